What follows belongs to an exercise in optimizing a design on an open flow for small area and a short achievable clock period; a production flow would make more cautious choices.
Function was checked by simulation only, so behaviour that the tests miss may differ from the original.
Runs are listed by start time; runs that overlapped did not see each other's results, and the first one shown may already differ from the original design.
Some runs may be left out. An edit can pass the tests and still lose a function that they never use.
Power and IR drop assume default switching activity. The flow treats the clock pin as an ideal source, which a real chip does not have.

==> flow/config.mk <==
export PLATFORM = sky130hd
export DESIGN_NAME = Nto1_sync_fifo
export DESIGN_NICKNAME = Nto1_sync_fifo
export VERILOG_FILES = /design/flow/design.v
export SDC_FILE = /design/flow/constraint.sdc
export NUM_CORES = 4
export LEC_CHECK = 0
export CAP_MARGIN = 20
export CORE_MARGIN = 2
export CORE_UTILIZATION = 40
export SLEW_MARGIN = 20
==> flow/constraint.sdc <==
create_clock -name core_clock -period 6.0 [get_ports {clk_i}]
set_input_delay 1.2000 -clock core_clock [delete_from_list [all_inputs] [get_ports {clk_i}]]
set_output_delay 1.2000 -clock core_clock [all_outputs]
set_load 0.01 [all_outputs]
==> flow/design.v <==
module sync_fifo #(parameter DATA_WIDTH  = 8,
                   parameter FIFO_DEPTH  = 32,
                   parameter FIFO_AF_CNT = 16,
                   parameter INIT_FIFO   = 0)(
input   logic                  clk, 
input   logic                  rst_n,
input   logic [DATA_WIDTH-1:0] data_in,
input   logic                  rd_en,
input   logic                  wr_en,
output  logic [DATA_WIDTH-1:0] data_out,
output  logic                  empty,
output  logic                  afull,
output  logic                  full
);    
localparam ADDR_WIDTH = $clog2(FIFO_DEPTH);
typedef logic [DATA_WIDTH-1:0] DATA_VEC;
logic [DATA_WIDTH-1:0] fifo_data [0:FIFO_DEPTH-1];
logic [ADDR_WIDTH-1:0] wr_ptr;
logic [ADDR_WIDTH-1:0] rd_ptr;
logic [ADDR_WIDTH :0]  fill_cnt;
logic [DATA_WIDTH-1:0] data_ram ;
assign full    = (fill_cnt == FIFO_DEPTH);
assign empty   = (fill_cnt == 0);
assign afull   = (fill_cnt == FIFO_AF_CNT);
assign data_out = fifo_data[rd_ptr];
always_ff @ (posedge clk, negedge rst_n)
begin : wr_ptr_update
  if (!rst_n) begin
    wr_ptr <= 0;
  end else if (wr_en) begin
    if (!full)
      wr_ptr <= wr_ptr + 1;
  end
end
always_ff @ (posedge clk, negedge rst_n)
begin : rd_ptr_update
  if (!rst_n) begin
    rd_ptr <= 0;
  end else if (rd_en && !empty) begin
    rd_ptr <= rd_ptr + 1;
  end
end
always_ff @ (posedge clk, negedge rst_n)
begin : write_fifo
  if (!rst_n) begin
    for(int i=0;i<FIFO_DEPTH;i++) begin
      if (INIT_FIFO) begin
        fifo_data[i] <= i;
      end
      else begin
        fifo_data[i] <= '0;
      end
    end
  end 
  else begin
    if (wr_en && !full) fifo_data[wr_ptr] <= data_in;
  end
end
always_ff @ (posedge clk, negedge rst_n)
begin : fill_cnt_update
  if (!rst_n) begin
    if (INIT_FIFO)
      fill_cnt <= FIFO_DEPTH;
    else
      fill_cnt <= 0;
  end else if ((rd_en) && !(wr_en) && (fill_cnt != 0) || (rd_en && (fill_cnt == FIFO_DEPTH))) begin
    fill_cnt <= fill_cnt - 1;
  end else if ((wr_en) && !(rd_en) && (fill_cnt != FIFO_DEPTH) || (wr_en && (fill_cnt == 0))) begin
    fill_cnt <= fill_cnt + 1;
  end
end 
endmodule
 module Nto1_sync_fifo #(N = 4, DATA_WIDTH = 32, DEPTH = 16)
         (input logic clk_i,
          input logic rst_n_i,
          input logic [N*DATA_WIDTH-1:0] data_i,  
          input logic [N-1:0] wr_en_i,            
          input logic rd_en_i,
          output logic                   fifo_full_o,
          output logic                   fifo_empty_o,
          output logic [DATA_WIDTH-1:0]  data_o
         );
logic            fifo_rd_en;
logic [N-1:0] [DATA_WIDTH-1:0] infifo_data;
logic     outfifo_wr_en;
logic     outfifo_full;
logic [N-1:0] validfifo_data;
logic         validfifo_empty;
logic [$clog2(N+1)-1:0] fifo_sel;
logic [$clog2(N+1)-1:0] fifo_sel_reg;
generate
  for (genvar i=0; i<N; i++) begin
    sync_fifo #(
      .DATA_WIDTH  (DATA_WIDTH),
      .FIFO_DEPTH  (DEPTH), 
      .FIFO_AF_CNT (DEPTH-1), 
      .INIT_FIFO   (0))
    input_fifo (
      .clk       (clk_i), 
      .rst_n     (rst_n_i),
      .data_in   (data_i[i*DATA_WIDTH +: DATA_WIDTH]),
      .rd_en     (fifo_rd_en),
      .wr_en     (|wr_en_i),  
      .data_out  (infifo_data[i]),
      .empty     (),
      .afull     (),
      .full      ()
    );
  end
endgenerate
    sync_fifo #(
      .DATA_WIDTH  (N),
      .FIFO_DEPTH  (DEPTH), 
      .FIFO_AF_CNT (DEPTH-1), 
      .INIT_FIFO   (0))
    valid_fifo (
      .clk       (clk_i), 
      .rst_n     (rst_n_i),
      .data_in   (wr_en_i),
      .rd_en     (fifo_rd_en),
      .wr_en     (|wr_en_i),  
      .data_out  (validfifo_data),
      .empty     (validfifo_empty),
      .afull     (),
      .full      (fifo_full_o)
    );
logic valid_found;  
always_comb
begin
  fifo_rd_en       = 0;
  outfifo_wr_en    = 0;
  valid_found      = 0;  
  fifo_sel         = fifo_sel_reg;
  if (!validfifo_empty && !outfifo_full) begin
    fifo_rd_en       = 1;
    fifo_sel         = 0;
    fifo_rd_en       = 1;
    for (int i=N-1; i>=0; i--) begin
      if (i>=fifo_sel_reg) begin
        if (validfifo_data[i]) begin
          outfifo_wr_en    = 1;
          if (valid_found) begin
            fifo_rd_en    = 0;
            fifo_sel      = i;
          end
          else begin
            valid_found = 1;
            fifo_sel    = i;
          end
        end
      end
    end
  end
end
always_ff @(posedge clk_i) begin
  if (!rst_n_i) begin
    fifo_sel_reg <= 0;
  end
  else begin
    if (outfifo_wr_en) begin
      if (fifo_rd_en) begin
        fifo_sel_reg <= 0;
      end
      else begin
        fifo_sel_reg <= fifo_sel+1;
      end
    end
  end
end
    sync_fifo #(
      .DATA_WIDTH (DATA_WIDTH),
      .FIFO_DEPTH (DEPTH/2),  
      .INIT_FIFO  (0))
    output_fifo (
      .clk       (clk_i), 
      .rst_n     (rst_n_i),
      .data_in   (infifo_data[fifo_sel]),
      .rd_en     (rd_en_i),
      .wr_en     (outfifo_wr_en),
      .data_out  (data_o),
      .empty     (fifo_empty_o),
      .full      (outfifo_full)
    );
endmodule
==> flow/run.sh <==
#!/bin/bash
# synth_recipe.tcl (not shown) runs the flow's synth.tcl, then flattens the netlist and writes it again
# the make line also repeats each setting of config.mk as NAME=value (left out here)
make -C /OpenROAD-flow-scripts/flow DESIGN_CONFIG=/design/flow/config.mk WORK_HOME=/design/flow/orfs CLKGATE_MAP_FILE= SYNTH_SCRIPT=/design/flow/synth_recipe.tcl finish
==> results of run 1 <==
## worst paths after layout
| path | start | end | cells past startpoint |
|---|---|---|---|
| setup / recovery | output_fifo.rd_ptr[1] | data_o[1] | 7 |
| hold / removal | rst_n_i | genblk1[2].input_fifo.fifo_data[10][29] | 1 |
| setup reg to reg | valid_fifo.rd_ptr[3] | genblk1[2].input_fifo.fill_cnt[4] | 15 |
| hold reg to reg | output_fifo.fifo_data[6][9] | output_fifo.fifo_data[6][9] | 2 |
| max in group asynchronous | rst_n_i | genblk1[3].input_fifo.fifo_data[5][4] | 2 |
| min in group core_clock | output_fifo.fifo_data[6][9] | output_fifo.fifo_data[6][9] | 2 |
## kinds of logic (layout without fill, tap and decap cells)
logic type,Yosys count,count (layout),share of synthesized area [%]
XOR/XNOR,53,53,0.433
flip-flops,2446,2446,57.0
AO/OA/AOI/OAI,1457,1457,10.6
adder cells (fa/ha/maj),76,76,0.928
AND/OR/NAND/NOR,697,697,3.29
multiplexers,2401,2401,25.2
buffers and inverters,690,958,2.53
other,0,16,0
## cell usage after synthesis (37+ instances only)
cell and count:
inv_1 37, o21ai_0 90, xnor2_1 43, a221oi_1 209
a22oi_1 418, a21oi_1 163, ha_1 70, dfrtp_1 2443
nand3_1 100, buf_1 172, a22o_1 241, nand2_1 210
nand4_1 113, nor2_1 122, clkbuf_1 429, a222oi_1 107
mux2_2 2365
## layout by cell type, fill, tap and decap left out, types with 107 or more instances in the layout
cell type	Yosys	routed
a21oi_1	163	163
a221oi_1	209	209
a222oi_1	107	107
a22o_1	241	241
a22oi_1	418	418
buf_4	15	248
clkbuf_16	0	282
clkdlybuf4s50_1	0	167
dfrtp_1	2443	2443
mux2_2	2365	2365
nand2_1	210	162
nand4_1	113	113
## area by class of cell
cell class | instances | area share (%)
clock inverters | 77 | 0.710
flip-flops and latches | 2446 | 49.9
multi-input cells | 4684 | 35.7
repair buffers | 443 | 3.34
diodes | 16 | 0.0326
inverters | 39 | 0.120
clock buffers | 399 | 6.59
well taps | 3552 | 3.62
## layer usage
layer	vias up	share of wire (%)
li1	29600	-
met1	38300	43
met2	2463	46
met3	675	6.6
met4	36	4.4
met5	-	0.067
## power breakdown
part | switching, W | internal (W) | leakage, nW | total, W
combinational | 0.0208 | 0.0151 | 18.2 | 0.0359
clock | 0.00710 | 0.00974 | 4.41 | 0.0168
sequential | 0.00467 | 0.0251 | 29.4 | 0.0297
## metrics by stage
stage	cells	power (W)	hold WS, ns
5_1_grt	11700	0.0864	0.363
3_3_place_gp	11200	0.0643	0.459
3_5_place_dp	11200	0.0656	0.472
2_1_floorplan	7820	0.0507	0.444
6_report	11700	0.0825	0.343
4_1_cts	11600	0.0826	0.335
## critical path, cell delays in order (launching register included)
cell	delay (ns)
dfrtp_1	0.43
inv_1	0.11
ha_1	0.60
nor2b_2	0.65
buf_4	0.35
a22oi_1	0.10
a41oi_1	0.74
clkdlybuf4s50_1	0.69
==> run summary, run 1 <==
* Mapped Cells at 7820
* Fin. Hold Viols at 0
* Critical path class: flop to primary output
* Post-DR vias/cell at 6.10
* Peak Freq at 0.174 GHz
* Tcrit/Tclk final at 95.8%
* Flop2flop setup slack at 0.90 ns
* TritonRoute pass-1 iters at 8
* H-tree Lvls at 5
* Synthesized flop and latch total at 2446
* P_leak at 52.0 nW
* Yosys top cell by area: dfrtp_1
* Postcts setup bufs at 0
* Share of layout cells above drive strength 1 at 40.0%
* Met1 layer usage reported by global route at 34.5%
* Critical path data required time at 4.80 ns
* # resized after CTS at 0
* Worst-Margin Slew at 1.26 ns
* Die Y-Extent at 522 µm
* Average wire per standard cell at 29.8 µm
* Min Clock Period, post-route at 5.75 ns
* Total CTS buffers at 276
* Synth top area share at 57.0%
* Multi-input combinational cell area at 43800 µm²
* Asr flop ratio synth at 99.9%
* Vias after detailed routing at 71200
* # setup viols final at 0
* Top flop regs: genblk1.input_fifo.fifo_data (2048), output_fifo.fifo_data (256), valid_fifo.fifo_data (64)
* Area growth, synth to finish at 14.3%
* Residual DRC count at 0
* Insertion delay to the later sink of the worst-skew pair at 0.92 ns
* Routability cong. at 0.819
* Met3 usage at 4.23%
* Sink Count at 2446
* Cts hold-fix bufs at 0
* Crit. End Element: primary output
* FP Rows at 190
* Clock tree buffer depth at 4
* Worst Skew at 0.0701 ns
* Syn Std Cell Area at 107000 µm²
* Core Util, Final at 45.9%
* Clk slew on worst S/H paths at 0.06 ns
* Antenna violations before repair at 42
* Fin. max-slew vios at 0
* Warnings, synthesis at 7
* Vias in the first global route at 73500
* Biggest register: genblk1.input_fifo.fifo_data
* Top Ports at 169
* Syn_nets at 8031
* Setup TNS at 0 ns
* Worst setup margin at 0.251 ns
* EDFF count, synth at 0
* Mapped Avg Cell Area at 13.7 µm²
* Synth cell types at 83
* Die area at 272000 µm²
* DPL Wire Length at 209000 µm
* Slew headroom at 16.3%
* Top cells by area, synth: dfrtp_1, mux2_2, a22oi_1, a22o_1, a221oi_1
* ANT nets after route at 0
* Grt met2 use at 39.4%
* Max-Cap Viols at 0
* Area after DPL at 114000 µm²
* CTS tree: built
* Largest register FFs at 2048
* Core Area at 267000 µm²
* CP arrival at 4.55 ns
* Status: finished clean
* First-pass GRT wire length at 512000 µm
* Largest net degree at the start of global routing at 166
* Fillers at 23600
* Overflow after GRT at 0
* Crit path launch type: flop
* Worst Hold Class: input port to asynchronous set/reset pin
* Die X-Extent at 522 µm
* Initial Util at 40.1%
* WL final at 347000 µm
* Max Fanout on Critical Path at 15
* Clock root buffer: clkbuf_16
* Final nets at 8101
* GRT busiest layer: met2
* Gr usage total at 25.1%
* Seq/Total Area, Yosys at 57.0%
* Pre-CTS WS at 1.00 ns
* Drt initial violations at 6351
* RSZ-0062 raised after global routing: false
* Reg area at 61200 µm²
* IO buf count at 168
* Main flop type after synthesis: dfrtp_1
* Final instance area at 123000 µm²
* PD cells at 673 nW/µm²
* Max VDD drop at 0.662 mV
==> inputs of run 2 (changes only) <==
==> flow/design.v (replaced) <==
module Nto1_sync_fifo #(N = 4, DATA_WIDTH = 32, DEPTH = 16)
         (input logic clk_i,
          input logic rst_n_i,
          input logic [N*DATA_WIDTH-1:0] data_i,  
          input logic [N-1:0] wr_en_i,            
          input logic rd_en_i,
          output logic                   fifo_full_o,
          output logic                   fifo_empty_o,
          output logic [DATA_WIDTH-1:0]  data_o
         );
localparam AW  = $clog2(DEPTH);
localparam OD  = DEPTH/2;         
localparam BD  = OD-1;            
localparam BW  = $clog2(BD);
localparam OCW = $clog2(OD+1);
localparam ECW = $clog2(DEPTH+1);
logic [DATA_WIDTH-1:0] e_data [0:DEPTH-1][0:N-1];
logic [N-1:0]          e_mask [0:DEPTH-1];
logic [AW-1:0]    e_wp;
logic [DEPTH-1:0] e_rp;           
logic [ECW-1:0]   e_cnt;
logic             e_full, e_empty, e_one;
wire any_wr = |wr_en_i;
wire e_wr   = any_wr & ~e_full;
always_ff @(posedge clk_i) begin
  for (int k = 0; k < DEPTH; k++) begin
    for (int j = 0; j < N; j++)
      if (wr_en_i[j] && !e_full && e_wp == AW'(k))
        e_data[k][j] <= data_i[j*DATA_WIDTH +: DATA_WIDTH];
    if (any_wr && !e_full && e_wp == AW'(k))
      e_mask[k] <= wr_en_i;
  end
end
logic o_full, o_empty, o_one;
logic [N-1:0] h_rem;              
wire xfer = ~e_empty & ~o_full;
wire [N-1:0] lane = h_rem & ~(h_rem - 1'b1);    
wire         last = ((h_rem & ~lane) == '0);
wire         pop  = xfer & last;
logic [DATA_WIDTH-1:0] h_word [0:N-1];
logic [N-1:0]          n_mask;
always_comb begin
  for (int j = 0; j < N; j++) begin
    h_word[j] = '0;
    for (int k = 0; k < DEPTH; k++)
      if (e_rp[k]) h_word[j] = h_word[j] | e_data[k][j];
  end
  n_mask = '0;
  for (int k = 0; k < DEPTH; k++)
    if (e_rp[(k+DEPTH-1)%DEPTH]) n_mask = n_mask | e_mask[k];
end
logic [DATA_WIDTH-1:0] xword;
always_comb begin
  xword = '0;
  for (int j = 0; j < N; j++)
    if (lane[j]) xword = xword | h_word[j];
end
always_ff @(posedge clk_i) begin
  if (pop)          h_rem <= e_one ? wr_en_i : n_mask;
  else if (xfer)    h_rem <= h_rem & ~lane;
  else if (e_empty) h_rem <= wr_en_i;
end
always_ff @(posedge clk_i, negedge rst_n_i) begin
  if (!rst_n_i) begin
    e_wp    <= '0;
    e_rp    <= DEPTH'(1);
    e_cnt   <= '0;
    e_full  <= 1'b0;
    e_empty <= 1'b1;
    e_one   <= 1'b0;
  end else begin
    if (e_wr) e_wp <= e_wp + 1'b1;
    if (pop)  e_rp <= {e_rp[DEPTH-2:0], e_rp[DEPTH-1]};
    if (e_wr && !pop) begin
      e_cnt   <= e_cnt + 1'b1;
      e_empty <= 1'b0;
      e_one   <= e_empty;
      e_full  <= (e_cnt == ECW'(DEPTH-1));
    end else if (!e_wr && pop) begin
      e_cnt   <= e_cnt - 1'b1;
      e_full  <= 1'b0;
      e_one   <= (e_cnt == ECW'(2));
      e_empty <= e_one;
    end
  end
end
logic [DATA_WIDTH-1:0] o_head;
logic [DATA_WIDTH-1:0] o_buf [0:BD-1];
logic [BW-1:0]         b_wp, b_rp;
logic [OCW-1:0]        o_cnt;
wire o_rd     = rd_en_i & ~o_empty;
wire h_from_x = xfer & (o_empty | (o_rd & o_one));
wire h_from_b = o_rd & ~o_one;
wire b_push   = xfer & ~o_empty & ~(o_rd & o_one);
always_ff @(posedge clk_i) begin
  if (h_from_x)      o_head <= xword;
  else if (h_from_b) o_head <= o_buf[b_rp];
  for (int k = 0; k < BD; k++)
    if (b_push && b_wp == BW'(k)) o_buf[k] <= xword;
end
always_ff @(posedge clk_i, negedge rst_n_i) begin
  if (!rst_n_i) begin
    b_wp    <= '0;
    b_rp    <= '0;
    o_cnt   <= '0;
    o_empty <= 1'b1;
    o_one   <= 1'b0;
    o_full  <= 1'b0;
  end else begin
    if (b_push)   b_wp <= (b_wp == BW'(BD-1)) ? '0 : b_wp + 1'b1;
    if (h_from_b) b_rp <= (b_rp == BW'(BD-1)) ? '0 : b_rp + 1'b1;
    if (xfer && !o_rd) begin
      o_cnt   <= o_cnt + 1'b1;
      o_empty <= 1'b0;
      o_one   <= o_empty;
      o_full  <= (o_cnt == OCW'(OD-1));
    end else if (!xfer && o_rd) begin
      o_cnt   <= o_cnt - 1'b1;
      o_full  <= 1'b0;
      o_one   <= (o_cnt == OCW'(2));
      o_empty <= o_one;
    end
  end
end
assign fifo_full_o  = e_full;
assign fifo_empty_o = o_empty;
assign data_o       = o_head;
endmodule
--- a/flow/config.mk
+++ b/flow/config.mk
@@ -5,7 +5,9 @@
 export SDC_FILE = /design/flow/constraint.sdc
 export NUM_CORES = 4
 export LEC_CHECK = 0
-export CAP_MARGIN = 20
+export CAP_MARGIN = 35
 export CORE_MARGIN = 2
-export CORE_UTILIZATION = 40
-export SLEW_MARGIN = 20
+export CORE_UTILIZATION = 60
+export PLACE_DENSITY = 0.68
+export SETUP_SLACK_MARGIN = 3.2
+export SLEW_MARGIN = 30
==> run summary, run 2 <==
* Clock root buffer: clkbuf_16
* Top flop regs: e_data (2048), o_buf (224), e_mask (64)
* Worst Skew at 0.0299 ns (-0.0402 ns)
* Synthesized flop and latch total at 2413 (-1.3%)
* Syn Std Cell Area at 87900 µm² (-18%)
* Core Area at 146000 µm² (-46%)
* Clock tree buffer depth at 3 (-1)
* PD cells at 404 nW/µm² (-40%)
* Slowest cell on crit path: edfxtp_1
* Mapped Cells at 4501 (-42%)
* Max-Cap Viols at 0 (unchanged)
* Crit path launch type: flop
* Top Ports at 169 (unchanged)
* Reg area at 72300 µm² (+18%)
* Clk slew on worst S/H paths at 0.06 ns (about the same)
* Residual DRC count at 0 (unchanged)
* CTS tree: built
* Fin. Hold Viols at 0 (unchanged)
* Biggest register: e_data
* Seq/Total Area, Yosys at 82.2% (+25 points)
* FP Rows at 140 (-26%)
* Critical path class: flop to primary output
* Yosys top cell by area: edfxtp_1
* Top Family by Delay on Critical Path: flip-flops
* Max Fanout on Critical Path at 1 (-14)
* H-tree Lvls at 4 (-1)
* Crit. End Element: primary output
* Sink Count at 2413 (-1.3%)
* Tcrit/Tclk final at 47.7% (-48 points)
* CP peak stage delay at 0.60 ns (-0.14 ns)
* Die Y-Extent at 387 µm (-26%)
* Critical path data required time at 4.80 ns (about the same)
* Syn_nets at 4651 (-42%)
* Final nets at 5026 (-38%)
* CP Buf/Inv Count at 1 (-2)
* ANT nets after route at 0 (unchanged)
* Cts hold-fix bufs at 0 (unchanged)
* Most common cell after layout, fill and taps aside: edfxtp_1
* Antenna violations before repair at 25 (-40%)
* RSZ-0062 raised after global routing: true
* Top post-synthesis cells by count: edfxtp_1, a221oi_1, a22o_1
* IO buf count at 168 (unchanged)
* Routability cong. at 0.840 (+2.5%)
* Average wire per standard cell at 35.5 µm (+19%)
* WL final at 248000 µm (-28%)
* Worst setup margin at 3.14 ns (+2.89 ns)
* Area growth, synth to finish at 16.3%
* Largest net degree at the start of global routing at 90 (-46%)
* Gr usage total at 32.8% (+7.6 points)
* Total CTS buffers at 225 (-18%)
* Worst Hold Class: input port to asynchronous set/reset pin
* CP arrival at 1.66 ns (-2.89 ns)
* Fillers at 8928 (-62%)
* EDFF count, synth at 2372 (+2372)
* Overflow after GRT at 0 (unchanged)
* # setup viols final at 0 (unchanged)
* Most frequent cells in the layout: edfxtp_1, a22o_1, a221oi_1, clkbuf_16, buf_4
* Slew headroom at 30.0% (+14 points)
* Asr flop ratio synth at 1.70% (-98 points)
* Hold Slack at 0.470 ns (+0.127 ns)
* Synth cell types at 49 (-41%)
* First-pass GRT wire length at 347000 µm (-32%)
* Mapped Avg Cell Area at 19.5 µm² (+42%)
* Worst-Margin Slew at 1.05 ns (-0.208 ns)
* Setup TNS at 0 ns (unchanged)
* TritonRoute pass-1 iters at 6 (-2)
* Die area at 150000 µm² (-45%)
* Insertion delay to the later sink of the worst-skew pair at 0.84 ns (-0.08 ns)
* Die X-Extent at 387 µm (-26%)
* Min Clock Period, post-route at 2.86 ns (-2.89 ns)
* Warnings, synthesis at 5 (-2)
* DPL Wire Length at 136000 µm (-35%)
* Peak Freq at 0.349 GHz (+100%)
* Most used standard cell by instance count after synthesis: edfxtp_1
* Main flop type after synthesis: edfxtp_1
* Post-DR vias/cell at 7.08 (+16%)
* Max VDD drop at 0.255 mV (-62%)
* Crit-path cells: buf_6
* Fin. max-slew vios at 0 (unchanged)
* Pre-CTS WS at 1.68 ns (+0.674 ns)
* Largest register FFs at 2048 (unchanged)
* Synth top area share at 81.0% (+24 points)
* Initial Util at 60.4% (+20 points)
* Status: finished clean
* Share of layout cells above drive strength 1 at 18.0% (-22 points)
* Vias after detailed routing at 49500 (-30%)
* Drt initial violations at 7033 (+11%)
* P_leak at 32.0 nW (-38%)
* Top cells by area, synth: edfxtp_1, a221oi_1, a22o_1, dfrtp_1, a22oi_1
* Pwr Total at 0.0413 W (-50%)
* Vias in the first global route at 47200 (-36%)
* Multi-input combinational cell area at 15500 µm² (-65%)
## run 2: changes by cell type after synthesis, moves of 97 or more
| cell | delta |
|---|---|
| edfxtp_1 | +2372 |
| a22oi_1 | -300 |
| and4_1 | +97 |
| buf_1 | -154 |
| a22o_1 | +272 |
| nand2_1 | -140 |
| a222oi_1 | -103 |
| dfrtp_1 | -2405 |
| a221oi_1 | +305 |
| a21oi_1 | -153 |
| mux2_2 | -2347 |
| clkbuf_1 | -224 |
## run 2: layout make-up
class | instances | area share (%)
multi-input cells | 1779 | 15.2
well taps | 1917 | 2.35
diodes | 6 | 0.0147
clock buffers | 279 | 5.90
repair buffers | 442 | 4.37
inverters | 15 | 0.0661
flip-flops and latches | 2413 | 70.8
clock inverters | 144 | 1.32
## run 2: cells by family after synthesis
logic type               after synthesis  share of synthesized area (%)
multiplexers                          18                          0.231
adder cells (fa/ha/maj)               16                          0.242
AND/OR/NAND/NOR                      366                           2.34
flip-flops                          2413                           82.2
buffers and inverters                324                           1.53
XOR/XNOR                              12                          0.120
AO/OA/AOI/OAI                       1352                           13.3
## run 2: stage by stage
stage / util (%) / area (µm²) / instances
floorplan: - / 88300 / 4501
global placement: 63.5 / 92500 / 6403
detailed placement: 63.7 / 92800 / 6416
CTS: 69.7 / 101000 / 6930
global route: 70.2 / 102000 / 6994
finish: 70.2 / 102000 / 6995
## run 2: power breakdown
| group | internal, W | switching [W] | total, W |
|---|---|---|---|
| clock | 0.00820 | 0.00603 | 0.0142 |
| sequential | 0.0207 | 0.000748 | 0.0215 |
| combinational | 0.00174 | 0.00382 | 0.00556 |
| total | 0.0307 | 0.0106 | 0.0413 |
## run 2: routing by layer
metal  up-vias  GRT usage [%]  part of all wire [%]
met5         -              0                 0.075
met4        28           11.1                   3.2
met3       454           8.08                    13
met2      3308           49.0                    46
met1     25500           47.9                    38
li1      20200              -                     -
## run 2: worst paths after layout
kind	from	endpoint	slack (ns)	depth (start not counted)
worst max-delay path	o_head[6]	data_o[6]	3.14	1
min in group core_clock	o_cnt[3]	o_cnt[3]	0.47	1
worst min-delay path	rst_n_i	o_cnt[0]	0.47	2
max in group asynchronous	rst_n_i	e_rp[13]	4.97	2
worst max register to register	e_rp[10]	o_buf[2][2]	3.18	5
worst min register to register	o_cnt[3]	o_cnt[3]	0.47	1
## run 2: repair_timing
| action | 4_1_cts | 5_1_grt |
|---|---|---|
| buffers inserted | 74 | 51 |
| resized for setup | 232 | 63 |
| setup endpoints to repair | 2281 | 517 |
| hold endpoints to repair | 0 | 0 |
| pin swaps | 47 | 21 |
| gates cloned | 17 | 1 |
==> inputs of run 3 (changes only) <==
--- a/flow/config.mk
+++ b/flow/config.mk
@@ -9,5 +9,4 @@
 export CORE_MARGIN = 2
 export CORE_UTILIZATION = 60
 export PLACE_DENSITY = 0.68
-export SETUP_SLACK_MARGIN = 3.2
 export SLEW_MARGIN = 30
==> run summary, run 3 <==
* Top cell by count, worst path: inv_1
* Area growth, synth to finish at 13.9%
* Warnings, synthesis at 5 (unchanged)
* Gr usage total at 32.3% (-0.47 points)
* Area after DPL at 92800 µm² (about the same)
* Routability cong. at 0.856 (+1.9%)
* Largest register FFs at 2048 (unchanged)
* Setup TNS at 0 ns (unchanged)
* Crit path launch type: input port
* Synth cell types at 49 (unchanged)
* # resized after CTS at 0 (-100%)
* Syn_nets at 4651 (unchanged)
* Worst Hold Class: input port to asynchronous set/reset pin
* TritonRoute pass-1 iters at 6 (unchanged)
* Main flop type after synthesis: edfxtp_1
* Slowest cell on crit path: clkdlybuf4s50_1
* Multi-input combinational cell area at 14900 µm² (-4.4%)
* Top flop regs: e_data (2048), o_buf (224), e_mask (64)
* Most used standard cell by instance count after synthesis: edfxtp_1
* Worst Skew at 0.0317 ns (+0.00177 ns)
* WL final at 242000 µm (-2.6%)
* Share of layout cells above drive strength 1 at 12.5% (-5.5 points)
* Top Family by Delay on Critical Path: buffers and inverters
* Vias in the first global route at 47300 (+0.23%)
* Top Ports at 169 (unchanged)
* Die X-Extent at 387 µm (unchanged)
* Overflow after GRT at 0 (unchanged)
* Slew headroom at 35.2% (+5.2 points)
* Fillers at 9112 (+2.1%)
* Reg area at 72300 µm² (about the same)
* Cts hold-fix bufs at 0 (unchanged)
* Critical path origin: wr_en_i[2]
* Largest net degree at the start of global routing at 94 (+4.4%)
* Area share of fa/ha/maj cells after synthesis at 0.242% (unchanged)
* Crit-path cells: clkdlybuf4s50_1 -> buf_4 -> nor4_1 -> or2_2 -> inv_1 -> ha_1 -> inv_1 -> fa_1 -> a21o_1 -> a21oi_1 -> xnor2_1 -> nor2_1 -> xor2_1
* Fin. max-slew vios at 0 (unchanged)
* Critical path data required time at 6.73 ns (+1.93 ns)
* Simple-Gate Fraction of Synth Area at 2.34% (unchanged)
* Min Clock Period, post-route at 3.75 ns (+0.892 ns)
* Fin. Hold Viols at 0 (unchanged)
* Largest family of logic cells by synthesized area: compound AO/OA/AOI/OAI gates
* Synth Area in Compound Gates at 13.3% (unchanged)
* Clock root buffer: clkbuf_16
* Worst-Margin Slew at 0.972 ns (-0.0749 ns)
* Synth top area share at 81.0% (unchanged)
* Max Fanout on Critical Path at 20 (+19)
* Crit. End Element: flop
* Synthesized flop and latch total at 2413 (unchanged)
* First-pass GRT wire length at 343000 µm (-1.1%)
* Worst R2R Path Depth at 6 (+1)
* PD cells at 404 nW/µm² (-0.10%)
* H-tree Lvls at 4 (unchanged)
* Initial Util at 60.4% (unchanged)
* Top cells by area, synth: edfxtp_1, a221oi_1, a22o_1, dfrtp_1, a22oi_1
* Most common cell after layout, fill and taps aside: edfxtp_1
* Residual DRC count at 0 (unchanged)
* Worst r2r src: e_rp[15]
* Max VDD drop at 0.357 mV (+40%)
* Reg-to-reg critical path endpoint: o_buf[2][9]
* Biggest register: e_data
* Clk slew on worst S/H paths at 0.06 ns (about the same)
* CP arrival at 4.49 ns (+2.83 ns)
* Mapped Avg Cell Area at 19.5 µm² (unchanged)
* Status: finished clean
* Max-Cap Viols at 0 (unchanged)
* Die Y-Extent at 387 µm (unchanged)
* Flop2flop setup slack at 2.47 ns (-0.71 ns)
* Postcts setup bufs at 0 (-100%)
* ANT nets after route at 0 (unchanged)
* EDFF count, synth at 2372 (unchanged)
* Core Area at 146000 µm² (unchanged)
* DPL Wire Length at 139000 µm (+2.9%)
* Mapped Cells at 4501 (unchanged)
* Critical path class: input port to flop
* P_leak at 30.9 nW (-3.2%)
* RSZ-0062 raised after global routing: false
* Tcrit/Tclk final at 62.6% (+15 points)
* Asr flop ratio synth at 1.70% (unchanged)
* XOR/XNOR Fraction of Synth Area at 0.120% (unchanged)
* # setup viols final at 0 (unchanged)
* Top post-synthesis cells by count: edfxtp_1, a221oi_1, a22o_1
* Most frequent cells in the layout: edfxtp_1, a221oi_1, a22o_1, clkbuf_16, clkdlybuf4s50_1
* Critical path depth at 13 (+12)
* Insertion delay to the later sink of the worst-skew pair at 0.85 ns (about the same)
* Peak Freq at 0.266 GHz (-24%)
* Mux cell area share after synthesis at 0.231% (unchanged)
* Sink Count at 2413 (unchanged)
* Post-DR vias/cell at 7.06 (-0.23%)
* Total CTS buffers at 228 (+1.3%)
* Final nets at 4905 (-2.4%)
* CTS tree: built
* CP Buf/Inv Count at 4 (+3)
* Yosys top cell by area: edfxtp_1
* FP Rows at 140 (unchanged)
* Vias after detailed routing at 48500 (-2.1%)
* Clock tree buffer depth at 3 (unchanged)
* CP peak stage delay at 0.62 ns (+0.02 ns)
* Seq/Total Area, Yosys at 82.2% (unchanged)
* Final instance area at 100000 µm² (-2.0%)
* Syn Std Cell Area at 87900 µm² (unchanged)
* Worst setup endpoint: e_cnt[4]
* Drt initial violations at 6746 (-4.1%)
* Antenna violations before repair at 20 (-20%)
* Die area at 150000 µm² (unchanged)
* IO buf count at 168 (unchanged)
* Average wire per standard cell at 35.3 µm (-0.65%)
* Pwr Total at 0.0404 W (-2.1%)
run 3: metal layers:
| layer | track usage (%) | wire length (µm) |
|---|---|---|
| met3 | 8.27 | 28400 |
| met1 | 46.5 | 94000 |
| met5 | 0 | 173 |
| met2 | 48.8 | 112000 |
| met4 | 10.8 | 7990 |
run 3: kinds of logic after synthesis:
group,Yosys count
xor+xnor,12
fa+ha+maj,16
simple gates,366
mux,18
compound gates,1352
flops,2413
buf+inv,324
run 3: how the worst min path moves through the flow:
stage / to / slack, ns
4_1_cts: o_cnt[1] / 0.45
3_3_place_gp: o_cnt[3] / 0.46
5_1_grt: o_cnt[3] / 0.49
2_1_floorplan: e_cnt[4] / 0.44
3_5_place_dp: o_cnt[3] / 0.46
6_report: o_cnt[1] / 0.46
run 3: cell type report:
type                       count  share of cell area (%)
antenna                        5                  0.0125
clock buffer                 291                    6.05
clock inverter               123                    1.09
inverter                      15                  0.0562
multi-input combinational   1764                    14.8
sequential                  2413                    72.2
tap                         1917                    2.40
timing repair buffer         333                    3.36
run 3: power by group:
group | total (W) | switching, W | internal [W]
registers | 0.0215 | 0.000739 | 0.0207
clock network | 0.0139 | 0.00596 | 0.00793
logic | 0.00504 | 0.00356 | 0.00149
total | 0.0404 | 0.0103 | 0.0302
run 3: per-stage QoR:
step                      hold slack (ns)  worst slack, ns  util [%]  std cells
after floorplan                     0.442            0.796         -       4501
after global placement              0.457             1.40      63.6       6424
after detailed placement            0.461             1.50      63.8       6436
after CTS                           0.447             2.35      68.7       6850
after global routing                0.490             2.12      68.8       6860
final                               0.463             2.25      68.8       6861
==> inputs of run 4 (changes only) <==
--- a/flow/design.v
+++ b/flow/design.v
@@ -8,7 +8,6 @@
           output logic                   fifo_empty_o,
           output logic [DATA_WIDTH-1:0]  data_o
          );
-localparam AW  = $clog2(DEPTH);
 localparam OD  = DEPTH/2;         
 localparam BD  = OD-1;            
 localparam BW  = $clog2(BD);
@@ -16,8 +15,7 @@
 localparam ECW = $clog2(DEPTH+1);
 logic [DATA_WIDTH-1:0] e_data [0:DEPTH-1][0:N-1];
 logic [N-1:0]          e_mask [0:DEPTH-1];
-logic [AW-1:0]    e_wp;
-logic [DEPTH-1:0] e_rp;           
+logic [DEPTH-1:0] e_wp, e_rp;     
 logic [ECW-1:0]   e_cnt;
 logic             e_full, e_empty, e_one;
 wire any_wr = |wr_en_i;
@@ -25,9 +23,9 @@
 always_ff @(posedge clk_i) begin
   for (int k = 0; k < DEPTH; k++) begin
     for (int j = 0; j < N; j++)
-      if (wr_en_i[j] && !e_full && e_wp == AW'(k))
+      if (wr_en_i[j] && !e_full && e_wp[k])
         e_data[k][j] <= data_i[j*DATA_WIDTH +: DATA_WIDTH];
-    if (any_wr && !e_full && e_wp == AW'(k))
+    if (any_wr && !e_full && e_wp[k])
       e_mask[k] <= wr_en_i;
   end
 end
@@ -62,14 +60,14 @@
 end
 always_ff @(posedge clk_i, negedge rst_n_i) begin
   if (!rst_n_i) begin
-    e_wp    <= '0;
+    e_wp    <= DEPTH'(1);
     e_rp    <= DEPTH'(1);
     e_cnt   <= '0;
     e_full  <= 1'b0;
     e_empty <= 1'b1;
     e_one   <= 1'b0;
   end else begin
-    if (e_wr) e_wp <= e_wp + 1'b1;
+    if (e_wr) e_wp <= {e_wp[DEPTH-2:0], e_wp[DEPTH-1]};
     if (pop)  e_rp <= {e_rp[DEPTH-2:0], e_rp[DEPTH-1]};
     if (e_wr && !pop) begin
       e_cnt   <= e_cnt + 1'b1;
@@ -92,9 +90,12 @@
 wire h_from_x = xfer & (o_empty | (o_rd & o_one));
 wire h_from_b = o_rd & ~o_one;
 wire b_push   = xfer & ~o_empty & ~(o_rd & o_one);
+always_ff @(posedge clk_i, negedge rst_n_i) begin
+  if (!rst_n_i)      o_head <= '0;
+  else if (h_from_x) o_head <= xword;
+  else if (h_from_b) o_head <= o_buf[b_rp];
+end
 always_ff @(posedge clk_i) begin
-  if (h_from_x)      o_head <= xword;
-  else if (h_from_b) o_head <= o_buf[b_rp];
   for (int k = 0; k < BD; k++)
     if (b_push && b_wp == BW'(k)) o_buf[k] <= xword;
 end
--- a/flow/config.mk
+++ b/flow/config.mk
@@ -9,4 +9,5 @@
 export CORE_MARGIN = 2
 export CORE_UTILIZATION = 60
 export PLACE_DENSITY = 0.68
+export SETUP_SLACK_MARGIN = 3.4
 export SLEW_MARGIN = 30
==> run summary, run 4 <==
* IO buf count at 168 (unchanged)
* Pwr Total at 0.0370 W (-8.4%)
* Insertion delay to the later sink of the worst-skew pair at 0.88 ns (+0.03 ns)
* First-pass GRT wire length at 353000 µm (+2.8%)
* Setup TNS at 0 ns (unchanged)
* Max-Cap Viols at 0 (unchanged)
* Worst Skew at 0.0365 ns (+0.00479 ns)
* Antenna violations before repair at 18 (-10%)
* Critical path class: flop to flop
* Die area at 151000 µm² (+1.0%)
* DPL Wire Length at 140000 µm (+0.19%)
* Tcrit/Tclk final at 49.3% (-13 points)
* Main flop type after synthesis: edfxtp_1
* Critical path data required time at 6.60 ns (-0.13 ns)
* Area growth, synth to finish at 18.2%
* CTS tree: built
* Overflow after GRT at 0 (unchanged)
* Top flop regs: e_data (2048), o_buf (224), e_mask (64)
* Asr flop ratio synth at 3.51% (+1.8 points)
* Syn Std Cell Area at 88800 µm² (+1.0%)
* Top Ports at 169 (unchanged)
* RSZ-0062 raised after global routing: true
* Vias in the first global route at 47700 (+0.73%)
* Synth cell types at 56 (+14%)
* Largest register FFs at 2048 (unchanged)
* Mapped Cells at 4662 (+3.6%)
* CP arrival at 3.56 ns (-0.93 ns)
* Die X-Extent at 389 µm (+0.50%)
* TritonRoute pass-1 iters at 5 (-1)
* Routability cong. at 0.842 (-1.6%)
* Initial Util at 60.3% (-0.11 points)
* Slew headroom at 39.3% (+4.2 points)
* # setup viols final at 0 (unchanged)
* Synth top area share at 79.1% (-1.9 points)
* Syn_nets at 4808 (+3.4%)
* Crit. End Element: flop
* H-tree Lvls at 4 (unchanged)
* Wl on met1 at 98700 µm (+5.0%)
* Pre-CTS WS at 1.59 ns (+0.0839 ns)
* Die Y-Extent at 389 µm (+0.50%)
* Min Clock Period, post-route at 2.96 ns (-0.797 ns)
* Worst setup margin at 3.04 ns (+0.797 ns)
* Routed wl met2 at 118000 µm (+5.6%)
* Clk slew on worst S/H paths at 0.06 ns (about the same)
* Fin. Hold Viols at 0 (unchanged)
* Top post-synthesis cells by count: edfxtp_1, a22o_1, a221oi_1
* Most used standard cell by instance count after synthesis: edfxtp_1
* Max Fanout on Critical Path at 51 (+160%)
* Most common cell after layout, fill and taps aside: edfxtp_1
* Drt initial violations at 6720 (-0.39%)
* FP Rows at 141 (+0.71%)
* EDFF count, synth at 2340 (-1.3%)
* Average wire per standard cell at 36.1 µm (+2.4%)
* Vias after detailed routing at 50100 (+3.4%)
* Met3 wire length at 31900 µm (+13%)
* Most frequent cells in the layout: edfxtp_1, a22o_1, a221oi_1, clkbuf_16, a221oi_2
* Biggest register: e_data
* Synthesized flop and latch total at 2425 (+0.50%)
* Fillers at 8641 (-5.2%)
* Share of layout cells above drive strength 1 at 21.6% (+9.1 points)
* Total CTS buffers at 226 (-0.88%)
* Highest metal used: met5
* Crit path launch type: flop
* Max VDD drop at 0.292 mV (-18%)
* Yosys top cell by area: edfxtp_1
* ANT nets after route at 0 (unchanged)
* Worst R2R Path Depth at 5 (-1)
* Core Area at 147000 µm² (+1.2%)
* Final nets at 5094 (+3.9%)
* Mapped Avg Cell Area at 19.0 µm² (-2.5%)
* Warnings, synthesis at 5 (unchanged)
* Sink Count at 2425 (+0.50%)
* Clock root buffer: clkbuf_16
* PD cells at 353 nW/µm² (-13%)
* Status: finished clean
* Gr usage total at 33.2% (+0.91 points)
* Seq/Total Area, Yosys at 81.6% (-0.66 points)
* Peak Freq at 0.338 GHz (+27%)
* Post-DR vias/cell at 7.08 (+0.20%)
* Fin. max-slew vios at 0 (unchanged)
* P_leak at 33.7 nW (+8.8%)
* Top cells by area, synth: edfxtp_1, a22o_1, a221oi_1, dfrtp_1, clkbuf_1
* Largest net degree at the start of global routing at 68 (-28%)
* Worst Hold Class: input port to asynchronous set/reset pin
* WL final at 256000 µm (+5.7%)
* Residual DRC count at 0 (unchanged)
* Worst-Margin Slew at 0.910 ns (-0.0623 ns)
* Clock tree buffer depth at 3 (unchanged)
[run 4: cell families after synthesis]
kind of cell,synth area share [%]
AO/OA/AOI/OAI,12.7
adder cells (fa/ha/maj),0.183
flip-flops,81.6
XOR/XNOR,0.0888
AND/OR/NAND/NOR,3.04
multiplexers,0.660
buffers and inverters,1.76
[run 4: what timing repair did]
item | in CTS | in global routing
endpoints found under the setup margin | 2591 | 291
endpoints found under the hold margin | 0 | 0
cloned | 20 | 7
pin swaps | 71 | 89
hold buffers | 0 | 0
setup buffers | 85 | 25
gates resized for setup | 661 | 159
[run 4: path summary, 6_finish.rpt]
| kind | from | to | slack, ns |
|---|---|---|---|
| setup / recovery | e_rp[6] | o_buf[0][30] | 3.04 |
| hold / removal | rst_n_i | o_cnt[1] | 0.36 |
| setup reg to reg | e_rp[6] | o_buf[0][30] | 3.04 |
| hold reg to reg | o_cnt[3] | o_cnt[3] | 0.47 |
| max in group asynchronous | rst_n_i | e_rp[12] | 4.41 |
| min in group core_clock | o_cnt[3] | o_cnt[3] | 0.47 |
[run 4: area by class of cell]
class,count,area (µm²),share of cell area [%]
clock inverters,131,1200,1.14
flip-flops and latches,2425,72500,69.1
multi-input cells,1907,17900,17.0
clock buffers,294,6000,5.72
well taps,1930,2410,2.30
diodes,6,15.0,0.0143
inverters,10,43.8,0.0417
repair buffers,378,4890,4.66
[run 4: metal layers]
metal | track usage (%) | up-vias
li1 | - | 20600
met1 | 48.5 | 25900
met2 | 49.4 | 3196
met3 | 9.35 | 395
met4 | 9.82 | 10
met5 | 0 | -
[run 4: per-stage QoR]
stage	area [µm²]	cells	hold slack (ns)	utilization, %
2_1_floorplan	89000	4662	0.439	-
3_3_place_gp	92200	6497	0.456	62.6
3_5_place_dp	92500	6511	0.459	62.8
4_1_cts	104000	7041	0.356	70.3
5_1_grt	105000	7077	0.372	71.2
6_report	105000	7081	0.361	71.2
[run 4: where the power goes]
group          switching [W]  internal [W]
Sequential          0.000283        0.0190
Combinational        0.00253       0.00122
Clock                0.00618       0.00779
Total                0.00899        0.0280
[run 4: worst max-delay path, stage by stage, from the launching register on]
cell and delay (ns):
dfrtp_4 0.54, buf_16 0.20, a221oi_2 0.45, nand4_1 0.53, a22o_4 0.48, or2_4 0.28
==> inputs of run 5 (changes only) <==
--- a/flow/config.mk
+++ b/flow/config.mk
@@ -8,6 +8,8 @@
 export CAP_MARGIN = 35
 export CORE_MARGIN = 2
 export CORE_UTILIZATION = 60
+export CTS_BUF_LIST = sky130_fd_sc_hd__clkbuf_8 sky130_fd_sc_hd__clkbuf_4
+export CTS_CLUSTER_SIZE = 30
 export PLACE_DENSITY = 0.68
 export SETUP_SLACK_MARGIN = 3.4
 export SLEW_MARGIN = 30
==> run summary, run 5 <==
* Status: finished clean
* Crit-path cells: buf_6
* EDFF count, synth at 2340 (unchanged)
* Share of layout cells above drive strength 1 at 26.5% (+4.9 points)
* Clock root buffer: clkbuf_8
* Peak Freq at 0.339 GHz (+0.19%)
* Setup TNS at 0 ns (unchanged)
* Most used standard cell by instance count after synthesis: edfxtp_1
* Synth top area share at 79.1% (unchanged)
* Insertion delay to the later sink of the worst-skew pair at 1.05 ns (+0.17 ns)
* Mux cell area share after synthesis at 0.660% (unchanged)
* Vias in the first global route at 49500 (+3.8%)
* Final nets at 5297 (+4.0%)
* Clock power frac at 37.2% (-0.6 points)
* Syn Std Cell Area at 88800 µm² (unchanged)
* Die X-Extent at 389 µm (unchanged)
* Worst setup margin at 3.05 ns (+0.00551 ns)
* Largest net degree at the start of global routing at 68 (unchanged)
* Reg power frac at 52.5% (+0.4 points)
* Most common cell after layout, fill and taps aside: edfxtp_1
* Pre-CTS WS at 1.59 ns (unchanged)
* CTS tree: built
* RSZ-0062 raised after global routing: true
* First-pass GRT wire length at 361000 µm (+2.4%)
* P_leak at 34.4 nW (+2.0%)
* IO buf count at 168 (unchanged)
* DPL Wire Length at 140000 µm (unchanged)
* Die Y-Extent at 389 µm (unchanged)
* Max Fanout on Critical Path at 2 (-96%)
* Fin. Hold Viols at 0 (unchanged)
* Asr flop ratio synth at 3.51% (unchanged)
* Cts hold-fix bufs at 0 (unchanged)
* Area growth, synth to finish at 19.0%
* CP peak stage delay at 0.55 ns (about the same)
* Worst Skew at 0.0561 ns (+0.0196 ns)
* Top cells by area, synth: edfxtp_1, a22o_1, a221oi_1, dfrtp_1, clkbuf_1
* CP arrival at 1.75 ns (-1.81 ns)
* Fin. max-slew vios at 0 (unchanged)
* P_int at 0.0277 W (-1.0%)
* # setup viols final at 0 (unchanged)
* Overflow after GRT at 0 (unchanged)
* Slowest cell on crit path: dfrtp_4
* Top post-synthesis cells by count: edfxtp_1, a22o_1, a221oi_1
* Top flop regs: e_data (2048), o_buf (224), e_mask (64)
* Core Area at 147000 µm² (unchanged)
* PD cells at 348 nW/µm² (-1.3%)
* Critical path data required time at 4.80 ns (-1.80 ns)
* XOR/XNOR Fraction of Synth Area at 0.0888% (unchanged)
* Syn_nets at 4808 (unchanged)
* H-tree Lvls at 5 (+1)
* Met3 wire length at 33300 µm (+4.3%)
* Final instance area at 106000 µm² (+0.71%)
* Sink Count at 2425 (unchanged)
* Clk slew on worst S/H paths at 0.06 ns (about the same)
* ANT nets after route at 0 (unchanged)
* TritonRoute pass-1 iters at 6 (+1)
* Drt initial violations at 6630 (-1.3%)
* Most frequent cells in the layout: edfxtp_1, a22o_1, clkbuf_8, a221oi_1, a221oi_2
* Critical path class: flop to primary output
* Vias after detailed routing at 51100 (+1.9%)
* Layout Cells excl Fill at 7358 (+3.9%)
* Comb pwr share at 10.3% (+0.2 points)
* Routability cong. at 0.842 (unchanged)
* Max VDD drop at 0.249 mV (-15%)
* Crit. End Element: primary output
* Warnings, synthesis at 5 (unchanged)
* Area share of fa/ha/maj cells after synthesis at 0.183% (unchanged)
* FP Rows at 141 (unchanged)
* Top Family by Delay on Critical Path: flip-flops
* Switching Fraction at 24.6% (+0.30 points)
* Initial Util at 60.3% (unchanged)
* Mapped Avg Cell Area at 19.0 µm² (unchanged)
* Wl on met1 at 99900 µm (+1.2%)
* Clock tree buffer depth at 4 (+1)
* Worst-Margin Slew at 0.942 ns (+0.0318 ns)
* Die area at 151000 µm² (unchanged)
* Gr usage total at 34.0% (+0.80 points)
* WL final at 260000 µm (+1.4%)
* Fillers at 8571 (-0.81%)
* Antenna violations before repair at 16 (-2)
* Min Clock Period, post-route at 2.95 ns (-0.00551 ns)
* CP Buf/Inv Count at 1 (unchanged)
* Tcrit/Tclk final at 49.2% (-0.092 points)
* Residual DRC count at 0 (unchanged)
* Core Util, Final at 71.7% (+0.50 points)
* Post-DR vias/cell at 6.94 (-1.9%)
* Max-Cap Viols at 0 (unchanged)
* Highest metal used: met5
* Average wire per standard cell at 35.3 µm (-2.4%)
* Worst Hold Class: input port to asynchronous set/reset pin
* Biggest register: e_data
* Simple-Gate Fraction of Synth Area at 3.04% (unchanged)
* Placed Cells at 6511 (unchanged)
* Synth cell types at 56 (unchanged)
* Psw at 0.00905 W (+0.60%)
* Crit path launch type: flop
* Total CTS buffers at 386 (+71%)
* Top Ports at 169 (unchanged)
* Synthesized flop and latch total at 2425 (unchanged)
* Largest family of logic cells by synthesized area: compound AO/OA/AOI/OAI gates
* Largest register FFs at 2048 (unchanged)
* Mapped Cells at 4662 (unchanged)
* Routed wl met2 at 117000 µm (-0.74%)
* Synth Area in Compound Gates at 12.7% (unchanged)
* Area after DPL at 92500 µm² (unchanged)
* Main flop type after synthesis: edfxtp_1
* Seq/Total Area, Yosys at 81.6% (unchanged)
* Yosys top cell by area: edfxtp_1
* Slew headroom at 37.2% (-2.1 points)
## run 5: cell counts after synthesis
No cell type changed its count.
## run 5: logic make-up after synthesis
kind of cell / count (synthesis)
compound gates: 1368
xor+xnor: 9
fa+ha+maj: 12
buf+inv: 331
flops: 2425
mux: 53
simple gates: 464
## run 5: power groups by stage
stage / sequential (W) / combinational, W / clock, W
after floorplan: 0.0195 / 0.00193 / 0
after global placement: 0.0196 / 0.00334 / 0
after detailed placement: 0.0196 / 0.00342 / 0
after CTS: 0.0193 / 0.00360 / 0.0137
after global routing: 0.0193 / 0.00398 / 0.0145
final: 0.0193 / 0.00379 / 0.0137
## run 5: repair_timing
| item | in CTS | in global routing |
|---|---|---|
| setup buffers | 120 | 30 |
| cloned | 28 | 2 |
| endpoints found under the setup margin | 2532 | 421 |
| gates resized for setup | 732 | 102 |
| pin swaps | 85 | 79 |
## run 5: area by class of cell
class | instances | area, µm² | share of cell area (%)
antenna | 11 | 27.5 | 0.0261
clock buffer | 543 | 6590 | 6.23
clock inverter | 111 | 759 | 0.719
inverter | 10 | 43.8 | 0.0414
multi-input combinational | 1907 | 17900 | 16.9
sequential | 2425 | 72500 | 68.6
tap | 1930 | 2410 | 2.29
timing repair buffer | 421 | 5450 | 5.16
## run 5: metrics by stage
stage                     hold WS (ns)  power [W]
after CTS                        0.139     0.0366
after detailed placement         0.459     0.0230
after global routing             0.197     0.0378
after global placement           0.456     0.0229
after floorplan                  0.439     0.0215
final                            0.197     0.0368
## run 5: final timing paths
| kind | end | start | depth (start not counted) | slack, ns |
|---|---|---|---|---|
| worst min-delay path | o_cnt[1] | rst_n_i | 1 | 0.20 |
| worst min register to register | o_cnt[3] | o_cnt[3] | 1 | 0.47 |
| min in group core_clock | o_cnt[3] | o_cnt[3] | 1 | 0.47 |
| worst max register to register | o_buf[5][26] | e_rp[3] | 8 | 3.06 |
| worst max-delay path | fifo_full_o | e_full | 1 | 3.05 |
| max in group asynchronous | e_rp[9] | rst_n_i | 2 | 4.58 |
## run 5: layer usage
layer | vias up | GRT usage (%)
met5 | - | 0
met4 | 10 | 12.2
li1 | 21000 | -
met3 | 437 | 9.96
met2 | 3331 | 50.0
met1 | 26300 | 49.0
==> inputs of run 6 (changes only) <==
--- a/flow/config.mk
+++ b/flow/config.mk
@@ -8,8 +8,8 @@
 export CAP_MARGIN = 35
 export CORE_MARGIN = 2
 export CORE_UTILIZATION = 60
-export CTS_BUF_LIST = sky130_fd_sc_hd__clkbuf_8 sky130_fd_sc_hd__clkbuf_4
+export CTS_CLUSTER_DIAMETER = 100
 export CTS_CLUSTER_SIZE = 30
 export PLACE_DENSITY = 0.68
-export SETUP_SLACK_MARGIN = 3.4
+export SETUP_SLACK_MARGIN = 3.2
 export SLEW_MARGIN = 30
==> run summary, run 6 <==
* Status: finished clean
* IO buf count at 168 (unchanged)
* Largest net degree at the start of global routing at 77 (+13%)
* Insertion delay to the later sink of the worst-skew pair at 0.75 ns (-0.30 ns)
* Most common cell after layout, fill and taps aside: edfxtp_1
* Mapped Avg Cell Area at 19.0 µm² (unchanged)
* Syn_nets at 4808 (unchanged)
* Critical path data required time at 6.50 ns (+1.70 ns)
* Initial Util at 60.3% (unchanged)
* CP arrival at 3.39 ns (+1.64 ns)
* Routability cong. at 0.870 (+3.4%)
* Min Clock Period, post-route at 2.89 ns (-0.0646 ns)
* Seq/Total Area, Yosys at 81.6% (unchanged)
* Synthesized flop and latch total at 2425 (unchanged)
* Synth top area share at 79.1% (unchanged)
* Max-Cap Viols at 0 (unchanged)
* Die area at 151000 µm² (unchanged)
* Synth cell types at 56 (unchanged)
* Vias in the first global route at 45200 (-8.7%)
* Worst Skew at 0.0264 ns (-0.0298 ns)
* Worst-Margin Slew at 0.966 ns (+0.0236 ns)
* Share of layout cells above drive strength 1 at 13.5% (-13 points)
* Yosys top cell by area: edfxtp_1
* Sink Count at 2425 (unchanged)
* Die Y-Extent at 389 µm (unchanged)
* Antenna violations before repair at 22 (+6)
* ANT nets after route at 0 (unchanged)
* CTS tree: built
* Warnings, synthesis at 5 (unchanged)
* Syn Std Cell Area at 88800 µm² (unchanged)
* Post-DR vias/cell at 7.19 (+3.6%)
* Main flop type after synthesis: edfxtp_1
* Clk slew on worst S/H paths at 0.11 ns (+0.05 ns)
* PD cells at 312 nW/µm² (-10%)
* Most used standard cell by instance count after synthesis: edfxtp_1
* Core Area at 147000 µm² (unchanged)
* Average wire per standard cell at 35.7 µm (+1.2%)
* Top post-synthesis cells by count: edfxtp_1, a22o_1, a221oi_1
* FP Rows at 141 (unchanged)
* P_leak at 30.6 nW (-11%)
* TritonRoute pass-1 iters at 10 (+4)
* Slew headroom at 35.6% (-1.6 points)
* Clock root buffer: clkbuf_16
* Peak Freq at 0.346 GHz (+2.2%)
* Critical path class: flop to flop
* Clock tree buffer depth at 3 (-1)
* Cts hold-fix bufs at 0 (unchanged)
* WL final at 241000 µm (-7.2%)
* Crit-path cells: buf_8 -> a221oi_2 -> nand4_1 -> a22o_4 -> or2_4
* Layout Cells excl Fill at 6747 (-8.3%)
* Gr usage total at 31.4% (-2.6 points)
* Top flop regs: e_data (2048), o_buf (224), e_mask (64)
* EDFF count, synth at 2340 (unchanged)
* Placed Cells at 6528 (+0.26%)
* Area growth, synth to finish at 10.6%
* Overflow after GRT at 0 (unchanged)
* Crit path launch type: flop
* Setup TNS at 0 ns (unchanged)
* Fin. Hold Viols at 0 (unchanged)
* # setup viols final at 0 (unchanged)
* H-tree Lvls at 3 (-2)
* Top Ports at 169 (unchanged)
* Residual DRC count at 0 (unchanged)
* Worst Hold Class: flop to flop
* RSZ-0062 raised after global routing: true
* Tcrit/Tclk final at 48.1% (-1.1 points)
* Final nets at 4917 (-7.2%)
* Die X-Extent at 389 µm (unchanged)
* Drt initial violations at 7347 (+11%)
* Largest register FFs at 2048 (unchanged)
* CP peak stage delay at 0.62 ns (+0.07 ns)
* Biggest register: e_data
* Slowest cell on crit path: dfrtp_4
* Asr flop ratio synth at 3.51% (unchanged)
* Top cells by area, synth: edfxtp_1, a22o_1, a221oi_1, dfrtp_1, clkbuf_1
* Max Fanout on Critical Path at 35 (+33)
* Crit. End Element: flop
* Max VDD drop at 0.206 mV (-17%)
* DPL Wire Length at 141000 µm (+0.93%)
* Mapped Cells at 4662 (unchanged)
* Total CTS buffers at 90 (-77%)
* Vias after detailed routing at 48500 (-5.0%)
* First-pass GRT wire length at 337000 µm (-6.8%)
* Fin. max-slew vios at 0 (unchanged)
* Pwr Total at 0.0306 W (-17%)
* Most frequent cells in the layout: edfxtp_1, a22o_1, a221oi_1, clkdlybuf4s50_1, a221oi_2
==> run 6: cell types whose count changed in the layout (fill, tap and decap cells not counted), sizes merged, moves of 11 or more <==
cell,delta
buf,-111
dlygate4sd2,+22
clkdlybuf4s15,+12
bufinv,-11
clkinv,-94
clkbuf,-414
==> run 6: path summary, 6_finish.rpt <==
check                          from      endpoint  slack (ns)  cells past startpoint
setup / recovery            e_rp[6]  o_buf[1][12]        3.11                      5
hold / removal             e_cnt[4]      e_cnt[4]        0.48                      1
setup reg to reg            e_rp[6]  o_buf[1][12]        3.11                      5
hold reg to reg            e_cnt[4]      e_cnt[4]        0.48                      1
max in group asynchronous   rst_n_i      e_rp[14]        4.32                      2
min in group asynchronous   rst_n_i    o_head[12]        0.51                      1
==> run 6: power breakdown <==
| part | leakage (nW) | internal [W] | total, W | switching, W |
|---|---|---|---|---|
| logic | 6.92 | 0.00113 | 0.00360 | 0.00247 |
| registers | 22.4 | 0.0190 | 0.0193 | 0.000280 |
| clock network | 1.22 | 0.00295 | 0.00773 | 0.00478 |
| total | 30.6 | 0.0230 | 0.0306 | 0.00753 |
==> run 6: worst max-delay path, delay by kind of cell, from the launching register on <==
family | cells | cell delay (ns)
simple gates | 2 | 0.78
compound gates | 2 | 0.91
buf+inv | 1 | 0.26
flops | 1 | 0.62
==> run 6: final cells by class <==
type / count / area, µm²
fillers: 9519 / 49200
well taps: 1930 / 2410
repair buffers: 338 / 4270
diodes: 5 / 12.5
flip-flops and latches: 2425 / 72500
clock inverters: 2 / 13.8
multi-input cells: 1906 / 16400
inverters: 10 / 43.8
clock buffers: 131 / 2510
==> run 6: per-layer routing <==
layer  track usage, %  vias up  part of all wire (%)
met1             49.2    25100                    40
li1                 -    20000                     -
met2             45.4     3114                    44
met5                0        -                 0.033
met4             8.33       12                   2.6
met3             6.62      279                    12
==> run 6: cells by family after synthesis <==
family | count (synthesis) | synth area share [%]
muxes | 53 | 0.660
adders and majority gates | 12 | 0.183
buffers and inverters | 331 | 1.76
DFF | 2425 | 81.6
xor gates and xnor gates | 9 | 0.0888
and+or+nand+nor | 464 | 3.04
AOI/OAI and AO/OA | 1368 | 12.7
==> run 6: timing repair <==
item,CTS,global route
gates cloned,7,3
setup buffers,50,17
endpoints found under the setup margin,2012,668
resized for setup,285,99
pin swaps,39,33
==> run 6: per-stage QoR <==
stage / util [%] / hold slack, ns / worst slack [ns] / instance area (µm²)
detailed placement: 63.0 / 0.459 / 1.46 / 92900
CTS: 66.1 / 0.483 / 3.04 / 97400
global placement: 62.7 / 0.457 / 1.61 / 92300
floorplan: - / 0.439 / 2.98 / 89000
finish: 66.6 / 0.481 / 3.11 / 98200
global route: 66.6 / 0.493 / 3.13 / 98100
==> inputs of run 7 (changes only) <==
--- a/flow/config.mk
+++ b/flow/config.mk
@@ -5,11 +5,10 @@
 export SDC_FILE = /design/flow/constraint.sdc
 export NUM_CORES = 4
 export LEC_CHECK = 0
+export ABC_CLOCK_PERIOD_IN_PS = 2000
 export CAP_MARGIN = 35
 export CORE_MARGIN = 2
 export CORE_UTILIZATION = 60
-export CTS_CLUSTER_DIAMETER = 100
-export CTS_CLUSTER_SIZE = 30
 export PLACE_DENSITY = 0.68
 export SETUP_SLACK_MARGIN = 3.2
 export SLEW_MARGIN = 30
==> run summary, run 7 <==
* Most used standard cell by instance count after synthesis: edfxtp_1
* Final nets at 5060 (+2.9%)
* Warnings, synthesis at 5 (unchanged)
* Die area at 151000 µm² (unchanged)
* Sink Count at 2425 (unchanged)
* Crit. End Element: flop
* Flop2flop setup slack at 3.13 ns (about the same)
* Top post-synthesis cells by count: edfxtp_1, a22o_1, a221oi_1
* Slowest cell on crit path: dfrtp_4
* Fin. Hold Viols at 0 (unchanged)
* Total CTS buffers at 229 (+150%)
* CP Buf/Inv Count at 1 (unchanged)
* Mapped Cells at 4662 (unchanged)
* Post-DR vias/cell at 7.06 (-1.9%)
* Drt initial violations at 7091 (-3.5%)
* Initial Util at 60.3% (unchanged)
* Largest net degree at the start of global routing at 75 (-2.6%)
* Syn Std Cell Area at 88800 µm² (unchanged)
* Synthesized flop and latch total at 2425 (unchanged)
* Seq/Total Area, Yosys at 81.6% (unchanged)
* Peak Freq at 0.348 GHz (+0.48%)
* Status: finished clean
* IO buf count at 168 (unchanged)
* H-tree Lvls at 4 (+1)
* Syn_nets at 4808 (unchanged)
* Yosys top cell by area: edfxtp_1
* Cts hold-fix bufs at 0 (unchanged)
* CP peak stage delay at 0.63 ns (about the same)
* Final instance area at 103000 µm² (+4.9%)
* Top Family by Delay on Critical Path: compound AO/OA/AOI/OAI gates
* Worst-Margin Slew at 0.945 ns (-0.0207 ns)
* Setup TNS at 0 ns (unchanged)
* Die X-Extent at 389 µm (unchanged)
* Area growth, synth to finish at 16.0%
* Overflow after GRT at 0 (unchanged)
* WL final at 246000 µm (+2.0%)
* Worst Hold Class: input port to asynchronous set/reset pin
* Top flop regs: e_data (2048), o_buf (224), e_mask (64)
* Most frequent cells in the layout: edfxtp_1, a22o_1, a221oi_1, clkbuf_16, clkdlybuf4s50_1
* # setup viols final at 0 (unchanged)
* Crit-path cells: buf_12 -> a22o_1 -> a221oi_1 -> and4_1 -> o22ai_1 -> or2_4
* Mapped Avg Cell Area at 19.0 µm² (unchanged)
* Synth top area share at 79.1% (unchanged)
* Die Y-Extent at 389 µm (unchanged)
* Asr flop ratio synth at 3.51% (unchanged)
* Max Fanout on Critical Path at 64 (+83%)
* PD cells at 357 nW/µm² (+15%)
* Core Area at 147000 µm² (unchanged)
* ANT nets after route at 0 (unchanged)
* Routability cong. at 0.870 (unchanged)
* Biggest register: e_data
* Fin. max-slew vios at 0 (unchanged)
* Reg-to-reg critical path endpoint: o_buf[0][15]
* Vias after detailed routing at 49800 (+2.6%)
* Critical path class: flop to flop
* Synth cell types at 56 (unchanged)
* EDFF count, synth at 2340 (unchanged)
* CP arrival at 3.47 ns (+0.08 ns)
* Vias in the first global route at 46900 (+3.6%)
* Tcrit/Tclk final at 47.9% (-0.23 points)
* Residual DRC count at 0 (unchanged)
* Clk slew on worst S/H paths at 0.07 ns (-0.04 ns)
* Min Clock Period, post-route at 2.87 ns (-0.0138 ns)
* TritonRoute pass-1 iters at 6 (-4)
* Worst Skew at 0.0256 ns (-0.000748 ns)
* Most common cell after layout, fill and taps aside: edfxtp_1
* Area after DPL at 92900 µm² (unchanged)
* Max VDD drop at 0.349 mV (+70%)
* Average wire per standard cell at 34.8 µm (-2.5%)
* Max-Cap Viols at 0 (unchanged)
* Largest register FFs at 2048 (unchanged)
* P_leak at 32.9 nW (+7.7%)
* CTS tree: built
* Worst R2R Path Depth at 6 (+1)
* Hold Slack at 0.416 ns (-0.0657 ns)
* Worst r2r src: e_rp[1]
* Clock root buffer: clkbuf_16
* Gr usage total at 31.9% (+0.52 points)
* DPL Wire Length at 141000 µm (unchanged)
* FP Rows at 141 (unchanged)
* Share of layout cells above drive strength 1 at 17.7% (+4.3 points)
* Antenna violations before repair at 13 (-41%)
* Slew headroom at 37.0% (+1.4 points)
* Clock tree buffer depth at 3 (unchanged)
* Crit path launch type: flop
* Main flop type after synthesis: edfxtp_1
* Insertion delay to the later sink of the worst-skew pair at 0.86 ns (+0.11 ns)
* First-pass GRT wire length at 342000 µm (+1.6%)
* RSZ-0062 raised after global routing: true
* Top cells by area, synth: edfxtp_1, a22o_1, a221oi_1, dfrtp_1, clkbuf_1
* Critical path data required time at 6.59 ns (+0.09 ns)
* Top Ports at 169 (unchanged)
## run 7: cell count changes in the layout (fill, tap and decap cells not counted), moves of 10 or more
cell / change
clkbuf_8: +14
clkinv_2: +40
dlygate4sd2_1: -18
buf_2: +13
clkinv_1: +53
a221oi_2: +10
clkbuf_16: +140
a221oi_1: -12
bufinv_16: +11
clkbuf_1: +24
## run 7: what timing repair did
item,in CTS,in global routing
endpoints found under the setup margin,2005,1045
gates resized for setup,320,141
cloned,5,3
pin swaps,22,39
setup buffers,47,21
## run 7: power by group
group	internal, W	total [W]	switching [W]
Sequential	0.0190	0.0193	0.000284
Clock	0.00780	0.0139	0.00608
Combinational	0.00113	0.00361	0.00248
Total	0.0279	0.0368	0.00885
## run 7: cell type report
class                   count  area, µm²
repair buffers            342       4300
flip-flops and latches   2425      72500
diodes                     13       32.5
fillers                  8966      44300
well taps                1930       2410
clock buffers             309       6300
clock inverters           122        906
inverters                  10       43.8
multi-input cells        1906      16500
## run 7: worst reg2reg max path, cell delays in order (launching register included)
cell and delay [ns]:
dfrtp_4 0.63, buf_12 0.27, a22o_1 0.43, a221oi_1 0.46, and4_1 0.33, o22ai_1 0.15
or2_4 0.34
## run 7: cell families after synthesis
| group | share of synthesized area [%] |
|---|---|
| buf+inv | 1.76 |
| xor+xnor | 0.0888 |
| flops | 81.6 |
| simple gates | 3.04 |
| fa+ha+maj | 0.183 |
| compound gates | 12.7 |
| mux | 0.660 |
## run 7: metal layers
layer	global-route usage, %	part of all wire, %	vias up
met5	0	0.098	-
met4	9.42	2.7	4
met3	7.70	13	343
met2	45.8	45	3235
met1	49.2	40	25700
li1	-	-	20500
## run 7: worst max path at each step
stage | start | to | slack [ns] | cells after the start
2_1_floorplan | rd_en_i | o_buf[4][0] | 2.98 | 3
3_3_place_gp | wr_en_i[3] | e_data[39][20] | 1.61 | 3
3_5_place_dp | wr_en_i[3] | e_data[47][12] | 1.46 | 3
4_1_cts | e_rp[9] | o_buf[0][13] | 2.99 | 5
5_1_grt | e_rp[5] | o_head[15] | 3.17 | 7
6_report | e_rp[1] | o_buf[0][15] | 3.13 | 6
## run 7: through the flow
stage               cells  power, W  worst slack [ns]  utilization [%]
CTS                  7011    0.0367              2.99             69.1
detailed placement   6528    0.0231              1.46             63.0
global placement     6507    0.0230              1.61             62.7
finish               7057    0.0368              3.13             69.9
global route         7047    0.0377              3.17             69.9
floorplan            4662    0.0214              2.98                -
==> inputs of run 8 (changes only) <==
==> flow/design.v (replaced) <==
module Nto1_sync_fifo #(N = 4, DATA_WIDTH = 32, DEPTH = 16)
         (input logic clk_i,
          input logic rst_n_i,
          input logic [N*DATA_WIDTH-1:0] data_i,  
          input logic [N-1:0] wr_en_i,            
          input logic rd_en_i,
          output logic                   fifo_full_o,
          output logic                   fifo_empty_o,
          output logic [DATA_WIDTH-1:0]  data_o
         );
localparam RD  = DEPTH-1;         
localparam OD  = DEPTH/2;         
localparam BD  = OD-1;            
localparam OCW = $clog2(OD+1);
localparam ECW = $clog2(DEPTH+1);
logic [DATA_WIDTH-1:0] r_data [0:RD-1][0:N-1];
logic [N-1:0]          r_mask [0:RD-1];
logic [RD-1:0]         r_wp, r_rp;      
logic [DATA_WIDTH-1:0] h_data [0:N-1];
logic [N-1:0]          h_rem;
logic [ECW-1:0] e_cnt;
logic           e_nfull, e_nempty, e_one;
logic           e_full;                 
logic           o_nfull, o_nempty, o_one;
logic           o_empty;                
wire any_wr = |wr_en_i;
wire e_wr   = any_wr & e_nfull;
wire xfer   = e_nempty & o_nfull;
wire [N-1:0] lane = h_rem & ~(h_rem - 1'b1);    
wire         last = ((h_rem & ~lane) == '0);
wire         pop  = xfer & last;
wire h_from_in   = ~e_nempty | (pop & e_one);
wire h_from_ring = pop & ~e_one;
wire r_push      = e_wr & ~h_from_in;
logic [DATA_WIDTH-1:0] r_word [0:N-1];
logic [N-1:0]          r_hmask;
always_comb begin
  for (int j = 0; j < N; j++) begin
    r_word[j] = '0;
    for (int k = 0; k < RD; k++)
      if (r_rp[k]) r_word[j] = r_word[j] | r_data[k][j];
  end
  r_hmask = '0;
  for (int k = 0; k < RD; k++)
    if (r_rp[k]) r_hmask = r_hmask | r_mask[k];
end
always_ff @(posedge clk_i) begin
  for (int k = 0; k < RD; k++) begin
    for (int j = 0; j < N; j++)
      if (r_push && wr_en_i[j] && r_wp[k])
        r_data[k][j] <= data_i[j*DATA_WIDTH +: DATA_WIDTH];
    if (r_push && r_wp[k])
      r_mask[k] <= wr_en_i;
  end
  for (int j = 0; j < N; j++)
    if (h_from_ring)                 h_data[j] <= r_word[j];
    else if (h_from_in && e_wr)      h_data[j] <= data_i[j*DATA_WIDTH +: DATA_WIDTH];
  if (h_from_ring)    h_rem <= r_hmask;
  else if (h_from_in) h_rem <= wr_en_i;
  else if (xfer)      h_rem <= h_rem & ~lane;
end
always_ff @(posedge clk_i, negedge rst_n_i) begin
  if (!rst_n_i) begin
    r_wp     <= RD'(1);
    r_rp     <= RD'(1);
    e_cnt    <= '0;
    e_nfull  <= 1'b1;
    e_full   <= 1'b0;
    e_nempty <= 1'b0;
    e_one    <= 1'b0;
  end else begin
    if (r_push)      r_wp <= {r_wp[RD-2:0], r_wp[RD-1]};
    if (h_from_ring) r_rp <= {r_rp[RD-2:0], r_rp[RD-1]};
    if (e_wr && !pop) begin
      e_cnt    <= e_cnt + 1'b1;
      e_nempty <= 1'b1;
      e_one    <= ~e_nempty;
      e_nfull  <= (e_cnt != ECW'(DEPTH-1));
      e_full   <= (e_cnt == ECW'(DEPTH-1));
    end else if (!e_wr && pop) begin
      e_cnt    <= e_cnt - 1'b1;
      e_nfull  <= 1'b1;
      e_full   <= 1'b0;
      e_one    <= (e_cnt == ECW'(2));
      e_nempty <= ~e_one;
    end
  end
end
logic [DATA_WIDTH-1:0] xword;
always_comb begin
  xword = '0;
  for (int j = 0; j < N; j++)
    if (lane[j]) xword = xword | h_data[j];
end
logic [DATA_WIDTH-1:0] o_head;
logic [DATA_WIDTH-1:0] o_buf [0:BD-1];
logic [BD-1:0]         b_wp, b_rp;      
logic [OCW-1:0]        o_cnt;
wire o_rd     = rd_en_i & o_nempty;
wire h_from_x = xfer & (~o_nempty | (o_rd & o_one));
wire h_from_b = o_rd & ~o_one;
wire b_push   = xfer & o_nempty & ~(o_rd & o_one);
logic [DATA_WIDTH-1:0] b_word;
always_comb begin
  b_word = '0;
  for (int k = 0; k < BD; k++)
    if (b_rp[k]) b_word = b_word | o_buf[k];
end
always_ff @(posedge clk_i, negedge rst_n_i) begin
  if (!rst_n_i)      o_head <= '0;
  else if (h_from_x) o_head <= xword;
  else if (h_from_b) o_head <= b_word;
end
always_ff @(posedge clk_i) begin
  for (int k = 0; k < BD; k++)
    if (b_push && b_wp[k]) o_buf[k] <= xword;
end
always_ff @(posedge clk_i, negedge rst_n_i) begin
  if (!rst_n_i) begin
    b_wp     <= BD'(1);
    b_rp     <= BD'(1);
    o_cnt    <= '0;
    o_nempty <= 1'b0;
    o_empty  <= 1'b1;
    o_one    <= 1'b0;
    o_nfull  <= 1'b1;
  end else begin
    if (b_push)   b_wp <= {b_wp[BD-2:0], b_wp[BD-1]};
    if (h_from_b) b_rp <= {b_rp[BD-2:0], b_rp[BD-1]};
    if (xfer && !o_rd) begin
      o_cnt    <= o_cnt + 1'b1;
      o_nempty <= 1'b1;
      o_empty  <= 1'b0;
      o_one    <= ~o_nempty;
      o_nfull  <= (o_cnt != OCW'(OD-1));
    end else if (!xfer && o_rd) begin
      o_cnt    <= o_cnt - 1'b1;
      o_nfull  <= 1'b1;
      o_one    <= (o_cnt == OCW'(2));
      o_nempty <= ~o_one;
      o_empty  <= o_one;
    end
  end
end
assign fifo_full_o  = e_full;
assign fifo_empty_o = o_empty;
assign data_o       = o_head;
endmodule
--- a/flow/config.mk
+++ b/flow/config.mk
@@ -5,10 +5,11 @@
 export SDC_FILE = /design/flow/constraint.sdc
 export NUM_CORES = 4
 export LEC_CHECK = 0
-export ABC_CLOCK_PERIOD_IN_PS = 2000
 export CAP_MARGIN = 35
 export CORE_MARGIN = 2
 export CORE_UTILIZATION = 60
+export CTS_CLUSTER_DIAMETER = 80
+export CTS_CLUSTER_SIZE = 24
 export PLACE_DENSITY = 0.68
 export SETUP_SLACK_MARGIN = 3.2
 export SLEW_MARGIN = 30
==> run summary, run 8 <==
* Share of layout cells above drive strength 1 at 11.5% (-6.3 points)
* Multi-input combinational cell area at 15000 µm² (-8.9%)
* H-tree Lvls at 3 (-1)
* Seq/Total Area, Yosys at 82.3% (+0.78 points)
* Fin. max-slew vios at 0 (unchanged)
* Crit. End Element: flop
* Status: finished clean
* IO buf count at 168 (unchanged)
* Yosys top cell by area: edfxtp_1
* Average wire per standard cell at 34.7 µm (-0.14%)
* Syn Std Cell Area at 88000 µm² (-0.83%)
* Tcrit/Tclk final at 48.2% (+0.30 points)
* Biggest register: r_data
* Max VDD drop at 0.539 mV (+54%)
* CP arrival at 3.57 ns (+0.10 ns)
* Die Y-Extent at 387 µm (-0.41%)
* Worst Hold Class: input port to asynchronous set/reset pin
* Most used standard cell by instance count after synthesis: edfxtp_1
* Min Clock Period, post-route at 2.89 ns (+0.0181 ns)
* CTS tree: built
* FP Rows at 140 (-0.71%)
* WL final at 247000 µm (+0.44%)
* Die area at 150000 µm² (-0.82%)
* Final nets at 5269 (+4.1%)
* Worst Skew at 0.0436 ns (+0.0179 ns)
* Syn_nets at 5022 (+4.5%)
* Initial Util at 60.4% (+0.14 points)
* Fin. Hold Viols at 0 (unchanged)
* Crit path launch type: input port
* Top post-synthesis cells by count: edfxtp_1, a22oi_1, nand2_1
* Sink Count at 2429 (+0.16%)
* Worst-Margin Slew at 1.03 ns (+0.0848 ns)
* Main flop type after synthesis: edfxtp_1
* Routability cong. at 0.875 (+0.53%)
* Antenna violations before repair at 8 (-5)
* EDFF count, synth at 2336 (-0.17%)
* Total CTS buffers at 112 (-51%)
* Max Fanout on Critical Path at 18 (-72%)
* Insertion delay to the later sink of the worst-skew pair at 0.79 ns (-0.07 ns)
* Critical path data required time at 6.67 ns (+0.08 ns)
* Vias in the first global route at 48800 (+4.1%)
* P_leak at 31.0 nW (-5.9%)
* Placed Cells at 6766 (+3.6%)
* Most frequent cells in the layout: edfxtp_1, a22oi_1, nand2_1, buf_4, a222oi_1
* Reg area at 72500 µm² (about the same)
* Synth cell types at 56 (unchanged)
* Core Area at 146000 µm² (-1.1%)
* Die X-Extent at 387 µm (-0.41%)
* Synthesized flop and latch total at 2429 (+0.16%)
* Mapped Cells at 4878 (+4.6%)
* Top Ports at 169 (unchanged)
* Clk slew on worst S/H paths at 0.10 ns (+0.03 ns)
* Fillers at 9550 (+6.5%)
* Overflow after GRT at 0 (unchanged)
* TritonRoute pass-1 iters at 9 (+3)
* RSZ-0062 raised after global routing: true
* Max-Cap Viols at 0 (unchanged)
* Area growth, synth to finish at 11.1%
* Gr usage total at 32.5% (+0.58 points)
* DPL Wire Length at 135000 µm (-4.4%)
* Most common cell after layout, fill and taps aside: edfxtp_1
* Synth top area share at 79.7% (+0.53 points)
* Post-DR vias/cell at 7.13 (+1.1%)
* Clock root buffer: clkbuf_16
* Largest register FFs at 1920 (-6.3%)
* Warnings, synthesis at 6 (+1)
* Slew headroom at 31.2% (-5.8 points)
* Asr flop ratio synth at 3.83% (+0.32 points)
* # setup viols final at 0 (unchanged)
* Drt initial violations at 8565 (+21%)
* Clock tree buffer depth at 3 (unchanged)
* Layout Cells excl Fill at 7098 (+0.58%)
* First-pass GRT wire length at 350000 µm (+2.4%)
* ANT nets after route at 0 (unchanged)
* Top cells by area, synth: edfxtp_1, a22oi_1, dfrtp_1, a222oi_1, nand2_1
* Top flop regs: r_data (1920), o_buf (224), h_data (128)
* Setup TNS at 0 ns (unchanged)
* Mapped Avg Cell Area at 18.0 µm² (-5.2%)
* PD cells at 352 nW/µm² (-1.4%)
* Largest net degree at the start of global routing at 135 (+80%)
* Critical path class: input port to flop
* Peak Freq at 0.346 GHz (-0.63%)
* Vias after detailed routing at 50600 (+1.7%)
* Residual DRC count at 0 (unchanged)
## run 8: layout make-up
class / count / share of cell area [%]
sequential: 2429 / 74.2
multi-input combinational: 2133 / 15.4
timing repair buffer: 440 / 4.69
clock buffer: 151 / 3.11
tap: 1917 / 2.45
clock inverter: 12 / 0.132
inverter: 9 / 0.0384
antenna: 7 / 0.0179
## run 8: per-layer routing
layer,GRT usage (%),share of wire [%],vias up
met4,10.6,3.2,8
met1,46.3,37,25900
li1,-,-,20700
met3,6.91,12,419
met5,0,0.024,-
met2,51.0,47,3645
## run 8: cells by family after synthesis
kind of cell | after synthesis | share of synthesized area (%)
AO/OA/AOI/OAI | 1326 | 11.5
adder cells (fa/ha/maj) | 9 | 0.145
flip-flops | 2429 | 82.3
XOR/XNOR | 5 | 0.0497
buffers and inverters | 336 | 1.57
multiplexers | 41 | 0.586
AND/OR/NAND/NOR | 732 | 3.86
## run 8: repair_timing
action | 4_1_cts | 5_1_grt
setup endpoints to repair | 1792 | 533
resized for setup | 90 | 19
pin swaps | 53 | 28
hold buffers | 0 | 0
buffers inserted | 81 | 47
hold endpoints to repair | 0 | 0
gates cloned | 20 | 0
## run 8: critical path, cell delays in order
cell	delay (ns)
clkdlybuf4s50_1	0.52
buf_12	0.18
nor4_4	0.07
nor2_4	0.14
ha_4	0.21
inv_2	0.09
fa_1	0.41
a21o_1	0.25
a21oi_2	0.17
mux2i_1	0.23
o31ai_1	0.09
## run 8: path summary, 6_finish.rpt
kind                             from  endpoint  slack (ns)  depth (start not counted)
max                        wr_en_i[2]  e_cnt[4]        3.11                         11
min                           rst_n_i  o_cnt[0]        0.48                          1
max reg2reg                  h_rem[1]  e_cnt[4]        3.11                         11
min reg2reg                   b_wp[2]   b_wp[2]        0.48                          1
max in group asynchronous     rst_n_i   r_rp[8]        4.29                          2
min in group core_clock       b_wp[2]   b_wp[2]        0.48                          1
## run 8: report_power, final
group          total [W]  internal, W  switching, W
combinational    0.00544      0.00151       0.00393
sequential        0.0204       0.0199      0.000498
clock            0.00859      0.00364       0.00495
total             0.0344       0.0250       0.00938
## run 8: through the flow
stage | cell area, µm² | util (%) | hold slack [ns] | power (W) | worst slack (ns)
2_1_floorplan | 88300 | - | 0.441 | 0.0230 | 2.24
3_3_place_gp | 92300 | 63.4 | 0.450 | 0.0254 | 1.66
3_5_place_dp | 92800 | 63.7 | 0.459 | 0.0256 | 1.57
4_1_cts | 97100 | 66.6 | 0.480 | 0.0341 | 3.07
5_1_grt | 97800 | 67.1 | 0.496 | 0.0353 | 2.98
6_report | 97800 | 67.1 | 0.479 | 0.0344 | 3.11
==> inputs of run 9 (changes only) <==
--- a/flow/config.mk
+++ b/flow/config.mk
@@ -11,5 +11,5 @@
 export CTS_CLUSTER_DIAMETER = 80
 export CTS_CLUSTER_SIZE = 24
 export PLACE_DENSITY = 0.68
-export SETUP_SLACK_MARGIN = 3.2
+export SETUP_SLACK_MARGIN = 3.5
 export SLEW_MARGIN = 30
==> run summary, run 9 <==
* Status: finished clean
* Initial Util at 60.4% (unchanged)
* Die X-Extent at 387 µm (unchanged)
* Sink Count at 2429 (unchanged)
* Layout Cells excl Fill at 7202 (+1.5%)
* Setup TNS at 0 ns (unchanged)
* Overflow after GRT at 0 (unchanged)
* Total CTS buffers at 113 (+0.89%)
* Slew headroom at 37.1% (+5.9 points)
* H-tree Lvls at 3 (unchanged)
* Crit. End Element: flop
* Gr usage total at 33.3% (+0.80 points)
* Synth top area share at 79.7% (unchanged)
* Syn_nets at 5022 (unchanged)
* PD cells at 359 nW/µm² (+2.1%)
* Area growth, synth to finish at 12.3%
* Antenna violations before repair at 27 (+19)
* Top Ports at 169 (unchanged)
* Crit-path cells: buf_4 -> buf_4 -> bufbuf_16 -> a22oi_1 -> o211ai_1 -> buf_4 -> a221o_1
* Mapped Avg Cell Area at 18.0 µm² (unchanged)
* Die area at 150000 µm² (unchanged)
* Fin. Hold Viols at 0 (unchanged)
* Warnings, synthesis at 6 (unchanged)
* Max Fanout on Critical Path at 20 (+2)
* ANT nets after route at 0 (unchanged)
* IO buf count at 168 (unchanged)
* CTS tree: built
* EDFF count, synth at 2336 (unchanged)
* Seq/Total Area, Yosys at 82.3% (unchanged)
* Vias in the first global route at 49000 (+0.55%)
* Critical path class: flop to flop
* CP Buf/Inv Count at 4 (+1)
* # setup viols final at 0 (unchanged)
* TritonRoute pass-1 iters at 8 (-1)
* Clock root buffer: clkbuf_16
* Max VDD drop at 0.481 mV (-11%)
* Placed Cells at 6783 (+0.25%)
* Peak Freq at 0.382 GHz (+10%)
* Top cell by count, worst path: buf_4
* Synthesized flop and latch total at 2429 (unchanged)
* Drt initial violations at 8830 (+3.1%)
* Biggest register: r_data
* Routability cong. at 0.874 (-0.16%)
* Most frequent cells in the layout: edfxtp_1, a22oi_1, nand2_1, buf_4, a222oi_1
* Critical path depth at 7 (-4)
* Fin. max-slew vios at 0 (unchanged)
* Tcrit/Tclk final at 43.7% (-4.5 points)
* WL final at 257000 µm (+4.3%)
* Crit path launch type: flop
* Most common cell after layout, fill and taps aside: edfxtp_1
* Worst-Margin Slew at 0.941 ns (-0.0885 ns)
* P_leak at 31.5 nW (+1.7%)
* Top cells by area, synth: edfxtp_1, a22oi_1, dfrtp_1, a222oi_1, nand2_1
* Top Family by Delay on Critical Path: compound AO/OA/AOI/OAI gates
* Worst Hold Class: flop to flop
* Residual DRC count at 0 (unchanged)
* Final nets at 5350 (+1.5%)
* Worst R2R Path Depth at 7 (-4)
* CP arrival at 3.27 ns (-0.30 ns)
* Largest register FFs at 1920 (unchanged)
* Top post-synthesis cells by count: edfxtp_1, a22oi_1, nand2_1
* Slowest cell on crit path: a22oi_1
* Main flop type after synthesis: edfxtp_1
* Average wire per standard cell at 35.7 µm (+2.8%)
* Mapped Cells at 4878 (unchanged)
* Min Clock Period, post-route at 2.62 ns (-0.271 ns)
* Die Y-Extent at 387 µm (unchanged)
* Share of layout cells above drive strength 1 at 13.6% (+2.1 points)
* Yosys top cell by area: edfxtp_1
* Core Area at 146000 µm² (unchanged)
* Insertion delay to the later sink of the worst-skew pair at 0.78 ns (about the same)
* Syn Std Cell Area at 88000 µm² (unchanged)
* Flop2flop setup slack at 3.38 ns (+0.27 ns)
* DPL Wire Length at 138000 µm (+2.0%)
* Top flop regs: r_data (1920), o_buf (224), h_data (128)
* Most used standard cell by instance count after synthesis: edfxtp_1
* Post-DR vias/cell at 7.17 (+0.55%)
* Critical path data required time at 6.65 ns (-0.02 ns)
* Largest net degree at the start of global routing at 124 (-8.1%)
* Worst Skew at 0.0336 ns (-0.00992 ns)
* Hold path depth at 1
* Vias after detailed routing at 51700 (+2.0%)
* CP peak stage delay at 0.54 ns (+0.02 ns)
* Asr flop ratio synth at 3.83% (unchanged)
* Cts hold-fix bufs at 0 (unchanged)
* RSZ-0062 raised after global routing: true
* Pwr Total at 0.0355 W (+3.2%)
* FP Rows at 140 (unchanged)
* Clock tree buffer depth at 3 (unchanged)
* Synth cell types at 56 (unchanged)
* Max-Cap Viols at 0 (unchanged)
* First-pass GRT wire length at 358000 µm (+2.3%)
* Clk slew on worst S/H paths at 0.09 ns (about the same)
==> run 9: cell count changes in the layout (fill, tap and decap cells not counted), moves of 6 or more <==
cell | previous run | this run
nor2_4 | 79 | 69
clkbuf_16 | 115 | 121
a22oi_1 | 877 | 886
buf_4 | 198 | 250
dlygate4sd2_1 | 33 | 4
a22oi_2 | 11 | 2
buf_12 | 41 | 53
buf_2 | 0 | 27
buf_6 | 6 | 37
clkbuf_1 | 33 | 52
==> run 9: path summary, 6_finish.rpt <==
kind,start,endpoint
min in group asynchronous,rst_n_i,o_head[29]
hold reg to reg,b_wp[3],b_wp[3]
max in group asynchronous,rst_n_i,b_rp[6]
hold / removal,b_wp[3],b_wp[3]
setup reg to reg,h_rem[1],o_head[31]
setup / recovery,h_rem[1],o_head[31]
==> run 9: layer usage <==
layer  GRT usage, %  up-vias  share of wire (%)
met5              0        -              0.064
met4           12.4       26                4.0
met3           7.07      511                 13
met2           51.0     3869                 46
met1           48.0    26400                 37
li1               -    20800                  -
==> run 9: layout make-up <==
type / count / area (µm²)
Multi-Input combinational cell: 2120 / 15000
Clock inverter: 14 / 128
Tap cell: 1917 / 2400
Timing Repair Buffer: 533 / 5560
Sequential cell: 2429 / 72600
Antenna cell: 10 / 25.0
Inverter: 9 / 48.8
Clock buffer: 170 / 3130
Fill cell: 9464 / 46900
==> run 9: cells by family (layout without fill, tap and decap cells) <==
group,after synthesis,in the layout,synth area share (%)
buf+inv,336,726,1.57
other cells,0,10,0
simple gates,732,739,3.86
xor+xnor,5,5,0.0497
flops,2429,2429,82.3
mux,41,41,0.586
fa+ha+maj,9,9,0.145
compound gates,1326,1326,11.5
==> run 9: power breakdown <==
part / total (W) / internal, W / switching, W
sequential: 0.0202 / 0.0199 / 0.000363
clock: 0.00869 / 0.00367 / 0.00502
combinational: 0.00659 / 0.00207 / 0.00452
==> run 9: worst reg2reg max path: stages, from the launching register on <==
cell	delay [ns]
edfxtp_1	0.46
buf_4	0.16
buf_4	0.16
bufbuf_16	0.31
a22oi_1	0.54
o211ai_1	0.27
buf_4	0.26
a221o_1	0.32
==> run 9: per-stage QoR <==
stage,instance area (µm²),util [%],hold slack (ns),setup slack (ns)
2_1_floorplan,88300,-,0.441,2.24
3_3_place_gp,92600,63.5,0.451,1.48
3_5_place_dp,92800,63.7,0.457,1.47
4_1_cts,97900,67.2,0.478,3.33
5_1_grt,98800,67.8,0.514,3.33
6_report,98900,67.8,0.480,3.38
==> run 9: timing repair <==
action | in CTS | in global routing
endpoints found under the hold margin | 0 | 0
resized for setup | 241 | 48
setup buffers | 157 | 50
endpoints found under the setup margin | 2714 | 1116
pin swaps | 77 | 19
cloned | 11 | 5
==> inputs of run 10 (changes only) <==
==> flow/design.v (replaced) <==
module Nto1_sync_fifo #(N = 4, DATA_WIDTH = 32, DEPTH = 16)
         (input logic clk_i,
          input logic rst_n_i,
          input logic [N*DATA_WIDTH-1:0] data_i,  
          input logic [N-1:0] wr_en_i,            
          input logic rd_en_i,
          output logic                   fifo_full_o,
          output logic                   fifo_empty_o,
          output logic [DATA_WIDTH-1:0]  data_o
         );
localparam RD  = DEPTH-1;         
localparam OD  = DEPTH/2;         
localparam BD  = OD-1;            
logic [DATA_WIDTH-1:0] r_data [0:RD-1][0:N-1];
logic [N-1:0]          r_mask [0:RD-1];
logic [RD-1:0]         r_wp, r_rp;      
logic [DATA_WIDTH-1:0] h_data [0:N-1];
logic [N-1:0]          h_rem;
logic [DEPTH-1:0] e_lvl;                
logic             e_full;               
logic [OD-1:0]    o_lvl;                
logic             o_empty;              
wire e_nempty = e_lvl[0];
wire e_one    = e_lvl[0] & ~e_lvl[1];
wire e_nfull  = ~e_lvl[DEPTH-1];
wire o_nempty = o_lvl[0];
wire o_one    = o_lvl[0] & ~o_lvl[1];
wire o_nfull  = ~o_lvl[OD-1];
wire any_wr = |wr_en_i;
wire e_wr   = any_wr & e_nfull;
wire xfer   = e_nempty & o_nfull;
wire [N-1:0] lane = h_rem & ~(h_rem - 1'b1);    
wire         last = ((h_rem & ~lane) == '0);
wire         pop  = xfer & last;
wire h_from_in   = ~e_nempty | (pop & e_one);
wire h_from_ring = pop & ~e_one;
wire r_take      = e_nfull & ~h_from_in;
wire h_take      = e_nfull & h_from_in;
wire r_push      = any_wr & r_take;
logic [DATA_WIDTH-1:0] r_word [0:N-1];
logic [N-1:0]          r_hmask;
always_comb begin
  for (int j = 0; j < N; j++) begin
    r_word[j] = '0;
    for (int k = 0; k < RD; k++)
      if (r_rp[k]) r_word[j] = r_word[j] | r_data[k][j];
  end
  r_hmask = '0;
  for (int k = 0; k < RD; k++)
    if (r_rp[k]) r_hmask = r_hmask | r_mask[k];
end
always_ff @(posedge clk_i) begin
  for (int k = 0; k < RD; k++) begin
    for (int j = 0; j < N; j++)
      if (wr_en_i[j] && (r_take && r_wp[k]))
        r_data[k][j] <= data_i[j*DATA_WIDTH +: DATA_WIDTH];
    if (any_wr && (r_take && r_wp[k]))
      r_mask[k] <= wr_en_i;
  end
  for (int j = 0; j < N; j++)
    if (h_from_ring)             h_data[j] <= r_word[j];
    else if (wr_en_i[j] && h_take) h_data[j] <= data_i[j*DATA_WIDTH +: DATA_WIDTH];
  if (h_from_ring)    h_rem <= r_hmask;
  else if (h_from_in) h_rem <= wr_en_i;
  else if (xfer)      h_rem <= h_rem & ~lane;
end
always_ff @(posedge clk_i, negedge rst_n_i) begin
  if (!rst_n_i) begin
    r_wp   <= RD'(1);
    r_rp   <= RD'(1);
    e_lvl  <= '0;
    e_full <= 1'b0;
  end else begin
    if (r_push)      r_wp <= {r_wp[RD-2:0], r_wp[RD-1]};
    if (h_from_ring) r_rp <= {r_rp[RD-2:0], r_rp[RD-1]};
    if (e_wr && !pop) begin
      e_lvl  <= {e_lvl[DEPTH-2:0], 1'b1};
      e_full <= e_lvl[DEPTH-2];
    end else if (!e_wr && pop) begin
      e_lvl  <= {1'b0, e_lvl[DEPTH-1:1]};
      e_full <= 1'b0;
    end
  end
end
logic [DATA_WIDTH-1:0] xword;
always_comb begin
  xword = '0;
  for (int j = 0; j < N; j++)
    if (lane[j]) xword = xword | h_data[j];
end
logic [DATA_WIDTH-1:0] o_head;
logic [DATA_WIDTH-1:0] o_buf [0:BD-1];
logic [BD-1:0]         b_wp, b_rp;      
wire o_rd     = rd_en_i & o_nempty;
wire h_from_x = xfer & (~o_nempty | (o_rd & o_one));
wire h_from_b = o_rd & ~o_one;
wire b_push   = xfer & o_nempty & ~(o_rd & o_one);
logic [DATA_WIDTH-1:0] b_word;
always_comb begin
  b_word = '0;
  for (int k = 0; k < BD; k++)
    if (b_rp[k]) b_word = b_word | o_buf[k];
end
always_ff @(posedge clk_i, negedge rst_n_i) begin
  if (!rst_n_i)      o_head <= '0;
  else if (h_from_x) o_head <= xword;
  else if (h_from_b) o_head <= b_word;
end
always_ff @(posedge clk_i) begin
  for (int k = 0; k < BD; k++)
    if (b_push && b_wp[k]) o_buf[k] <= xword;
end
always_ff @(posedge clk_i, negedge rst_n_i) begin
  if (!rst_n_i) begin
    b_wp    <= BD'(1);
    b_rp    <= BD'(1);
    o_lvl   <= '0;
    o_empty <= 1'b1;
  end else begin
    if (b_push)   b_wp <= {b_wp[BD-2:0], b_wp[BD-1]};
    if (h_from_b) b_rp <= {b_rp[BD-2:0], b_rp[BD-1]};
    if (xfer && !o_rd) begin
      o_lvl   <= {o_lvl[OD-2:0], 1'b1};
      o_empty <= 1'b0;
    end else if (!xfer && o_rd) begin
      o_lvl   <= {1'b0, o_lvl[OD-1:1]};
      o_empty <= ~o_lvl[1];
    end
  end
end
assign fifo_full_o  = e_full;
assign fifo_empty_o = o_empty;
assign data_o       = o_head;
endmodule
==> run summary, run 10 <==
* Status: finished clean
* Top Ports at 169 (unchanged)
* Synth cell types at 45 (-20%)
* Synthesized flop and latch total at 2437 (+0.33%)
* IO buf count at 168 (unchanged)
* Mapped Avg Cell Area at 18.1 µm² (+0.24%)
* Setup TNS at 0 ns (unchanged)
* Yosys top cell by area: edfxtp_1
* Fillers at 9537 (+0.77%)
* Routability cong. at 0.842 (-3.6%)
* First-pass GRT wire length at 361000 µm (+0.88%)
* Fin. max-slew vios at 0 (unchanged)
* Average wire per standard cell at 36.6 µm (+2.6%)
* CP Buf/Inv Count at 1 (-3)
* Die Y-Extent at 388 µm (+0.18%)
* Mapped Cells at 4884 (+0.12%)
* Final nets at 5230 (-2.2%)
* Syn Std Cell Area at 88400 µm² (+0.37%)
* Post-DR vias/cell at 7.25 (+1.1%)
* Biggest register: r_data
* Largest register FFs at 1920 (unchanged)
* DPL Wire Length at 119000 µm (-14%)
* WL final at 260000 µm (+0.99%)
* Gr usage total at 33.8% (+0.50 points)
* TritonRoute pass-1 iters at 9 (+1)
* Worst Skew at 0.0311 ns (-0.00255 ns)
* Asr flop ratio synth at 4.14% (+0.32 points)
* Worst-Margin Slew at 1.10 ns (+0.157 ns)
* Clock root buffer: clkbuf_16
* Insertion delay to the later sink of the worst-skew pair at 0.78 ns (about the same)
* Core Area at 146000 µm² (+0.12%)
* Warnings, synthesis at 6 (unchanged)
* Slew headroom at 26.8% (-10 points)
* Syn_nets at 5021 (-0.020%)
* Crit path launch type: flop
* Vias after detailed routing at 51400 (-0.47%)
* Most frequent cells in the layout: edfxtp_1, a22oi_1, nand2_1, a222oi_1, o21ai_0
* Max VDD drop at 0.366 mV (-24%)
* Critical path data required time at 4.80 ns (-1.85 ns)
* Drt initial violations at 8699 (-1.5%)
* Vias in the first global route at 49200 (+0.35%)
* Clock tree buffer depth at 3 (unchanged)
* Top post-synthesis cells by count: edfxtp_1, a22oi_1, clkbuf_1
* CTS tree: built
* Main flop type after synthesis: edfxtp_1
* Fin. Hold Viols at 0 (unchanged)
* Crit-path cells: buf_6
* Most used standard cell by instance count after synthesis: edfxtp_1
* Sink Count at 2437 (+0.33%)
* CP peak stage delay at 0.55 ns (about the same)
* Max-Cap Viols at 0 (unchanged)
* Slowest cell on crit path: dfstp_2
* Die area at 150000 µm² (+0.37%)
* Initial Util at 60.6% (+0.15 points)
* P_leak at 30.7 nW (-2.6%)
* Reg area at 72800 µm² (+0.28%)
* RSZ-0062 raised after global routing: true
* FP Rows at 140 (unchanged)
* Crit. End Element: primary output
* Peak Freq at 0.382 GHz (about the same)
* Multi-input combinational cell area at 15300 µm² (+1.6%)
* Share of layout cells above drive strength 1 at 11.6% (-2.0 points)
* Critical path class: flop to primary output
* Clk slew on worst S/H paths at 0.10 ns (about the same)
* Area growth, synth to finish at 11.1%
* Tcrit/Tclk final at 43.7% (about the same)
* H-tree Lvls at 3 (unchanged)
* EDFF count, synth at 2336 (unchanged)
* Synth top area share at 79.4% (-0.29 points)
* Residual DRC count at 0 (unchanged)
* CP arrival at 1.42 ns (-1.85 ns)
* Final instance area at 98200 µm² (-0.66%)
* # setup viols final at 0 (unchanged)
* Overflow after GRT at 0 (unchanged)
* Most common cell after layout, fill and taps aside: edfxtp_1
* Max Fanout on Critical Path at 2 (-90%)
* Die X-Extent at 388 µm (+0.18%)
* Min Clock Period, post-route at 2.62 ns (-0.000500 ns)
* ANT nets after route at 0 (unchanged)
* Area after DPL at 92100 µm² (-0.84%)
* Total CTS buffers at 115 (+1.8%)
* Worst Hold Class: input port to asynchronous set/reset pin
* PD cells at 357 nW/µm² (-0.50%)
* Largest net degree at the start of global routing at 135 (+8.9%)
* Seq/Total Area, Yosys at 82.3% (about the same)
* Antenna violations before repair at 22 (-19%)
* Top cells by area, synth: edfxtp_1, a22oi_1, dfrtp_1, a222oi_1, clkbuf_1
* Top Family by Delay on Critical Path: flip-flops
* Top flop regs: r_data (1920), o_buf (224), h_data (128)
==> run 10: worst paths after layout <==
| check | cells past startpoint | from | to | slack (ns) |
|---|---|---|---|---|
| max in group asynchronous | 2 | rst_n_i | r_rp[13] | 4.36 |
| max | 1 | o_empty | fifo_empty_o | 3.38 |
| min in group core_clock | 2 | o_lvl[5] | o_lvl[5] | 0.52 |
| min | 1 | rst_n_i | b_rp[3] | 0.38 |
| min reg2reg | 2 | o_lvl[5] | o_lvl[5] | 0.52 |
| max reg2reg | 6 | h_rem[1] | o_head[31] | 3.41 |
==> run 10: worst register-to-register path: cells and delay by family, from the launching register on <==
family / cells / cell delay (ns)
flip-flops: 1 / 0.45
AO/OA/AOI/OAI: 3 / 1.53
AND/OR/NAND/NOR: 1 / 0.19
buffers and inverters: 2 / 0.37
==> run 10: power by group <==
| part | internal, W | total (W) | switching, W |
|---|---|---|---|
| sequential | 0.0200 | 0.0208 | 0.000787 |
| clock | 0.00389 | 0.00899 | 0.00510 |
| combinational | 0.00167 | 0.00534 | 0.00368 |
| total | 0.0255 | 0.0351 | 0.00957 |
==> run 10: per-stage QoR <==
stage	power (W)	instances	hold WS [ns]	setup slack, ns	util, %
floorplan	0.0228	4884	0.470	3.39	-
global placement	0.0251	6678	0.491	1.90	62.9
detailed placement	0.0253	6689	0.502	1.90	63.1
CTS	0.0346	7020	0.372	3.34	66.7
global route	0.0358	7088	0.409	3.37	67.3
finish	0.0351	7092	0.377	3.38	67.3
==> run 10: metal layers <==
metal | global-route usage (%) | part of all wire [%]
met4 | 13.5 | 4.4
met5 | 0 | 0.13
met2 | 52.7 | 47
met3 | 7.95 | 13
met1 | 46.7 | 36
==> run 10: logic make-up (layout without fill, tap and decap cells) <==
logic type	after synthesis	in the layout	synth area share, %
other	0	11	0
AND/OR/NAND/NOR	724	787	4.09
adder cells (fa/ha/maj)	3	3	0.0396
multiplexers	64	64	0.787
flip-flops	2437	2437	82.3
AO/OA/AOI/OAI	1318	1319	11.3
buffers and inverters	338	554	1.53
==> run 10: area by class of cell <==
type	instances	area share (%)
tap	1917	2.44
sequential	2437	74.1
timing repair buffer	363	4.38
clock inverter	20	0.185
inverter	3	0.0115
antenna	11	0.0280
clock buffer	168	3.32
multi-input combinational	2173	15.5
==> run 10: what timing repair did <==
action                     in CTS  in global routing
pin swaps                      15                 11
resized for setup             245                 56
cloned                         63                  8
hold buffers                    0                  0
setup endpoints to repair    2576               1445
buffers inserted               80                 43
==> inputs of run 11 (changes only) <==
==> flow/flow/run.sh (new file) <==
#!/bin/bash
# Own layout flow: the standard ORFS flow (standard.sh), with two changes:
#  - clock tree synthesis without dummy loads,
#  - repair steps free to pick cells of any footprint.
# The whole ORFS run's output goes to standard_flow.log; each ORFS step also
# keeps its own log under orfs/logs/.
set -euo pipefail
bash standard.sh MATCH_CELL_FOOTPRINT=0 \
  "CTS_ARGS=-sink_clustering_enable -repair_clock_nets -sink_clustering_size 24 -sink_clustering_max_diameter 80 -dont_use_dummy_load" \
  finish > standard_flow.log 2>&1
==> flow/standard.sh (new file) <==
#!/bin/bash
# synth_recipe.tcl (not shown) runs the flow's synth.tcl, then flattens the netlist and writes it again
# the make line also repeats each setting of config.mk as NAME=value (left out here)
make -C /OpenROAD-flow-scripts/flow DESIGN_CONFIG=/design/flow/config.mk WORK_HOME=/design/flow/orfs CLKGATE_MAP_FILE= SYNTH_SCRIPT=/design/flow/synth_recipe.tcl "${@:-finish}"
removed: flow/run.sh
==> run summary, run 11 <==
* Slowest cell on crit path: dfstp_2
* Insertion delay to the later sink of the worst-skew pair at 0.80 ns (+0.02 ns)
* Fillers at 9501 (-0.38%)
* P_leak at 30.6 nW (-0.21%)
* Critical path class: flop to primary output
* Sink Count at 2437 (unchanged)
* Main flop type after synthesis: edfxtp_1
* Seq/Total Area, Yosys at 82.3% (unchanged)
* Top Ports at 169 (unchanged)
* CP Buf/Inv Count at 1 (unchanged)
* Vias in the first global route at 49300 (+0.26%)
* DPL Wire Length at 119000 µm (unchanged)
* Die X-Extent at 388 µm (unchanged)
* IO buf count at 168 (unchanged)
* First-pass GRT wire length at 362000 µm (+0.22%)
* Status: finished clean
* Most common cell after layout, fill and taps aside: edfxtp_1
* Synth cell types at 45 (unchanged)
* CP peak stage delay at 0.54 ns (about the same)
* Syn Std Cell Area at 88400 µm² (unchanged)
* Final nets at 5257 (+0.52%)
* Critical path data required time at 4.80 ns (about the same)
* Crit-path cells: buf_6
* Post-DR vias/cell at 7.31 (+0.76%)
* Die area at 150000 µm² (unchanged)
* TritonRoute pass-1 iters at 7 (-2)
* Top Family by Delay on Critical Path: flip-flops
* CP arrival at 1.39 ns (-0.03 ns)
* Peak Freq at 0.386 GHz (+1.1%)
* Asr flop ratio synth at 4.14% (unchanged)
* Top cells by area, synth: edfxtp_1, a22oi_1, dfrtp_1, a222oi_1, clkbuf_1
* Worst Skew at 0.0451 ns (+0.0140 ns)
* RSZ-0062 raised after global routing: true
* PD cells at 348 nW/µm² (-2.5%)
* Reg area at 72800 µm² (about the same)
* Mapped Avg Cell Area at 18.1 µm² (unchanged)
* Max-Cap Viols at 0 (unchanged)
* FP Rows at 140 (unchanged)
* Largest net degree at the start of global routing at 135 (unchanged)
* Synth top area share at 79.4% (unchanged)
* Worst-Margin Slew at 1.14 ns (+0.0436 ns)
* Overflow after GRT at 0 (unchanged)
* Multi-input combinational cell area at 15200 µm² (-0.58%)
* Hold Slack at 0.375 ns (-0.00236 ns)
* Die Y-Extent at 388 µm (unchanged)
* CTS tree: built
* Yosys top cell by area: edfxtp_1
* Most frequent cells in the layout: edfxtp_1, a22oi_1, nand2_1, a222oi_1, o21ai_0
* # setup viols final at 0 (unchanged)
* Antenna violations before repair at 28 (+27%)
* Min Clock Period, post-route at 2.59 ns (-0.0276 ns)
* Fin. max-slew vios at 0 (unchanged)
* Clock tree buffer depth at 3 (unchanged)
* Core Area at 146000 µm² (unchanged)
* Setup TNS at 0 ns (unchanged)
* Biggest register: r_data
* ANT nets after route at 0 (unchanged)
* Max Fanout on Critical Path at 2 (unchanged)
* Fin. Hold Viols at 0 (unchanged)
* Crit path launch type: flop
* Synthesized flop and latch total at 2437 (unchanged)
* Most used standard cell by instance count after synthesis: edfxtp_1
* Top flop regs: r_data (1920), o_buf (224), h_data (128)
* Max VDD drop at 0.354 mV (-3.4%)
* Syn_nets at 5021 (unchanged)
* Tcrit/Tclk final at 43.2% (-0.46 points)
* Routability cong. at 0.842 (unchanged)
* Initial Util at 60.6% (unchanged)
* Area growth, synth to finish at 11.0%
* Average wire per standard cell at 36.8 µm (+0.61%)
* Warnings, synthesis at 6 (unchanged)
* Vias after detailed routing at 51500 (+0.20%)
* Worst Hold Class: input port to asynchronous set/reset pin
* Top post-synthesis cells by count: edfxtp_1, a22oi_1, clkbuf_1
* Crit. End Element: primary output
* Mapped Cells at 4884 (unchanged)
* Pwr Total at 0.0342 W (-2.6%)
* H-tree Lvls at 3 (unchanged)
* Clk slew on worst S/H paths at 0.09 ns (about the same)
* Residual DRC count at 0 (unchanged)
* WL final at 260000 µm (about the same)
* Drt initial violations at 8687 (-0.14%)
* Gr usage total at 33.9% (+0.11 points)
* Slew headroom at 23.9% (-2.9 points)
* Total CTS buffers at 115 (unchanged)
* EDFF count, synth at 2336 (unchanged)
* Share of layout cells above drive strength 1 at 11.4% (-0.19 points)
* Clock root buffer: clkbuf_16
* Largest register FFs at 1920 (unchanged)
==> run 11: cell counts after synthesis <==
Identical to the previous run, type by type.
==> run 11: kinds of logic (layout without fill, tap and decap cells) <==
kind of cell	count (synthesis)	in the layout	share of synthesized area (%)
AOI/OAI and AO/OA	1318	1319	11.3
muxes	64	64	0.787
buffers and inverters	338	511	1.53
DFF	2437	2437	82.3
other	0	17	0
adders and majority gates	3	3	0.0396
and+or+nand+nor	724	784	4.09
==> run 11: area by class of cell <==
| class | instances | share of cell area [%] |
|---|---|---|
| antenna | 17 | 0.0434 |
| clock buffer | 115 | 2.93 |
| inverter | 3 | 0.0115 |
| multi-input combinational | 2170 | 15.5 |
| sequential | 2437 | 74.2 |
| tap | 1917 | 2.45 |
| timing repair buffer | 393 | 4.93 |
==> run 11: worst paths after layout <==
path	startpoint	end	slack, ns	cells past startpoint
worst max-delay path	o_empty	fifo_empty_o	3.41	1
worst min-delay path	rst_n_i	b_rp[3]	0.37	1
worst max register to register	h_rem[2]	h_data[2][11]	3.51	7
worst min register to register	o_lvl[5]	o_lvl[5]	0.52	2
max in group asynchronous	rst_n_i	r_rp[3]	4.33	2
min in group core_clock	o_lvl[5]	o_lvl[5]	0.52	2
==> run 11: what timing repair did <==
item	4_1_cts	5_1_grt
setup buffers	121	33
pin swaps	13	8
gates resized for setup	183	36
gates cloned	60	5
hold buffers	0	0
setup endpoints to repair	2576	1936
==> run 11: power by group <==
group          switching, W  internal, W  leakage (nW)
clock               0.00491      0.00340          1.42
combinational       0.00358      0.00151          6.79
sequential         0.000783       0.0200          22.4
==> run 11: routing by layer <==
metal  GRT usage (%)  wire [µm]  share of wire, %  up-vias
li1                -          -                 -    20700
met1            46.7      92500                36    26300
met2            52.8     122000                47     3954
met3            7.60      33800                13      576
met4            15.0      11800               4.5       24
met5               0        158             0.061        -
==> run 11: worst reg2reg max path, cell delays in order, from the launching register on <==
cell	delay (ns)
edfxtp_1	0.38
clkbuf_8	0.26
or3_4	0.44
o221ai_4	0.38
buf_4	0.19
nand3b_1	0.07
nand2_1	0.11
buf_8	0.31
==> run 11: through the flow <==
stage | setup WS, ns | instances | cell area, µm² | utilization (%)
final | 3.41 | 7052 | 98100 | 67.2
after global routing | 3.39 | 7047 | 98100 | 67.2
after CTS | 3.36 | 6985 | 97300 | 66.7
after detailed placement | 1.90 | 6689 | 92100 | 63.1
after global placement | 1.90 | 6678 | 91800 | 62.9
after floorplan | 3.39 | 4884 | 88500 | -
==> inputs of run 12 (changes only) <==
--- a/flow/design.v
+++ b/flow/design.v
@@ -16,6 +16,8 @@
 logic [RD-1:0]         r_wp, r_rp;      
 logic [DATA_WIDTH-1:0] h_data [0:N-1];
 logic [N-1:0]          h_rem;
+logic [N-1:0]          h_lane;          
+logic                  h_last;          
 logic [DEPTH-1:0] e_lvl;                
 logic             e_full;               
 logic [OD-1:0]    o_lvl;                
@@ -29,8 +31,14 @@
 wire any_wr = |wr_en_i;
 wire e_wr   = any_wr & e_nfull;
 wire xfer   = e_nempty & o_nfull;
-wire [N-1:0] lane = h_rem & ~(h_rem - 1'b1);    
-wire         last = ((h_rem & ~lane) == '0);
+function automatic [N-1:0] lowest(input [N-1:0] m);
+  lowest = m & ~(m - 1'b1);
+endfunction
+function automatic single(input [N-1:0] m);
+  single = ((m & (m - 1'b1)) == '0);
+endfunction
+wire [N-1:0] lane = h_lane;
+wire         last = h_last;
 wire         pop  = xfer & last;
 wire h_from_in   = ~e_nempty | (pop & e_one);
 wire h_from_ring = pop & ~e_one;
@@ -49,6 +57,7 @@
   for (int k = 0; k < RD; k++)
     if (r_rp[k]) r_hmask = r_hmask | r_mask[k];
 end
+wire [N-1:0] h_next = h_rem & ~lane;    
 always_ff @(posedge clk_i) begin
   for (int k = 0; k < RD; k++) begin
     for (int j = 0; j < N; j++)
@@ -60,28 +69,34 @@
   for (int j = 0; j < N; j++)
     if (h_from_ring)             h_data[j] <= r_word[j];
     else if (wr_en_i[j] && h_take) h_data[j] <= data_i[j*DATA_WIDTH +: DATA_WIDTH];
-  if (h_from_ring)    h_rem <= r_hmask;
-  else if (h_from_in) h_rem <= wr_en_i;
-  else if (xfer)      h_rem <= h_rem & ~lane;
+  if (h_from_ring) begin
+    h_rem  <= r_hmask;
+    h_lane <= lowest(r_hmask);
+    h_last <= single(r_hmask);
+  end else if (h_from_in) begin
+    h_rem  <= wr_en_i;
+    h_lane <= lowest(wr_en_i);
+    h_last <= single(wr_en_i);
+  end else if (xfer) begin
+    h_rem  <= h_next;
+    h_lane <= lowest(h_next);
+    h_last <= single(h_next);
+  end
 end
 always_ff @(posedge clk_i, negedge rst_n_i) begin
   if (!rst_n_i) begin
     r_wp   <= RD'(1);
     r_rp   <= RD'(1);
     e_lvl  <= '0;
-    e_full <= 1'b0;
   end else begin
     if (r_push)      r_wp <= {r_wp[RD-2:0], r_wp[RD-1]};
     if (h_from_ring) r_rp <= {r_rp[RD-2:0], r_rp[RD-1]};
-    if (e_wr && !pop) begin
-      e_lvl  <= {e_lvl[DEPTH-2:0], 1'b1};
-      e_full <= e_lvl[DEPTH-2];
-    end else if (!e_wr && pop) begin
-      e_lvl  <= {1'b0, e_lvl[DEPTH-1:1]};
-      e_full <= 1'b0;
-    end
+    if (e_wr && !pop)      e_lvl <= {e_lvl[DEPTH-2:0], 1'b1};
+    else if (!e_wr && pop) e_lvl <= {1'b0, e_lvl[DEPTH-1:1]};
   end
 end
+always_ff @(posedge clk_i)
+  e_full <= (e_lvl[DEPTH-1] & ~pop) | (e_lvl[DEPTH-2] & e_wr & ~pop);
 logic [DATA_WIDTH-1:0] xword;
 always_comb begin
   xword = '0;
@@ -115,19 +130,15 @@
     b_wp    <= BD'(1);
     b_rp    <= BD'(1);
     o_lvl   <= '0;
-    o_empty <= 1'b1;
   end else begin
     if (b_push)   b_wp <= {b_wp[BD-2:0], b_wp[BD-1]};
     if (h_from_b) b_rp <= {b_rp[BD-2:0], b_rp[BD-1]};
-    if (xfer && !o_rd) begin
-      o_lvl   <= {o_lvl[OD-2:0], 1'b1};
-      o_empty <= 1'b0;
-    end else if (!xfer && o_rd) begin
-      o_lvl   <= {1'b0, o_lvl[OD-1:1]};
-      o_empty <= ~o_lvl[1];
-    end
+    if (xfer && !o_rd)      o_lvl <= {o_lvl[OD-2:0], 1'b1};
+    else if (!xfer && o_rd) o_lvl <= {1'b0, o_lvl[OD-1:1]};
   end
 end
+always_ff @(posedge clk_i)
+  o_empty <= ~xfer & (~o_lvl[0] | (o_rd & ~o_lvl[1]));
 assign fifo_full_o  = e_full;
 assign fifo_empty_o = o_empty;
 assign data_o       = o_head;
==> flow/run.sh (new file) <==
#!/bin/bash
# synth_recipe.tcl (not shown) runs the flow's synth.tcl, then flattens the netlist and writes it again
# the make line also repeats each setting of config.mk as NAME=value (left out here)
make -C /OpenROAD-flow-scripts/flow DESIGN_CONFIG=/design/flow/config.mk WORK_HOME=/design/flow/orfs CLKGATE_MAP_FILE= SYNTH_SCRIPT=/design/flow/synth_recipe.tcl finish
removed: flow/flow/run.sh
removed: flow/standard.sh
==> run summary, run 12 <==
* Status: finished clean
* Average wire per standard cell at 36.9 µm (+0.24%)
* Min Clock Period, post-route at 2.56 ns (-0.0332 ns)
* Die area at 152000 µm² (+0.90%)
* Post-DR vias/cell at 7.26 (-0.57%)
* EDFF count, synth at 2340 (+0.17%)
* Clock root buffer: clkbuf_16
* Die X-Extent at 390 µm (+0.45%)
* IO buf count at 168 (unchanged)
* Max-Cap Viols at 0 (unchanged)
* P_int at 0.0250 W (+0.28%)
* Clk slew on worst S/H paths at 0.10 ns (about the same)
* Top cells by area, synth: edfxtp_1, a22oi_1, dfrtp_1, a222oi_1, nand2_1
* Worst Hold Class: input port to asynchronous set/reset pin
* Final nets at 5252 (-0.095%)
* Top Family by Delay on Critical Path: flip-flops
* Top Ports at 169 (unchanged)
* Insertion delay to the later sink of the worst-skew pair at 0.78 ns (-0.02 ns)
* Max Fanout on Critical Path at 2 (unchanged)
* Mapped Cells at 4947 (+1.3%)
* Critical path class: flop to primary output
* Setup TNS at 0 ns (unchanged)
* Slew headroom at 28.0% (+4.1 points)
* Largest register FFs at 1920 (unchanged)
* Sink Count at 2442 (+0.21%)
* Antenna violations before repair at 33 (+18%)
* Syn_nets at 5084 (+1.3%)
* Most common cell after layout, fill and taps aside: edfxtp_1
* RSZ-0062 raised after global routing: true
* # setup viols final at 0 (unchanged)
* Drt initial violations at 9982 (+15%)
* Warnings, synthesis at 6 (unchanged)
* Share of layout cells above drive strength 1 at 12.3% (+0.86 points)
* CTS tree: built
* Worst setup margin at 3.44 ns (+0.0332 ns)
* Fillers at 9705 (+2.1%)
* Die Y-Extent at 390 µm (+0.45%)
* Worst-Margin Slew at 1.08 ns (-0.0608 ns)
* Clock tree buffer depth at 3 (unchanged)
* Pre-CTS WS at 1.95 ns (+0.0476 ns)
* Fin. max-slew vios at 0 (unchanged)
* Routability cong. at 0.841 (about the same)
* Tcrit/Tclk final at 42.7% (-0.55 points)
* Overflow after GRT at 0 (unchanged)
* Vias in the first global route at 48200 (-2.3%)
* WL final at 264000 µm (+1.5%)
* Reg power frac at 60.3% (-0.5 points)
* Area growth, synth to finish at 10.1%
* Hold Slack at 0.473 ns (+0.0982 ns)
* Crit-path cells: buf_2
* Cts hold-fix bufs at 0 (unchanged)
* Switching Fraction at 26.6% (-0.59 points)
* Top post-synthesis cells by count: edfxtp_1, a22oi_1, nand2_1
* TritonRoute pass-1 iters at 8 (+1)
* Syn Std Cell Area at 89200 µm² (+0.91%)
* Total CTS buffers at 115 (unchanged)
* Initial Util at 60.4% (-0.17 points)
* Fin. Hold Viols at 0 (unchanged)
* Peak Freq at 0.391 GHz (+1.3%)
* Max VDD drop at 0.277 mV (-22%)
* Top flop regs: r_data (1920), o_buf (224), h_data (128)
* Largest net degree at the start of global routing at 100 (-26%)
* ANT nets after route at 0 (unchanged)
* Main flop type after synthesis: edfxtp_1
* P_leak at 31.6 nW (+3.3%)
* Most used standard cell by instance count after synthesis: edfxtp_1
* Core Util, Final at 66.5% (-0.72 points)
* Biggest register: r_data
* Synthesized flop and latch total at 2442 (+0.21%)
* First-pass GRT wire length at 363000 µm (+0.17%)
* Gr usage total at 33.8% (-0.12 points)
* Asr flop ratio synth at 4.10% (-0.049 points)
* Critical path data required time at 4.80 ns (about the same)
* PD cells at 346 nW/µm² (-0.64%)
* Worst Skew at 0.0355 ns (-0.00957 ns)
* Yosys top cell by area: edfxtp_1
* Crit. End Element: primary output
* Psw at 0.00903 W (-2.7%)
* Residual DRC count at 0 (unchanged)
* CP arrival at 1.36 ns (-0.03 ns)
* Crit path launch type: flop
* Comb pwr share at 13.2% (-1.7 points)
* Most frequent cells in the layout: edfxtp_1, a22oi_1, nand2_1, nand3_1, a222oi_1
* DPL Wire Length at 125000 µm (+4.8%)
* CP peak stage delay at 0.43 ns (-0.11 ns)
* Mapped Avg Cell Area at 18.0 µm² (-0.38%)
* Seq/Total Area, Yosys at 81.7% (-0.59 points)
* CP Buf/Inv Count at 1 (unchanged)
* Synth top area share at 78.8% (-0.58 points)
* Vias after detailed routing at 51900 (+0.66%)
* Pwr Total at 0.0340 W (-0.53%)
* H-tree Lvls at 3 (unchanged)
* Clock power frac at 26.5% (+2.2 points)
* FP Rows at 141 (+0.71%)
* Synth cell types at 48 (+6.7%)
* Core Area at 148000 µm² (+1.2%)
* Slowest cell on crit path: dfrtp_1
## run 12: cell count changes after synthesis, moves of 61 or more
cell,delta
and3_1,+61
nor2_1,-90
a221o_1,-64
nand3_1,+129
o21ai_2,+64
nand4_1,-130
a221oi_1,+159
a22oi_1,-256
nand2_1,+187
a22o_1,+160
## run 12: metrics by stage
| step | cells | area (µm²) |
|---|---|---|
| final | 7139 | 98200 |
| after global routing | 7135 | 98200 |
| after CTS | 7067 | 97500 |
| after detailed placement | 6789 | 93000 |
| after global placement | 6782 | 92700 |
| after floorplan | 4947 | 89300 |
## run 12: path summary, 6_finish.rpt
| path | slack, ns | depth (start not counted) | end | startpoint |
|---|---|---|---|---|
| max in group asynchronous | 4.18 | 2 | o_lvl[7] | rst_n_i |
| worst min register to register | 0.52 | 2 | e_lvl[8] | e_lvl[8] |
| worst max register to register | 3.52 | 6 | r_data[31][6] | h_last |
| worst max-delay path | 3.44 | 1 | data_o[2] | o_head[2] |
| worst min-delay path | 0.47 | 1 | o_head[25] | rst_n_i |
| min in group core_clock | 0.52 | 2 | e_lvl[8] | e_lvl[8] |
## run 12: layout make-up
class / count / area [µm²] / share of cell area [%]
inverters: 3 / 16.3 / 0.0166
multi-input cells: 2207 / 15800 / 16.0
flip-flops and latches: 2442 / 72900 / 74.2
repair buffers: 346 / 3650 / 3.72
clock inverters: 22 / 264 / 0.269
clock buffers: 173 / 3180 / 3.24
well taps: 1930 / 2410 / 2.46
diodes: 16 / 40.0 / 0.0408
## run 12: logic make-up (layout without fill, tap and decap cells)
group | Yosys count | in the layout | share of synthesized area (%)
other cells | 0 | 16 | 0
compound gates | 1291 | 1291 | 11.6
flops | 2442 | 2442 | 81.7
mux | 82 | 82 | 1.01
simple gates | 786 | 830 | 4.01
fa+ha+maj | 4 | 4 | 0.0505
buf+inv | 342 | 544 | 1.72
## run 12: layer usage
| layer | global-route usage, % | wire [µm] | vias up |
|---|---|---|---|
| met2 | 50.9 | 120000 | 4140 |
| met4 | 12.7 | 10400 | 30 |
| met1 | 49.1 | 94700 | 26300 |
| met3 | 7.52 | 38300 | 513 |
| met5 | 0 | 189 | - |
| li1 | - | - | 20800 |
## run 12: power groups by stage
stage          logic [W]  clock network [W]  registers (W)
2_1_floorplan    0.00210                  0         0.0205
3_3_place_gp     0.00381                  0         0.0208
3_5_place_dp     0.00397                  0         0.0208
4_1_cts          0.00415            0.00902         0.0204
5_1_grt          0.00467            0.00958         0.0205
6_report         0.00449            0.00901         0.0205
## run 12: timing repair
| item | 4_1_cts | 5_1_grt |
|---|---|---|
| setup endpoints to repair | 2534 | 1421 |
| pin swaps | 32 | 7 |
| resized for setup | 244 | 31 |
| setup buffers | 39 | 49 |
| cloned | 44 | 6 |
==> inputs of run 13 (changes only) <==
--- a/flow/config.mk
+++ b/flow/config.mk
@@ -7,9 +7,9 @@
 export LEC_CHECK = 0
 export CAP_MARGIN = 35
 export CORE_MARGIN = 2
-export CORE_UTILIZATION = 60
+export CORE_UTILIZATION = 70
 export CTS_CLUSTER_DIAMETER = 80
 export CTS_CLUSTER_SIZE = 24
-export PLACE_DENSITY = 0.68
+export PLACE_DENSITY = 0.78
 export SETUP_SLACK_MARGIN = 3.5
 export SLEW_MARGIN = 30
==> run summary, run 13 <==
* Synth cell types at 48 (unchanged)
* PD cells at 345 nW/µm² (-0.45%)
* DPL Wire Length at 121000 µm (-2.7%)
* Clk slew on worst S/H paths at 0.09 ns (about the same)
* Synth top area share at 78.8% (unchanged)
* Core Area at 126000 µm² (-15%)
* Final nets at 5208 (-0.84%)
* Top flop regs: r_data (1920), o_buf (224), h_data (128)
* Clock tree buffer depth at 3 (unchanged)
* Vias in the first global route at 49500 (+2.6%)
* Syn Std Cell Area at 89200 µm² (unchanged)
* Largest register FFs at 1920 (unchanged)
* Critical path depth at 6 (+5)
* Worst setup endpoint: h_lane[1]
* Warnings, synthesis at 6 (unchanged)
* Vias after detailed routing at 52200 (+0.73%)
* RSZ-0062 raised after global routing: true
* Top cells by area, synth: edfxtp_1, a22oi_1, dfrtp_1, a222oi_1, nand2_1
* Setup TNS at 0 ns (unchanged)
* Main flop type after synthesis: edfxtp_1
* Most used standard cell by instance count after synthesis: edfxtp_1
* Top Family by Delay on Critical Path: flip-flops
* Clock root buffer: clkbuf_16
* CTS tree: built
* Fillers at 6645 (-32%)
* Die X-Extent at 361 µm (-7.3%)
* Fin. Hold Viols at 0 (unchanged)
* Mux cell area share after synthesis at 1.01% (unchanged)
* Top Ports at 169 (unchanged)
* Area after DPL at 92600 µm² (-0.38%)
* WL final at 250000 µm (-5.2%)
* Sink Count at 2442 (unchanged)
* Synthesized flop and latch total at 2442 (unchanged)
* Worst r2r src: r_rp[13]
* Overflow after GRT at 0 (unchanged)
* Routability cong. at 0.858 (+2.0%)
* Residual DRC count at 0 (unchanged)
* Reg area at 72900 µm² (about the same)
* Mapped Cells at 4947 (unchanged)
* Largest family of logic cells by synthesized area: compound AO/OA/AOI/OAI gates
* EDFF count, synth at 2340 (unchanged)
* First-pass GRT wire length at 346000 µm (-4.6%)
* Final instance area at 97100 µm² (-1.1%)
* Seq/Total Area, Yosys at 81.7% (unchanged)
* Area growth, synth to finish at 8.92%
* CP peak stage delay at 0.82 ns (+0.39 ns)
* Initial Util at 70.7% (+10 points)
* IO buf count at 168 (unchanged)
* Tcrit/Tclk final at 43.5% (+0.79 points)
* Largest net degree at the start of global routing at 121 (+21%)
* Reg-to-reg critical path endpoint: h_lane[1]
* Antenna violations before repair at 36 (+9.1%)
* Mapped Avg Cell Area at 18.0 µm² (unchanged)
* Flop2flop setup slack at 3.39 ns (-0.13 ns)
* Average wire per standard cell at 36.7 µm (-0.57%)
* Slew headroom at 27.3% (-0.69 points)
* Cts hold-fix bufs at 0 (unchanged)
* Worst R2R Path Depth at 6 (unchanged)
* CP arrival at 3.13 ns (+1.77 ns)
* Area share of fa/ha/maj cells after synthesis at 0.0505% (unchanged)
* Worst Hold Class: input port to asynchronous set/reset pin
* Critical path data required time at 6.52 ns (+1.72 ns)
* Simple-Gate Fraction of Synth Area at 4.01% (unchanged)
* Biggest register: r_data
* Status: finished clean
* Top post-synthesis cells by count: edfxtp_1, a22oi_1, nand2_1
* Synth Area in Compound Gates at 11.6% (unchanged)
* TritonRoute pass-1 iters at 9 (+1)
* Total CTS buffers at 112 (-2.6%)
* H-tree Lvls at 3 (unchanged)
* Peak Freq at 0.384 GHz (-1.8%)
* Critical path origin: r_rp[13]
* Gr usage total at 37.2% (+3.3 points)
* Worst Skew at 0.0411 ns (+0.00564 ns)
* XOR/XNOR Fraction of Synth Area at 0% (unchanged)
* Crit path launch type: flop
* Die Y-Extent at 361 µm (-7.3%)
* Critical path class: flop to flop
* Drt initial violations at 11400 (+14%)
* ANT nets after route at 0 (unchanged)
* Most common cell after layout, fill and taps aside: edfxtp_1
* Most frequent cells in the layout: edfxtp_1, a22oi_1, nand2_1, nand3_1, a222oi_1
* Fin. max-slew vios at 0 (unchanged)
* Worst-Margin Slew at 1.09 ns (+0.0103 ns)
* Pwr Total at 0.0335 W (-1.5%)
* Share of layout cells above drive strength 1 at 11.2% (-1.0 points)
* FP Rows at 130 (-7.8%)
* Crit-path cells: buf_12 -> a22oi_1 -> nand2_1 -> nor3_4 -> nand3b_1 -> o21ai_0
* Insertion delay to the later sink of the worst-skew pair at 0.79 ns (about the same)
* Yosys top cell by area: edfxtp_1
* Post-DR vias/cell at 7.67 (+5.6%)
* Crit. End Element: flop
* Min Clock Period, post-route at 2.61 ns (+0.0474 ns)
* Max Fanout on Critical Path at 63 (+61)
* Asr flop ratio synth at 4.10% (unchanged)
* # setup viols final at 0 (unchanged)
* Max-Cap Viols at 0 (unchanged)
* P_leak at 31.2 nW (-1.3%)
* CP Buf/Inv Count at 1 (unchanged)
* Multi-input combinational cell area at 15700 µm² (-0.19%)
* Die area at 130000 µm² (-14%)
* Max VDD drop at 0.320 mV (+16%)
* Slowest cell on crit path: dfrtp_4
* Syn_nets at 5084 (unchanged)
run 13: cell counts after synthesis:
Identical to the previous run, type by type.
run 13: through the flow:
stage	util (%)	hold slack (ns)	cells	worst slack, ns
2_1_floorplan	-	0.470	4947	3.45
5_1_grt	77.0	0.369	6802	3.39
3_5_place_dp	73.5	0.502	6507	1.75
3_3_place_gp	73.3	0.494	6501	1.95
4_1_cts	76.6	0.321	6753	3.38
6_report	77.0	0.333	6809	3.39
run 13: cells by family (layout without fill, tap and decap cells):
kind of cell,Yosys count,in the layout
multiplexers,82,82
AO/OA/AOI/OAI,1291,1291
AND/OR/NAND/NOR,786,835
flip-flops,2442,2442
adder cells (fa/ha/maj),4,4
buffers and inverters,342,485
other,0,20
run 13: final cells by class:
cell class | instances | area share, %
Antenna cell | 20 | 0.0515
Clock buffer | 176 | 3.25
Clock inverter | 6 | 0.0541
Inverter | 3 | 0.0167
Multi-Input combinational cell | 2212 | 16.2
Sequential cell | 2442 | 75.0
Tap cell | 1650 | 2.13
Timing Repair Buffer | 300 | 3.26
run 13: worst min-delay path by stage:
stage | from | cells after the start | end
2_1_floorplan | e_lvl[10] | 2 | e_lvl[10]
6_report | rst_n_i | 1 | o_head[17]
3_3_place_gp | o_lvl[5] | 2 | o_lvl[5]
5_1_grt | rst_n_i | 1 | o_head[17]
3_5_place_dp | e_lvl[2] | 2 | e_lvl[2]
4_1_cts | rst_n_i | 1 | o_head[17]
run 13: routing by layer:
| layer | wire, µm | track usage, % |
|---|---|---|
| met3 | 40300 | 9.41 |
| met5 | 255 | 0 |
| met2 | 113000 | 54.6 |
| met1 | 84400 | 53.6 |
| met4 | 11800 | 17.1 |
run 13: timing repair:
action / 4_1_cts / 5_1_grt
setup endpoints to repair: 2532 / 2136
gates resized for setup: 232 / 46
pin swaps: 14 / 17
cloned: 34 / 18
buffers inserted: 30 / 18
run 13: where the power goes:
| group | internal (W) | leakage (nW) | switching (W) |
|---|---|---|---|
| clock network | 0.00364 | 1.54 | 0.00499 |
| registers | 0.0199 | 22.5 | 0.000616 |
| logic | 0.00118 | 7.22 | 0.00315 |
run 13: worst reg2reg max path, cell delays in order (launching register included):
cell,delay (ns)
dfrtp_4,0.82
buf_12,0.38
a22oi_1,0.38
nand2_1,0.13
nor3_4,0.35
nand3b_1,0.18
o21ai_0,0.11
==> inputs of run 14 (changes only) <==
==> flow/flow/run.sh (new file) <==
#!/bin/bash
# Own layout flow: the standard ORFS flow (standard.sh), with three changes:
#  - ports buffered with buf_2 cells (by default the port buffers came out as
#    slow delay cells),
#  - clock tree synthesis without dummy loads,
#  - repair steps free to pick cells of any footprint.
# The whole ORFS run's output goes to standard_flow.log; each ORFS step also
# keeps its own log under orfs/logs/.
set -euo pipefail
bash standard.sh MATCH_CELL_FOOTPRINT=0 \
  "BUFFER_PORTS_ARGS=-buffer_cell sky130_fd_sc_hd__buf_2" \
  "CTS_ARGS=-sink_clustering_enable -repair_clock_nets -sink_clustering_size 24 -sink_clustering_max_diameter 80 -dont_use_dummy_load" \
  finish > standard_flow.log 2>&1
==> flow/standard.sh (new file) <==
#!/bin/bash
# synth_recipe.tcl (not shown) runs the flow's synth.tcl, then flattens the netlist and writes it again
# the make line also repeats each setting of config.mk as NAME=value (left out here)
make -C /OpenROAD-flow-scripts/flow DESIGN_CONFIG=/design/flow/config.mk WORK_HOME=/design/flow/orfs CLKGATE_MAP_FILE= SYNTH_SCRIPT=/design/flow/synth_recipe.tcl "${@:-finish}"
--- a/flow/config.mk
+++ b/flow/config.mk
@@ -7,9 +7,9 @@
 export LEC_CHECK = 0
 export CAP_MARGIN = 35
 export CORE_MARGIN = 2
-export CORE_UTILIZATION = 70
+export CORE_UTILIZATION = 60
 export CTS_CLUSTER_DIAMETER = 80
 export CTS_CLUSTER_SIZE = 24
-export PLACE_DENSITY = 0.78
+export PLACE_DENSITY = 0.68
 export SETUP_SLACK_MARGIN = 3.5
 export SLEW_MARGIN = 30
removed: flow/run.sh
==> run summary, run 14 <==
* Fillers at 9884 (+49%)
* Vias after detailed routing at 50800 (-2.7%)
* DPL Wire Length at 123000 µm (+1.7%)
* Biggest register: r_data
* Seq/Total Area, Yosys at 81.7% (unchanged)
* Most frequent cells in the layout: edfxtp_1, a22oi_1, nand2_1, nand3_1, a222oi_1
* Flop2flop setup slack at 3.48 ns (+0.09 ns)
* Fin. max-slew vios at 0 (unchanged)
* Peak Freq at 0.392 GHz (+2.1%)
* Post-DR vias/cell at 7.24 (-5.6%)
* Layout Cells excl Fill at 7016 (+3.0%)
* Largest net degree at the start of global routing at 99 (-18%)
* Most common cell after layout, fill and taps aside: edfxtp_1
* Asr flop ratio synth at 4.10% (unchanged)
* Slowest cell on crit path: dfrtp_1
* Reg-to-reg critical path endpoint: r_data[11][6]
* FP Rows at 141 (+8.5%)
* CTS tree: built
* Die area at 152000 µm² (+16%)
* CP peak stage delay at 0.42 ns (-0.40 ns)
* Min Clock Period, post-route at 2.55 ns (-0.0537 ns)
* Critical path depth at 1 (-5)
* Yosys top cell by area: edfxtp_1
* Top Family by Delay on Critical Path: flip-flops
* Syn_nets at 5084 (unchanged)
* Slew headroom at 41.1% (+14 points)
* Top Ports at 169 (unchanged)
* Share of layout cells above drive strength 1 at 13.7% (+2.5 points)
* Final nets at 5202 (-0.12%)
* Top cells by area, synth: edfxtp_1, a22oi_1, dfrtp_1, a222oi_1, nand2_1
* Critical path class: flop to primary output
* Worst R2R Path Depth at 4 (-2)
* Clk slew on worst S/H paths at 0.09 ns (about the same)
* Synth top area share at 78.8% (unchanged)
* P_leak at 31.1 nW (-0.31%)
* Core Util, Final at 65.2% (-12 points)
* Core Area at 148000 µm² (+17%)
* Hold Slack at 0.375 ns (+0.0423 ns)
* Critical path origin: o_head[26]
* Clock root buffer: clkbuf_16
* Clock tree buffer depth at 3 (unchanged)
* Overflow after GRT at 0 (unchanged)
* Drt initial violations at 9193 (-19%)
* Worst Skew at 0.0822 ns (+0.0411 ns)
* Worst r2r src: e_lvl[0]
* PD cells at 344 nW/µm² (-0.18%)
* Residual DRC count at 0 (unchanged)
* Average wire per standard cell at 36.6 µm (-0.23%)
* Pwr Total at 0.0331 W (-1.1%)
* Fin. Hold Viols at 0 (unchanged)
* Worst setup endpoint: data_o[26]
* Worst-Margin Slew at 0.883 ns (-0.208 ns)
* Routability cong. at 0.827 (-3.6%)
* Synth cell types at 48 (unchanged)
* Max Fanout on Critical Path at 2 (-97%)
* Max VDD drop at 0.270 mV (-16%)
* Die X-Extent at 390 µm (+7.9%)
* Worst Hold Class: input port to asynchronous set/reset pin
* Antenna violations before repair at 41 (+14%)
* Cts hold-fix bufs at 0 (unchanged)
* Top flop regs: r_data (1920), o_buf (224), h_data (128)
* Tcrit/Tclk final at 42.6% (-0.89 points)
* Crit path launch type: flop
* Warnings, synthesis at 6 (unchanged)
* Crit-path cells: buf_2
* Mapped Avg Cell Area at 18.0 µm² (unchanged)
* Mapped Cells at 4947 (unchanged)
* H-tree Lvls at 3 (unchanged)
* First-pass GRT wire length at 354000 µm (+2.2%)
* Sink Count at 2442 (unchanged)
* TritonRoute pass-1 iters at 9 (unchanged)
* CP arrival at 1.35 ns (-1.78 ns)
* Setup TNS at 0 ns (unchanged)
* Syn Std Cell Area at 89200 µm² (unchanged)
* # setup viols final at 0 (unchanged)
* ANT nets after route at 0 (unchanged)
* Main flop type after synthesis: edfxtp_1
* RSZ-0062 raised after global routing: true
* Status: finished clean
* Insertion delay to the later sink of the worst-skew pair at 0.80 ns (about the same)
* Synthesized flop and latch total at 2442 (unchanged)
* WL final at 257000 µm (+2.8%)
* Max-Cap Viols at 0 (unchanged)
* Area growth, synth to finish at 7.92%
* Total CTS buffers at 114 (+1.8%)
* Crit. End Element: primary output
* Vias in the first global route at 48200 (-2.5%)
* Initial Util at 60.4% (-10 points)
* Placed Cells at 6795 (+4.4%)
* Gr usage total at 32.9% (-4.3 points)
* Largest register FFs at 1920 (unchanged)
* Top post-synthesis cells by count: edfxtp_1, a22oi_1, nand2_1
* EDFF count, synth at 2340 (unchanged)
* Die Y-Extent at 390 µm (+7.9%)
* Critical path data required time at 4.80 ns (-1.72 ns)
* Most used standard cell by instance count after synthesis: edfxtp_1
* CP Buf/Inv Count at 1 (unchanged)
* IO buf count at 168 (unchanged)
-- run 14: changes by cell type in the layout (fill, tap and decap cells not counted), sizes merged, moves of 3 or more --
cell,delta
clkbuf,-63
inv,-4
and3,-29
diode,+3
buf,+159
and2,-5
clkdlybuf4s50,-129
-- run 14: per-layer routing --
| metal | up-vias | track usage [%] | share of wire, % |
|---|---|---|---|
| met4 | 30 | 11.1 | 3.4 |
| met3 | 452 | 7.87 | 14 |
| met1 | 26000 | 46.9 | 36 |
| met2 | 3763 | 50.5 | 46 |
| li1 | 20600 | - | - |
| met5 | - | 0 | 0.077 |
-- run 14: where the power goes --
part           internal (W)  switching [W]
clock network       0.00338        0.00492
registers            0.0199       0.000713
logic               0.00114        0.00306
total                0.0244        0.00869
-- run 14: per-stage QoR --
step / worst slack (ns) / cell area [µm²]
global placement: 2.49 / 91900
finish: 3.45 / 96200
detailed placement: 2.49 / 92100
CTS: 3.41 / 95600
global route: 3.42 / 96200
floorplan: 3.45 / 89300
-- run 14: timing repair --
| item | CTS | global route |
|---|---|---|
| gates cloned | 4 | 13 |
| setup endpoints to repair | 2185 | 1264 |
| buffers inserted | 40 | 26 |
| pin swaps | 3 | 10 |
| resized for setup | 40 | 39 |
-- run 14: final cells by class --
class | count | area, µm² | share of cell area [%]
Sequential cell | 2442 | 72900 | 75.7
Multi-Input combinational cell | 2177 | 15300 | 15.9
Clock buffer | 114 | 2850 | 2.96
Timing Repair Buffer | 327 | 2720 | 2.82
Tap cell | 1930 | 2410 | 2.51
Antenna cell | 23 | 57.6 | 0.0598
Inverter | 3 | 16.3 | 0.0169
-- run 14: kinds of logic (layout without fill, tap and decap cells) --
| family | count (synthesis) | count (layout) | synth area share (%) |
|---|---|---|---|
| AOI/OAI and AO/OA | 1291 | 1291 | 11.6 |
| adders and majority gates | 4 | 4 | 0.0505 |
| buffers and inverters | 342 | 444 | 1.72 |
| DFF | 2442 | 2442 | 81.7 |
| muxes | 82 | 82 | 1.01 |
| other | 0 | 23 | 0 |
| and+or+nand+nor | 786 | 800 | 4.01 |
-- run 14: worst min path at each step --
stage | from | end | slack, ns | cells past startpoint
after floorplan | e_lvl[10] | e_lvl[10] | 0.47 | 2
after global placement | o_lvl[4] | o_lvl[4] | 0.50 | 2
after detailed placement | o_lvl[4] | o_lvl[4] | 0.50 | 2
after CTS | rst_n_i | o_head[26] | 0.37 | 1
after global routing | rst_n_i | o_head[27] | 0.42 | 1
final | rst_n_i | o_head[27] | 0.38 | 1
==> inputs of run 15 (changes only) <==
--- a/flow/config.mk
+++ b/flow/config.mk
@@ -7,9 +7,9 @@
 export LEC_CHECK = 0
 export CAP_MARGIN = 35
 export CORE_MARGIN = 2
-export CORE_UTILIZATION = 60
+export CORE_UTILIZATION = 70
 export CTS_CLUSTER_DIAMETER = 80
 export CTS_CLUSTER_SIZE = 24
-export PLACE_DENSITY = 0.68
+export PLACE_DENSITY = 0.78
 export SETUP_SLACK_MARGIN = 3.5
 export SLEW_MARGIN = 30
==> run summary, run 15 <==
* Critical path data required time at 6.62 ns (+1.82 ns)
* Initial Util at 70.7% (+10 points)
* Clk slew on worst S/H paths at 0.09 ns (about the same)
* Fin. max-slew vios at 0 (unchanged)
* Worst Skew at 0.0293 ns (-0.0529 ns)
* Synth top area share at 78.8% (unchanged)
* Flop2flop setup slack at 3.49 ns (about the same)
* Status: finished clean
* Die Y-Extent at 361 µm (-7.3%)
* Worst setup endpoint: o_head[26]
* Residual DRC count at 0 (unchanged)
* Switching Fraction at 25.9% (-0.33 points)
* RSZ-0062 raised after global routing: true
* Fin. Hold Viols at 0 (unchanged)
* H-tree Lvls at 3 (unchanged)
* IO buf count at 168 (unchanged)
* Routability cong. at 0.868 (+5.0%)
* Drt initial violations at 10600 (+15%)
* Tcrit/Tclk final at 41.8% (-0.72 points)
* Area growth, synth to finish at 6.95%
* CTS tree: built
* Mapped Cells at 4947 (unchanged)
* Critical path class: flop to flop
* Die area at 130000 µm² (-14%)
* Worst R2R Path Depth at 4 (unchanged)
* Clock tree buffer depth at 3 (unchanged)
* Max-Cap Viols at 0 (unchanged)
* Pwr Total at 0.0328 W (-0.98%)
* WL final at 242000 µm (-5.9%)
* CP arrival at 3.13 ns (+1.78 ns)
* Reg-to-reg critical path endpoint: o_head[26]
* Top post-synthesis cells by count: edfxtp_1, a22oi_1, nand2_1
* Most common cell after layout, fill and taps aside: edfxtp_1
* Core Area at 126000 µm² (-15%)
* Placed Cells at 6498 (-4.4%)
* Slew headroom at 28.1% (-13 points)
* Overflow after GRT at 0 (unchanged)
* ANT nets after route at 0 (unchanged)
* Clock power frac at 24.7% (-0.4 points)
* Warnings, synthesis at 6 (unchanged)
* Final nets at 5145 (-1.1%)
* Worst-Margin Slew at 1.08 ns (+0.195 ns)
* Seq/Total Area, Yosys at 81.7% (unchanged)
* Reg power frac at 62.8% (+0.6 points)
* Biggest register: r_data
* Vias in the first global route at 49100 (+1.7%)
* Critical path origin: h_lane[2]
* Comb pwr share at 12.5% (-0.2 points)
* Most used standard cell by instance count after synthesis: edfxtp_1
* Sink Count at 2442 (unchanged)
* P_int at 0.0243 W (-0.53%)
* Crit. End Element: flop
* Min Clock Period, post-route at 2.51 ns (-0.0433 ns)
* Top Ports at 169 (unchanged)
* Synth cell types at 48 (unchanged)
* Top flop regs: r_data (1920), o_buf (224), h_data (128)
* First-pass GRT wire length at 339000 µm (-4.0%)
* Die X-Extent at 361 µm (-7.3%)
* Worst Hold Class: input port to asynchronous set/reset pin
* Vias after detailed routing at 51200 (+0.67%)
* Yosys top cell by area: edfxtp_1
* # setup viols final at 0 (unchanged)
* Post-DR vias/cell at 7.66 (+5.7%)
* Clock root buffer: clkbuf_16
* Most frequent cells in the layout: edfxtp_1, a22oi_1, nand2_1, nand3_1, a222oi_1
* Synthesized flop and latch total at 2442 (unchanged)
* TritonRoute pass-1 iters at 9 (unchanged)
* Peak Freq at 0.398 GHz (+1.7%)
* Crit path launch type: flop
* Mapped Avg Cell Area at 18.0 µm² (unchanged)
* Total CTS buffers at 112 (-1.8%)
* FP Rows at 130 (-7.8%)
* Max Fanout on Critical Path at 33 (+31)
* Layout Cells excl Fill at 6681 (-4.8%)
* P_leak at 30.8 nW (-1.1%)
* Share of layout cells above drive strength 1 at 12.6% (-1.1 points)
* DPL Wire Length at 120000 µm (-2.5%)
* Average wire per standard cell at 36.2 µm (-1.2%)
* Max VDD drop at 0.400 mV (+48%)
* Psw at 0.00850 W (-2.2%)
* PD cells at 344 nW/µm² (about the same)
* EDFF count, synth at 2340 (unchanged)
* Main flop type after synthesis: edfxtp_1
* Syn Std Cell Area at 89200 µm² (unchanged)
* Antenna violations before repair at 44 (+7.3%)
* Core Util, Final at 75.6% (+10 points)
* Gr usage total at 36.5% (+3.6 points)
* Setup TNS at 0 ns (unchanged)
* Largest net degree at the start of global routing at 102 (+3.0%)
* Syn_nets at 5084 (unchanged)
* Largest register FFs at 1920 (unchanged)
* Top cells by area, synth: edfxtp_1, a22oi_1, dfrtp_1, a222oi_1, nand2_1
* Insertion delay to the later sink of the worst-skew pair at 0.74 ns (-0.06 ns)
* Worst r2r src: h_lane[2]
* Asr flop ratio synth at 4.10% (unchanged)
* Cts hold-fix bufs at 0 (unchanged)
[run 15: cell counts after synthesis]
Identical to the previous run, type by type.
[run 15: layout make-up]
class,count,area (µm²)
inverter,3,16.3
sequential,2442,72900
antenna,25,62.6
multi-input combinational,2167,15300
tap,1650,2060
fill,6712,30700
timing repair buffer,282,2280
clock buffer,112,2800
[run 15: power groups by stage]
stage | combinational, W | sequential, W | clock, W
2_1_floorplan | 0.00210 | 0.0205 | 0
3_3_place_gp | 0.00348 | 0.0209 | 0
3_5_place_dp | 0.00368 | 0.0209 | 0
4_1_cts | 0.00388 | 0.0205 | 0.00806
5_1_grt | 0.00424 | 0.0206 | 0.00862
6_report | 0.00408 | 0.0206 | 0.00811
[run 15: worst min path at each step]
stage            endpoint  slack (ns)  depth (start not counted)
3_3_place_gp     o_lvl[4]        0.49                          2
6_report       o_head[27]        0.49                          1
3_5_place_dp    e_lvl[10]        0.50                          2
2_1_floorplan   e_lvl[10]        0.47                          2
4_1_cts        o_head[28]        0.49                          1
5_1_grt        o_head[25]        0.54                          1
[run 15: what timing repair did]
item / CTS / global route
buffers inserted: 26 / 15
gates resized for setup: 31 / 16
endpoints found under the setup margin: 1468 / 637
pin swaps: 3 / 0
gates cloned: 4 / 1
[run 15: metal layers]
layer  GRT usage (%)  up-vias  routed length [µm]
met5               0        -                 240
met4            14.2       36                9510
met3            8.86      542               38600
met2            55.1     4625              111000
met1            52.7    25500               82700
li1                -    20400                   -
[run 15: metrics by stage]
stage	cell area, µm²	hold WS, ns	setup slack (ns)
after floorplan	89300	0.470	3.45
after global placement	91400	0.491	2.73
after detailed placement	91700	0.503	2.55
after CTS	95000	0.490	3.47
after global routing	95300	0.537	3.48
final	95400	0.492	3.49
[run 15: kinds of logic after synthesis]
logic type      Yosys count  synth area share, %
fa+ha+maj                 4               0.0505
mux                      82                 1.01
compound gates         1291                 11.6
simple gates            786                 4.01
flops                  2442                 81.7
buf+inv                 342                 1.72
[run 15: critical path, stage by stage, from the launching register on]
cell,delay (ns)
edfxtp_1,0.38
buf_4,0.28
a22oi_1,0.90
nand2_1,0.44
mux2_2,0.38
==> inputs of run 16 (changes only) <==
--- a/flow/config.mk
+++ b/flow/config.mk
@@ -11,5 +11,5 @@
 export CTS_CLUSTER_DIAMETER = 80
 export CTS_CLUSTER_SIZE = 24
 export PLACE_DENSITY = 0.78
-export SETUP_SLACK_MARGIN = 3.5
+export SETUP_SLACK_MARGIN = 3.6
 export SLEW_MARGIN = 30
==> run summary, run 16 <==
* Drt initial violations at 11700 (+10%)
* Mapped Avg Cell Area at 18.0 µm² (unchanged)
* Worst setup margin at 3.44 ns (-0.0493 ns)
* Mapped Cells at 4947 (unchanged)
* Initial Util at 70.7% (unchanged)
* First-pass GRT wire length at 356000 µm (+4.8%)
* Worst-Margin Slew at 1.25 ns (+0.170 ns)
* Syn_nets at 5084 (unchanged)
* TritonRoute pass-1 iters at 10 (+1)
* Area share of fa/ha/maj cells after synthesis at 0.0505% (unchanged)
* Top flop regs: r_data (1920), o_buf (224), h_data (128)
* Synth Area in Compound Gates at 11.6% (unchanged)
* Clock tree buffer depth at 3 (unchanged)
* Yosys top cell by area: edfxtp_1
* Final nets at 5258 (+2.2%)
* FP Rows at 130 (unchanged)
* Crit. End Element: primary output
* Most used standard cell by instance count after synthesis: edfxtp_1
* Syn Std Cell Area at 89200 µm² (unchanged)
* CP arrival at 1.36 ns (-1.77 ns)
* EDFF count, synth at 2340 (unchanged)
* DPL Wire Length at 122000 µm (+1.8%)
* Slew headroom at 16.8% (-11 points)
* Gr usage total at 38.7% (+2.3 points)
* Worst Hold Class: input port to asynchronous set/reset pin
* Area after DPL at 91800 µm² (+0.12%)
* Average wire per standard cell at 38.7 µm (+7.0%)
* Synth top area share at 78.8% (unchanged)
* Total CTS buffers at 112 (unchanged)
* Largest register FFs at 1920 (unchanged)
* Pre-CTS WS at 2.67 ns (+0.115 ns)
* Top Family by Delay on Critical Path: flip-flops
* Die Y-Extent at 361 µm (unchanged)
* Met1 layer usage reported by global route at 54.5% (+1.9 points)
* Synth cell types at 48 (unchanged)
* H-tree Lvls at 3 (unchanged)
* Clk slew on worst S/H paths at 0.09 ns (about the same)
* RSZ-0062 raised after global routing: true
* Top Ports at 169 (unchanged)
* # setup viols final at 0 (unchanged)
* Post-DR vias/cell at 7.82 (+2.1%)
* Crit path launch type: flop
* Hold Slack at 0.444 ns (-0.0489 ns)
* Worst Skew at 0.0488 ns (+0.0195 ns)
* Die X-Extent at 361 µm (unchanged)
* Insertion delay to the later sink of the worst-skew pair at 0.77 ns (+0.03 ns)
* Share of layout cells above drive strength 1 at 14.7% (+2.1 points)
* Top post-synthesis cells by count: edfxtp_1, a22oi_1, nand2_1
* Status: finished clean
* Crit-path cells: buf_2
* Overflow after GRT at 0 (unchanged)
* CP peak stage delay at 0.44 ns (-0.46 ns)
* Vias after detailed routing at 53100 (+3.8%)
* Max Fanout on Critical Path at 2 (-94%)
* Critical path class: flop to primary output
* CTS tree: built
* Min Clock Period, post-route at 2.56 ns (+0.0493 ns)
* Die area at 130000 µm² (unchanged)
* Peak Freq at 0.391 GHz (-1.9%)
* P_leak at 31.5 nW (+2.3%)
* ANT nets after route at 0 (unchanged)
* Vias in the first global route at 49200 (+0.27%)
* Synthesized flop and latch total at 2442 (unchanged)
* Biggest register: r_data
* Main flop type after synthesis: edfxtp_1
* Warnings, synthesis at 6 (unchanged)
* Setup TNS at 0 ns (unchanged)
* Critical path data required time at 4.80 ns (-1.82 ns)
* Met3 usage at 10.9% (+2.1 points)
* Core Util, Final at 77.1% (+1.4 points)
* Routability cong. at 0.869 (+0.10%)
* Most common cell after layout, fill and taps aside: edfxtp_1
* Grt met2 use at 57.3% (+2.2 points)
* IO buf count at 168 (unchanged)
* Residual DRC count at 0 (unchanged)
* Tcrit/Tclk final at 42.7% (+0.82 points)
* Sink Count at 2442 (unchanged)
* Slowest cell on crit path: dfrtp_1
* Core Area at 126000 µm² (unchanged)
* XOR/XNOR Fraction of Synth Area at 0% (unchanged)
* Max-Cap Viols at 0 (unchanged)
* Asr flop ratio synth at 4.10% (unchanged)
* CP Buf/Inv Count at 1 (unchanged)
* Most frequent cells in the layout: edfxtp_1, a22oi_1, nand2_1, nand3_1, a222oi_1
* Mux cell area share after synthesis at 1.01% (unchanged)
* Max VDD drop at 0.387 mV (-3.3%)
* Fin. max-slew vios at 0 (unchanged)
* Simple-Gate Fraction of Synth Area at 4.01% (unchanged)
* Top cells by area, synth: edfxtp_1, a22oi_1, dfrtp_1, a222oi_1, nand2_1
* Clock root buffer: clkbuf_16
* Area growth, synth to finish at 8.95%
* Largest family of logic cells by synthesized area: compound AO/OA/AOI/OAI gates
* GRT busiest layer: met2
* WL final at 263000 µm (+8.7%)
* Cts hold-fix bufs at 0 (unchanged)
* Fillers at 6498 (-3.2%)
* Multi-input combinational cell area at 15800 µm² (+3.8%)
* Final instance area at 97100 µm² (+1.9%)
* Reg area at 72900 µm² (about the same)
* Seq/Total Area, Yosys at 81.7% (unchanged)
* Largest net degree at the start of global routing at 90 (-12%)
* PD cells at 342 nW/µm² (-0.54%)
* Fin. Hold Viols at 0 (unchanged)
* Antenna violations before repair at 39 (-11%)
[run 16: cell types whose count changed in the layout (fill, tap and decap cells not counted), sizes merged]
cell    change
diode       -6
and3       +44
clkinv      +1
clkbuf      +6
nor2        +2
nand3       -2
inv         -1
buf        +63
[run 16: cell type report]
cell class | count | share of cell area (%)
Sequential cell | 2442 | 75.0
Multi-Input combinational cell | 2211 | 16.3
Timing Repair Buffer | 351 | 3.60
Clock buffer | 112 | 2.88
Tap cell | 1650 | 2.13
Antenna cell | 19 | 0.0489
Inverter | 3 | 0.0245
[run 16: what timing repair did]
item / CTS / global route
endpoints found under the setup margin: 2244 / 1291
cloned: 35 / 17
buffers inserted: 47 / 70
pin swaps: 5 / 7
gates resized for setup: 78 / 42
[run 16: per-layer routing]
| metal | vias to the layer above | wire, µm | share of wire (%) |
|---|---|---|---|
| met5 | - | 138 | 0.052 |
| met4 | 22 | 14700 | 5.6 |
| met3 | 827 | 45600 | 17 |
| met2 | 5544 | 118000 | 45 |
| met1 | 26000 | 85000 | 32 |
| li1 | 20700 | - | - |
[run 16: per-stage QoR]
step	cells	power [W]
global route	6784	0.0338
CTS	6680	0.0326
finish	6788	0.0332
floorplan	4947	0.0226
detailed placement	6486	0.0246
global placement	6472	0.0245
[run 16: logic make-up (layout without fill, tap and decap cells)]
logic type	after synthesis	in the layout
other cells	0	19
buf+inv	342	466
flops	2442	2442
simple gates	786	834
compound gates	1291	1291
mux	82	82
fa+ha+maj	4	4
[run 16: where the power goes]
part	internal, W	switching (W)
registers	0.0199	0.000742
clock network	0.00332	0.00483
logic	0.00114	0.00328
total	0.0244	0.00885
[run 16: worst paths after layout]
kind / cells after the start / slack (ns) / to / start
max in group asynchronous: 2 / 4.48 / r_rp[14] / rst_n_i
hold / removal: 1 / 0.44 / o_lvl[4] / rst_n_i
setup / recovery: 1 / 3.44 / data_o[25] / o_head[25]
setup reg to reg: 4 / 3.46 / o_head[12] / h_rem[0]
min in group core_clock: 2 / 0.52 / o_lvl[2] / o_lvl[2]
hold reg to reg: 2 / 0.52 / o_lvl[2] / o_lvl[2]
==> inputs of run 17 (changes only) <==
--- a/flow/flow/run.sh
+++ b/flow/flow/run.sh
@@ -9,5 +9,5 @@
 set -euo pipefail
 bash standard.sh MATCH_CELL_FOOTPRINT=0 \
   "BUFFER_PORTS_ARGS=-buffer_cell sky130_fd_sc_hd__buf_2" \
-  "CTS_ARGS=-sink_clustering_enable -repair_clock_nets -sink_clustering_size 24 -sink_clustering_max_diameter 80 -dont_use_dummy_load" \
+  "CTS_ARGS=-sink_clustering_enable -repair_clock_nets -sink_clustering_size 28 -sink_clustering_max_diameter 90 -dont_use_dummy_load" \
   finish > standard_flow.log 2>&1
--- a/flow/config.mk
+++ b/flow/config.mk
@@ -8,8 +8,8 @@
 export CAP_MARGIN = 35
 export CORE_MARGIN = 2
 export CORE_UTILIZATION = 70
-export CTS_CLUSTER_DIAMETER = 80
-export CTS_CLUSTER_SIZE = 24
+export CTS_CLUSTER_DIAMETER = 90
+export CTS_CLUSTER_SIZE = 28
 export PLACE_DENSITY = 0.78
-export SETUP_SLACK_MARGIN = 3.6
+export SETUP_SLACK_MARGIN = 3.5
 export SLEW_MARGIN = 30
==> run summary, run 17 <==
* Worst setup endpoint: o_head[23]
* CP peak stage delay at 0.87 ns (+0.43 ns)
* Biggest register: r_data
* Yosys top cell by area: edfxtp_1
* Top Family by Delay on Critical Path: compound AO/OA/AOI/OAI gates
* Synth top area share at 78.8% (unchanged)
* Max-Cap Viols at 0 (unchanged)
* Switching Fraction at 26.0% (-0.62 points)
* Seq/Total Area, Yosys at 81.7% (unchanged)
* Top cells by area, synth: edfxtp_1, a22oi_1, dfrtp_1, a222oi_1, nand2_1
* Most common cell after layout, fill and taps aside: edfxtp_1
* Initial Util at 70.7% (unchanged)
* Main flop type after synthesis: edfxtp_1
* Critical path depth at 4 (+3)
* # setup viols final at 0 (unchanged)
* Crit path launch type: flop
* Min Clock Period, post-route at 2.61 ns (+0.0487 ns)
* Tcrit/Tclk final at 43.5% (+0.81 points)
* Most frequent cells in the layout: edfxtp_1, a22oi_1, nand2_1, nand3_1, a222oi_1
* Fillers at 6775 (+4.3%)
* Syn Std Cell Area at 89200 µm² (unchanged)
* Top flop regs: r_data (1920), o_buf (224), h_data (128)
* Multi-input combinational cell area at 15300 µm² (-3.5%)
* RSZ-0062 raised after global routing: true
* Crit-path cells: buf_4 -> a22oi_1 -> nand2_1 -> mux2_2
* Fin. max-slew vios at 0 (unchanged)
* Worst Skew at 0.0576 ns (+0.00876 ns)
* PD cells at 340 nW/µm² (-0.55%)
* Crit. End Element: flop
* CTS tree: built
* H-tree Lvls at 3 (unchanged)
* Mapped Avg Cell Area at 18.0 µm² (unchanged)
* Top post-synthesis cells by count: edfxtp_1, a22oi_1, nand2_1
* Largest register FFs at 1920 (unchanged)
* CP arrival at 3.21 ns (+1.85 ns)
* FP Rows at 130 (unchanged)
* Routability cong. at 0.868 (-0.10%)
* Worst-Margin Slew at 1.08 ns (-0.164 ns)
* Mapped Cells at 4947 (unchanged)
* Clock power frac at 23.5% (-1.1 points)
* Synthesized flop and latch total at 2442 (unchanged)
* Total CTS buffers at 97 (-13%)
* Most used standard cell by instance count after synthesis: edfxtp_1
* Sink Count at 2442 (unchanged)
* Critical path origin: h_lane[2]
* Residual DRC count at 0 (unchanged)
* Vias after detailed routing at 51100 (-3.8%)
* Syn_nets at 5084 (unchanged)
* CP Buf/Inv Count at 1 (unchanged)
* Clock root buffer: clkbuf_16
* Overflow after GRT at 0 (unchanged)
* EDFF count, synth at 2340 (unchanged)
* Worst Hold Class: input port to asynchronous set/reset pin
* Worst R2R Path Depth at 4 (unchanged)
* Max Fanout on Critical Path at 33 (+31)
* Vias in the first global route at 48800 (-0.85%)
* WL final at 241000 µm (-8.3%)
* First-pass GRT wire length at 338000 µm (-5.1%)
* Top Ports at 169 (unchanged)
* Max VDD drop at 0.300 mV (-22%)
* Reg-to-reg critical path endpoint: o_head[23]
* TritonRoute pass-1 iters at 10 (unchanged)
* Antenna violations before repair at 44 (+13%)
* P_leak at 30.7 nW (-2.7%)
* Slowest cell on crit path: a22oi_1
* Area growth, synth to finish at 6.65%
* Psw at 0.00842 W (-4.9%)
* Final nets at 5139 (-2.3%)
* Critical path data required time at 6.60 ns (+1.80 ns)
* Slew headroom at 27.7% (+11 points)
* ANT nets after route at 0 (unchanged)
* IO buf count at 168 (unchanged)
* Share of layout cells above drive strength 1 at 12.5% (-2.2 points)
* Die X-Extent at 361 µm (unchanged)
* Status: finished clean
* DPL Wire Length at 120000 µm (-1.8%)
* Setup TNS at 0 ns (unchanged)
* Clock tree buffer depth at 3 (unchanged)
* Comb pwr share at 12.8% (-0.5 points)
* Peak Freq at 0.383 GHz (-1.9%)
* Fin. Hold Viols at 0 (unchanged)
* Gr usage total at 36.3% (-2.4 points)
* Pwr Total at 0.0323 W (-2.7%)
* Warnings, synthesis at 6 (unchanged)
* Synth cell types at 48 (unchanged)
* Average wire per standard cell at 36.1 µm (-6.7%)
* P_int at 0.0239 W (-1.8%)
* Worst r2r src: h_lane[2]
* Post-DR vias/cell at 7.65 (-2.1%)
* Flop2flop setup slack at 3.39 ns (-0.07 ns)
* Asr flop ratio synth at 4.10% (unchanged)
* Die area at 130000 µm² (unchanged)
* Reg power frac at 63.7% (+1.6 points)
* Die Y-Extent at 361 µm (unchanged)
* Largest net degree at the start of global routing at 102 (+13%)
* Drt initial violations at 9968 (-15%)
* Core Area at 126000 µm² (unchanged)
* Insertion delay to the later sink of the worst-skew pair at 0.75 ns (-0.02 ns)
* Clk slew on worst S/H paths at 0.10 ns (about the same)
* Critical path class: flop to flop
* Reg area at 72900 µm² (about the same)
run 17: cell count changes in the layout (fill, tap and decap cells not counted), moves of 5 or more:
cell	delta
buf_12	-20
buf_16	-13
and3_2	+10
and3_4	-51
buf_2	+13
clkbuf_16	-19
dfrtp_2	-5
buf_4	-29
buf_6	-5
run 17: repair_timing:
| item | CTS | global route |
|---|---|---|
| hold buffers | 0 | 0 |
| gates cloned | 5 | 3 |
| pin swaps | 4 | 1 |
| setup buffers | 25 | 21 |
| resized for setup | 32 | 11 |
| endpoints found under the setup margin | 1999 | 697 |
run 17: worst register-to-register path, delay by kind of cell (launching register included):
kind	cells	cell delay (ns)
multiplexers	1	0.41
AO/OA/AOI/OAI	1	0.90
flip-flops	1	0.39
AND/OR/NAND/NOR	1	0.51
buffers and inverters	1	0.28
run 17: how the worst min path moves through the flow:
stage                   start          to  slack [ns]  cells after the start
finish                rst_n_i  o_head[12]        0.49                      1
global route          rst_n_i  o_head[12]        0.54                      1
CTS                   rst_n_i  o_head[12]        0.49                      1
detailed placement  e_lvl[10]   e_lvl[10]        0.50                      2
global placement     o_lvl[4]    o_lvl[4]        0.49                      2
floorplan           e_lvl[10]   e_lvl[10]        0.47                      2
run 17: power by group through the flow:
stage          Clock, W  Combinational, W  Sequential (W)
2_1_floorplan         0           0.00210          0.0205
3_3_place_gp          0           0.00348          0.0209
3_5_place_dp          0           0.00368          0.0209
4_1_cts         0.00758           0.00392          0.0205
5_1_grt         0.00809           0.00430          0.0206
6_report        0.00761           0.00414          0.0206
run 17: cells by family (layout without fill, tap and decap cells):
logic type / Yosys count / after routing / synth area share, %
buf+inv: 342 / 388 / 1.72
compound gates: 1291 / 1291 / 11.6
flops: 2442 / 2442 / 81.7
mux: 82 / 82 / 1.01
fa+ha+maj: 4 / 4 / 0.0505
simple gates: 786 / 793 / 4.01
other cells: 0 / 23 / 0
run 17: layout make-up:
| class | instances | share of cell area [%] |
|---|---|---|
| Antenna cell | 23 | 0.0605 |
| Clock buffer | 97 | 2.55 |
| Inverter | 3 | 0.0171 |
| Multi-Input combinational cell | 2170 | 16.1 |
| Sequential cell | 2442 | 76.6 |
| Tap cell | 1650 | 2.17 |
| Timing Repair Buffer | 288 | 2.50 |
run 17: layer usage:
layer	GRT usage, %	share of wire, %
met1	52.0	34
met2	54.7	46
met3	9.02	16
met4	14.9	4.3
met5	0	0.092
run 17: per-stage QoR:
stage | cells | hold slack (ns) | setup WS, ns | cell area, µm² | util, %
5_1_grt | 6666 | 0.540 | 3.47 | 95100 | 75.4
2_1_floorplan | 4947 | 0.470 | 3.45 | 89300 | -
4_1_cts | 6625 | 0.494 | 3.46 | 94700 | 75.1
6_report | 6673 | 0.492 | 3.39 | 95100 | 75.4
3_3_place_gp | 6490 | 0.491 | 2.73 | 91400 | 72.5
3_5_place_dp | 6498 | 0.503 | 2.55 | 91700 | 72.7
==> inputs of run 18 (changes only) <==
--- a/flow/config.mk
+++ b/flow/config.mk
@@ -7,9 +7,9 @@
 export LEC_CHECK = 0
 export CAP_MARGIN = 35
 export CORE_MARGIN = 2
-export CORE_UTILIZATION = 70
+export CORE_UTILIZATION = 75
 export CTS_CLUSTER_DIAMETER = 90
 export CTS_CLUSTER_SIZE = 28
-export PLACE_DENSITY = 0.78
+export PLACE_DENSITY = 0.83
 export SETUP_SLACK_MARGIN = 3.5
 export SLEW_MARGIN = 30
==> run summary, run 18 <==
* Worst Hold Class: input port to asynchronous set/reset pin
* Share of layout cells above drive strength 1 at 13.3% (+0.80 points)
* CTS tree: built
* Clk slew on worst S/H paths at 0.11 ns (about the same)
* Pwr Total at 0.0327 W (+1.0%)
* TritonRoute pass-1 iters at 10 (unchanged)
* Clock tree buffer depth at 3 (unchanged)
* Synth cell types at 48 (unchanged)
* Worst-Margin Slew at 1.14 ns (+0.0523 ns)
* Antenna violations before repair at 48 (+9.1%)
* Asr flop ratio synth at 4.10% (unchanged)
* Die X-Extent at 349 µm (-3.4%)
* Area share of fa/ha/maj cells after synthesis at 0.0505% (unchanged)
* CP arrival at 2.95 ns (-0.26 ns)
* Residual DRC count at 0 (unchanged)
* Max VDD drop at 0.355 mV (+18%)
* Largest register FFs at 1920 (unchanged)
* Gr usage total at 41.9% (+5.6 points)
* Drt initial violations at 13300 (+34%)
* Total CTS buffers at 97 (unchanged)
* Routability cong. at 0.839 (-3.4%)
* Reg power frac at 63.2% (-0.5 points)
* Largest family of logic cells by synthesized area: compound AO/OA/AOI/OAI gates
* Area growth, synth to finish at 7.30%
* EDFF count, synth at 2340 (unchanged)
* Critical path origin: e_lvl[1]
* Main flop type after synthesis: edfxtp_1
* Reg area at 72900 µm² (about the same)
* Max-Cap Viols at 0 (unchanged)
* # setup viols final at 0 (unchanged)
* Psw at 0.00878 W (+4.2%)
* Mapped Avg Cell Area at 18.0 µm² (unchanged)
* Biggest register: r_data
* Top Ports at 169 (unchanged)
* PD cells at 341 nW/µm² (+0.43%)
* Synth top area share at 78.8% (unchanged)
* Fillers at 5313 (-22%)
* Tcrit/Tclk final at 42.6% (-0.83 points)
* Fin. max-slew vios at 0 (unchanged)
* Max Fanout on Critical Path at 29 (-12%)
* Top cells by area, synth: edfxtp_1, a22oi_1, dfrtp_1, a222oi_1, nand2_1
* XOR/XNOR Fraction of Synth Area at 0% (unchanged)
* Post-DR vias/cell at 8.23 (+7.5%)
* P_leak at 30.8 nW (+0.59%)
* Min Clock Period, post-route at 2.56 ns (-0.0498 ns)
* Sink Count at 2442 (unchanged)
* Most used standard cell by instance count after synthesis: edfxtp_1
* Yosys top cell by area: edfxtp_1
* Most frequent cells in the layout: edfxtp_1, a22oi_1, nand2_1, nand3_1, a222oi_1
* Simple-Gate Fraction of Synth Area at 4.01% (unchanged)
* Core Area at 118000 µm² (-6.5%)
* Worst Skew at 0.0614 ns (+0.00384 ns)
* Setup TNS at 0 ns (unchanged)
* Overflow after GRT at 0 (unchanged)
* Worst r2r src: e_lvl[1]
* Average wire per standard cell at 39.9 µm (+10%)
* ANT nets after route at 0 (unchanged)
* Critical path class: flop to flop
* FP Rows at 126 (-3.1%)
* Final nets at 5184 (+0.88%)
* Hold Slack at 0.508 ns (+0.0159 ns)
* Slew headroom at 24.2% (-3.5 points)
* Comb pwr share at 13.5% (+0.7 points)
* Final instance area at 95700 µm² (+0.61%)
* Top post-synthesis cells by count: edfxtp_1, a22oi_1, nand2_1
* Critical path data required time at 6.39 ns (-0.21 ns)
* Syn Std Cell Area at 89200 µm² (unchanged)
* Clock power frac at 23.3% (-0.2 points)
* First-pass GRT wire length at 358000 µm (+6.1%)
* Syn_nets at 5084 (unchanged)
* P_int at 0.0239 W (about the same)
* Seq/Total Area, Yosys at 81.7% (unchanged)
* Synth Area in Compound Gates at 11.6% (unchanged)
* Switching Fraction at 26.9% (+0.82 points)
* Vias in the first global route at 51000 (+4.6%)
* IO buf count at 168 (unchanged)
* Most common cell after layout, fill and taps aside: edfxtp_1
* RSZ-0062 raised after global routing: true
* Multi-input combinational cell area at 15900 µm² (+3.7%)
* Warnings, synthesis at 6 (unchanged)
* Mapped Cells at 4947 (unchanged)
* Area after DPL at 91600 µm² (-0.13%)
* Peak Freq at 0.391 GHz (+1.9%)
* Die area at 122000 µm² (-6.6%)
* Clock root buffer: clkbuf_16
* Die Y-Extent at 349 µm (-3.4%)
* Crit. End Element: flop
* Synthesized flop and latch total at 2442 (unchanged)
* Mux cell area share after synthesis at 1.01% (unchanged)
* Vias after detailed routing at 54400 (+6.6%)
* Initial Util at 75.6% (+4.9 points)
* DPL Wire Length at 121000 µm (+1.0%)
* Fin. Hold Viols at 0 (unchanged)
* Status: finished clean
* Insertion delay to the later sink of the worst-skew pair at 0.75 ns (about the same)
* H-tree Lvls at 3 (unchanged)
* WL final at 264000 µm (+9.5%)
* Top flop regs: r_data (1920), o_buf (224), h_data (128)
* Crit path launch type: flop
* Largest net degree at the start of global routing at 135 (+32%)
* Cts hold-fix bufs at 0 (unchanged)
==> run 18: cell counts after synthesis <==
Identical to the previous run, type by type.
==> run 18: worst max-delay path: stages, from the launching register on <==
cell and delay, ns:
dfrtp_4 0.59, o31ai_4 0.12, buf_12 0.16, nor2_2 0.34
buf_6 0.42, and3_4 0.56
==> run 18: area by class of cell <==
type                       instances  area share, %
timing repair buffer             286           2.61
antenna                           34         0.0889
inverter                           3         0.0170
sequential                      2442           76.2
tap                             1536           2.01
multi-input combinational       2217           16.6
clock buffer                      97           2.54
==> run 18: power by group through the flow <==
| stage | Sequential [W] | Combinational [W] | Clock [W] |
|---|---|---|---|
| 6_report | 0.0206 | 0.00441 | 0.00762 |
| 3_5_place_dp | 0.0209 | 0.00362 | 0 |
| 5_1_grt | 0.0206 | 0.00449 | 0.00796 |
| 3_3_place_gp | 0.0209 | 0.00346 | 0 |
| 4_1_cts | 0.0205 | 0.00391 | 0.00749 |
| 2_1_floorplan | 0.0205 | 0.00210 | 0 |
==> run 18: final timing paths <==
| path | endpoint | slack (ns) | cells past startpoint |
|---|---|---|---|
| setup / recovery | r_data[12][20] | 3.44 | 5 |
| hold / removal | o_head[25] | 0.51 | 1 |
| setup reg to reg | r_data[12][20] | 3.44 | 5 |
| hold reg to reg | o_lvl[6] | 0.54 | 2 |
| max in group asynchronous | r_rp[7] | 4.16 | 2 |
| min in group core_clock | o_lvl[6] | 0.54 | 2 |
==> run 18: what timing repair did <==
item,CTS,global route
gates cloned,52,5
resized for setup,79,25
buffers inserted,22,21
setup endpoints to repair,2224,2090
pin swaps,11,2
==> run 18: metrics by stage <==
| step | setup WS, ns | util [%] | instances |
|---|---|---|---|
| floorplan | 3.45 | - | 4947 |
| global placement | 2.79 | 77.3 | 6367 |
| detailed placement | 2.63 | 77.7 | 6377 |
| CTS | 3.31 | 80.5 | 6548 |
| global route | 3.45 | 81.1 | 6597 |
| finish | 3.44 | 81.1 | 6615 |
==> run 18: cells by family after synthesis <==
kind of cell / Yosys count
fa+ha+maj: 4
simple gates: 786
buf+inv: 342
flops: 2442
compound gates: 1291
mux: 82
==> run 18: layer usage <==
metal | part of all wire [%] | GRT usage, % | up-vias
li1 | - | - | 20600
met1 | 30 | 57.6 | 26400
met2 | 44 | 61.6 | 6253
met3 | 19 | 12.5 | 1135
met4 | 6.7 | 22.9 | 30
met5 | 0.081 | 1.20 | -
==> inputs of run 19 (changes only) <==
==> flow/config.mk (replaced) <==
export PLATFORM = sky130hd
export DESIGN_NAME = Nto1_sync_fifo
export DESIGN_NICKNAME = Nto1_sync_fifo
export VERILOG_FILES = /design/flow/design.v
export SDC_FILE = /design/flow/constraint.sdc
export NUM_CORES = 4
export LEC_CHECK = 0
export CAP_MARGIN = 25
export CORE_MARGIN = 2
export CORE_UTILIZATION = 70
export CTS_CLUSTER_DIAMETER = 90
export CTS_CLUSTER_SIZE = 28
export PLACE_DENSITY = 0.78
export SETUP_SLACK_MARGIN = 3.5
export SLEW_MARGIN = 25
==> run summary, run 19 <==
* Largest register FFs at 1920 (unchanged)
* Sink Count at 2442 (unchanged)
* Top Ports at 169 (unchanged)
* Main flop type after synthesis: edfxtp_1
* Die X-Extent at 361 µm (+3.5%)
* Syn Std Cell Area at 89200 µm² (unchanged)
* Clk slew on worst S/H paths at 0.11 ns (about the same)
* Biggest register: r_data
* Synth cell types at 48 (unchanged)
* Crit. End Element: flop
* Overflow after GRT at 0 (unchanged)
* Clock root buffer: clkbuf_16
* Clock tree buffer depth at 3 (unchanged)
* Slew headroom at 27.9% (+3.7 points)
* Tcrit/Tclk final at 43.1% (+0.49 points)
* Largest net degree at the start of global routing at 102 (-24%)
* Gr usage total at 36.5% (-5.4 points)
* FP Rows at 130 (+3.2%)
* Area growth, synth to finish at 6.62%
* # setup viols final at 0 (unchanged)
* Mapped Avg Cell Area at 18.0 µm² (unchanged)
* CP peak stage delay at 0.71 ns (+0.12 ns)
* Fin. Hold Viols at 0 (unchanged)
* IO buf count at 168 (unchanged)
* Synth top area share at 78.8% (unchanged)
* TritonRoute pass-1 iters at 10 (unchanged)
* CTS tree: built
* Asr flop ratio synth at 4.10% (unchanged)
* Post-DR vias/cell at 7.64 (-7.1%)
* Final instance area at 95100 µm² (-0.64%)
* Worst Hold Class: input port to asynchronous set/reset pin
* Most common cell after layout, fill and taps aside: edfxtp_1
* Max VDD drop at 0.429 mV (+21%)
* Final nets at 5134 (-0.96%)
* Most frequent cells in the layout: edfxtp_1, a22oi_1, nand2_1, nand3_1
* Most used standard cell by instance count after synthesis: edfxtp_1
* RSZ-0062 raised after global routing: true
* Min Clock Period, post-route at 2.59 ns (+0.0293 ns)
* Synthesized flop and latch total at 2442 (unchanged)
* Crit path launch type: flop
* CP arrival at 3.10 ns (+0.15 ns)
* Critical path class: flop to flop
* Residual DRC count at 0 (unchanged)
* Vias in the first global route at 48600 (-4.7%)
* Initial Util at 70.7% (-4.9 points)
* Max Fanout on Critical Path at 71 (+140%)
* Critical path data required time at 6.52 ns (+0.13 ns)
* Core Area at 126000 µm² (+6.9%)
* Routability cong. at 0.868 (+3.5%)
* Insertion delay to the later sink of the worst-skew pair at 0.75 ns (about the same)
* Status: finished clean
* PD cells at 339 nW/µm² (-0.79%)
* H-tree Lvls at 3 (unchanged)
* Worst Skew at 0.0711 ns (+0.00966 ns)
* Die area at 130000 µm² (+7.1%)
* Slowest cell on crit path: dfrtp_4
* EDFF count, synth at 2340 (unchanged)
* Seq/Total Area, Yosys at 81.7% (unchanged)
* Peak Freq at 0.386 GHz (-1.1%)
* Cts hold-fix bufs at 0 (unchanged)
* WL final at 243000 µm (-7.8%)
* Top post-synthesis cells by count: edfxtp_1, a22oi_1, nand2_1
* Total CTS buffers at 97 (unchanged)
* Max-Cap Viols at 0 (unchanged)
* Syn_nets at 5084 (unchanged)
* Area after DPL at 91600 µm² (about the same)
* Fin. max-slew vios at 0 (unchanged)
* Warnings, synthesis at 6 (unchanged)
* ANT nets after route at 0 (unchanged)
* Share of layout cells above drive strength 1 at 12.4% (-0.89 points)
* Antenna violations before repair at 42 (-13%)
* Worst-Margin Slew at 1.08 ns (-0.0548 ns)
* DPL Wire Length at 121000 µm (-0.69%)
* Mapped Cells at 4947 (unchanged)
* Top flop regs: r_data (1920), o_buf (224), h_data (128)
* Yosys top cell by area: edfxtp_1
* Die Y-Extent at 361 µm (+3.5%)
* Average wire per standard cell at 36.5 µm (-8.7%)
* Drt initial violations at 10000 (-25%)
* P_leak at 30.6 nW (-0.74%)
* Vias after detailed routing at 51000 (-6.3%)
* Crit-path cells: buf_12 -> a22oi_1 -> nand2_1 -> nor3_4 -> o211ai_1 -> a31oi_1
* First-pass GRT wire length at 339000 µm (-5.4%)
* Top cells by area, synth: edfxtp_1, a22oi_1, dfrtp_1, a222oi_1, nand2_1
* Setup TNS at 0 ns (unchanged)
run 19: cell types whose count changed in the layout (fill, tap and decap cells not counted), sizes merged:
cell	change
and3	-42
buf	-5
clkbuf	-4
diode	-4
nand3	+1
run 19: per-layer routing:
| layer | track usage [%] | part of all wire, % | vias to the layer above |
|---|---|---|---|
| met2 | 54.6 | 46 | 4523 |
| met5 | 0 | 0.085 | - |
| met4 | 14.9 | 4.2 | 32 |
| met3 | 9.49 | 16 | 560 |
| li1 | - | - | 20400 |
| met1 | 52.4 | 34 | 25500 |
run 19: critical path, delay by kind of cell, from the launching register on:
kind	cells	cell delay, ns
AO/OA/AOI/OAI	3	0.74
flip-flops	1	0.71
AND/OR/NAND/NOR	2	0.49
buffers and inverters	1	0.29
run 19: cells by family (layout without fill, tap and decap cells):
logic type               count (synthesis)  count (layout)  share of synthesized area (%)
other                                    0              30                              0
flip-flops                            2442            2442                           81.7
buffers and inverters                  342             377                           1.72
AO/OA/AOI/OAI                         1291            1291                           11.6
multiplexers                            82              82                           1.01
adder cells (fa/ha/maj)                  4               4                         0.0505
AND/OR/NAND/NOR                        786             799                           4.01
run 19: final timing paths:
kind                                from    endpoint  slack [ns]  cells after the start
worst max-delay path             r_rp[2]      h_last        3.41                      6
worst min-delay path             rst_n_i  o_head[12]        0.49                      1
worst max register to register   r_rp[2]      h_last        3.41                      6
worst min register to register  o_lvl[4]    o_lvl[4]        0.53                      2
max in group asynchronous        rst_n_i     r_rp[8]        4.44                      2
min in group core_clock         o_lvl[4]    o_lvl[4]        0.53                      2
run 19: power breakdown:
part / internal, W / total (W) / leakage, nW / switching (W)
clock: 0.00291 / 0.00762 / 1.20 / 0.00472
sequential: 0.0199 / 0.0206 / 22.5 / 0.000690
combinational: 0.00101 / 0.00400 / 6.94 / 0.00299
total: 0.0238 / 0.0322 / 30.6 / 0.00840
run 19: cell type report:
class | instances | area (µm²)
sequential | 2442 | 72900
fill | 6746 | 31000
multi-input combinational | 2176 | 15300
clock buffer | 97 | 2430
timing repair buffer | 277 | 2260
tap | 1650 | 2060
antenna | 30 | 75.1
inverter | 3 | 16.3
run 19: through the flow:
step,hold WS [ns],utilization (%),std cells,worst slack [ns],total power [W]
floorplan,0.470,-,4947,3.45,0.0226
CTS,0.482,75.1,6621,3.45,0.0319
global placement,0.491,72.5,6490,2.73,0.0244
detailed placement,0.504,72.7,6499,2.57,0.0245
global route,0.539,75.4,6661,3.44,0.0329
finish,0.486,75.4,6675,3.41,0.0322
run 19: timing repair:
action,in CTS,in global routing
pin swaps,4,4
buffers inserted,21,14
gates resized for setup,62,18
gates cloned,4,10
endpoints found under the setup margin,1719,636

-- static timing again, ports no longer ideal --
How much do the figures lean on ideal ports? The routed layouts below were timed once more, with nothing changed but the port constraints.
Step 1 assumes that a clkbuf_16 drives the clock port and a buf_2 every other input.
Step 2 adds t to the input delays and takes it off the output delays; t is the mean of the earliest and latest rising clock arrival at the registers after step 1. Input paths then give back, and output paths get back, about the clock's delay inside the block.
Three values: ideal ports, drivers, drivers and shift; two values: the first two.
run | t (ns) | setup WS [ns] | worst data-port slew with drivers (ns) | pins driven straight from the clock port
run 1 | 0.975 | 0.251 / 0.156 / 0.897 | 0.18 | 1
run 2 | 0.904 | 3.137 / 3.060 / 2.372 | 0.19 | 1
run 3 | 0.930 | 2.245 / 2.308 / 1.378 | 0.19 | 1
run 4 | 0.941 | 3.042 / 3.042 / 2.488 | 0.18 | 1
run 5 | 1.109 | 3.047 / 2.970 / 2.488 | 0.17 | 1
run 6 | 0.826 | 3.112 / 3.112 / 2.421 | 0.18 | 1
run 7 | 0.937 | 3.126 / 3.126 / 2.390 | 0.21 | 1
run 8 | 0.853 | 3.108 / 3.071 / 2.218 | 0.18 | 1
run 9 | 0.849 | 3.379 / 3.304 / 2.724 | 0.21 | 1
run 10 | 0.855 | 3.380 / 3.297 / 2.626 | 0.15 | 1
run 11 | 0.850 | 3.407 / 3.327 / 2.629 | 0.16 | 1
run 12 | 0.860 | 3.440 / 3.345 / 2.672 | 0.18 | 1
run 13 | 0.856 | 3.393 / 3.340 / 2.688 | 0.18 | 1
run 14 | 0.843 | 3.447 / 3.361 / 2.741 | 0.17 | 1
run 15 | 0.807 | 3.490 / 3.408 / 2.776 | 0.17 | 1
run 16 | 0.827 | 3.441 / 3.356 / 2.899 | 0.19 | 1
run 17 | 0.795 | 3.392 / 3.392 / 2.794 | 0.17 | 1
run 18 | 0.800 | 3.442 / 3.383 / 2.669 | 0.17 | 1
run 19 | 0.790 | 3.412 / 3.406 / 2.709 | 0.18 | 1
After both steps setup and hold are still met in every run listed. The setup slack of run 8, which loses most, moves by -0.037 ns with the drivers and by -0.890 ns with both steps.
